Context: an optimization exercise on an open-source flow, tuned for small area. The choices shown serve that exercise and are no tape-out recipe.
Only simulation tests tie the RTL to the original design; equivalence was not proved.
Order is by start time. A run may have started before the one above it ended, and the first run may already hold edits.
The series may have gaps, and a smaller design here may also do less where the tests do not look.

==> flow/run.sh <==
#!/bin/bash
# synth_recipe.tcl (not shown) runs the flow's synth.tcl, then flattens the netlist and writes it again
# the make line also repeats each setting of config.mk as NAME=value (left out here)
make -C /OpenROAD-flow-scripts/flow DESIGN_CONFIG=/design/flow/config.mk WORK_HOME=/design/flow/orfs CLKGATE_MAP_FILE= SYNTH_SCRIPT=/design/flow/synth_recipe.tcl finish
==> flow/image.hex <==
000
000
000
000
898
818
008
888
088
008
898
818
000
000
000
000
898
898
888
898
088
098
888
098
000
000
000
000
098
09C
09C
898
81C
014
810
814
000
000
000
000
094
89C
89C
8DC
8D4
8D4
894
09C
000
000
000
000
8D4
8DC
8D4
89C
8D4
89C
894
89C
000
000
000
000
8DC
8DC
894
8D4
8D4
89C
8D4
8DC
000
000
000
000
88C
8DE
8DC
88C
89C
8CE
8DC
8CE
000
000
000
000
EAE
CBA
ABA
B8E
9CA
EBA
88A
EEA
000
000
000
000
EBA
FAA
FBA
EBE
7AB
F2E
EAE
EAE
000
000
000
000
32A
62B
2AB
6AE
3AB
32E
7AE
72A
000
000
000
000
323
72B
72A
723
323
72A
32A
72B
000
000
000
000
723
723
722
723
723
723
723
723
000
000
000
000
702
722
702
722
722
723
722
703
000
000
000
000
702
702
722
702
722
722
722
700
000
000
000
000
722
722
722
622
622
622
622
722
000
000
000
000
620
622
702
622
622
622
320
602
000
000
000
000
898
818
008
888
088
008
898
818
000
000
000
000
898
898
888
898
088
098
888
098
000
000
000
000
098
09C
09C
898
81C
014
810
814
000
000
000
000
094
89C
89C
8DC
8D4
8D4
894
09C
000
000
000
000
8D4
8DC
8D4
89C
8D4
89C
894
89C
000
000
000
000
8DC
8DC
894
8D4
8D4
89C
8D4
8DC
000
000
000
000
88C
8DE
8DC
88C
89C
8CE
8DC
8CE
000
000
000
000
EAE
CBA
ABA
B8E
9CA
EBA
88A
EEA
000
000
000
000
EBA
FAA
FBA
EBE
7AB
F2E
EAE
EAE
000
000
000
000
32A
62B
2AB
6AE
3AB
32E
7AE
72A
000
000
000
000
323
72B
72A
723
323
72A
32A
72B
000
000
000
000
723
723
722
723
723
723
723
723
000
000
000
000
702
722
702
722
722
723
722
703
000
000
000
000
702
702
722
702
722
722
722
700
000
000
000
000
722
722
722
622
622
622
622
722
000
000
000
000
620
622
702
622
622
622
320
602
000
000
000
000
898
818
008
888
088
008
898
818
000
000
000
000
898
898
888
898
088
098
888
098
000
000
000
000
098
09C
09C
898
81C
014
810
814
000
000
000
000
094
89C
89C
8DC
8D4
8D4
894
09C
000
000
000
000
8D4
8DC
8D4
89C
8D4
89C
894
89C
000
000
000
000
8DC
8DC
894
8D4
8D4
89C
8D4
8DC
000
000
000
000
88C
8DE
8DC
88C
89C
8CE
8DC
8CE
000
000
000
000
EAE
CBA
ABA
B8E
9CA
EBA
88A
EEA
000
000
000
000
EBA
FAA
FBA
EBE
7AB
F2E
EAE
EAE
000
000
000
000
32A
62B
2AB
6AE
3AB
32E
7AE
72A
000
000
000
000
323
72B
72A
723
323
72A
32A
72B
000
000
000
000
723
723
722
723
723
723
723
723
000
000
000
000
702
722
702
722
722
723
722
703
000
000
000
000
702
702
722
702
722
722
722
700
000
000
000
000
722
722
722
622
622
622
622
722
000
000
000
000
620
622
702
622
622
622
320
602
000
000
000
000
818
810
818
018
810
810
898
890
000
000
000
000
098
098
898
018
898
098
018
898
000
000
000
000
09C
098
098
098
09C
098
098
09C
000
000
000
000
09C
09C
09C
09C
09C
09C
09C
08C
000
000
000
000
09C
89C
8CC
88C
89C
88C
8D4
08C
000
000
000
000
8CC
8CC
8CE
8DC
8DC
8DC
8C4
8DE
000
000
000
000
CDE
8CE
CDE
CCE
CCC
CDE
CCC
CDE
000
000
000
000
EFE
CFE
CBE
EBE
EBE
CBF
C9B
EBF
000
000
000
000
EBF
FBF
EBE
FB6
EBB
6BF
6B2
EBE
000
000
000
000
7B7
7AF
7AF
FB7
7B3
73F
72F
F2B
000
000
000
000
723
323
323
7A7
327
327
38F
397
000
000
000
000
302
322
703
322
302
302
703
703
000
000
000
000
702
702
302
702
302
302
302
302
000
000
000
000
702
702
702
702
702
702
702
702
000
000
000
000
602
702
622
720
602
722
502
702
000
000
000
000
420
620
620
422
600
620
400
620
000
000
000
000
818
810
818
018
810
810
898
890
000
000
000
000
098
098
898
018
898
098
018
898
000
000
000
000
09C
098
098
098
09C
098
098
09C
000
000
000
000
09C
09C
09C
09C
09C
09C
09C
08C
000
000
000
000
09C
89C
8CC
88C
89C
88C
8D4
08C
000
000
000
000
8CC
8CC
8CE
8DC
8DC
8DC
8C4
8DE
000
000
000
000
CDE
8CE
CDE
CCE
CCC
CDE
CCC
CDE
000
000
000
000
EFE
CFE
CBE
EBE
EBE
CBF
C9B
EBF
000
000
000
000
EBF
FBF
EBE
FB6
EBB
6BF
6B2
EBE
000
000
000
000
7B7
7AF
7AF
FB7
7B3
73F
72F
F2B
000
000
000
000
723
323
323
7A7
327
327
38F
397
000
000
000
000
302
322
703
322
302
302
703
703
000
000
000
000
702
702
302
702
302
302
302
302
000
000
000
000
702
702
702
702
702
702
702
702
000
000
000
000
602
702
622
720
602
722
502
702
000
000
000
000
420
620
620
422
600
620
400
620
000
000
000
000
818
810
818
018
810
810
898
890
000
000
000
000
098
098
898
018
898
098
018
898
000
000
000
000
09C
098
098
098
09C
098
098
09C
000
000
000
000
09C
09C
09C
09C
09C
09C
09C
08C
000
000
000
000
09C
89C
8CC
88C
89C
88C
8D4
08C
000
000
000
000
8CC
8CC
8CE
8DC
8DC
8DC
8C4
8DE
000
000
000
000
CDE
8CE
CDE
CCE
CCC
CDE
CCC
CDE
000
000
000
000
EFE
CFE
CBE
EBE
EBE
CBF
C9B
EBF
000
000
000
000
EBF
FBF
EBE
FB6
EBB
6BF
6B2
EBE
000
000
000
000
7B7
7AF
7AF
FB7
7B3
73F
72F
F2B
000
000
000
000
723
323
323
7A7
327
327
38F
397
000
000
000
000
302
322
703
322
302
302
703
703
000
000
000
000
702
702
302
702
302
302
302
302
000
000
000
000
702
702
702
702
702
702
702
702
000
000
000
000
602
702
622
720
602
722
502
702
000
000
000
000
420
620
620
422
600
620
400
620
000
000
000
000
010
000
800
000
810
000
000
008
000
000
000
000
008
01C
01C
018
094
090
008
008
000
000
000
000
08C
01C
08C
09C
01C
09C
00C
00C
000
000
000
000
08C
08C
09C
40C
48C
41C
09C
48C
000
000
000
000
08C
09C
48C
49E
48E
01C
09E
01E
000
000
000
000
49E
8DE
09E
88E
CCC
08C
CCC
09C
000
000
000
000
CDE
CDE
CDE
CDE
CDE
CDE
49E
CDE
000
000
000
000
CFE
EFF
CDF
EFE
FDE
EFE
EDF
FDF
000
000
000
000
FBF
FFF
FFF
FFF
7BF
FFF
FFF
7FF
000
000
000
000
7BF
7BF
7BF
79F
7B7
7BF
79E
79E
000
000
000
000
786
792
7BB
737
7AA
73E
78A
7AA
000
000
000
000
702
302
312
392
700
712
782
302
000
000
000
000
302
302
312
300
302
300
302
302
000
000
000
000
302
300
702
302
700
302
302
300
000
000
000
000
000
600
300
600
702
502
602
302
000
000
000
000
000
420
400
400
420
420
000
420
000
000
000
000
010
000
800
000
810
000
000
008
000
000
000
000
008
01C
01C
018
094
090
008
008
000
000
000
000
08C
01C
08C
09C
01C
09C
00C
00C
000
000
000
000
08C
08C
09C
40C
48C
41C
09C
48C
000
000
000
000
08C
09C
48C
49E
48E
01C
09E
01E
000
000
000
000
49E
8DE
09E
88E
CCC
08C
CCC
09C
000
000
000
000
CDE
CDE
CDE
CDE
CDE
CDE
49E
CDE
000
000
000
000
CFE
EFF
CDF
EFE
FDE
EFE
EDF
FDF
000
000
000
000
FBF
FFF
FFF
FFF
7BF
FFF
FFF
7FF
000
000
000
000
7BF
7BF
7BF
79F
7B7
7BF
79E
79E
000
000
000
000
786
792
7BB
737
7AA
73E
78A
7AA
000
000
000
000
702
302
312
392
700
712
782
302
000
000
000
000
302
302
312
300
302
300
302
302
000
000
000
000
302
300
702
302
700
302
302
300
000
000
000
000
000
600
300
600
702
502
602
302
000
000
000
000
000
420
400
400
420
420
000
420
000
000
000
000
010
000
800
000
810
000
000
008
000
000
000
000
008
01C
01C
018
094
090
008
008
000
000
000
000
08C
01C
08C
09C
01C
09C
00C
00C
000
000
000
000
08C
08C
09C
40C
48C
41C
09C
48C
000
000
000
000
08C
09C
48C
49E
48E
01C
09E
01E
000
000
000
000
49E
8DE
09E
88E
CCC
08C
CCC
09C
000
000
000
000
CDE
CDE
CDE
CDE
CDE
CDE
49E
CDE
000
000
000
000
CFE
EFF
CDF
EFE
FDE
EFE
EDF
FDF
000
000
000
000
FBF
FFF
FFF
FFF
7BF
FFF
FFF
7FF
000
000
000
000
7BF
7BF
7BF
79F
7B7
7BF
79E
79E
000
000
000
000
786
792
7BB
737
7AA
73E
78A
7AA
000
000
000
000
702
302
312
392
700
712
782
302
000
000
000
000
302
302
312
300
302
300
302
302
000
000
000
000
302
300
702
302
700
302
302
300
000
000
000
000
000
600
300
600
702
502
602
302
000
000
000
000
000
420
400
400
420
420
000
420
000
000
000
000
002
000
042
000
002
000
040
002
000
000
000
000
006
00C
00C
00E
400
406
002
40E
000
000
000
000
40C
40E
00C
00E
00E
40E
08E
00E
000
000
000
000
40C
40C
40C
48C
40C
40E
40C
48E
000
000
000
000
40C
40E
40C
48C
41E
48C
41E
48E
000
000
000
000
41E
CDE
49E
4DE
CDE
44E
44C
4DE
000
000
000
000
CDE
CDE
CDE
CDE
CDE
CDE
4DE
C9E
000
000
000
000
CDF
DFF
DFE
CDF
CDE
EDE
EFF
CDE
000
000
000
000
7FF
FFF
FFF
FFF
FBF
FBF
7FF
FFF
000
000
000
000
7BF
7BF
7BF
7BF
7BF
7BF
7BE
79F
000
000
000
000
798
792
7B5
39B
7B3
397
393
7B5
000
000
000
000
390
310
390
392
790
710
790
792
000
000
000
000
310
310
310
312
310
310
310
312
000
000
000
000
310
310
300
300
380
300
302
380
000
000
000
000
100
080
280
000
200
210
100
010
000
000
000
000
080
001
000
081
001
081
081
081
000
000
000
000
002
000
042
000
002
000
040
002
000
000
000
000
006
00C
00C
00E
400
406
002
40E
000
000
000
000
40C
40E
00C
00E
00E
40E
08E
00E
000
000
000
000
40C
40C
40C
48C
40C
40E
40C
48E
000
000
000
000
40C
40E
40C
48C
41E
48C
41E
48E
000
000
000
000
41E
CDE
49E
4DE
CDE
44E
44C
4DE
000
000
000
000
CDE
CDE
CDE
CDE
CDE
CDE
4DE
C9E
000
000
000
000
CDF
DFF
DFE
CDF
CDE
EDE
EFF
CDE
000
000
000
000
7FF
FFF
FFF
FFF
FBF
FBF
7FF
FFF
000
000
000
000
7BF
7BF
7BF
7BF
7BF
7BF
7BE
79F
000
000
000
000
798
792
7B5
39B
7B3
397
393
7B5
000
000
000
000
390
310
390
392
790
710
790
792
000
000
000
000
310
310
310
312
310
310
310
312
000
000
000
000
310
310
300
300
380
300
302
380
000
000
000
000
100
080
280
000
200
210
100
010
000
000
000
000
080
001
000
081
001
081
081
081
000
000
000
000
002
000
042
000
002
000
040
002
000
000
000
000
006
00C
00C
00E
400
406
002
40E
000
000
000
000
40C
40E
00C
00E
00E
40E
08E
00E
000
000
000
000
40C
40C
40C
48C
40C
40E
40C
48E
000
000
000
000
40C
40E
40C
48C
41E
48C
41E
48E
000
000
000
000
41E
CDE
49E
4DE
CDE
44E
44C
4DE
000
000
000
000
CDE
CDE
CDE
CDE
CDE
CDE
4DE
C9E
000
000
000
000
CDF
DFF
DFE
CDF
CDE
EDE
EFF
CDE
000
000
000
000
7FF
FFF
FFF
FFF
FBF
FBF
7FF
FFF
000
000
000
000
7BF
7BF
7BF
7BF
7BF
7BF
7BE
79F
000
000
000
000
798
792
7B5
39B
7B3
397
393
7B5
000
000
000
000
390
310
390
392
790
710
790
792
000
000
000
000
310
310
310
312
310
310
310
312
000
000
000
000
310
310
300
300
380
300
302
380
000
000
000
000
100
080
280
000
200
210
100
010
000
000
000
000
080
001
000
081
001
081
081
081
000
000
000
000
046
042
046
002
446
442
006
402
000
000
000
000
406
406
446
006
046
046
046
046
000
000
000
000
406
40E
40E
40E
40E
40E
40E
406
000
000
000
000
40E
40E
40E
40E
40E
40E
40E
40E
000
000
000
000
40E
44C
C4E
40C
C0E
C4C
C0C
C0C
000
000
000
000
C4C
C4C
C5E
C4E
44C
C5E
C58
C5E
000
000
000
000
CDE
C5C
CDC
C5E
CCE
CDC
CDC
C5E
000
000
000
000
DDF
4DF
CDF
DDF
DDF
CFE
5F7
4C6
000
000
000
000
5FF
7DF
5FF
5F7
7F3
5BF
7BF
7DB
000
000
000
000
7BF
7B9
7B9
3F7
7B1
7B3
3BF
771
000
000
000
000
3B1
331
339
7B1
731
711
719
31D
000
000
000
000
310
311
3B0
391
330
3B1
390
391
000
000
000
000
390
310
390
390
310
310
390
310
000
000
000
000
390
390
390
390
390
390
390
390
000
000
000
000
190
390
191
381
181
281
391
091
000
000
000
000
081
181
181
191
081
180
190
080
000
000
000
000
046
042
046
002
446
442
006
402
000
000
000
000
406
406
446
006
046
046
046
046
000
000
000
000
406
40E
40E
40E
40E
40E
40E
406
000
000
000
000
40E
40E
40E
40E
40E
40E
40E
40E
000
000
000
000
40E
44C
C4E
40C
C0E
C4C
C0C
C0C
000
000
000
000
C4C
C4C
C5E
C4E
44C
C5E
C58
C5E
000
000
000
000
CDE
C5C
CDC
C5E
CCE
CDC
CDC
C5E
000
000
000
000
DDF
4DF
CDF
DDF
DDF
CFE
5F7
4C6
000
000
000
000
5FF
7DF
5FF
5F7
7F3
5BF
7BF
7DB
000
000
000
000
7BF
7B9
7B9
3F7
7B1
7B3
3BF
771
000
000
000
000
3B1
331
339
7B1
731
711
719
31D
000
000
000
000
310
311
3B0
391
330
3B1
390
391
000
000
000
000
390
310
390
390
310
310
390
310
000
000
000
000
390
390
390
390
390
390
390
390
000
000
000
000
190
390
191
381
181
281
391
091
000
000
000
000
081
181
181
191
081
180
190
080
000
000
000
000
046
042
046
002
446
442
006
402
000
000
000
000
406
406
446
006
046
046
046
046
000
000
000
000
406
40E
40E
40E
40E
40E
40E
406
000
000
000
000
40E
40E
40E
40E
40E
40E
40E
40E
000
000
000
000
40E
44C
C4E
40C
C0E
C4C
C0C
C0C
000
000
000
000
C4C
C4C
C5E
C4E
44C
C5E
C58
C5E
000
000
000
000
CDE
C5C
CDC
C5E
CCE
CDC
CDC
C5E
000
000
000
000
DDF
4DF
CDF
DDF
DDF
CFE
5F7
4C6
000
000
000
000
5FF
7DF
5FF
5F7
7F3
5BF
7BF
7DB
000
000
000
000
7BF
7B9
7B9
3F7
7B1
7B3
3BF
771
000
000
000
000
3B1
331
339
7B1
731
711
719
31D
000
000
000
000
310
311
3B0
391
330
3B1
390
391
000
000
000
000
390
310
390
390
310
310
390
310
000
000
000
000
390
390
390
390
390
390
390
390
000
000
000
000
190
390
191
381
181
281
391
091
000
000
000
000
081
181
181
191
081
180
190
080
000
000
000
000
446
046
004
446
406
406
446
444
000
000
000
000
446
446
446
406
446
444
444
404
000
000
000
000
406
40E
40E
40E
446
04E
04E
446
000
000
000
000
44E
40A
40A
C0A
40E
C0A
44E
00A
000
000
000
000
C4A
C4A
C4A
C4E
44E
44A
C4E
C4E
000
000
000
000
C4E
C4A
C4A
C4E
44E
C48
44A
44E
000
000
000
000
C4E
45C
44C
44C
C4C
C5E
4DC
C5C
000
000
000
000
5DD
457
5D4
7DD
4D6
7DD
45F
754
000
000
000
000
5D7
7D5
5D7
7D7
795
7D7
3D5
3D5
000
000
000
000
315
1B5
535
735
735
135
1B5
535
000
000
000
000
3B1
335
335
335
391
395
391
311
000
000
000
000
3B1
3B1
391
3B1
3B1
3B1
311
3B1
000
000
000
000
390
391
391
391
390
391
391
381
000
000
000
000
390
390
391
390
391
381
390
381
000
000
000
000
391
391
391
191
191
391
190
391
000
000
000
000
181
191
191
190
390
380
390
390
000
000
000
000
446
046
004
446
406
406
446
444
000
000
000
000
446
446
446
406
446
444
444
404
000
000
000
000
406
40E
40E
40E
446
04E
04E
446
000
000
000
000
44E
40A
40A
C0A
40E
C0A
44E
00A
000
000
000
000
C4A
C4A
C4A
C4E
44E
44A
C4E
C4E
000
000
000
000
C4E
C4A
C4A
C4E
44E
C48
44A
44E
000
000
000
000
C4E
45C
44C
44C
C4C
C5E
4DC
C5C
000
000
000
000
5DD
457
5D4
7DD
4D6
7DD
45F
754
000
000
000
000
5D7
7D5
5D7
7D7
795
7D7
3D5
3D5
000
000
000
000
315
1B5
535
735
735
135
1B5
535
000
000
000
000
3B1
335
335
335
391
395
391
311
000
000
000
000
3B1
3B1
391
3B1
3B1
3B1
311
3B1
000
000
000
000
390
391
391
391
390
391
391
381
000
000
000
000
390
390
391
390
391
381
390
381
000
000
000
000
391
391
391
191
191
391
190
391
000
000
000
000
181
191
191
190
390
380
390
390
000
000
000
000
446
046
004
446
406
406
446
444
000
000
000
000
446
446
446
406
446
444
444
404
000
000
000
000
406
40E
40E
40E
446
04E
04E
446
000
000
000
000
44E
40A
40A
C0A
40E
C0A
44E
00A
000
000
000
000
C4A
C4A
C4A
C4E
44E
44A
C4E
C4E
000
000
000
000
C4E
C4A
C4A
C4E
44E
C48
44A
44E
000
000
000
000
C4E
45C
44C
44C
C4C
C5E
4DC
C5C
000
000
000
000
5DD
457
5D4
7DD
4D6
7DD
45F
754
000
000
000
000
5D7
7D5
5D7
7D7
795
7D7
3D5
3D5
000
000
000
000
315
1B5
535
735
735
135
1B5
535
000
000
000
000
3B1
335
335
335
391
395
391
311
000
000
000
000
3B1
3B1
391
3B1
3B1
3B1
311
3B1
000
000
000
000
390
391
391
391
390
391
391
381
000
000
000
000
390
390
391
390
391
381
390
381
000
000
000
000
391
391
391
191
191
391
190
391
000
000
000
000
181
191
191
190
390
380
390
390
000
000
000
000
000
000
000
000
000
000
000
000
000
000
000
000
000
000
000
000
000
000
000
000
000
000
000
000
000
000
000
000
000
000
000
000
000
000
000
000
000
000
000
000
000
000
000
000
000
000
000
000
000
000
000
000
000
000
000
000
000
000
000
000
000
000
000
000
000
000
000
000
000
000
000
000
000
000
000
000
000
000
000
000
000
000
000
000
000
000
000
000
000
000
000
000
000
000
000
000
000
000
000
000
000
000
000
000
000
000
000
000
000
000
000
000
000
000
000
000
000
000
000
000
000
000
000
000
000
000
000
000
000
000
000
000
000
000
000
000
000
000
000
000
000
000
000
000
000
000
000
000
000
000
000
000
000
000
000
000
000
000
000
000
000
000
000
000
000
000
000
000
000
000
000
000
000
000
000
000
000
000
000
000
000
000
000
000
000
000
000
000
000
000
000
000
000
000
000
000
000
000
000
000
000
000
000
000
000
000
000
000
000
000
000
000
000
000
000
000
000
000
000
000
000
000
000
000
000
000
000
000
000
000
000
000
000
000
000
000
000
000
000
000
000
000
000
000
000
000
000
000
000
000
000
000
000
000
000
000
000
000
000
000
000
000
000
000
000
000
000
000
000
000
000
000
000
000
000
000
000
000
000
000
000
000
000
000
000
000
000
000
000
000
000
000
000
000
000
000
000
000
000
000
000
000
000
000
000
000
000
000
000
000
000
000
000
000
000
000
000
000
000
000
000
000
000
000
000
000
000
000
000
000
000
000
000
000
000
000
000
000
000
000
000
000
000
000
000
000
000
000
000
000
000
000
000
000
000
000
000
000
000
000
000
000
000
000
000
000
000
000
000
000
000
000
000
000
000
000
000
000
000
000
000
000
000
000
000
000
000
000
000
000
000
000
000
000
000
000
000
000
000
000
000
000
000
000
000
000
000
000
000
000
000
000
000
000
000
000
000
000
000
000
000
000
000
000
000
000
000
000
000
000
000
000
000
000
000
000
000
000
000
000
000
000
000
000
000
000
000
000
000
000
000
000
000
000
000
000
000
000
000
000
000
000
000
000
000
000
000
000
000
000
000
000
000
000
000
000
000
000
000
000
000
000
000
000
000
000
000
000
000
000
000
000
000
000
000
000
000
000
000
000
000
000
000
000
000
000
000
000
000
000
000
000
000
000
000
000
000
000
000
000
000
000
000
000
000
000
000
000
000
000
000
000
000
000
000
000
000
000
000
000
000
000
000
000
000
000
000
000
000
000
000
000
000
000
000
000
000
000
000
000
000
000
000
000
000
000
000
000
000
000
000
000
000
000
000
000
000
000
000
000
000
000
000
000
000
000
000
000
000
000
000
000
000
000
000
000
000
000
000
000
000
000
000
000
000
000
000
000
000
000
000
000
000
000
000
000
000
000
000
000
000
000
000
000
000
000
000
000
000
000
000
000
000
000
000
000
000
000
000
000
000
000
000
000
000
000
000
000
000
000
000
000
000
000
000
000
000
000
000
000
000
000
000
000
000
000
000
000
000
000
000
000
000
000
000
000
000
000
000
000
000
000
000
000
000
000
000
000
000
000
000
000
000
000
000
000
000
000
000
000
000
000
000
000
000
000
000
000
000
000
000
000
000
000
000
000
000
000
000
000
000
000
000
000
000
000
000
000
000
000
000
000
000
000
000
000
000
000
000
000
000
000
000
000
000
000
000
000
000
000
000
000
000
000
000
000
000
000
000
000
000
000
000
000
000
000
000
000
000
000
000
000
000
000
000
000
000
000
000
000
000
000
000
000
000
000
000
000
000
000
000
000
000
000
000
000
000
000
000
000
000
000
000
000
000
000
000
000
000
000
000
000
000
000
000
000
000
000
000
000
000
000
000
000
000
000
000
000
000
000
000
000
000
000
000
000
000
000
000
000
000
000
000
000
000
000
000
000
000
000
000
000
000
000
000
000
000
000
000
000
000
000
000
000
000
000
000
000
000
000
000
000
000
000
000
000
000
000
000
000
000
000
000
000
000
000
000
000
000
000
000
000
000
000
000
000
000
000
000
000
000
000
000
000
000
000
000
000
000
000
000
000
000
000
000
000
000
000
000
000
000
000
000
000
000
000
000
000
000
000
000
000
000
000
000
000
000
000
000
000
000
000
000
000
000
000
000
000
000
000
000
000
000
000
000
000
000
000
000
000
000
000
000
000
000
000
000
000
000
000
000
000
000
000
000
000
000
000
000
000
000
000
000
000
000
000
000
000
000
000
000
000
000
000
000
000
000
000
000
000
000
000
000
000
000
000
000
000
000
000
000
000
000
000
000
000
000
000
000
000
000
000
000
000
000
000
000
000
000
000
000
000
000
000
000
000
000
000
000
000
000
000
000
000
000
000
000
000
000
000
000
000
000
000
000
000
000
000
000
000
000
000
000
000
000
000
000
000
000
000
000
000
000
000
000
000
000
000
000
000
000
000
000
000
000
000
000
000
000
000
000
000
000
000
000
000
000
000
000
000
000
000
000
000
000
000
000
000
000
000
000
000
000
000
000
000
000
000
000
000
000
000
000
000
000
000
000
000
000
000
000
000
000
000
000
000
000
000
000
000
000
000
000
000
000
000
000
000
==> flow/config.mk <==
export PLATFORM = sky130hd
export DESIGN_NAME = toplevel
export DESIGN_NICKNAME = toplevel
export VERILOG_FILES = /design/flow/design.v
export SDC_FILE = /design/flow/constraint.sdc
export NUM_CORES = 4
export LEC_CHECK = 0
export CAP_MARGIN = 20
export CORE_MARGIN = 2
export CORE_UTILIZATION = 40
export SLEW_MARGIN = 20
export SYNTH_MEMORY_MAX_BITS = 65536
==> flow/constraint.sdc <==
create_clock -name core_clock -period 10.0 [get_ports {clock}]
set_input_delay 2.0000 -clock core_clock [delete_from_list [all_inputs] [get_ports {clock}]]
set_output_delay 2.0000 -clock core_clock [all_outputs]
set_load 0.01 [all_outputs]
==> flow/design.v <==
`timescale 1ns / 1ps
module romimage (
    input  clock,
    input  reset,
    output led_sclk,
    output [6:1] led_l_sin,
    output [6:1] led_r_sin,
    output led_mode,
    output led_blank,
    output led_xlat,
    output led_gsclk
  );
  parameter INDEX_MAX   = 576;
  parameter GSCLK_WIDTH = 15;
  reg [11:0] sins;
  reg [2:0]  sclk;
  reg        sclk_pulse;
  reg        sclk_stopped;
  reg        gsclk_pulse;
  reg [GSCLK_WIDTH - 1:0] gsclk;
  reg        gsclk_stopped;
  reg [2:0]  blank;
  reg [11:0] rom[INDEX_MAX*8-1:0];
  reg [12:0] index;
  reg [12:0] offset;
  assign {led_r_sin,led_l_sin} = sins;
  assign led_sclk     = sclk[2];
  assign led_gsclk    = gsclk[2];
  assign led_blank    = |blank;
  assign led_xlat     = blank > 1 && blank < 7 && index == 0;
  assign led_mode     = 0;
  initial begin
    $readmemh("image.hex", rom, 0, INDEX_MAX*8-1);
  end
  always @(posedge clock) begin
    if (reset) begin
      sins          <= 0;
      sclk          <= 0;
      sclk_pulse    <= 0;
      sclk_stopped  <= 0;
      gsclk_pulse   <= 0;
      gsclk         <= 0;
      gsclk_stopped <= 0;
      blank         <= 0;
      index         <= 0;
      offset        <= 0;
    end else begin
      sins <= rom[index + offset];
      if (!sclk_stopped) begin
        {sclk_pulse, sclk} <= sclk + 1;
      end
      if (sclk_pulse) begin
        if (index == INDEX_MAX-1) begin
          index <= 0;
          offset <= offset == INDEX_MAX*7 ? 0 : offset + INDEX_MAX;
          sclk_stopped <= 1;
        end else begin
          index <= index + 1;
        end
      end
      if (blank == 0) begin
        {gsclk_pulse, gsclk} <= gsclk + 1;
        if (gsclk_stopped) begin
          sclk_stopped <= 0;
        end
        gsclk_stopped <= 0;
      end else begin
        blank <= blank + 1;
      end
      if (gsclk_pulse) begin
        gsclk_stopped <= 1;
        gsclk <= 0;
        blank <= 1;
      end
    end
  end
endmodule
`timescale 1ns / 1ps
module toplevel(
    input clock,
    input reset,
    output led_sclk,
    output [6:1] led_l_sin,
    output [6:1] led_r_sin,
    input led_xerr,
    output led_mode,
    output led_blank,
    output led_xlat,
    output led_gsclk,
    output cpld_p8,
    output status_yellow,
    output status_orange,
    output status_red,
    output cpld_p2
  );
  parameter INDEX_MAX   = 576;
  parameter GSCLK_WIDTH = 15;
  romimage #(
    .INDEX_MAX(INDEX_MAX),
    .GSCLK_WIDTH(GSCLK_WIDTH)
  ) driver (
    .clock(clock),
    .reset(reset),
    .led_sclk(led_sclk),
    .led_l_sin(led_l_sin),
    .led_r_sin(led_r_sin),
    .led_mode(led_mode),
    .led_blank(led_blank),
    .led_xlat(led_xlat),
    .led_gsclk(led_gsclk)
  );
  reg blank_previous;
  reg [9:0] blank_count;
  assign status_yellow = blank_count[9];
  assign status_orange = 0;
  assign status_red    = !led_xerr;  
  assign cpld_p8       = led_blank;  
  assign cpld_p2       = 1;          
  always @(posedge clock) begin
    if (reset) begin
      blank_previous <= 0;
      blank_count    <= 0;
    end else begin
      blank_previous <= led_blank;
      if (!blank_previous && led_blank) begin
          blank_count <= blank_count + 1;
      end
    end
  end
endmodule
==> flow_metrics.tcl, run 1 <==
set metrics [dict create \
    status "complete, no violations" \
    drt_iter0_markers 3294 \
    dieWidth_um 172 \
    clockBufferDepth 2 \
    path_delay_family "buffers and inverters" \
    finalClockSkew_ps 19.1 \
    crit_chain "clkdlybuf4s50_1 -> inv_1 -> clkdlybuf4s50_1" \
    cts_sinks 68 \
    root_buffer "clkbuf_16" \
    antenna_found_initial 2 \
    critical_path_class "input port to output port" \
    ctsHoldBuffers 0 \
    grt_max_degree 81 \
    wire_per_inst_um 34.8 \
    cts_buffers 9 \
    setup-tns-final_ps 0 \
    finalCritPeriodShare 0.496 \
    syn_to_final_growth_pct 5.60 \
    grt_pass1_wl_mm 101 \
    synth_edf_count 0 \
    crit_top_cell "clkdlybuf4s50_1" \
    initial_core_util 0.406 \
    ys_types 97 \
    drv_slew 0 \
    relSlewSlack 0.172 \
    cts_setup_buffers 0 \
    max_freq_mhz 202 \
    post-route-min-period_ps 4960 \
    ant_nets 0 \
    end_kind "output port" \
    synthFlopType "dfxtp_1" \
    ios 25 \
    cts_htree_levels 3 \
    grt_pass1_vias 13762 \
    post-synth-top-count-cell "a21oi_1" \
    gp_congestion 1.08 \
    dieArea_mm2 0.0297 \
    startpoint_type "input port" \
    cap_violations 0 \
    die_y_um 172 \
    syn_area_per_cell_um2 6.48 \
    max_stage_delay_ps 520 \
    tightest_slew_ps 1230 \
    insertion_delay_ps 360 \
    syn_area_mm2 0.0113 \
    min_path_type "flip-flop to flip-flop" \
    drive_gt1_frac 0.0762 \
    synthTopCellsByArea "dfxtp_1 (12%), a21oi_1 (8.7%), nor2_1 (5.7%), o21ai_0 (5.7%), nand2_1 (5.2%)" \
    avgViaCountPerCell 7.52 \
    setup_violations 0 \
    synth_top_area_share 0.120 \
    core_area_mm2 0.0279 \
    synth_seq_cells 68 \
    drcViolationCount 0 \
    crit_fanout 1 \
    synth_commonest_cells "a21oi_1 (196), nor2_1 (173), nand2_1 (158)" \
    synth_top_area_cell "dfxtp_1" \
    cp_num_buf_inv 3 \
    vias 15285 \
    syn-instance-count 1748 \
    yosysWarnings 2 \
    post_cts_resized 0 \
    placementRows 61 \
    hold_viol 0 \
    ys_seq_area_frac 0.120 \
    synthArstFlopShare 0 \
    gr-total-overflow 0 \
    rsz0062_at_grt "no" \
    required_ps 8000 \
    cts_tree "yes" \
    drtPass1Iterations 8 \
    layout.nets 1677 \
    dp_hpwl_mm 48.7 \
    portBuffers 21 \
    cp.arrival_ps 2960 \
    clkTransAtPathRegs_ps 60 \
    grtUsageTotal 0.476 \
    wl_mm 70.7 \
    critical_path.slowest_cell "clkdlybuf4s50_1" \
]
[metrics by stage]
| stage | cell area, um^2 | hold slack [ps] | utilization | worst slack [ps] | instances |
|---|---|---|---|---|---|
| finish | 12000 | 451 | 0.429 | 5040 | 2033 |
| floorplan | 11300 | 414 | - | 5930 | 1749 |
| global placement | 11600 | 434 | 0.417 | 5020 | 2014 |
| global route | 11900 | 468 | 0.429 | 4960 | 2031 |
| detailed placement | 11600 | 442 | 0.417 | 5040 | 2014 |
| CTS | 11900 | 452 | 0.428 | 5040 | 2030 |
[cells in the final DEF, fill, tap and decap left out, types with 28 or more instances in the layout]
cell / netlist / layout
a211oi_1: 33 / 33
nand2_1: 158 / 158
nand3_1: 53 / 53
a31oi_1: 34 / 34
nor2b_1: 33 / 32
o21ai_0: 128 / 128
dfxtp_1: 68 / 64
buf_4: 11 / 53
a21oi_1: 196 / 196
o21ai_1: 32 / 32
o22ai_1: 37 / 37
o211ai_1: 43 / 43
nor3_1: 36 / 36
nor2_1: 173 / 173
nand2b_1: 37 / 37
xor2_1: 30 / 28
[per-layer routing]
| metal | vias up | global-route usage | part of all wire |
|---|---|---|---|
| li1 | 6411 | - | - |
| met1 | 7087 | 0.574 | 0.35 |
| met2 | 1375 | 0.670 | 0.39 |
| met3 | 412 | 0.177 | 0.15 |
| met4 | 0 | 0.391 | 0.11 |
| met5 | - | 0 | 0 |
[cell type report]
type                    instances  area (um^2)
diodes                          2         5.00
clock buffers                  11          243
clock inverters                 5         60.1
fillers                      3009        15900
inverters                      23         86.3
multi-input cells            1471         9090
flip-flops and latches         68         1380
well taps                     378          473
repair buffers                 75          616
[sequential cells by signal, indices dropped and copies added (netlist names)]
register	flops
blank_count	10
blank_previous	1
driver.blank	3
driver.gsclk	15
driver.gsclk_pulse	1
driver.gsclk_stopped	1
driver.index	13
driver.offset	7
driver.sclk	3
driver.sclk_pulse	1
driver.sclk_stopped	1
driver.sins	12
[worst paths after layout]
| path | end | slack [ps] | cells past startpoint | start |
|---|---|---|---|---|
| setup reg to reg | driver.sins[3] | 5350 | 10 | driver.index[2] |
| hold reg to reg | driver.sclk_stopped | 450 | 1 | driver.gsclk_stopped |
| setup / recovery | status_red | 5040 | 3 | led_xerr |
| hold / removal | driver.sclk_stopped | 450 | 1 | driver.gsclk_stopped |
[logic make-up (layout without fill, tap and decap cells)]
| logic type | after synthesis | after routing | share of synthesized area |
|---|---|---|---|
| DFF | 68 | 68 | 0.120 |
| other | 2 | 5 | 0.000664 |
| muxes | 15 | 15 | 0.0150 |
| and+or+nand+nor | 619 | 619 | 0.269 |
| adders and majority gates | 28 | 28 | 0.0305 |
| xor gates and xnor gates | 57 | 57 | 0.0448 |
| buffers and inverters | 210 | 114 | 0.0838 |
| AOI/OAI and AO/OA | 749 | 749 | 0.436 |
Power of run 1 is not shown: the default activity estimate is doubtful for this run.
==> run 2, diff against run 1 <==
==> flow/design.v (replaced) <==
`timescale 1ns / 1ps
module romimage (
    input  [2:0]  row,
    input  [3:0]  ch,
    input  [2:0]  pos,    
    output reg [11:0] word
  );
  always @* begin
    case ({row, ch, pos})
      10'd0: word = 12'h898;
      10'd1: word = 12'h818;
      10'd2: word = 12'h008;
      10'd3: word = 12'h888;
      10'd4: word = 12'h088;
      10'd5: word = 12'h008;
      10'd6: word = 12'h898;
      10'd7: word = 12'h818;
      10'd8: word = 12'h898;
      10'd9: word = 12'h898;
      10'd10: word = 12'h888;
      10'd11: word = 12'h898;
      10'd12: word = 12'h088;
      10'd13: word = 12'h098;
      10'd14: word = 12'h888;
      10'd15: word = 12'h098;
      10'd16: word = 12'h098;
      10'd17: word = 12'h09c;
      10'd18: word = 12'h09c;
      10'd19: word = 12'h898;
      10'd20: word = 12'h81c;
      10'd21: word = 12'h014;
      10'd22: word = 12'h810;
      10'd23: word = 12'h814;
      10'd24: word = 12'h094;
      10'd25: word = 12'h89c;
      10'd26: word = 12'h89c;
      10'd27: word = 12'h8dc;
      10'd28: word = 12'h8d4;
      10'd29: word = 12'h8d4;
      10'd30: word = 12'h894;
      10'd31: word = 12'h09c;
      10'd32: word = 12'h8d4;
      10'd33: word = 12'h8dc;
      10'd34: word = 12'h8d4;
      10'd35: word = 12'h89c;
      10'd36: word = 12'h8d4;
      10'd37: word = 12'h89c;
      10'd38: word = 12'h894;
      10'd39: word = 12'h89c;
      10'd40: word = 12'h8dc;
      10'd41: word = 12'h8dc;
      10'd42: word = 12'h894;
      10'd43: word = 12'h8d4;
      10'd44: word = 12'h8d4;
      10'd45: word = 12'h89c;
      10'd46: word = 12'h8d4;
      10'd47: word = 12'h8dc;
      10'd48: word = 12'h88c;
      10'd49: word = 12'h8de;
      10'd50: word = 12'h8dc;
      10'd51: word = 12'h88c;
      10'd52: word = 12'h89c;
      10'd53: word = 12'h8ce;
      10'd54: word = 12'h8dc;
      10'd55: word = 12'h8ce;
      10'd56: word = 12'heae;
      10'd57: word = 12'hcba;
      10'd58: word = 12'haba;
      10'd59: word = 12'hb8e;
      10'd60: word = 12'h9ca;
      10'd61: word = 12'heba;
      10'd62: word = 12'h88a;
      10'd63: word = 12'heea;
      10'd64: word = 12'heba;
      10'd65: word = 12'hfaa;
      10'd66: word = 12'hfba;
      10'd67: word = 12'hebe;
      10'd68: word = 12'h7ab;
      10'd69: word = 12'hf2e;
      10'd70: word = 12'heae;
      10'd71: word = 12'heae;
      10'd72: word = 12'h32a;
      10'd73: word = 12'h62b;
      10'd74: word = 12'h2ab;
      10'd75: word = 12'h6ae;
      10'd76: word = 12'h3ab;
      10'd77: word = 12'h32e;
      10'd78: word = 12'h7ae;
      10'd79: word = 12'h72a;
      10'd80: word = 12'h323;
      10'd81: word = 12'h72b;
      10'd82: word = 12'h72a;
      10'd83: word = 12'h723;
      10'd84: word = 12'h323;
      10'd85: word = 12'h72a;
      10'd86: word = 12'h32a;
      10'd87: word = 12'h72b;
      10'd88: word = 12'h723;
      10'd89: word = 12'h723;
      10'd90: word = 12'h722;
      10'd91: word = 12'h723;
      10'd92: word = 12'h723;
      10'd93: word = 12'h723;
      10'd94: word = 12'h723;
      10'd95: word = 12'h723;
      10'd96: word = 12'h702;
      10'd97: word = 12'h722;
      10'd98: word = 12'h702;
      10'd99: word = 12'h722;
      10'd100: word = 12'h722;
      10'd101: word = 12'h723;
      10'd102: word = 12'h722;
      10'd103: word = 12'h703;
      10'd104: word = 12'h702;
      10'd105: word = 12'h702;
      10'd106: word = 12'h722;
      10'd107: word = 12'h702;
      10'd108: word = 12'h722;
      10'd109: word = 12'h722;
      10'd110: word = 12'h722;
      10'd111: word = 12'h700;
      10'd112: word = 12'h722;
      10'd113: word = 12'h722;
      10'd114: word = 12'h722;
      10'd115: word = 12'h622;
      10'd116: word = 12'h622;
      10'd117: word = 12'h622;
      10'd118: word = 12'h622;
      10'd119: word = 12'h722;
      10'd120: word = 12'h620;
      10'd121: word = 12'h622;
      10'd122: word = 12'h702;
      10'd123: word = 12'h622;
      10'd124: word = 12'h622;
      10'd125: word = 12'h622;
      10'd126: word = 12'h320;
      10'd127: word = 12'h602;
      10'd128: word = 12'h818;
      10'd129: word = 12'h810;
      10'd130: word = 12'h818;
      10'd131: word = 12'h018;
      10'd132: word = 12'h810;
      10'd133: word = 12'h810;
      10'd134: word = 12'h898;
      10'd135: word = 12'h890;
      10'd136: word = 12'h098;
      10'd137: word = 12'h098;
      10'd138: word = 12'h898;
      10'd139: word = 12'h018;
      10'd140: word = 12'h898;
      10'd141: word = 12'h098;
      10'd142: word = 12'h018;
      10'd143: word = 12'h898;
      10'd144: word = 12'h09c;
      10'd145: word = 12'h098;
      10'd146: word = 12'h098;
      10'd147: word = 12'h098;
      10'd148: word = 12'h09c;
      10'd149: word = 12'h098;
      10'd150: word = 12'h098;
      10'd151: word = 12'h09c;
      10'd152: word = 12'h09c;
      10'd153: word = 12'h09c;
      10'd154: word = 12'h09c;
      10'd155: word = 12'h09c;
      10'd156: word = 12'h09c;
      10'd157: word = 12'h09c;
      10'd158: word = 12'h09c;
      10'd159: word = 12'h08c;
      10'd160: word = 12'h09c;
      10'd161: word = 12'h89c;
      10'd162: word = 12'h8cc;
      10'd163: word = 12'h88c;
      10'd164: word = 12'h89c;
      10'd165: word = 12'h88c;
      10'd166: word = 12'h8d4;
      10'd167: word = 12'h08c;
      10'd168: word = 12'h8cc;
      10'd169: word = 12'h8cc;
      10'd170: word = 12'h8ce;
      10'd171: word = 12'h8dc;
      10'd172: word = 12'h8dc;
      10'd173: word = 12'h8dc;
      10'd174: word = 12'h8c4;
      10'd175: word = 12'h8de;
      10'd176: word = 12'hcde;
      10'd177: word = 12'h8ce;
      10'd178: word = 12'hcde;
      10'd179: word = 12'hcce;
      10'd180: word = 12'hccc;
      10'd181: word = 12'hcde;
      10'd182: word = 12'hccc;
      10'd183: word = 12'hcde;
      10'd184: word = 12'hefe;
      10'd185: word = 12'hcfe;
      10'd186: word = 12'hcbe;
      10'd187: word = 12'hebe;
      10'd188: word = 12'hebe;
      10'd189: word = 12'hcbf;
      10'd190: word = 12'hc9b;
      10'd191: word = 12'hebf;
      10'd192: word = 12'hebf;
      10'd193: word = 12'hfbf;
      10'd194: word = 12'hebe;
      10'd195: word = 12'hfb6;
      10'd196: word = 12'hebb;
      10'd197: word = 12'h6bf;
      10'd198: word = 12'h6b2;
      10'd199: word = 12'hebe;
      10'd200: word = 12'h7b7;
      10'd201: word = 12'h7af;
      10'd202: word = 12'h7af;
      10'd203: word = 12'hfb7;
      10'd204: word = 12'h7b3;
      10'd205: word = 12'h73f;
      10'd206: word = 12'h72f;
      10'd207: word = 12'hf2b;
      10'd208: word = 12'h723;
      10'd209: word = 12'h323;
      10'd210: word = 12'h323;
      10'd211: word = 12'h7a7;
      10'd212: word = 12'h327;
      10'd213: word = 12'h327;
      10'd214: word = 12'h38f;
      10'd215: word = 12'h397;
      10'd216: word = 12'h302;
      10'd217: word = 12'h322;
      10'd218: word = 12'h703;
      10'd219: word = 12'h322;
      10'd220: word = 12'h302;
      10'd221: word = 12'h302;
      10'd222: word = 12'h703;
      10'd223: word = 12'h703;
      10'd224: word = 12'h702;
      10'd225: word = 12'h702;
      10'd226: word = 12'h302;
      10'd227: word = 12'h702;
      10'd228: word = 12'h302;
      10'd229: word = 12'h302;
      10'd230: word = 12'h302;
      10'd231: word = 12'h302;
      10'd232: word = 12'h702;
      10'd233: word = 12'h702;
      10'd234: word = 12'h702;
      10'd235: word = 12'h702;
      10'd236: word = 12'h702;
      10'd237: word = 12'h702;
      10'd238: word = 12'h702;
      10'd239: word = 12'h702;
      10'd240: word = 12'h602;
      10'd241: word = 12'h702;
      10'd242: word = 12'h622;
      10'd243: word = 12'h720;
      10'd244: word = 12'h602;
      10'd245: word = 12'h722;
      10'd246: word = 12'h502;
      10'd247: word = 12'h702;
      10'd248: word = 12'h420;
      10'd249: word = 12'h620;
      10'd250: word = 12'h620;
      10'd251: word = 12'h422;
      10'd252: word = 12'h600;
      10'd253: word = 12'h620;
      10'd254: word = 12'h400;
      10'd255: word = 12'h620;
      10'd256: word = 12'h010;
      10'd258: word = 12'h800;
      10'd260: word = 12'h810;
      10'd263: word = 12'h008;
      10'd264: word = 12'h008;
      10'd265: word = 12'h01c;
      10'd266: word = 12'h01c;
      10'd267: word = 12'h018;
      10'd268: word = 12'h094;
      10'd269: word = 12'h090;
      10'd270: word = 12'h008;
      10'd271: word = 12'h008;
      10'd272: word = 12'h08c;
      10'd273: word = 12'h01c;
      10'd274: word = 12'h08c;
      10'd275: word = 12'h09c;
      10'd276: word = 12'h01c;
      10'd277: word = 12'h09c;
      10'd278: word = 12'h00c;
      10'd279: word = 12'h00c;
      10'd280: word = 12'h08c;
      10'd281: word = 12'h08c;
      10'd282: word = 12'h09c;
      10'd283: word = 12'h40c;
      10'd284: word = 12'h48c;
      10'd285: word = 12'h41c;
      10'd286: word = 12'h09c;
      10'd287: word = 12'h48c;
      10'd288: word = 12'h08c;
      10'd289: word = 12'h09c;
      10'd290: word = 12'h48c;
      10'd291: word = 12'h49e;
      10'd292: word = 12'h48e;
      10'd293: word = 12'h01c;
      10'd294: word = 12'h09e;
      10'd295: word = 12'h01e;
      10'd296: word = 12'h49e;
      10'd297: word = 12'h8de;
      10'd298: word = 12'h09e;
      10'd299: word = 12'h88e;
      10'd300: word = 12'hccc;
      10'd301: word = 12'h08c;
      10'd302: word = 12'hccc;
      10'd303: word = 12'h09c;
      10'd304: word = 12'hcde;
      10'd305: word = 12'hcde;
      10'd306: word = 12'hcde;
      10'd307: word = 12'hcde;
      10'd308: word = 12'hcde;
      10'd309: word = 12'hcde;
      10'd310: word = 12'h49e;
      10'd311: word = 12'hcde;
      10'd312: word = 12'hcfe;
      10'd313: word = 12'heff;
      10'd314: word = 12'hcdf;
      10'd315: word = 12'hefe;
      10'd316: word = 12'hfde;
      10'd317: word = 12'hefe;
      10'd318: word = 12'hedf;
      10'd319: word = 12'hfdf;
      10'd320: word = 12'hfbf;
      10'd321: word = 12'hfff;
      10'd322: word = 12'hfff;
      10'd323: word = 12'hfff;
      10'd324: word = 12'h7bf;
      10'd325: word = 12'hfff;
      10'd326: word = 12'hfff;
      10'd327: word = 12'h7ff;
      10'd328: word = 12'h7bf;
      10'd329: word = 12'h7bf;
      10'd330: word = 12'h7bf;
      10'd331: word = 12'h79f;
      10'd332: word = 12'h7b7;
      10'd333: word = 12'h7bf;
      10'd334: word = 12'h79e;
      10'd335: word = 12'h79e;
      10'd336: word = 12'h786;
      10'd337: word = 12'h792;
      10'd338: word = 12'h7bb;
      10'd339: word = 12'h737;
      10'd340: word = 12'h7aa;
      10'd341: word = 12'h73e;
      10'd342: word = 12'h78a;
      10'd343: word = 12'h7aa;
      10'd344: word = 12'h702;
      10'd345: word = 12'h302;
      10'd346: word = 12'h312;
      10'd347: word = 12'h392;
      10'd348: word = 12'h700;
      10'd349: word = 12'h712;
      10'd350: word = 12'h782;
      10'd351: word = 12'h302;
      10'd352: word = 12'h302;
      10'd353: word = 12'h302;
      10'd354: word = 12'h312;
      10'd355: word = 12'h300;
      10'd356: word = 12'h302;
      10'd357: word = 12'h300;
      10'd358: word = 12'h302;
      10'd359: word = 12'h302;
      10'd360: word = 12'h302;
      10'd361: word = 12'h300;
      10'd362: word = 12'h702;
      10'd363: word = 12'h302;
      10'd364: word = 12'h700;
      10'd365: word = 12'h302;
      10'd366: word = 12'h302;
      10'd367: word = 12'h300;
      10'd369: word = 12'h600;
      10'd370: word = 12'h300;
      10'd371: word = 12'h600;
      10'd372: word = 12'h702;
      10'd373: word = 12'h502;
      10'd374: word = 12'h602;
      10'd375: word = 12'h302;
      10'd377: word = 12'h420;
      10'd378: word = 12'h400;
      10'd379: word = 12'h400;
      10'd380: word = 12'h420;
      10'd381: word = 12'h420;
      10'd383: word = 12'h420;
      10'd384: word = 12'h002;
      10'd386: word = 12'h042;
      10'd388: word = 12'h002;
      10'd390: word = 12'h040;
      10'd391: word = 12'h002;
      10'd392: word = 12'h006;
      10'd393: word = 12'h00c;
      10'd394: word = 12'h00c;
      10'd395: word = 12'h00e;
      10'd396: word = 12'h400;
      10'd397: word = 12'h406;
      10'd398: word = 12'h002;
      10'd399: word = 12'h40e;
      10'd400: word = 12'h40c;
      10'd401: word = 12'h40e;
      10'd402: word = 12'h00c;
      10'd403: word = 12'h00e;
      10'd404: word = 12'h00e;
      10'd405: word = 12'h40e;
      10'd406: word = 12'h08e;
      10'd407: word = 12'h00e;
      10'd408: word = 12'h40c;
      10'd409: word = 12'h40c;
      10'd410: word = 12'h40c;
      10'd411: word = 12'h48c;
      10'd412: word = 12'h40c;
      10'd413: word = 12'h40e;
      10'd414: word = 12'h40c;
      10'd415: word = 12'h48e;
      10'd416: word = 12'h40c;
      10'd417: word = 12'h40e;
      10'd418: word = 12'h40c;
      10'd419: word = 12'h48c;
      10'd420: word = 12'h41e;
      10'd421: word = 12'h48c;
      10'd422: word = 12'h41e;
      10'd423: word = 12'h48e;
      10'd424: word = 12'h41e;
      10'd425: word = 12'hcde;
      10'd426: word = 12'h49e;
      10'd427: word = 12'h4de;
      10'd428: word = 12'hcde;
      10'd429: word = 12'h44e;
      10'd430: word = 12'h44c;
      10'd431: word = 12'h4de;
      10'd432: word = 12'hcde;
      10'd433: word = 12'hcde;
      10'd434: word = 12'hcde;
      10'd435: word = 12'hcde;
      10'd436: word = 12'hcde;
      10'd437: word = 12'hcde;
      10'd438: word = 12'h4de;
      10'd439: word = 12'hc9e;
      10'd440: word = 12'hcdf;
      10'd441: word = 12'hdff;
      10'd442: word = 12'hdfe;
      10'd443: word = 12'hcdf;
      10'd444: word = 12'hcde;
      10'd445: word = 12'hede;
      10'd446: word = 12'heff;
      10'd447: word = 12'hcde;
      10'd448: word = 12'h7ff;
      10'd449: word = 12'hfff;
      10'd450: word = 12'hfff;
      10'd451: word = 12'hfff;
      10'd452: word = 12'hfbf;
      10'd453: word = 12'hfbf;
      10'd454: word = 12'h7ff;
      10'd455: word = 12'hfff;
      10'd456: word = 12'h7bf;
      10'd457: word = 12'h7bf;
      10'd458: word = 12'h7bf;
      10'd459: word = 12'h7bf;
      10'd460: word = 12'h7bf;
      10'd461: word = 12'h7bf;
      10'd462: word = 12'h7be;
      10'd463: word = 12'h79f;
      10'd464: word = 12'h798;
      10'd465: word = 12'h792;
      10'd466: word = 12'h7b5;
      10'd467: word = 12'h39b;
      10'd468: word = 12'h7b3;
      10'd469: word = 12'h397;
      10'd470: word = 12'h393;
      10'd471: word = 12'h7b5;
      10'd472: word = 12'h390;
      10'd473: word = 12'h310;
      10'd474: word = 12'h390;
      10'd475: word = 12'h392;
      10'd476: word = 12'h790;
      10'd477: word = 12'h710;
      10'd478: word = 12'h790;
      10'd479: word = 12'h792;
      10'd480: word = 12'h310;
      10'd481: word = 12'h310;
      10'd482: word = 12'h310;
      10'd483: word = 12'h312;
      10'd484: word = 12'h310;
      10'd485: word = 12'h310;
      10'd486: word = 12'h310;
      10'd487: word = 12'h312;
      10'd488: word = 12'h310;
      10'd489: word = 12'h310;
      10'd490: word = 12'h300;
      10'd491: word = 12'h300;
      10'd492: word = 12'h380;
      10'd493: word = 12'h300;
      10'd494: word = 12'h302;
      10'd495: word = 12'h380;
      10'd496: word = 12'h100;
      10'd497: word = 12'h080;
      10'd498: word = 12'h280;
      10'd500: word = 12'h200;
      10'd501: word = 12'h210;
      10'd502: word = 12'h100;
      10'd503: word = 12'h010;
      10'd504: word = 12'h080;
      10'd505: word = 12'h001;
      10'd507: word = 12'h081;
      10'd508: word = 12'h001;
      10'd509: word = 12'h081;
      10'd510: word = 12'h081;
      10'd511: word = 12'h081;
      10'd512: word = 12'h046;
      10'd513: word = 12'h042;
      10'd514: word = 12'h046;
      10'd515: word = 12'h002;
      10'd516: word = 12'h446;
      10'd517: word = 12'h442;
      10'd518: word = 12'h006;
      10'd519: word = 12'h402;
      10'd520: word = 12'h406;
      10'd521: word = 12'h406;
      10'd522: word = 12'h446;
      10'd523: word = 12'h006;
      10'd524: word = 12'h046;
      10'd525: word = 12'h046;
      10'd526: word = 12'h046;
      10'd527: word = 12'h046;
      10'd528: word = 12'h406;
      10'd529: word = 12'h40e;
      10'd530: word = 12'h40e;
      10'd531: word = 12'h40e;
      10'd532: word = 12'h40e;
      10'd533: word = 12'h40e;
      10'd534: word = 12'h40e;
      10'd535: word = 12'h406;
      10'd536: word = 12'h40e;
      10'd537: word = 12'h40e;
      10'd538: word = 12'h40e;
      10'd539: word = 12'h40e;
      10'd540: word = 12'h40e;
      10'd541: word = 12'h40e;
      10'd542: word = 12'h40e;
      10'd543: word = 12'h40e;
      10'd544: word = 12'h40e;
      10'd545: word = 12'h44c;
      10'd546: word = 12'hc4e;
      10'd547: word = 12'h40c;
      10'd548: word = 12'hc0e;
      10'd549: word = 12'hc4c;
      10'd550: word = 12'hc0c;
      10'd551: word = 12'hc0c;
      10'd552: word = 12'hc4c;
      10'd553: word = 12'hc4c;
      10'd554: word = 12'hc5e;
      10'd555: word = 12'hc4e;
      10'd556: word = 12'h44c;
      10'd557: word = 12'hc5e;
      10'd558: word = 12'hc58;
      10'd559: word = 12'hc5e;
      10'd560: word = 12'hcde;
      10'd561: word = 12'hc5c;
      10'd562: word = 12'hcdc;
      10'd563: word = 12'hc5e;
      10'd564: word = 12'hcce;
      10'd565: word = 12'hcdc;
      10'd566: word = 12'hcdc;
      10'd567: word = 12'hc5e;
      10'd568: word = 12'hddf;
      10'd569: word = 12'h4df;
      10'd570: word = 12'hcdf;
      10'd571: word = 12'hddf;
      10'd572: word = 12'hddf;
      10'd573: word = 12'hcfe;
      10'd574: word = 12'h5f7;
      10'd575: word = 12'h4c6;
      10'd576: word = 12'h5ff;
      10'd577: word = 12'h7df;
      10'd578: word = 12'h5ff;
      10'd579: word = 12'h5f7;
      10'd580: word = 12'h7f3;
      10'd581: word = 12'h5bf;
      10'd582: word = 12'h7bf;
      10'd583: word = 12'h7db;
      10'd584: word = 12'h7bf;
      10'd585: word = 12'h7b9;
      10'd586: word = 12'h7b9;
      10'd587: word = 12'h3f7;
      10'd588: word = 12'h7b1;
      10'd589: word = 12'h7b3;
      10'd590: word = 12'h3bf;
      10'd591: word = 12'h771;
      10'd592: word = 12'h3b1;
      10'd593: word = 12'h331;
      10'd594: word = 12'h339;
      10'd595: word = 12'h7b1;
      10'd596: word = 12'h731;
      10'd597: word = 12'h711;
      10'd598: word = 12'h719;
      10'd599: word = 12'h31d;
      10'd600: word = 12'h310;
      10'd601: word = 12'h311;
      10'd602: word = 12'h3b0;
      10'd603: word = 12'h391;
      10'd604: word = 12'h330;
      10'd605: word = 12'h3b1;
      10'd606: word = 12'h390;
      10'd607: word = 12'h391;
      10'd608: word = 12'h390;
      10'd609: word = 12'h310;
      10'd610: word = 12'h390;
      10'd611: word = 12'h390;
      10'd612: word = 12'h310;
      10'd613: word = 12'h310;
      10'd614: word = 12'h390;
      10'd615: word = 12'h310;
      10'd616: word = 12'h390;
      10'd617: word = 12'h390;
      10'd618: word = 12'h390;
      10'd619: word = 12'h390;
      10'd620: word = 12'h390;
      10'd621: word = 12'h390;
      10'd622: word = 12'h390;
      10'd623: word = 12'h390;
      10'd624: word = 12'h190;
      10'd625: word = 12'h390;
      10'd626: word = 12'h191;
      10'd627: word = 12'h381;
      10'd628: word = 12'h181;
      10'd629: word = 12'h281;
      10'd630: word = 12'h391;
      10'd631: word = 12'h091;
      10'd632: word = 12'h081;
      10'd633: word = 12'h181;
      10'd634: word = 12'h181;
      10'd635: word = 12'h191;
      10'd636: word = 12'h081;
      10'd637: word = 12'h180;
      10'd638: word = 12'h190;
      10'd639: word = 12'h080;
      10'd640: word = 12'h446;
      10'd641: word = 12'h046;
      10'd642: word = 12'h004;
      10'd643: word = 12'h446;
      10'd644: word = 12'h406;
      10'd645: word = 12'h406;
      10'd646: word = 12'h446;
      10'd647: word = 12'h444;
      10'd648: word = 12'h446;
      10'd649: word = 12'h446;
      10'd650: word = 12'h446;
      10'd651: word = 12'h406;
      10'd652: word = 12'h446;
      10'd653: word = 12'h444;
      10'd654: word = 12'h444;
      10'd655: word = 12'h404;
      10'd656: word = 12'h406;
      10'd657: word = 12'h40e;
      10'd658: word = 12'h40e;
      10'd659: word = 12'h40e;
      10'd660: word = 12'h446;
      10'd661: word = 12'h04e;
      10'd662: word = 12'h04e;
      10'd663: word = 12'h446;
      10'd664: word = 12'h44e;
      10'd665: word = 12'h40a;
      10'd666: word = 12'h40a;
      10'd667: word = 12'hc0a;
      10'd668: word = 12'h40e;
      10'd669: word = 12'hc0a;
      10'd670: word = 12'h44e;
      10'd671: word = 12'h00a;
      10'd672: word = 12'hc4a;
      10'd673: word = 12'hc4a;
      10'd674: word = 12'hc4a;
      10'd675: word = 12'hc4e;
      10'd676: word = 12'h44e;
      10'd677: word = 12'h44a;
      10'd678: word = 12'hc4e;
      10'd679: word = 12'hc4e;
      10'd680: word = 12'hc4e;
      10'd681: word = 12'hc4a;
      10'd682: word = 12'hc4a;
      10'd683: word = 12'hc4e;
      10'd684: word = 12'h44e;
      10'd685: word = 12'hc48;
      10'd686: word = 12'h44a;
      10'd687: word = 12'h44e;
      10'd688: word = 12'hc4e;
      10'd689: word = 12'h45c;
      10'd690: word = 12'h44c;
      10'd691: word = 12'h44c;
      10'd692: word = 12'hc4c;
      10'd693: word = 12'hc5e;
      10'd694: word = 12'h4dc;
      10'd695: word = 12'hc5c;
      10'd696: word = 12'h5dd;
      10'd697: word = 12'h457;
      10'd698: word = 12'h5d4;
      10'd699: word = 12'h7dd;
      10'd700: word = 12'h4d6;
      10'd701: word = 12'h7dd;
      10'd702: word = 12'h45f;
      10'd703: word = 12'h754;
      10'd704: word = 12'h5d7;
      10'd705: word = 12'h7d5;
      10'd706: word = 12'h5d7;
      10'd707: word = 12'h7d7;
      10'd708: word = 12'h795;
      10'd709: word = 12'h7d7;
      10'd710: word = 12'h3d5;
      10'd711: word = 12'h3d5;
      10'd712: word = 12'h315;
      10'd713: word = 12'h1b5;
      10'd714: word = 12'h535;
      10'd715: word = 12'h735;
      10'd716: word = 12'h735;
      10'd717: word = 12'h135;
      10'd718: word = 12'h1b5;
      10'd719: word = 12'h535;
      10'd720: word = 12'h3b1;
      10'd721: word = 12'h335;
      10'd722: word = 12'h335;
      10'd723: word = 12'h335;
      10'd724: word = 12'h391;
      10'd725: word = 12'h395;
      10'd726: word = 12'h391;
      10'd727: word = 12'h311;
      10'd728: word = 12'h3b1;
      10'd729: word = 12'h3b1;
      10'd730: word = 12'h391;
      10'd731: word = 12'h3b1;
      10'd732: word = 12'h3b1;
      10'd733: word = 12'h3b1;
      10'd734: word = 12'h311;
      10'd735: word = 12'h3b1;
      10'd736: word = 12'h390;
      10'd737: word = 12'h391;
      10'd738: word = 12'h391;
      10'd739: word = 12'h391;
      10'd740: word = 12'h390;
      10'd741: word = 12'h391;
      10'd742: word = 12'h391;
      10'd743: word = 12'h381;
      10'd744: word = 12'h390;
      10'd745: word = 12'h390;
      10'd746: word = 12'h391;
      10'd747: word = 12'h390;
      10'd748: word = 12'h391;
      10'd749: word = 12'h381;
      10'd750: word = 12'h390;
      10'd751: word = 12'h381;
      10'd752: word = 12'h391;
      10'd753: word = 12'h391;
      10'd754: word = 12'h391;
      10'd755: word = 12'h191;
      10'd756: word = 12'h191;
      10'd757: word = 12'h391;
      10'd758: word = 12'h190;
      10'd759: word = 12'h391;
      10'd760: word = 12'h181;
      10'd761: word = 12'h191;
      10'd762: word = 12'h191;
      10'd763: word = 12'h190;
      10'd764: word = 12'h390;
      10'd765: word = 12'h380;
      10'd766: word = 12'h390;
      10'd767: word = 12'h390;
      default: word = 12'h000;
    endcase
  end
endmodule
`timescale 1ns / 1ps
module toplevel(
    input clock,
    input reset,
    output led_sclk,
    output [6:1] led_l_sin,
    output [6:1] led_r_sin,
    input led_xerr,
    output led_mode,
    output led_blank,
    output led_xlat,
    output led_gsclk,
    output cpld_p8,
    output status_yellow,
    output status_orange,
    output status_red,
    output cpld_p2
  );
  reg [2:0] ph;
  reg [3:0] b;
  reg [3:0] ch;
  reg [4:0] hi;
  reg [9:0] blank_count;
  wire ph_end   = ph == 3'd7;
  wire b_end    = b == 4'd15;
  wire last     = hi == 5'd21 && ch == 4'd5 && b == 4'd8;    
  wire pre_last = hi == 5'd21 && ch == 4'd5 && b == 4'd7;    
  wire shifting = hi < 5'd3;
  wire phase    = ph[2] ^ ph[1];                              
  always @(posedge clock) begin
    if (reset) begin
      ph <= 3'd6;
      b  <= 4'd8;
      ch <= 4'd5;
      hi <= 5'd21;
      blank_count <= 0;
    end else begin
      ph <= ph + 3'd1;
      if (ph_end) begin
        if (last) begin
          b  <= 4'd4;
          ch <= 4'd0;
          hi <= 5'd0;
        end else begin
          b <= b_end ? 4'd4 : b + 4'd1;
          if (b_end) begin
            ch <= ch + 4'd1;
            if (ch == 4'd15)
              hi <= hi + 5'd1;
          end
        end
        if (pre_last)
          blank_count <= blank_count + 10'd1;
      end
    end
  end
  wire [11:0] word;
  romimage rom (
    .row(blank_count[2:0]),
    .ch(ch),
    .pos(b[2:0]),
    .word(word)
  );
  assign {led_r_sin, led_l_sin} = (shifting && b[3]) ? word : 12'h000;
  assign led_sclk      = phase && shifting;
  assign led_gsclk     = phase && !last;
  assign led_blank     = (pre_last && ph_end) || (last && ph <= 3'd5);
  assign led_xlat      = last && ph <= 3'd4;
  assign led_mode      = 0;
  assign status_yellow = blank_count[9];
  assign status_orange = 0;
  assign status_red    = !led_xerr;  
  assign cpld_p8       = led_blank;  
  assign cpld_p2       = 1;          
endmodule
removed: flow/image.hex
==> run 2 against run 1 <==
Net effect: still clean; register-to-register slack improved by 1300 ps; fmax fell by 24%; clock skew fell by 11 ps; sequential share of layout area fell by 2.5 points; flip-flop and latch count fell by 42; worst setup slack got worse by 1600 ps; synthesized cell count fell by 50%; design area fell by 51%; critical path depth rose by 6; utilization fell by 0.82 points; first-iteration DRC count fell by 45%; non-clock buffer count fell by 38.
==> flow_metrics.tcl, run 2 <==
set metrics [dict create \
    num-fill-cells 1476 \
    setup-tns-final_ps 0 \
    drt_iter0_markers 1800 \
    dieArea_mm2 0.0153 \
    hold_viol 0 \
    root_buffer "clkbuf_16" \
    wl_met3_mm 4.66 \
    synth_top_family_by_area "compound AO/OA/AOI/OAI gates" \
    wl_met2_mm 11.8 \
    final_common_cell "o21ai_0" \
    synth_top_area_share 0.0911 \
    clockBufferDepth 2 \
    syn_area_mm2 0.00571 \
    post-route-min-period_ps 6540 \
    critical_path_class "flip-flop to output port" \
    max_freq_mhz 153 \
    drtPass1Iterations 9 \
    syn_to_final_growth_pct 2.67 \
    required_ps 8000 \
    wl_mm 30.6 \
    reg_top3 "blank_count x10, hi x5" \
    end_kind "output port" \
    cp.arrival_ps 4540 \
    syn-instance-count 868 \
    synth_top_area_cell "dfxtp_1" \
    die_y_um 123 \
    final_cell_mix "o21ai_0 (79), nor2_1 (72), a21oi_1 (69)" \
    synth_compound_area_frac 0.397 \
    cts_buffers 3 \
    antenna_cells 0 \
    drive_gt1_frac 0.0555 \
    insertion_delay_ps 270 \
    status "complete, no violations" \
    startpoint_type "flip-flop" \
    synth_seq_cells 26 \
    cts_tree "yes" \
    synthTopCellsByArea "dfxtp_1 (9.1%), ha_1 (8.8%), o21ai_0 (6.9%), a21oi_1 (6.0%), nor2_1 (4.7%)" \
    antenna_found_initial 1 \
    gp_congestion 1.16 \
    layout.nets 855 \
    rsz0062_at_grt "no" \
    cts_htree_levels 1 \
    ant_nets 0 \
    syn_area_per_cell_um2 6.58 \
    regMostFlops "blank_count" \
    avgViaCountPerCell 7.65 \
    ctsHoldBuffers 0 \
    synth_commonest_cells "o21ai_0 (79), nor2_1 (72), a21oi_1 (69)" \
    tightest_slew_ps 951 \
    min_path_type "flip-flop to flip-flop" \
    post-place-cells 986 \
    grt_max_degree 79 \
    placementRows 43 \
    drv_slew 0 \
    grtUsageTotal 0.401 \
    relSlewSlack 0.364 \
    met1_length_mm 11.5 \
    core_area_mm2 0.0139 \
    grt_pass1_vias 6825 \
    yosysWarnings 2 \
    dp_hpwl_mm 20.8 \
    drcViolationCount 0 \
    yosys.area_share.xor_xnor 0.0230 \
    clkTransAtPathRegs_ps 70 \
    ys_seq_area_frac 0.0911 \
    post-synth-top-count-cell "o21ai_0" \
    wire_per_inst_um 30.9 \
    synth_edf_count 0 \
    synthMuxAreaShare 0.0110 \
    synthArstFlopShare 0 \
    finalCritPeriodShare 0.654 \
    stdcell_count 991 \
    yosys.area_share.simple 0.287 \
    ios 25 \
    vias 7579 \
    crit_fanout 20 \
    cts_setup_buffers 0 \
    finalClockSkew_ps 7.95 \
    ys_types 76 \
    synthFlopType "dfxtp_1" \
    cts_sinks 26 \
    grt_pass1_wl_mm 45.0 \
    cap_violations 0 \
    whs_ps 488 \
    top_layer "met4" \
    portBuffers 21 \
    initial_core_util 0.410 \
    setup_violations 0 \
    largest_reg_flops 10 \
    yosys.area_share.adder 0.0876 \
    post_cts_resized 0 \
    dieWidth_um 123 \
    gr-total-overflow 0 \
]
==> run 2: path summary, 6_finish.rpt <==
| path | startpoint | endpoint | slack [ps] | cells after the start |
|---|---|---|---|---|
| setup / recovery | b[0] | led_l_sin[2] | 3460 | 9 |
| hold / removal | ph[0] | ph[0] | 490 | 1 |
| setup reg to reg | b[0] | ch[3] | 6690 | 7 |
| hold reg to reg | ph[0] | ph[0] | 490 | 1 |
==> run 2: per-stage QoR <==
step | utilization | setup slack [ps] | area (um^2)
final | 0.421 | 3460 | 5860
after global routing | 0.421 | 3330 | 5860
after CTS | 0.420 | 3800 | 5860
after detailed placement | 0.414 | 4110 | 5770
after global placement | 0.414 | 4100 | 5770
after floorplan | - | 5440 | 5720
==> run 2: critical path, cell delays in order, from the launching register on <==
cell	delay, ps
dfxtp_1	810
inv_1	330
ha_1	910
and2b_1	360
o21ai_0	530
a21oi_1	160
a21oi_1	300
o211ai_1	140
o31ai_1	110
clkdlybuf4s50_1	590
==> run 2: layout make-up <==
| class | count | area (um^2) | share of cell area |
|---|---|---|---|
| inverters | 21 | 78.8 | 0.0134 |
| clock buffers | 4 | 88.8 | 0.0151 |
| flip-flops and latches | 26 | 531 | 0.0905 |
| well taps | 180 | 225 | 0.0384 |
| repair buffers | 37 | 328 | 0.0559 |
| multi-input cells | 723 | 4610 | 0.787 |
==> run 2: per-layer routing <==
metal,GRT usage,vias up
li1,-,3153
met1,0.536,3416
met2,0.548,791
met3,0.141,219
met4,0.238,0
met5,0,-
==> run 2: logic make-up after synthesis <==
family,Yosys count
AO/OA/AOI/OAI,340
flip-flops,26
adder cells (fa/ha/maj),40
XOR/XNOR,15
buffers and inverters,120
other,2
multiplexers,5
AND/OR/NAND/NOR,320
Power of run 2 is not shown: the default activity estimate is doubtful for this run.
==> run 3, diff against run 2 <==
==> flow/design.v (replaced) <==
`timescale 1ns / 1ps
module romimage (
    input  [2:0]  row,
    input  [3:0]  ch,
    input  [2:0]  pos,
    output [11:0] word
  );
  wire a9 = row[2], a8 = row[1], a7 = row[0];
  wire a6 = ch[3], a5 = ch[2], a4 = ch[1], a3 = ch[0];
  wire a2 = pos[2], a1 = pos[1], a0 = pos[0];
  wire w11, w10, w9, w8, w7, w6, w5, w4, w3, w2, w1, w0;
  assign word = {w11, w10, w9, w8, w7, w6, w5, w4, w3, w2, w1, w0};
  wire new_n23, new_n24, new_n25, new_n26, new_n27, new_n28, new_n29,
    new_n30, new_n31, new_n32, new_n33, new_n34, new_n35, new_n36, new_n37,
    new_n38, new_n39, new_n40, new_n41, new_n42, new_n43, new_n44, new_n45,
    new_n46, new_n47, new_n48, new_n49, new_n50, new_n51, new_n52, new_n53,
    new_n54, new_n55, new_n56, new_n57, new_n58, new_n59, new_n60, new_n61,
    new_n62, new_n63, new_n64, new_n65, new_n66, new_n67, new_n68, new_n69,
    new_n70, new_n71, new_n72, new_n73, new_n74, new_n75, new_n76, new_n77,
    new_n78, new_n79, new_n80, new_n81, new_n82, new_n83, new_n84, new_n85,
    new_n86, new_n87, new_n88, new_n89, new_n90, new_n91, new_n92, new_n93,
    new_n94, new_n95, new_n96, new_n97, new_n98, new_n99, new_n100,
    new_n101, new_n102, new_n103, new_n104, new_n105, new_n106, new_n107,
    new_n108, new_n109, new_n110, new_n111, new_n112, new_n113, new_n114,
    new_n115, new_n116, new_n117, new_n118, new_n119, new_n120, new_n121,
    new_n122, new_n123, new_n124, new_n125, new_n126, new_n127, new_n128,
    new_n129, new_n130, new_n131, new_n132, new_n133, new_n134, new_n135,
    new_n136, new_n137, new_n138, new_n139, new_n140, new_n141, new_n142,
    new_n143, new_n144, new_n145, new_n146, new_n147, new_n148, new_n149,
    new_n150, new_n151, new_n152, new_n153, new_n155, new_n156, new_n157,
    new_n158, new_n159, new_n160, new_n161, new_n162, new_n163, new_n164,
    new_n165, new_n166, new_n167, new_n168, new_n169, new_n170, new_n171,
    new_n172, new_n173, new_n174, new_n175, new_n176, new_n177, new_n178,
    new_n179, new_n180, new_n181, new_n182, new_n183, new_n184, new_n185,
    new_n186, new_n187, new_n188, new_n189, new_n190, new_n191, new_n192,
    new_n193, new_n194, new_n195, new_n196, new_n197, new_n198, new_n199,
    new_n200, new_n201, new_n202, new_n203, new_n204, new_n205, new_n206,
    new_n207, new_n208, new_n209, new_n210, new_n211, new_n212, new_n213,
    new_n214, new_n215, new_n216, new_n217, new_n218, new_n219, new_n220,
    new_n221, new_n222, new_n223, new_n224, new_n225, new_n226, new_n227,
    new_n228, new_n229, new_n230, new_n231, new_n232, new_n233, new_n234,
    new_n235, new_n236, new_n237, new_n238, new_n239, new_n240, new_n241,
    new_n242, new_n243, new_n244, new_n245, new_n246, new_n247, new_n248,
    new_n249, new_n250, new_n251, new_n252, new_n253, new_n254, new_n255,
    new_n256, new_n257, new_n258, new_n259, new_n260, new_n261, new_n262,
    new_n263, new_n264, new_n265, new_n266, new_n267, new_n268, new_n269,
    new_n270, new_n271, new_n273, new_n274, new_n275, new_n276, new_n277,
    new_n278, new_n279, new_n280, new_n281, new_n282, new_n283, new_n284,
    new_n285, new_n286, new_n287, new_n288, new_n289, new_n290, new_n291,
    new_n292, new_n293, new_n294, new_n295, new_n296, new_n297, new_n298,
    new_n299, new_n300, new_n301, new_n302, new_n303, new_n304, new_n305,
    new_n306, new_n307, new_n308, new_n309, new_n310, new_n311, new_n312,
    new_n313, new_n314, new_n315, new_n316, new_n317, new_n318, new_n319,
    new_n320, new_n321, new_n322, new_n323, new_n324, new_n325, new_n327,
    new_n328, new_n329, new_n330, new_n331, new_n332, new_n333, new_n334,
    new_n335, new_n336, new_n337, new_n338, new_n339, new_n340, new_n341,
    new_n342, new_n343, new_n344, new_n345, new_n346, new_n347, new_n348,
    new_n349, new_n350, new_n351, new_n352, new_n353, new_n354, new_n355,
    new_n356, new_n357, new_n358, new_n359, new_n360, new_n361, new_n362,
    new_n363, new_n364, new_n365, new_n366, new_n367, new_n368, new_n369,
    new_n371, new_n372, new_n373, new_n374, new_n375, new_n376, new_n377,
    new_n378, new_n379, new_n380, new_n381, new_n382, new_n383, new_n384,
    new_n385, new_n386, new_n387, new_n388, new_n389, new_n390, new_n391,
    new_n392, new_n393, new_n394, new_n395, new_n396, new_n397, new_n398,
    new_n399, new_n400, new_n401, new_n402, new_n403, new_n404, new_n405,
    new_n406, new_n407, new_n408, new_n409, new_n410, new_n411, new_n412,
    new_n413, new_n414, new_n415, new_n416, new_n417, new_n418, new_n419,
    new_n420, new_n421, new_n422, new_n423, new_n424, new_n425, new_n426,
    new_n427, new_n428, new_n429, new_n430, new_n431, new_n432, new_n433,
    new_n434, new_n435, new_n436, new_n437, new_n438, new_n439, new_n440,
    new_n441, new_n442, new_n443, new_n444, new_n445, new_n446, new_n447,
    new_n448, new_n449, new_n450, new_n451, new_n452, new_n453, new_n454,
    new_n455, new_n456, new_n457, new_n458, new_n459, new_n460, new_n461,
    new_n462, new_n463, new_n464, new_n465, new_n466, new_n467, new_n468,
    new_n469, new_n470, new_n471, new_n472, new_n473, new_n474, new_n475,
    new_n476, new_n477, new_n478, new_n479, new_n480, new_n482, new_n483,
    new_n484, new_n485, new_n486, new_n487, new_n488, new_n489, new_n490,
    new_n491, new_n492, new_n493, new_n494, new_n495, new_n496, new_n497,
    new_n498, new_n499, new_n500, new_n501, new_n502, new_n503, new_n504,
    new_n505, new_n506, new_n507, new_n508, new_n509, new_n510, new_n511,
    new_n512, new_n513, new_n514, new_n515, new_n516, new_n517, new_n518,
    new_n519, new_n520, new_n521, new_n522, new_n523, new_n524, new_n525,
    new_n526, new_n527, new_n528, new_n529, new_n530, new_n531, new_n532,
    new_n533, new_n534, new_n535, new_n536, new_n537, new_n538, new_n539,
    new_n540, new_n542, new_n543, new_n544, new_n545, new_n546, new_n547,
    new_n548, new_n549, new_n550, new_n551, new_n552, new_n553, new_n554,
    new_n555, new_n556, new_n557, new_n558, new_n559, new_n560, new_n561,
    new_n562, new_n563, new_n564, new_n565, new_n566, new_n567, new_n568,
    new_n569, new_n570, new_n571, new_n572, new_n573, new_n574, new_n575,
    new_n576, new_n577, new_n578, new_n579, new_n580, new_n581, new_n582,
    new_n583, new_n584, new_n585, new_n586, new_n587, new_n588, new_n589,
    new_n590, new_n591, new_n592, new_n593, new_n594, new_n595, new_n596,
    new_n597, new_n598, new_n599, new_n601, new_n602, new_n603, new_n604,
    new_n605, new_n606, new_n607, new_n608, new_n609, new_n610, new_n611,
    new_n612, new_n613, new_n614, new_n615, new_n616, new_n617, new_n618,
    new_n619, new_n620, new_n621, new_n622, new_n623, new_n624, new_n625,
    new_n626, new_n627, new_n628, new_n629, new_n630, new_n631, new_n632,
    new_n633, new_n634, new_n635, new_n636, new_n637, new_n638, new_n639,
    new_n640, new_n641, new_n642, new_n643, new_n644, new_n645, new_n646,
    new_n647, new_n648, new_n649, new_n650, new_n651, new_n652, new_n653,
    new_n654, new_n655, new_n656, new_n657, new_n658, new_n659, new_n660,
    new_n661, new_n662, new_n663, new_n664, new_n665, new_n666, new_n667,
    new_n668, new_n669, new_n670, new_n671, new_n672, new_n673, new_n674,
    new_n675, new_n676, new_n677, new_n678, new_n679, new_n680, new_n681,
    new_n682, new_n683, new_n684, new_n685, new_n687, new_n688, new_n689,
    new_n690, new_n691, new_n692, new_n693, new_n694, new_n695, new_n696,
    new_n697, new_n698, new_n699, new_n700, new_n701, new_n702, new_n703,
    new_n704, new_n705, new_n706, new_n707, new_n708, new_n709, new_n710,
    new_n711, new_n712, new_n713, new_n714, new_n715, new_n716, new_n717,
    new_n718, new_n719, new_n720, new_n721, new_n722, new_n723, new_n724,
    new_n725, new_n726, new_n727, new_n728, new_n729, new_n730, new_n731,
    new_n732, new_n733, new_n734, new_n735, new_n736, new_n737, new_n739,
    new_n740, new_n741, new_n742, new_n743, new_n744, new_n745, new_n746,
    new_n747, new_n748, new_n749, new_n750, new_n751, new_n752, new_n753,
    new_n754, new_n755, new_n756, new_n757, new_n758, new_n759, new_n760,
    new_n761, new_n762, new_n763, new_n764, new_n765, new_n766, new_n767,
    new_n768, new_n769, new_n770, new_n771, new_n772, new_n773, new_n774,
    new_n775, new_n776, new_n777, new_n778, new_n779, new_n780, new_n781,
    new_n782, new_n783, new_n784, new_n785, new_n786, new_n787, new_n788,
    new_n789, new_n790, new_n791, new_n792, new_n793, new_n794, new_n796,
    new_n797, new_n798, new_n799, new_n800, new_n801, new_n802, new_n803,
    new_n804, new_n805, new_n806, new_n807, new_n808, new_n809, new_n810,
    new_n811, new_n812, new_n813, new_n814, new_n815, new_n816, new_n817,
    new_n818, new_n819, new_n820, new_n821, new_n822, new_n823, new_n824,
    new_n825, new_n826, new_n827, new_n828, new_n829, new_n830, new_n831,
    new_n832, new_n833, new_n834, new_n835, new_n836, new_n837, new_n838,
    new_n839, new_n840, new_n841, new_n842, new_n843, new_n844, new_n845,
    new_n846, new_n847, new_n848, new_n849, new_n850, new_n851, new_n852,
    new_n853, new_n854, new_n855, new_n856, new_n857, new_n858, new_n859,
    new_n860, new_n861, new_n862, new_n863, new_n864, new_n865, new_n866,
    new_n867, new_n868, new_n869, new_n870, new_n871, new_n872, new_n873,
    new_n874, new_n875, new_n876, new_n877, new_n878, new_n879, new_n880,
    new_n881, new_n882, new_n883, new_n885, new_n886, new_n887, new_n888,
    new_n889, new_n890, new_n891, new_n892, new_n893, new_n894, new_n895,
    new_n896, new_n897, new_n898, new_n899, new_n900, new_n901, new_n902,
    new_n903, new_n904, new_n905, new_n906, new_n907, new_n908, new_n909,
    new_n910, new_n911, new_n912, new_n913, new_n914, new_n915, new_n916,
    new_n917, new_n918, new_n919, new_n920, new_n921, new_n922, new_n923,
    new_n924, new_n925, new_n926, new_n927, new_n928, new_n929, new_n930,
    new_n931, new_n932, new_n933, new_n934;
  assign new_n23 = a7 & ~a2;
  assign new_n24 = a3 & ~a1;
  assign new_n25 = new_n23 & new_n24;
  assign new_n26 = a3 & a0;
  assign new_n27 = a2 & new_n26;
  assign new_n28 = ~a7 & new_n27;
  assign new_n29 = a1 & new_n28;
  assign new_n30 = ~new_n25 & ~new_n29;
  assign new_n31 = ~a1 & ~a0;
  assign new_n32 = a3 & ~new_n31;
  assign new_n33 = ~a1 & a0;
  assign new_n34 = ~a2 & ~a0;
  assign new_n35 = ~new_n33 & ~new_n34;
  assign new_n36 = ~new_n32 & ~new_n35;
  assign new_n37 = ~a9 & ~a7;
  assign new_n38 = a7 & a3;
  assign new_n39 = a9 & new_n38;
  assign new_n40 = ~new_n37 & ~new_n39;
  assign new_n41 = ~new_n36 & ~new_n40;
  assign new_n42 = a9 & ~a8;
  assign new_n43 = ~a4 & ~new_n42;
  assign new_n44 = ~a2 & a1;
  assign new_n45 = a0 & new_n44;
  assign new_n46 = a2 & ~a1;
  assign new_n47 = ~new_n44 & ~new_n46;
  assign new_n48 = ~a8 & ~a7;
  assign new_n49 = ~new_n47 & new_n48;
  assign new_n50 = ~new_n45 & ~new_n49;
  assign new_n51 = ~a6 & ~new_n50;
  assign new_n52 = new_n43 & ~new_n51;
  assign new_n53 = ~new_n41 & ~new_n52;
  assign new_n54 = new_n30 & ~new_n53;
  assign new_n55 = ~a5 & ~new_n54;
  assign new_n56 = a8 & ~a2;
  assign new_n57 = ~new_n31 & new_n56;
  assign new_n58 = a8 & a0;
  assign new_n59 = ~a7 & a1;
  assign new_n60 = new_n58 & new_n59;
  assign new_n61 = ~new_n57 & ~new_n60;
  assign new_n62 = a7 & a0;
  assign new_n63 = ~a8 & ~new_n62;
  assign new_n64 = new_n23 & ~new_n63;
  assign new_n65 = new_n61 & new_n64;
  assign new_n66 = ~a7 & a2;
  assign new_n67 = a1 & ~a0;
  assign new_n68 = a8 & ~new_n67;
  assign new_n69 = new_n66 & new_n68;
  assign new_n70 = ~new_n42 & ~new_n44;
  assign new_n71 = ~a7 & ~a0;
  assign new_n72 = ~new_n70 & new_n71;
  assign new_n73 = ~new_n69 & ~new_n72;
  assign new_n74 = ~new_n65 & new_n73;
  assign new_n75 = a5 & ~a3;
  assign new_n76 = a7 & new_n75;
  assign new_n77 = new_n74 & ~new_n76;
  assign new_n78 = ~a4 & ~new_n46;
  assign new_n79 = ~new_n33 & ~new_n67;
  assign new_n80 = new_n78 & new_n79;
  assign new_n81 = new_n70 & new_n80;
  assign new_n82 = ~new_n77 & new_n81;
  assign new_n83 = ~a2 & ~a1;
  assign new_n84 = a8 & ~new_n83;
  assign new_n85 = ~a7 & ~a6;
  assign new_n86 = ~a0 & new_n85;
  assign new_n87 = new_n84 & new_n86;
  assign new_n88 = ~a5 & ~a4;
  assign new_n89 = a8 & ~a6;
  assign new_n90 = new_n46 & new_n71;
  assign new_n91 = ~new_n89 & ~new_n90;
  assign new_n92 = new_n88 & ~new_n91;
  assign new_n93 = ~new_n87 & new_n92;
  assign new_n94 = ~new_n82 & ~new_n93;
  assign new_n95 = a2 & ~a0;
  assign new_n96 = a1 & new_n95;
  assign new_n97 = a8 & ~new_n96;
  assign new_n98 = ~a8 & ~a6;
  assign new_n99 = a7 & a2;
  assign new_n100 = a6 & ~new_n99;
  assign new_n101 = ~new_n98 & ~new_n100;
  assign new_n102 = ~new_n97 & new_n101;
  assign new_n103 = ~a3 & ~new_n79;
  assign new_n104 = new_n102 & new_n103;
  assign new_n105 = ~new_n23 & ~new_n66;
  assign new_n106 = a9 & new_n105;
  assign new_n107 = a8 & a7;
  assign new_n108 = ~new_n106 & ~new_n107;
  assign new_n109 = ~a4 & a3;
  assign new_n110 = a7 & a1;
  assign new_n111 = new_n109 & new_n110;
  assign new_n112 = ~a4 & ~new_n67;
  assign new_n113 = ~a6 & ~a3;
  assign new_n114 = ~new_n110 & new_n113;
  assign new_n115 = new_n112 & new_n114;
  assign new_n116 = ~new_n111 & ~new_n115;
  assign new_n117 = ~new_n108 & ~new_n116;
  assign new_n118 = ~a5 & new_n109;
  assign new_n119 = a2 & a0;
  assign new_n120 = ~a1 & new_n119;
  assign new_n121 = new_n95 & new_n110;
  assign new_n122 = ~a9 & ~new_n121;
  assign new_n123 = ~new_n120 & new_n122;
  assign new_n124 = new_n118 & ~new_n123;
  assign new_n125 = ~new_n117 & ~new_n124;
  assign new_n126 = ~new_n104 & new_n125;
  assign new_n127 = new_n42 & ~new_n78;
  assign new_n128 = a5 & a4;
  assign new_n129 = a7 & new_n128;
  assign new_n130 = ~a0 & ~new_n128;
  assign new_n131 = ~new_n129 & ~new_n130;
  assign new_n132 = a3 & ~new_n131;
  assign new_n133 = new_n32 & new_n47;
  assign new_n134 = a7 & ~a3;
  assign new_n135 = ~a2 & a0;
  assign new_n136 = new_n134 & new_n135;
  assign new_n137 = a7 & new_n67;
  assign new_n138 = ~new_n136 & ~new_n137;
  assign new_n139 = ~new_n133 & new_n138;
  assign new_n140 = ~new_n132 & new_n139;
  assign new_n141 = new_n127 & ~new_n140;
  assign new_n142 = a3 & ~new_n62;
  assign new_n143 = new_n88 & ~new_n142;
  assign new_n144 = a5 & a3;
  assign new_n145 = ~new_n34 & ~new_n119;
  assign new_n146 = new_n144 & new_n145;
  assign new_n147 = a8 & ~new_n128;
  assign new_n148 = ~new_n146 & new_n147;
  assign new_n149 = ~a6 & ~new_n148;
  assign new_n150 = ~new_n143 & ~new_n149;
  assign new_n151 = ~new_n141 & ~new_n150;
  assign new_n152 = new_n126 & new_n151;
  assign new_n153 = new_n94 & new_n152;
  assign w11 = ~new_n55 & new_n153;
  assign new_n155 = ~a9 & ~a8;
  assign new_n156 = ~a6 & new_n155;
  assign new_n157 = a4 & a3;
  assign new_n158 = a1 & a0;
  assign new_n159 = new_n157 & new_n158;
  assign new_n160 = new_n42 & new_n159;
  assign new_n161 = a4 & ~a3;
  assign new_n162 = ~new_n79 & new_n161;
  assign new_n163 = ~new_n160 & ~new_n162;
  assign new_n164 = new_n99 & ~new_n163;
  assign new_n165 = ~new_n34 & ~new_n46;
  assign new_n166 = new_n109 & ~new_n165;
  assign new_n167 = ~a3 & ~a0;
  assign new_n168 = a4 & ~new_n44;
  assign new_n169 = new_n167 & new_n168;
  assign new_n170 = ~new_n166 & ~new_n169;
  assign new_n171 = ~a7 & new_n155;
  assign new_n172 = ~new_n170 & new_n171;
  assign new_n173 = ~new_n46 & ~new_n158;
  assign new_n174 = a3 & ~new_n23;
  assign new_n175 = ~new_n173 & new_n174;
  assign new_n176 = new_n89 & ~new_n175;
  assign new_n177 = ~new_n172 & ~new_n176;
  assign new_n178 = ~new_n164 & new_n177;
  assign new_n179 = ~a3 & ~new_n33;
  assign new_n180 = ~new_n83 & new_n179;
  assign new_n181 = a7 & a4;
  assign new_n182 = new_n89 & new_n181;
  assign new_n183 = ~new_n180 & new_n182;
  assign new_n184 = ~a5 & ~new_n183;
  assign new_n185 = ~new_n178 & new_n184;
  assign new_n186 = ~new_n156 & ~new_n185;
  assign new_n187 = a3 & new_n128;
  assign new_n188 = ~a1 & new_n135;
  assign new_n189 = new_n129 & ~new_n188;
  assign new_n190 = ~new_n187 & ~new_n189;
  assign new_n191 = ~a7 & new_n44;
  assign new_n192 = ~a7 & new_n95;
  assign new_n193 = ~new_n191 & ~new_n192;
  assign new_n194 = ~new_n190 & new_n193;
  assign new_n195 = ~new_n186 & ~new_n194;
  assign new_n196 = a1 & new_n145;
  assign new_n197 = ~new_n23 & new_n196;
  assign new_n198 = new_n38 & ~new_n67;
  assign new_n199 = ~new_n35 & new_n198;
  assign new_n200 = ~a3 & a2;
  assign new_n201 = a1 & new_n200;
  assign new_n202 = new_n88 & ~new_n201;
  assign new_n203 = ~new_n199 & new_n202;
  assign new_n204 = ~new_n197 & new_n203;
  assign new_n205 = ~new_n34 & ~new_n83;
  assign new_n206 = ~a7 & ~a5;
  assign new_n207 = ~a3 & new_n206;
  assign new_n208 = new_n205 & new_n207;
  assign new_n209 = new_n42 & ~new_n208;
  assign new_n210 = ~new_n204 & new_n209;
  assign new_n211 = ~a7 & new_n67;
  assign new_n212 = a2 & new_n187;
  assign new_n213 = new_n211 & new_n212;
  assign new_n214 = a1 & new_n119;
  assign new_n215 = a8 & new_n75;
  assign new_n216 = ~new_n127 & ~new_n215;
  assign new_n217 = new_n214 & ~new_n216;
  assign new_n218 = ~new_n213 & ~new_n217;
  assign new_n219 = ~new_n210 & new_n218;
  assign new_n220 = a6 & ~new_n219;
  assign new_n221 = new_n85 & new_n109;
  assign new_n222 = ~a5 & new_n157;
  assign new_n223 = a6 & new_n222;
  assign new_n224 = ~new_n221 & ~new_n223;
  assign new_n225 = ~a2 & new_n79;
  assign new_n226 = a7 & new_n225;
  assign new_n227 = new_n88 & new_n205;
  assign new_n228 = new_n61 & ~new_n227;
  assign new_n229 = ~new_n226 & new_n228;
  assign new_n230 = ~new_n224 & ~new_n229;
  assign new_n231 = a2 & ~new_n67;
  assign new_n232 = ~a7 & ~new_n231;
  assign new_n233 = ~a2 & ~new_n79;
  assign new_n234 = ~new_n232 & ~new_n233;
  assign new_n235 = new_n88 & new_n113;
  assign new_n236 = ~new_n234 & new_n235;
  assign new_n237 = a6 & a5;
  assign new_n238 = ~a4 & ~a2;
  assign new_n239 = ~new_n34 & ~new_n238;
  assign new_n240 = new_n237 & ~new_n239;
  assign new_n241 = a5 & ~a4;
  assign new_n242 = ~a7 & new_n241;
  assign new_n243 = a6 & a4;
  assign new_n244 = new_n44 & new_n243;
  assign new_n245 = ~new_n242 & ~new_n244;
  assign new_n246 = ~new_n191 & ~new_n245;
  assign new_n247 = ~new_n240 & ~new_n246;
  assign new_n248 = ~a6 & a3;
  assign new_n249 = new_n47 & ~new_n248;
  assign new_n250 = ~a3 & new_n237;
  assign new_n251 = ~a0 & ~new_n250;
  assign new_n252 = ~new_n249 & new_n251;
  assign new_n253 = a8 & ~new_n252;
  assign new_n254 = ~new_n247 & new_n253;
  assign new_n255 = ~new_n236 & ~new_n254;
  assign new_n256 = ~new_n230 & new_n255;
  assign new_n257 = ~new_n220 & new_n256;
  assign new_n258 = ~new_n195 & new_n257;
  assign new_n259 = a7 & a6;
  assign new_n260 = a5 & ~new_n155;
  assign new_n261 = ~a4 & ~a3;
  assign new_n262 = a5 & new_n261;
  assign new_n263 = ~new_n135 & new_n262;
  assign new_n264 = ~a5 & a4;
  assign new_n265 = new_n155 & new_n264;
  assign new_n266 = ~new_n263 & ~new_n265;
  assign new_n267 = a3 & a1;
  assign new_n268 = ~new_n225 & ~new_n267;
  assign new_n269 = ~new_n266 & new_n268;
  assign new_n270 = ~new_n260 & ~new_n269;
  assign new_n271 = new_n259 & ~new_n270;
  assign w10 = new_n258 & ~new_n271;
  assign new_n273 = a8 & new_n24;
  assign new_n274 = new_n34 & new_n273;
  assign new_n275 = ~new_n42 & ~new_n107;
  assign new_n276 = ~new_n274 & new_n275;
  assign new_n277 = a3 & ~new_n276;
  assign new_n278 = new_n42 & new_n95;
  assign new_n279 = ~a1 & new_n278;
  assign new_n280 = ~new_n121 & ~new_n279;
  assign new_n281 = ~new_n277 & ~new_n280;
  assign new_n282 = ~a7 & a0;
  assign new_n283 = ~new_n46 & ~new_n282;
  assign new_n284 = new_n68 & new_n283;
  assign new_n285 = ~new_n281 & ~new_n284;
  assign new_n286 = ~a8 & ~new_n226;
  assign new_n287 = new_n46 & new_n282;
  assign new_n288 = ~a3 & ~new_n287;
  assign new_n289 = a6 & ~new_n288;
  assign new_n290 = ~new_n286 & new_n289;
  assign new_n291 = ~new_n26 & ~new_n167;
  assign new_n292 = a1 & new_n291;
  assign new_n293 = ~new_n24 & ~new_n292;
  assign new_n294 = ~new_n105 & ~new_n276;
  assign new_n295 = ~new_n293 & new_n294;
  assign new_n296 = ~new_n290 & ~new_n295;
  assign new_n297 = new_n285 & new_n296;
  assign new_n298 = new_n128 & ~new_n297;
  assign new_n299 = ~a3 & new_n88;
  assign new_n300 = ~new_n47 & new_n282;
  assign new_n301 = ~new_n34 & ~new_n300;
  assign new_n302 = new_n299 & ~new_n301;
  assign new_n303 = a7 & new_n88;
  assign new_n304 = new_n32 & ~new_n45;
  assign new_n305 = new_n303 & new_n304;
  assign new_n306 = ~a7 & ~new_n95;
  assign new_n307 = ~a3 & a0;
  assign new_n308 = new_n128 & ~new_n307;
  assign new_n309 = new_n306 & new_n308;
  assign new_n310 = ~new_n305 & ~new_n309;
  assign new_n311 = ~new_n302 & new_n310;
  assign new_n312 = new_n42 & ~new_n311;
  assign new_n313 = ~a1 & new_n107;
  assign new_n314 = ~new_n66 & new_n155;
  assign new_n315 = a8 & a2;
  assign new_n316 = ~new_n314 & ~new_n315;
  assign new_n317 = ~new_n313 & ~new_n316;
  assign new_n318 = ~a0 & ~new_n317;
  assign new_n319 = new_n23 & new_n67;
  assign new_n320 = new_n187 & ~new_n319;
  assign new_n321 = new_n33 & new_n314;
  assign new_n322 = new_n320 & ~new_n321;
  assign new_n323 = ~new_n318 & new_n322;
  assign new_n324 = ~a6 & ~new_n323;
  assign new_n325 = ~new_n312 & ~new_n324;
  assign w9 = ~new_n298 & new_n325;
  assign new_n327 = a7 & ~a0;
  assign new_n328 = ~new_n282 & ~new_n327;
  assign new_n329 = a2 & ~new_n328;
  assign new_n330 = ~a8 & ~new_n233;
  assign new_n331 = ~new_n329 & new_n330;
  assign new_n332 = ~new_n319 & ~new_n331;
  assign new_n333 = a9 & ~new_n332;
  assign new_n334 = ~a1 & new_n66;
  assign new_n335 = ~new_n300 & ~new_n334;
  assign new_n336 = ~new_n60 & ~new_n287;
  assign new_n337 = ~new_n335 & new_n336;
  assign new_n338 = new_n23 & ~new_n158;
  assign new_n339 = ~new_n329 & ~new_n338;
  assign new_n340 = ~new_n61 & ~new_n339;
  assign new_n341 = ~new_n337 & ~new_n340;
  assign new_n342 = ~new_n333 & new_n341;
  assign new_n343 = new_n128 & new_n248;
  assign new_n344 = ~new_n342 & new_n343;
  assign new_n345 = ~a7 & ~new_n158;
  assign new_n346 = ~new_n26 & new_n345;
  assign new_n347 = ~a9 & ~new_n346;
  assign new_n348 = ~new_n79 & new_n157;
  assign new_n349 = ~a7 & ~new_n135;
  assign new_n350 = ~new_n348 & new_n349;
  assign new_n351 = ~a8 & a6;
  assign new_n352 = ~new_n350 & new_n351;
  assign new_n353 = ~new_n347 & new_n352;
  assign new_n354 = new_n155 & ~new_n334;
  assign new_n355 = new_n88 & new_n354;
  assign new_n356 = ~new_n67 & ~new_n327;
  assign new_n357 = ~new_n300 & new_n356;
  assign new_n358 = new_n354 & new_n357;
  assign new_n359 = ~new_n121 & new_n128;
  assign new_n360 = ~new_n358 & new_n359;
  assign new_n361 = ~new_n355 & ~new_n360;
  assign new_n362 = a3 & ~new_n135;
  assign new_n363 = ~new_n74 & ~new_n362;
  assign new_n364 = new_n74 & new_n362;
  assign new_n365 = ~new_n363 & ~new_n364;
  assign new_n366 = ~new_n361 & new_n365;
  assign new_n367 = a6 & ~new_n187;
  assign new_n368 = ~new_n366 & new_n367;
  assign new_n369 = ~new_n353 & ~new_n368;
  assign w8 = new_n344 | ~new_n369;
  assign new_n371 = a2 & ~new_n158;
  assign new_n372 = ~a5 & a1;
  assign new_n373 = ~a0 & ~new_n372;
  assign new_n374 = new_n161 & ~new_n373;
  assign new_n375 = a2 & new_n109;
  assign new_n376 = ~new_n374 & ~new_n375;
  assign new_n377 = ~new_n371 & ~new_n376;
  assign new_n378 = ~new_n99 & ~new_n181;
  assign new_n379 = ~a5 & ~new_n157;
  assign new_n380 = ~new_n128 & ~new_n379;
  assign new_n381 = ~a0 & new_n24;
  assign new_n382 = ~a4 & new_n158;
  assign new_n383 = ~new_n381 & ~new_n382;
  assign new_n384 = new_n380 & new_n383;
  assign new_n385 = ~new_n378 & new_n384;
  assign new_n386 = new_n95 & new_n385;
  assign new_n387 = ~new_n377 & ~new_n386;
  assign new_n388 = ~new_n208 & ~new_n237;
  assign new_n389 = ~new_n387 & new_n388;
  assign new_n390 = new_n41 & new_n47;
  assign new_n391 = new_n128 & ~new_n390;
  assign new_n392 = ~a6 & ~new_n391;
  assign new_n393 = new_n42 & ~new_n392;
  assign new_n394 = ~new_n389 & new_n393;
  assign new_n395 = new_n264 & new_n300;
  assign new_n396 = new_n258 & new_n395;
  assign new_n397 = a6 & ~new_n379;
  assign new_n398 = ~a5 & new_n145;
  assign new_n399 = new_n378 & ~new_n398;
  assign new_n400 = new_n187 & ~new_n225;
  assign new_n401 = a2 & ~new_n31;
  assign new_n402 = new_n400 & ~new_n401;
  assign new_n403 = ~new_n399 & ~new_n402;
  assign new_n404 = new_n397 & ~new_n403;
  assign new_n405 = ~new_n24 & ~new_n109;
  assign new_n406 = new_n385 & ~new_n405;
  assign new_n407 = a4 & new_n191;
  assign new_n408 = new_n201 & new_n327;
  assign new_n409 = new_n157 & ~new_n327;
  assign new_n410 = ~a6 & ~a5;
  assign new_n411 = ~new_n409 & new_n410;
  assign new_n412 = ~new_n408 & new_n411;
  assign new_n413 = ~new_n407 & new_n412;
  assign new_n414 = ~new_n406 & ~new_n413;
  assign new_n415 = a4 & ~a0;
  assign new_n416 = new_n306 & new_n415;
  assign new_n417 = ~new_n287 & ~new_n416;
  assign new_n418 = ~new_n414 & new_n417;
  assign new_n419 = a8 & ~new_n418;
  assign new_n420 = ~a7 & ~a1;
  assign new_n421 = ~new_n119 & ~new_n420;
  assign new_n422 = a6 & a3;
  assign new_n423 = ~new_n95 & new_n422;
  assign new_n424 = ~new_n421 & new_n423;
  assign new_n425 = new_n155 & ~new_n397;
  assign new_n426 = ~new_n424 & new_n425;
  assign new_n427 = new_n66 & new_n273;
  assign new_n428 = ~new_n426 & ~new_n427;
  assign new_n429 = ~new_n419 & new_n428;
  assign new_n430 = ~new_n404 & ~new_n429;
  assign new_n431 = ~new_n396 & new_n430;
  assign new_n432 = ~new_n394 & ~new_n431;
  assign new_n433 = a2 & a1;
  assign new_n434 = ~new_n88 & ~new_n113;
  assign new_n435 = new_n82 & new_n434;
  assign new_n436 = ~new_n113 & ~new_n118;
  assign new_n437 = new_n42 & ~new_n188;
  assign new_n438 = ~new_n436 & new_n437;
  assign new_n439 = ~new_n435 & ~new_n438;
  assign new_n440 = a7 & ~new_n439;
  assign new_n441 = ~a7 & new_n79;
  assign new_n442 = new_n235 & ~new_n441;
  assign new_n443 = ~a9 & new_n351;
  assign new_n444 = ~new_n88 & ~new_n158;
  assign new_n445 = new_n443 & new_n444;
  assign new_n446 = ~new_n442 & ~new_n445;
  assign new_n447 = ~new_n440 & new_n446;
  assign new_n448 = ~new_n433 & ~new_n447;
  assign new_n449 = new_n88 & ~new_n155;
  assign new_n450 = ~new_n422 & ~new_n449;
  assign new_n451 = a6 & ~new_n155;
  assign new_n452 = new_n433 & ~new_n451;
  assign new_n453 = ~new_n450 & new_n452;
  assign new_n454 = a1 & new_n443;
  assign new_n455 = ~a5 & new_n155;
  assign new_n456 = ~new_n260 & ~new_n455;
  assign new_n457 = ~a8 & a7;
  assign new_n458 = new_n261 & ~new_n457;
  assign new_n459 = ~new_n456 & new_n458;
  assign new_n460 = ~new_n454 & new_n459;
  assign new_n461 = ~new_n453 & ~new_n460;
  assign new_n462 = ~new_n339 & ~new_n461;
  assign new_n463 = new_n215 & ~new_n233;
  assign new_n464 = ~new_n222 & ~new_n262;
  assign new_n465 = ~new_n119 & new_n420;
  assign new_n466 = ~a3 & ~a2;
  assign new_n467 = new_n31 & new_n466;
  assign new_n468 = new_n465 & ~new_n467;
  assign new_n469 = ~new_n464 & new_n468;
  assign new_n470 = ~new_n463 & ~new_n469;
  assign new_n471 = a6 & ~new_n470;
  assign new_n472 = ~a3 & new_n264;
  assign new_n473 = ~a8 & new_n66;
  assign new_n474 = new_n472 & new_n473;
  assign new_n475 = new_n248 & new_n303;
  assign new_n476 = new_n196 & new_n475;
  assign new_n477 = ~new_n474 & ~new_n476;
  assign new_n478 = ~new_n471 & new_n477;
  assign new_n479 = ~new_n462 & new_n478;
  assign new_n480 = ~new_n448 & new_n479;
  assign w7 = ~new_n432 & new_n480;
  assign new_n482 = new_n48 & ~new_n79;
  assign new_n483 = ~a4 & ~new_n482;
  assign new_n484 = ~a8 & a4;
  assign new_n485 = new_n66 & ~new_n484;
  assign new_n486 = new_n103 & ~new_n485;
  assign new_n487 = ~new_n155 & ~new_n201;
  assign new_n488 = new_n66 & ~new_n167;
  assign new_n489 = new_n79 & new_n488;
  assign new_n490 = ~new_n487 & ~new_n489;
  assign new_n491 = ~new_n486 & new_n490;
  assign new_n492 = ~new_n483 & ~new_n491;
  assign new_n493 = new_n30 & ~new_n109;
  assign new_n494 = ~new_n56 & ~new_n191;
  assign new_n495 = ~a0 & ~new_n494;
  assign new_n496 = new_n336 & ~new_n495;
  assign new_n497 = ~new_n493 & new_n496;
  assign new_n498 = ~new_n492 & ~new_n497;
  assign new_n499 = a5 & ~new_n498;
  assign new_n500 = ~new_n25 & ~new_n375;
  assign new_n501 = ~new_n165 & ~new_n500;
  assign new_n502 = ~a5 & ~new_n96;
  assign new_n503 = a7 & ~new_n502;
  assign new_n504 = ~new_n501 & ~new_n503;
  assign new_n505 = ~new_n35 & new_n112;
  assign new_n506 = ~new_n339 & new_n505;
  assign new_n507 = new_n181 & new_n200;
  assign new_n508 = ~new_n66 & ~new_n67;
  assign new_n509 = new_n109 & ~new_n508;
  assign new_n510 = ~new_n507 & ~new_n509;
  assign new_n511 = ~new_n506 & new_n510;
  assign new_n512 = new_n504 & new_n511;
  assign new_n513 = new_n42 & ~new_n512;
  assign new_n514 = new_n222 & ~new_n335;
  assign new_n515 = new_n128 & new_n134;
  assign new_n516 = ~new_n110 & ~new_n420;
  assign new_n517 = ~a0 & new_n241;
  assign new_n518 = ~new_n516 & new_n517;
  assign new_n519 = ~new_n515 & ~new_n518;
  assign new_n520 = ~new_n514 & new_n519;
  assign new_n521 = new_n155 & ~new_n520;
  assign new_n522 = ~new_n513 & ~new_n521;
  assign new_n523 = ~new_n499 & new_n522;
  assign new_n524 = ~a6 & ~new_n523;
  assign new_n525 = new_n48 & new_n158;
  assign new_n526 = ~new_n31 & new_n48;
  assign new_n527 = ~new_n313 & ~new_n526;
  assign new_n528 = a2 & ~new_n527;
  assign new_n529 = ~a3 & ~new_n528;
  assign new_n530 = ~new_n525 & ~new_n529;
  assign new_n531 = ~new_n23 & new_n31;
  assign new_n532 = a6 & ~new_n531;
  assign new_n533 = a8 & ~new_n137;
  assign new_n534 = a7 & new_n158;
  assign new_n535 = ~a8 & ~new_n345;
  assign new_n536 = ~new_n534 & new_n535;
  assign new_n537 = ~new_n533 & ~new_n536;
  assign new_n538 = ~new_n532 & ~new_n537;
  assign new_n539 = new_n449 & ~new_n538;
  assign new_n540 = ~new_n530 & new_n539;
  assign w6 = new_n524 | new_n540;
  assign new_n542 = new_n42 & ~new_n71;
  assign new_n543 = ~new_n62 & ~new_n433;
  assign new_n544 = new_n58 & new_n433;
  assign new_n545 = ~new_n543 & ~new_n544;
  assign new_n546 = ~new_n542 & ~new_n545;
  assign new_n547 = ~new_n24 & ~new_n546;
  assign new_n548 = a3 & ~new_n42;
  assign new_n549 = ~new_n83 & ~new_n548;
  assign new_n550 = ~new_n547 & new_n549;
  assign new_n551 = new_n39 & ~new_n67;
  assign new_n552 = ~new_n466 & ~new_n551;
  assign new_n553 = new_n484 & ~new_n552;
  assign new_n554 = ~new_n32 & new_n542;
  assign new_n555 = new_n335 & new_n554;
  assign new_n556 = new_n66 & new_n267;
  assign new_n557 = ~new_n214 & ~new_n556;
  assign new_n558 = a8 & ~new_n557;
  assign new_n559 = ~a4 & ~new_n60;
  assign new_n560 = ~new_n558 & new_n559;
  assign new_n561 = ~new_n555 & new_n560;
  assign new_n562 = ~new_n553 & ~new_n561;
  assign new_n563 = ~new_n550 & new_n562;
  assign new_n564 = ~a5 & ~new_n563;
  assign new_n565 = new_n67 & new_n109;
  assign new_n566 = a5 & ~new_n371;
  assign new_n567 = ~new_n565 & new_n566;
  assign new_n568 = ~a7 & ~new_n567;
  assign new_n569 = a7 & ~new_n44;
  assign new_n570 = ~new_n120 & new_n569;
  assign new_n571 = new_n161 & ~new_n570;
  assign new_n572 = ~new_n134 & new_n135;
  assign new_n573 = ~new_n109 & new_n572;
  assign new_n574 = ~new_n571 & ~new_n573;
  assign new_n575 = ~new_n568 & new_n574;
  assign new_n576 = new_n155 & ~new_n575;
  assign new_n577 = ~new_n564 & ~new_n576;
  assign new_n578 = a2 & new_n63;
  assign new_n579 = ~new_n23 & ~new_n119;
  assign new_n580 = a1 & new_n579;
  assign new_n581 = ~new_n578 & ~new_n580;
  assign new_n582 = new_n187 & new_n581;
  assign new_n583 = ~a6 & ~new_n582;
  assign new_n584 = ~new_n577 & ~new_n583;
  assign new_n585 = a7 & ~new_n96;
  assign new_n586 = new_n145 & ~new_n585;
  assign new_n587 = new_n155 & ~new_n586;
  assign new_n588 = ~new_n68 & ~new_n278;
  assign new_n589 = new_n232 & ~new_n588;
  assign new_n590 = ~new_n137 & ~new_n188;
  assign new_n591 = a8 & ~new_n590;
  assign new_n592 = ~new_n287 & ~new_n591;
  assign new_n593 = ~new_n589 & new_n592;
  assign new_n594 = ~new_n587 & new_n593;
  assign new_n595 = ~a6 & ~new_n594;
  assign new_n596 = a6 & new_n276;
  assign new_n597 = new_n581 & new_n596;
  assign new_n598 = ~new_n595 & ~new_n597;
  assign new_n599 = new_n187 & ~new_n598;
  assign w5 = new_n584 | new_n599;
  assign new_n601 = a3 & new_n67;
  assign new_n602 = new_n88 & new_n601;
  assign new_n603 = a2 & ~new_n291;
  assign new_n604 = new_n128 & ~new_n233;
  assign new_n605 = ~new_n603 & new_n604;
  assign new_n606 = ~new_n602 & ~new_n605;
  assign new_n607 = new_n94 & new_n606;
  assign new_n608 = new_n171 & ~new_n607;
  assign new_n609 = ~a3 & new_n145;
  assign new_n610 = new_n129 & new_n609;
  assign new_n611 = new_n233 & new_n422;
  assign new_n612 = ~new_n237 & ~new_n611;
  assign new_n613 = ~new_n610 & new_n612;
  assign new_n614 = ~new_n608 & new_n613;
  assign new_n615 = ~a7 & a5;
  assign new_n616 = new_n145 & ~new_n615;
  assign new_n617 = new_n24 & ~new_n616;
  assign new_n618 = new_n191 & new_n307;
  assign new_n619 = ~new_n334 & ~new_n618;
  assign new_n620 = ~new_n617 & new_n619;
  assign new_n621 = a4 & ~new_n620;
  assign new_n622 = ~new_n84 & ~new_n416;
  assign new_n623 = new_n144 & ~new_n622;
  assign new_n624 = ~new_n155 & ~new_n623;
  assign new_n625 = ~new_n621 & new_n624;
  assign new_n626 = ~new_n614 & ~new_n625;
  assign new_n627 = a4 & ~new_n214;
  assign new_n628 = a7 & ~new_n627;
  assign new_n629 = new_n179 & new_n238;
  assign new_n630 = new_n443 & ~new_n629;
  assign new_n631 = a8 & ~new_n264;
  assign new_n632 = ~new_n421 & ~new_n631;
  assign new_n633 = ~new_n609 & new_n632;
  assign new_n634 = new_n46 & new_n241;
  assign new_n635 = ~a4 & new_n44;
  assign new_n636 = new_n237 & ~new_n635;
  assign new_n637 = ~new_n634 & ~new_n636;
  assign new_n638 = ~new_n633 & new_n637;
  assign new_n639 = new_n27 & new_n128;
  assign new_n640 = ~a8 & ~new_n639;
  assign new_n641 = ~new_n120 & ~new_n640;
  assign new_n642 = ~new_n638 & new_n641;
  assign new_n643 = ~new_n630 & ~new_n642;
  assign new_n644 = ~new_n628 & ~new_n643;
  assign new_n645 = a3 & ~new_n63;
  assign new_n646 = ~new_n158 & ~new_n645;
  assign new_n647 = new_n102 & ~new_n646;
  assign new_n648 = ~new_n95 & new_n113;
  assign new_n649 = ~new_n83 & new_n648;
  assign new_n650 = ~a8 & new_n248;
  assign new_n651 = new_n173 & new_n650;
  assign new_n652 = ~new_n649 & ~new_n651;
  assign new_n653 = a7 & ~new_n652;
  assign new_n654 = ~new_n110 & ~new_n134;
  assign new_n655 = new_n58 & ~new_n113;
  assign new_n656 = new_n654 & new_n655;
  assign new_n657 = ~new_n47 & new_n656;
  assign new_n658 = ~new_n653 & ~new_n657;
  assign new_n659 = ~new_n647 & new_n658;
  assign new_n660 = new_n241 & ~new_n659;
  assign new_n661 = ~new_n49 & ~new_n58;
  assign new_n662 = new_n299 & ~new_n661;
  assign new_n663 = ~new_n99 & new_n155;
  assign new_n664 = new_n159 & ~new_n663;
  assign new_n665 = new_n276 & ~new_n664;
  assign new_n666 = ~new_n662 & new_n665;
  assign new_n667 = ~new_n23 & ~new_n46;
  assign new_n668 = new_n179 & ~new_n667;
  assign new_n669 = a4 & ~new_n668;
  assign new_n670 = new_n98 & ~new_n601;
  assign new_n671 = ~new_n28 & new_n670;
  assign new_n672 = ~new_n669 & new_n671;
  assign new_n673 = ~new_n410 & ~new_n672;
  assign new_n674 = ~new_n666 & ~new_n673;
  assign new_n675 = new_n192 & new_n243;
  assign new_n676 = ~new_n200 & new_n241;
  assign new_n677 = ~new_n372 & ~new_n676;
  assign new_n678 = new_n113 & ~new_n282;
  assign new_n679 = ~new_n677 & new_n678;
  assign new_n680 = ~new_n675 & ~new_n679;
  assign new_n681 = a8 & ~new_n680;
  assign new_n682 = ~new_n453 & ~new_n681;
  assign new_n683 = ~new_n674 & new_n682;
  assign new_n684 = ~new_n660 & new_n683;
  assign new_n685 = ~new_n644 & new_n684;
  assign w4 = ~new_n626 & new_n685;
  assign new_n687 = ~new_n187 & ~new_n472;
  assign new_n688 = a3 & ~a2;
  assign new_n689 = ~new_n79 & ~new_n688;
  assign new_n690 = a7 & ~new_n225;
  assign new_n691 = ~new_n689 & new_n690;
  assign new_n692 = ~new_n467 & ~new_n556;
  assign new_n693 = ~new_n691 & new_n692;
  assign new_n694 = ~new_n687 & ~new_n693;
  assign new_n695 = ~new_n259 & ~new_n694;
  assign new_n696 = new_n42 & ~new_n695;
  assign new_n697 = a3 & new_n504;
  assign new_n698 = new_n89 & ~new_n214;
  assign new_n699 = ~new_n697 & new_n698;
  assign new_n700 = ~new_n71 & ~new_n688;
  assign new_n701 = ~new_n96 & new_n700;
  assign new_n702 = ~new_n59 & new_n688;
  assign new_n703 = ~a5 & ~new_n273;
  assign new_n704 = ~new_n702 & ~new_n703;
  assign new_n705 = ~new_n701 & new_n704;
  assign new_n706 = a6 & ~new_n27;
  assign new_n707 = ~new_n43 & ~new_n706;
  assign new_n708 = ~new_n705 & ~new_n707;
  assign new_n709 = ~new_n699 & new_n708;
  assign new_n710 = ~new_n88 & ~new_n155;
  assign new_n711 = ~new_n217 & new_n710;
  assign new_n712 = ~new_n381 & ~new_n401;
  assign new_n713 = new_n206 & ~new_n712;
  assign new_n714 = a4 & ~new_n713;
  assign new_n715 = ~new_n159 & ~new_n714;
  assign new_n716 = ~new_n711 & new_n715;
  assign new_n717 = ~new_n709 & new_n716;
  assign new_n718 = ~a4 & ~new_n38;
  assign new_n719 = a0 & ~new_n42;
  assign new_n720 = ~new_n718 & ~new_n719;
  assign new_n721 = ~new_n278 & ~new_n720;
  assign new_n722 = a1 & ~new_n721;
  assign new_n723 = ~new_n37 & new_n196;
  assign new_n724 = new_n721 & ~new_n723;
  assign new_n725 = new_n351 & ~new_n724;
  assign new_n726 = ~new_n722 & new_n725;
  assign new_n727 = ~new_n66 & ~new_n211;
  assign new_n728 = ~new_n226 & new_n727;
  assign new_n729 = ~new_n96 & ~new_n420;
  assign new_n730 = ~a8 & ~new_n729;
  assign new_n731 = ~new_n44 & new_n235;
  assign new_n732 = ~new_n243 & ~new_n731;
  assign new_n733 = ~new_n730 & ~new_n732;
  assign new_n734 = new_n728 & new_n733;
  assign new_n735 = ~new_n397 & ~new_n734;
  assign new_n736 = ~new_n726 & new_n735;
  assign new_n737 = ~new_n717 & new_n736;
  assign w3 = ~new_n696 & new_n737;
  assign new_n739 = new_n113 & new_n196;
  assign new_n740 = new_n158 & new_n375;
  assign new_n741 = ~new_n739 & ~new_n740;
  assign new_n742 = ~a5 & ~new_n741;
  assign new_n743 = new_n33 & new_n134;
  assign new_n744 = ~new_n88 & ~new_n743;
  assign new_n745 = ~new_n196 & new_n579;
  assign new_n746 = new_n95 & new_n134;
  assign new_n747 = ~new_n410 & ~new_n746;
  assign new_n748 = ~new_n745 & new_n747;
  assign new_n749 = ~new_n744 & ~new_n748;
  assign new_n750 = new_n319 & new_n472;
  assign new_n751 = new_n400 & ~new_n585;
  assign new_n752 = ~new_n750 & ~new_n751;
  assign new_n753 = ~new_n749 & new_n752;
  assign new_n754 = ~new_n742 & new_n753;
  assign new_n755 = new_n155 & ~new_n754;
  assign new_n756 = ~new_n59 & new_n119;
  assign new_n757 = ~a7 & new_n225;
  assign new_n758 = ~new_n756 & ~new_n757;
  assign new_n759 = a8 & ~new_n758;
  assign new_n760 = new_n34 & new_n267;
  assign new_n761 = ~new_n90 & ~new_n760;
  assign new_n762 = ~a8 & ~new_n761;
  assign new_n763 = ~a4 & ~new_n762;
  assign new_n764 = new_n100 & ~new_n110;
  assign new_n765 = ~new_n451 & ~new_n764;
  assign new_n766 = new_n42 & ~new_n543;
  assign new_n767 = ~new_n319 & ~new_n766;
  assign new_n768 = ~new_n765 & new_n767;
  assign new_n769 = ~new_n763 & new_n768;
  assign new_n770 = ~new_n759 & new_n769;
  assign new_n771 = new_n205 & ~new_n328;
  assign new_n772 = ~new_n113 & ~new_n771;
  assign new_n773 = new_n85 & new_n307;
  assign new_n774 = ~new_n89 & ~new_n773;
  assign new_n775 = new_n88 & ~new_n774;
  assign new_n776 = ~new_n772 & new_n775;
  assign new_n777 = ~new_n397 & ~new_n776;
  assign new_n778 = ~new_n770 & new_n777;
  assign new_n779 = ~new_n755 & new_n778;
  assign new_n780 = new_n47 & new_n71;
  assign new_n781 = ~new_n710 & new_n780;
  assign new_n782 = new_n185 & new_n781;
  assign new_n783 = ~new_n375 & new_n579;
  assign new_n784 = new_n384 & ~new_n783;
  assign new_n785 = new_n243 & new_n433;
  assign new_n786 = ~new_n784 & ~new_n785;
  assign new_n787 = ~new_n24 & ~new_n433;
  assign new_n788 = a6 & ~new_n787;
  assign new_n789 = new_n282 & new_n788;
  assign new_n790 = new_n786 & ~new_n789;
  assign new_n791 = new_n282 & ~new_n786;
  assign new_n792 = new_n42 & ~new_n791;
  assign new_n793 = ~new_n790 & new_n792;
  assign new_n794 = ~new_n782 & ~new_n793;
  assign w2 = new_n779 & new_n794;
  assign new_n796 = a3 & new_n465;
  assign new_n797 = new_n66 & new_n67;
  assign new_n798 = ~new_n796 & ~new_n797;
  assign new_n799 = new_n241 & ~new_n798;
  assign new_n800 = ~a6 & ~new_n799;
  assign new_n801 = ~new_n34 & new_n569;
  assign new_n802 = ~a3 & ~new_n801;
  assign new_n803 = ~new_n120 & ~new_n797;
  assign new_n804 = ~new_n757 & new_n803;
  assign new_n805 = ~new_n802 & new_n804;
  assign new_n806 = new_n88 & ~new_n805;
  assign new_n807 = ~new_n800 & ~new_n806;
  assign new_n808 = a1 & new_n235;
  assign new_n809 = ~new_n187 & ~new_n808;
  assign new_n810 = ~new_n145 & ~new_n809;
  assign new_n811 = new_n128 & new_n158;
  assign new_n812 = ~new_n33 & ~new_n372;
  assign new_n813 = new_n375 & ~new_n812;
  assign new_n814 = ~new_n811 & ~new_n813;
  assign new_n815 = ~new_n810 & new_n814;
  assign new_n816 = a7 & ~new_n815;
  assign new_n817 = ~new_n415 & ~new_n420;
  assign new_n818 = ~new_n31 & new_n75;
  assign new_n819 = ~new_n817 & new_n818;
  assign new_n820 = new_n242 & new_n307;
  assign new_n821 = new_n42 & ~new_n820;
  assign new_n822 = ~new_n819 & new_n821;
  assign new_n823 = ~new_n610 & new_n822;
  assign new_n824 = ~new_n816 & new_n823;
  assign new_n825 = ~new_n807 & new_n824;
  assign new_n826 = ~new_n46 & ~new_n181;
  assign new_n827 = ~a0 & ~new_n826;
  assign new_n828 = ~new_n128 & ~new_n827;
  assign new_n829 = ~new_n200 & ~new_n828;
  assign new_n830 = ~new_n243 & new_n688;
  assign new_n831 = ~new_n382 & new_n830;
  assign new_n832 = ~a3 & ~new_n264;
  assign new_n833 = ~new_n420 & new_n832;
  assign new_n834 = ~new_n534 & new_n833;
  assign new_n835 = ~new_n831 & ~new_n834;
  assign new_n836 = ~a6 & ~a0;
  assign new_n837 = ~new_n267 & new_n836;
  assign new_n838 = ~new_n71 & ~new_n837;
  assign new_n839 = ~new_n835 & new_n838;
  assign new_n840 = ~new_n829 & ~new_n839;
  assign new_n841 = ~new_n217 & ~new_n840;
  assign new_n842 = new_n161 & new_n433;
  assign new_n843 = new_n405 & ~new_n842;
  assign new_n844 = a6 & new_n62;
  assign new_n845 = ~new_n843 & new_n844;
  assign new_n846 = new_n200 & new_n505;
  assign new_n847 = ~new_n85 & ~new_n846;
  assign new_n848 = ~new_n845 & new_n847;
  assign new_n849 = ~new_n841 & new_n848;
  assign new_n850 = ~new_n237 & ~new_n243;
  assign new_n851 = ~new_n410 & new_n850;
  assign new_n852 = a8 & ~new_n851;
  assign new_n853 = ~new_n849 & new_n852;
  assign new_n854 = ~a0 & new_n249;
  assign new_n855 = ~new_n809 & new_n854;
  assign new_n856 = ~new_n113 & ~new_n433;
  assign new_n857 = new_n676 & new_n836;
  assign new_n858 = ~new_n856 & new_n857;
  assign new_n859 = new_n85 & new_n375;
  assign new_n860 = ~new_n42 & ~new_n859;
  assign new_n861 = ~new_n858 & new_n860;
  assign new_n862 = ~new_n855 & new_n861;
  assign new_n863 = ~new_n853 & new_n862;
  assign new_n864 = ~new_n825 & ~new_n863;
  assign new_n865 = new_n179 & new_n579;
  assign new_n866 = a4 & ~new_n865;
  assign new_n867 = new_n110 & new_n362;
  assign new_n868 = ~new_n866 & ~new_n867;
  assign new_n869 = a5 & ~new_n868;
  assign new_n870 = new_n156 & ~new_n869;
  assign new_n871 = ~a4 & new_n107;
  assign new_n872 = ~new_n47 & new_n871;
  assign new_n873 = ~new_n246 & ~new_n872;
  assign new_n874 = new_n128 & new_n291;
  assign new_n875 = ~new_n422 & new_n433;
  assign new_n876 = a0 & ~new_n856;
  assign new_n877 = ~new_n875 & new_n876;
  assign new_n878 = ~new_n874 & ~new_n877;
  assign new_n879 = ~new_n873 & ~new_n878;
  assign new_n880 = new_n144 & new_n181;
  assign new_n881 = new_n788 & new_n880;
  assign new_n882 = ~new_n879 & ~new_n881;
  assign new_n883 = ~new_n870 & new_n882;
  assign w1 = ~new_n864 & new_n883;
  assign new_n885 = a8 & ~new_n204;
  assign new_n886 = ~new_n83 & ~new_n99;
  assign new_n887 = new_n161 & new_n886;
  assign new_n888 = new_n196 & new_n464;
  assign new_n889 = new_n31 & new_n261;
  assign new_n890 = a7 & ~new_n889;
  assign new_n891 = ~new_n212 & new_n890;
  assign new_n892 = ~new_n888 & new_n891;
  assign new_n893 = ~new_n887 & ~new_n892;
  assign new_n894 = new_n83 & new_n109;
  assign new_n895 = a9 & ~new_n894;
  assign new_n896 = ~new_n893 & new_n895;
  assign new_n897 = ~a7 & ~new_n233;
  assign new_n898 = new_n118 & ~new_n897;
  assign new_n899 = ~a9 & a2;
  assign new_n900 = new_n820 & new_n899;
  assign new_n901 = ~new_n898 & ~new_n900;
  assign new_n902 = ~new_n896 & new_n901;
  assign new_n903 = ~new_n885 & ~new_n902;
  assign new_n904 = ~a1 & ~new_n306;
  assign new_n905 = new_n155 & ~new_n904;
  assign new_n906 = ~new_n99 & new_n168;
  assign new_n907 = new_n267 & new_n315;
  assign new_n908 = new_n379 & ~new_n907;
  assign new_n909 = ~new_n906 & new_n908;
  assign new_n910 = ~new_n905 & new_n909;
  assign new_n911 = ~new_n903 & ~new_n910;
  assign new_n912 = a6 & ~new_n911;
  assign new_n913 = a9 & a3;
  assign new_n914 = ~new_n59 & ~new_n913;
  assign new_n915 = ~a0 & ~new_n914;
  assign new_n916 = new_n46 & new_n307;
  assign new_n917 = ~new_n198 & new_n351;
  assign new_n918 = ~new_n916 & new_n917;
  assign new_n919 = ~new_n915 & new_n918;
  assign new_n920 = ~new_n453 & ~new_n919;
  assign new_n921 = new_n264 & ~new_n920;
  assign new_n922 = ~new_n457 & ~new_n758;
  assign new_n923 = new_n23 & new_n58;
  assign new_n924 = a6 & ~new_n923;
  assign new_n925 = ~new_n531 & ~new_n924;
  assign new_n926 = ~new_n922 & new_n925;
  assign new_n927 = new_n48 & ~new_n401;
  assign new_n928 = new_n259 & new_n315;
  assign new_n929 = ~new_n927 & ~new_n928;
  assign new_n930 = ~new_n926 & new_n929;
  assign new_n931 = new_n320 & ~new_n663;
  assign new_n932 = ~new_n217 & new_n931;
  assign new_n933 = ~new_n930 & new_n932;
  assign new_n934 = ~new_n921 & ~new_n933;
  assign w0 = new_n912 | ~new_n934;
endmodule
`timescale 1ns / 1ps
module toplevel(
    input clock,
    input reset,
    output led_sclk,
    output [6:1] led_l_sin,
    output [6:1] led_r_sin,
    input led_xerr,
    output led_mode,
    output led_blank,
    output led_xlat,
    output led_gsclk,
    output cpld_p8,
    output status_yellow,
    output status_orange,
    output status_red,
    output cpld_p2
  );
  reg [2:0] ph;
  reg [3:0] b;
  reg [3:0] ch;
  reg [4:0] hi;
  reg [9:0] blank_count;
  wire ph_end   = ph == 3'd7;
  wire b_end    = b == 4'd15;
  wire last     = hi == 5'd21 && ch == 4'd5 && b == 4'd8;    
  wire pre_last = hi == 5'd21 && ch == 4'd5 && b == 4'd7;    
  wire shifting = hi < 5'd3;
  wire phase    = ph[2] ^ ph[1];                              
  always @(posedge clock) begin
    if (reset) begin
      ph <= 3'd6;
      b  <= 4'd8;
      ch <= 4'd5;
      hi <= 5'd21;
      blank_count <= 0;
    end else begin
      ph <= ph + 3'd1;
      if (ph_end) begin
        if (last) begin
          b  <= 4'd4;
          ch <= 4'd0;
          hi <= 5'd0;
        end else begin
          b <= b_end ? 4'd4 : b + 4'd1;
          if (b_end) begin
            ch <= ch + 4'd1;
            if (ch == 4'd15)
              hi <= hi + 5'd1;
          end
        end
        if (pre_last)
          blank_count <= blank_count + 10'd1;
      end
    end
  end
  wire [11:0] word;
  romimage rom (
    .row(blank_count[2:0]),
    .ch(ch),
    .pos(b[2:0]),
    .word(word)
  );
  assign {led_r_sin, led_l_sin} = (shifting && b[3] && !(blank_count[2] && blank_count[1])) ? word : 12'h000;
  assign led_sclk      = phase && shifting;
  assign led_gsclk     = phase && !last;
  assign led_blank     = (pre_last && ph_end) || (last && ph <= 3'd5);
  assign led_xlat      = last && ph <= 3'd4;
  assign led_mode      = 0;
  assign status_yellow = blank_count[9];
  assign status_orange = 0;
  assign status_red    = !led_xerr;  
  assign cpld_p8       = led_blank;  
  assign cpld_p2       = 1;          
endmodule
==> run 3 against run 2 <==
Net effect: worst setup slack lost 150 ps; count of clock-buffer cells in the layout unchanged; fmax down 2.2%; sequential share of layout area rose by 0.81 points; final cell count down 7.7%; area after synthesis down 13%; first-iteration DRC count fell by 14%; critical path type unchanged; utilization grew 1.7 points; register-to-register slack got worse by 840 ps; largest cell class unchanged.
==> flow_metrics.tcl, run 3 <==
set metrics [dict create \
    root_buffer "clkbuf_16" \
    setup_violations 0 \
    synth_commonest_cells "nor2_1 (85), a21oi_1 (83), nand2_1 (76)" \
    crit_fanout 33 \
    post-route-min-period_ps 6690 \
    hold_viol 0 \
    synth_top_area_share 0.120 \
    min_path_type "flip-flop to flip-flop" \
    required_ps 8000 \
    ctsHoldBuffers 0 \
    core_area_mm2 0.0121 \
    syn_area_mm2 0.00499 \
    yosysWarnings 1 \
    post_cts_resized 0 \
    placementRows 40 \
    drive_gt1_frac 0.0402 \
    portBuffers 21 \
    layout.nets 799 \
    startpoint_type "flip-flop" \
    met1_length_mm 9.47 \
    ios 25 \
    clockBufferDepth 2 \
    reg_top3 "blank_count x10, hi x5" \
    critical_path_class "flip-flop to output port" \
    ys_types 64 \
    syn-instance-count 781 \
    cp.arrival_ps 4690 \
    clkTransAtPathRegs_ps 60 \
    cap_violations 0 \
    ant_nets 0 \
    dieWidth_um 116 \
    wire_per_inst_um 30.3 \
    grt_pass1_wl_mm 41.5 \
    vias 6956 \
    cts_sinks 26 \
    cts_setup_buffers 0 \
    antenna_cells 0 \
    dp_hpwl_mm 18.4 \
    reg2reg_slack_ps 5850 \
    syn_area_per_cell_um2 6.39 \
    wl_mm 27.7 \
    insertion_delay_ps 270 \
    cts_tree "yes" \
    cts_htree_levels 1 \
    status "complete, no violations" \
    wl_met2_mm 11.2 \
    gp_congestion 1.08 \
    grtUsageTotal 0.413 \
    syn_to_final_growth_pct 6.32 \
    die_y_um 116 \
    wl_met3_mm 4.57 \
    relSlewSlack 0.321 \
    top_layer "met4" \
    end_kind "output port" \
    cts_buffers 3 \
    antenna_found_initial 0 \
    avgViaCountPerCell 7.60 \
    finalCritPeriodShare 0.669 \
    max_freq_mhz 150 \
    drtPass1Iterations 10 \
    final_cell_mix "nor2_1 (85), a21oi_1 (83), nand2_1 (76)" \
    grt_max_degree 60 \
    drv_slew 0 \
    post-synth-top-count-cell "nor2_1" \
    gr-total-overflow 0 \
    synth_edf_count 0 \
    setup-tns-final_ps 0 \
    largest_reg_flops 10 \
    dieArea_mm2 0.0134 \
    synthTopCellsByArea "ha_1 (12%), dfxtp_1 (10%), a21oi_1 (8.3%), nor2_1 (6.4%), o21ai_0 (6.1%)" \
    finalClockSkew_ps 4.79 \
    drcViolationCount 0 \
    initial_core_util 0.412 \
    drt_iter0_markers 1557 \
    synth_top_area_cell "ha_1" \
    synthArstFlopShare 0 \
    synthFlopType "dfxtp_1" \
    grt_pass1_vias 6557 \
    tightest_slew_ps 1020 \
    final_common_cell "nor2_1" \
    rsz0062_at_grt "no" \
    ys_seq_area_frac 0.104 \
    regMostFlops "blank_count" \
    synth_seq_cells 26 \
]
[run 3: changes by cell type in the layout (fill, tap and decap cells not counted), sizes merged, moves of 8 or more]
cell,change
nand2b,-8
ha,+8
o211ai,-8
a21oi,+13
o21ai,-18
inv,+9
nor2,+11
and2,-9
a31oi,-11
o31ai,-12
a221oi,+8
nand2,+9
[run 3: cell type report]
cell class                 instances  area, um^2
multi-input combinational        649        4030
clock buffer                       4        88.8
tap                              168         210
fill                            1326        6810
timing repair buffer              38         338
sequential                        26         523
inverter                          30         113
[run 3: cells by family (layout without fill, tap and decap cells)]
group | after synthesis | count (layout) | share of synthesized area
AO/OA/AOI/OAI | 288 | 288 | 0.373
XOR/XNOR | 11 | 11 | 0.0193
adder cells (fa/ha/maj) | 48 | 48 | 0.120
buffers and inverters | 107 | 72 | 0.0883
flip-flops | 26 | 26 | 0.104
multiplexers | 7 | 7 | 0.0143
other | 2 | 3 | 0.00151
AND/OR/NAND/NOR | 292 | 292 | 0.279
[run 3: final timing paths]
check              from            to  cells after the start
setup / recovery   b[0]  led_r_sin[5]                     11
setup reg to reg  ch[1]         hi[3]                     11
hold / removal    ph[0]         ph[0]                      1
hold reg to reg   ph[0]         ph[0]                      1
[run 3: layer usage]
layer,vias to the layer above,global-route usage
li1,2813,-
met1,3134,0.510
met2,794,0.611
met3,215,0.144
met4,0,0.265
met5,-,0
[run 3: critical path, cell delays in order (launching register included)]
cell             delay (ps)
dfxtp_1                 300
buf_4                   260
inv_1                   770
ha_1                    840
a2bb2oi_1               210
nor2_1                  100
a221oi_1                240
o21ai_0                 220
a211o_1                 340
or3_1                   400
nor3_1                  160
clkdlybuf4s50_1         580
[run 3: per-stage QoR]
| stage | utilization | hold WS [ps] | cell area, um^2 | setup slack [ps] | cells |
|---|---|---|---|---|---|
| floorplan | - | 444 | 4990 | 5190 | 782 |
| global placement | 0.431 | 465 | 5220 | 3790 | 911 |
| detailed placement | 0.431 | 484 | 5220 | 3820 | 911 |
| CTS | 0.438 | 498 | 5310 | 3500 | 915 |
| global route | 0.438 | 528 | 5310 | 3260 | 915 |
| finish | 0.438 | 496 | 5310 | 3310 | 915 |
Power of run 3 is not shown: the default activity estimate is doubtful for this run.
==> run 4, diff against run 3 <==
==> flow/design.v (replaced) <==
`timescale 1ns / 1ps
module romimage (
    input  [2:0]  row,
    input  [3:0]  ch,
    input  [2:0]  pos,
    output [11:0] word
  );
  wire a9 = row[2], a8 = row[1], a7 = row[0];
  wire a6 = ch[3], a5 = ch[3] ^ ch[2], a4 = ch[2] ^ ch[1], a3 = ch[1] ^ ch[0];
  wire a2 = pos[2], a1 = pos[2] ^ pos[1], a0 = pos[1] ^ pos[0];
  wire w11, w10, w9, w8, w7, w6, w5, w4, w3, w2, w1, w0;
  assign word = {w11, w10, w9, w8, w7, w6, w5, w4, w3, w2, w1, w0};
  wire new_n23, new_n24, new_n25, new_n26, new_n27, new_n28, new_n29,
    new_n30, new_n31, new_n32, new_n33, new_n34, new_n35, new_n36, new_n37,
    new_n38, new_n39, new_n40, new_n41, new_n42, new_n43, new_n44, new_n45,
    new_n46, new_n47, new_n48, new_n49, new_n50, new_n51, new_n52, new_n53,
    new_n54, new_n55, new_n56, new_n57, new_n58, new_n59, new_n60, new_n61,
    new_n62, new_n63, new_n64, new_n65, new_n66, new_n67, new_n68, new_n69,
    new_n70, new_n71, new_n72, new_n73, new_n74, new_n75, new_n76, new_n77,
    new_n78, new_n79, new_n80, new_n81, new_n82, new_n83, new_n84, new_n85,
    new_n86, new_n87, new_n88, new_n89, new_n90, new_n91, new_n92, new_n93,
    new_n94, new_n95, new_n96, new_n97, new_n98, new_n99, new_n100,
    new_n101, new_n102, new_n103, new_n104, new_n105, new_n106, new_n107,
    new_n108, new_n109, new_n110, new_n111, new_n112, new_n113, new_n114,
    new_n115, new_n116, new_n117, new_n118, new_n119, new_n120, new_n121,
    new_n122, new_n123, new_n124, new_n125, new_n126, new_n127, new_n128,
    new_n129, new_n130, new_n131, new_n132, new_n133, new_n134, new_n135,
    new_n136, new_n137, new_n138, new_n139, new_n140, new_n141, new_n142,
    new_n143, new_n144, new_n145, new_n146, new_n147, new_n148, new_n149,
    new_n150, new_n151, new_n152, new_n154, new_n155, new_n156, new_n157,
    new_n158, new_n159, new_n160, new_n161, new_n162, new_n163, new_n164,
    new_n165, new_n166, new_n167, new_n168, new_n169, new_n170, new_n171,
    new_n172, new_n173, new_n174, new_n175, new_n176, new_n177, new_n178,
    new_n179, new_n180, new_n181, new_n182, new_n183, new_n184, new_n185,
    new_n186, new_n187, new_n188, new_n189, new_n190, new_n191, new_n192,
    new_n193, new_n194, new_n195, new_n196, new_n197, new_n198, new_n199,
    new_n200, new_n201, new_n202, new_n203, new_n204, new_n205, new_n206,
    new_n207, new_n208, new_n209, new_n210, new_n211, new_n212, new_n213,
    new_n214, new_n215, new_n216, new_n217, new_n218, new_n219, new_n220,
    new_n221, new_n222, new_n223, new_n224, new_n225, new_n226, new_n227,
    new_n228, new_n229, new_n230, new_n231, new_n232, new_n233, new_n234,
    new_n235, new_n236, new_n237, new_n238, new_n239, new_n240, new_n241,
    new_n242, new_n243, new_n244, new_n245, new_n246, new_n247, new_n248,
    new_n249, new_n250, new_n251, new_n252, new_n253, new_n254, new_n255,
    new_n256, new_n257, new_n258, new_n259, new_n260, new_n261, new_n262,
    new_n263, new_n264, new_n265, new_n266, new_n267, new_n268, new_n269,
    new_n270, new_n271, new_n272, new_n273, new_n274, new_n275, new_n276,
    new_n277, new_n278, new_n279, new_n280, new_n281, new_n282, new_n283,
    new_n284, new_n285, new_n286, new_n287, new_n288, new_n289, new_n290,
    new_n291, new_n292, new_n293, new_n294, new_n295, new_n296, new_n298,
    new_n299, new_n300, new_n301, new_n302, new_n303, new_n304, new_n305,
    new_n306, new_n307, new_n308, new_n309, new_n310, new_n311, new_n312,
    new_n313, new_n314, new_n315, new_n316, new_n317, new_n318, new_n319,
    new_n320, new_n321, new_n322, new_n323, new_n324, new_n325, new_n326,
    new_n327, new_n328, new_n329, new_n330, new_n331, new_n332, new_n333,
    new_n334, new_n335, new_n337, new_n338, new_n339, new_n340, new_n341,
    new_n342, new_n343, new_n344, new_n345, new_n346, new_n347, new_n348,
    new_n349, new_n350, new_n351, new_n352, new_n353, new_n354, new_n355,
    new_n356, new_n357, new_n358, new_n359, new_n360, new_n362, new_n363,
    new_n364, new_n365, new_n366, new_n367, new_n368, new_n369, new_n370,
    new_n371, new_n372, new_n373, new_n374, new_n375, new_n376, new_n377,
    new_n378, new_n379, new_n380, new_n381, new_n382, new_n383, new_n384,
    new_n385, new_n386, new_n387, new_n388, new_n389, new_n390, new_n391,
    new_n392, new_n393, new_n394, new_n395, new_n396, new_n397, new_n398,
    new_n399, new_n400, new_n401, new_n402, new_n403, new_n404, new_n405,
    new_n406, new_n407, new_n408, new_n409, new_n410, new_n411, new_n412,
    new_n413, new_n414, new_n415, new_n416, new_n417, new_n418, new_n419,
    new_n420, new_n421, new_n422, new_n423, new_n424, new_n425, new_n426,
    new_n427, new_n428, new_n429, new_n430, new_n431, new_n432, new_n433,
    new_n434, new_n435, new_n436, new_n437, new_n438, new_n439, new_n440,
    new_n441, new_n442, new_n443, new_n444, new_n445, new_n446, new_n447,
    new_n448, new_n449, new_n450, new_n451, new_n452, new_n453, new_n454,
    new_n456, new_n457, new_n458, new_n459, new_n460, new_n461, new_n462,
    new_n463, new_n464, new_n465, new_n466, new_n467, new_n468, new_n469,
    new_n470, new_n471, new_n472, new_n473, new_n474, new_n475, new_n476,
    new_n477, new_n478, new_n479, new_n480, new_n481, new_n482, new_n483,
    new_n484, new_n485, new_n486, new_n487, new_n488, new_n489, new_n490,
    new_n491, new_n492, new_n493, new_n494, new_n495, new_n496, new_n497,
    new_n498, new_n499, new_n500, new_n501, new_n502, new_n503, new_n504,
    new_n505, new_n506, new_n507, new_n508, new_n509, new_n510, new_n511,
    new_n512, new_n513, new_n514, new_n515, new_n517, new_n518, new_n519,
    new_n520, new_n521, new_n522, new_n523, new_n524, new_n525, new_n526,
    new_n527, new_n528, new_n529, new_n530, new_n531, new_n532, new_n533,
    new_n534, new_n535, new_n536, new_n537, new_n538, new_n539, new_n540,
    new_n541, new_n542, new_n543, new_n544, new_n545, new_n546, new_n547,
    new_n548, new_n549, new_n550, new_n551, new_n552, new_n553, new_n554,
    new_n555, new_n556, new_n557, new_n558, new_n559, new_n560, new_n561,
    new_n562, new_n563, new_n564, new_n565, new_n566, new_n567, new_n569,
    new_n570, new_n571, new_n572, new_n573, new_n574, new_n575, new_n576,
    new_n577, new_n578, new_n579, new_n580, new_n581, new_n582, new_n583,
    new_n584, new_n585, new_n586, new_n587, new_n588, new_n589, new_n590,
    new_n591, new_n592, new_n593, new_n594, new_n595, new_n596, new_n597,
    new_n598, new_n599, new_n600, new_n601, new_n602, new_n603, new_n604,
    new_n605, new_n606, new_n607, new_n608, new_n609, new_n610, new_n611,
    new_n612, new_n613, new_n614, new_n615, new_n616, new_n617, new_n618,
    new_n619, new_n620, new_n621, new_n622, new_n623, new_n624, new_n625,
    new_n626, new_n627, new_n628, new_n629, new_n630, new_n631, new_n632,
    new_n633, new_n634, new_n635, new_n636, new_n637, new_n638, new_n639,
    new_n640, new_n641, new_n642, new_n643, new_n644, new_n645, new_n646,
    new_n647, new_n648, new_n649, new_n650, new_n651, new_n653, new_n654,
    new_n655, new_n656, new_n657, new_n658, new_n659, new_n660, new_n661,
    new_n662, new_n663, new_n664, new_n665, new_n666, new_n667, new_n668,
    new_n669, new_n670, new_n671, new_n672, new_n673, new_n674, new_n675,
    new_n676, new_n677, new_n678, new_n679, new_n680, new_n681, new_n682,
    new_n683, new_n684, new_n685, new_n686, new_n687, new_n688, new_n689,
    new_n690, new_n691, new_n692, new_n693, new_n694, new_n695, new_n696,
    new_n697, new_n698, new_n699, new_n700, new_n701, new_n703, new_n704,
    new_n705, new_n706, new_n707, new_n708, new_n709, new_n710, new_n711,
    new_n712, new_n713, new_n714, new_n715, new_n716, new_n717, new_n718,
    new_n719, new_n720, new_n721, new_n722, new_n723, new_n724, new_n725,
    new_n726, new_n727, new_n728, new_n729, new_n730, new_n731, new_n732,
    new_n733, new_n734, new_n735, new_n736, new_n737, new_n738, new_n739,
    new_n740, new_n741, new_n742, new_n743, new_n744, new_n745, new_n746,
    new_n747, new_n748, new_n749, new_n750, new_n751, new_n752, new_n753,
    new_n755, new_n756, new_n757, new_n758, new_n759, new_n760, new_n761,
    new_n762, new_n763, new_n764, new_n765, new_n766, new_n767, new_n768,
    new_n769, new_n770, new_n771, new_n772, new_n773, new_n774, new_n775,
    new_n776, new_n777, new_n778, new_n779, new_n780, new_n781, new_n782,
    new_n783, new_n784, new_n785, new_n786, new_n787, new_n788, new_n789,
    new_n790, new_n791, new_n792, new_n793, new_n794, new_n795, new_n796,
    new_n797, new_n798, new_n799, new_n800, new_n801, new_n802, new_n803,
    new_n804, new_n805, new_n806, new_n807, new_n808, new_n809, new_n810,
    new_n811, new_n812, new_n813, new_n814, new_n815, new_n816, new_n817,
    new_n818, new_n819, new_n820, new_n821, new_n822, new_n823, new_n824,
    new_n825, new_n826, new_n827, new_n828, new_n829, new_n831, new_n832,
    new_n833, new_n834, new_n835, new_n836, new_n837, new_n838, new_n839,
    new_n840, new_n841, new_n842, new_n843, new_n844, new_n845, new_n846,
    new_n847, new_n848, new_n849, new_n850, new_n851, new_n852, new_n853,
    new_n854, new_n855, new_n856, new_n857, new_n858, new_n859, new_n860,
    new_n861, new_n862, new_n863, new_n864, new_n865, new_n866, new_n867,
    new_n868, new_n869, new_n870, new_n871, new_n872, new_n873, new_n874,
    new_n875, new_n876, new_n877;
  assign new_n23 = ~a7 & a1;
  assign new_n24 = a3 & a0;
  assign new_n25 = ~a9 & ~a8;
  assign new_n26 = a4 & new_n25;
  assign new_n27 = ~new_n24 & new_n26;
  assign new_n28 = a2 & ~a0;
  assign new_n29 = ~a2 & a0;
  assign new_n30 = ~new_n28 & ~new_n29;
  assign new_n31 = ~a4 & ~a3;
  assign new_n32 = a8 & new_n31;
  assign new_n33 = ~new_n30 & new_n32;
  assign new_n34 = ~new_n27 & ~new_n33;
  assign new_n35 = new_n23 & ~new_n34;
  assign new_n36 = a7 & ~a0;
  assign new_n37 = a5 & ~new_n36;
  assign new_n38 = ~a3 & ~new_n37;
  assign new_n39 = a1 & a0;
  assign new_n40 = ~a7 & new_n39;
  assign new_n41 = a3 & a2;
  assign new_n42 = new_n40 & new_n41;
  assign new_n43 = ~a2 & ~a0;
  assign new_n44 = ~new_n23 & new_n43;
  assign new_n45 = ~a3 & ~a2;
  assign new_n46 = new_n39 & new_n45;
  assign new_n47 = ~new_n44 & ~new_n46;
  assign new_n48 = ~new_n42 & new_n47;
  assign new_n49 = ~new_n38 & new_n48;
  assign new_n50 = a8 & ~new_n49;
  assign new_n51 = a1 & new_n30;
  assign new_n52 = a7 & a4;
  assign new_n53 = ~a3 & new_n52;
  assign new_n54 = ~new_n25 & new_n53;
  assign new_n55 = new_n51 & new_n54;
  assign new_n56 = ~a5 & ~new_n55;
  assign new_n57 = ~a2 & a1;
  assign new_n58 = ~a1 & a0;
  assign new_n59 = a7 & new_n58;
  assign new_n60 = ~new_n57 & ~new_n59;
  assign new_n61 = ~a4 & ~new_n60;
  assign new_n62 = a1 & new_n28;
  assign new_n63 = ~a8 & a4;
  assign new_n64 = new_n62 & new_n63;
  assign new_n65 = ~a1 & ~a0;
  assign new_n66 = ~new_n39 & ~new_n65;
  assign new_n67 = a8 & ~new_n66;
  assign new_n68 = a2 & ~a1;
  assign new_n69 = new_n52 & new_n68;
  assign new_n70 = a8 & ~a4;
  assign new_n71 = a5 & ~a3;
  assign new_n72 = ~new_n70 & ~new_n71;
  assign new_n73 = ~new_n69 & new_n72;
  assign new_n74 = ~new_n67 & new_n73;
  assign new_n75 = ~new_n64 & new_n74;
  assign new_n76 = ~new_n61 & new_n75;
  assign new_n77 = ~new_n56 & new_n76;
  assign new_n78 = ~new_n50 & new_n77;
  assign new_n79 = ~new_n35 & ~new_n78;
  assign new_n80 = ~a7 & a2;
  assign new_n81 = ~new_n40 & ~new_n80;
  assign new_n82 = a2 & a1;
  assign new_n83 = a7 & ~new_n82;
  assign new_n84 = new_n81 & ~new_n83;
  assign new_n85 = new_n71 & ~new_n84;
  assign new_n86 = ~a9 & ~a7;
  assign new_n87 = ~new_n85 & ~new_n86;
  assign new_n88 = ~a3 & ~a1;
  assign new_n89 = a5 & new_n25;
  assign new_n90 = ~new_n88 & new_n89;
  assign new_n91 = new_n24 & new_n68;
  assign new_n92 = ~a4 & ~new_n91;
  assign new_n93 = ~new_n90 & ~new_n92;
  assign new_n94 = ~a9 & new_n36;
  assign new_n95 = ~a8 & ~new_n94;
  assign new_n96 = a3 & ~new_n68;
  assign new_n97 = ~a5 & ~a3;
  assign new_n98 = ~a0 & new_n97;
  assign new_n99 = ~new_n96 & ~new_n98;
  assign new_n100 = new_n95 & new_n99;
  assign new_n101 = new_n93 & new_n100;
  assign new_n102 = ~new_n87 & new_n101;
  assign new_n103 = a3 & a1;
  assign new_n104 = ~a2 & new_n103;
  assign new_n105 = ~new_n36 & ~new_n104;
  assign new_n106 = ~new_n43 & ~new_n105;
  assign new_n107 = ~a3 & ~new_n23;
  assign new_n108 = ~a7 & ~a2;
  assign new_n109 = ~new_n107 & ~new_n108;
  assign new_n110 = ~a3 & a1;
  assign new_n111 = new_n36 & new_n110;
  assign new_n112 = ~new_n40 & ~new_n111;
  assign new_n113 = ~new_n109 & new_n112;
  assign new_n114 = ~new_n106 & ~new_n113;
  assign new_n115 = new_n25 & ~new_n114;
  assign new_n116 = ~a5 & ~new_n115;
  assign new_n117 = a9 & ~a8;
  assign new_n118 = ~a7 & ~new_n68;
  assign new_n119 = ~new_n58 & new_n118;
  assign new_n120 = new_n117 & ~new_n119;
  assign new_n121 = ~new_n93 & ~new_n120;
  assign new_n122 = ~new_n116 & new_n121;
  assign new_n123 = ~new_n102 & ~new_n122;
  assign new_n124 = new_n79 & new_n123;
  assign new_n125 = ~a6 & ~new_n124;
  assign new_n126 = a4 & ~a3;
  assign new_n127 = ~a7 & ~a0;
  assign new_n128 = ~new_n126 & ~new_n127;
  assign new_n129 = ~new_n36 & ~new_n82;
  assign new_n130 = ~new_n128 & ~new_n129;
  assign new_n131 = a2 & a0;
  assign new_n132 = ~a8 & a7;
  assign new_n133 = new_n131 & new_n132;
  assign new_n134 = a8 & ~a7;
  assign new_n135 = new_n28 & new_n134;
  assign new_n136 = ~new_n133 & ~new_n135;
  assign new_n137 = a5 & ~new_n117;
  assign new_n138 = ~a4 & ~new_n24;
  assign new_n139 = new_n137 & new_n138;
  assign new_n140 = new_n136 & new_n139;
  assign new_n141 = ~new_n130 & new_n140;
  assign new_n142 = ~new_n57 & ~new_n68;
  assign new_n143 = new_n132 & ~new_n142;
  assign new_n144 = a3 & ~new_n143;
  assign new_n145 = ~a1 & new_n43;
  assign new_n146 = a8 & a7;
  assign new_n147 = new_n145 & new_n146;
  assign new_n148 = a7 & a0;
  assign new_n149 = new_n68 & new_n148;
  assign new_n150 = ~new_n147 & ~new_n149;
  assign new_n151 = ~new_n144 & new_n150;
  assign new_n152 = new_n141 & new_n151;
  assign w11 = new_n125 | new_n152;
  assign new_n154 = a8 & ~a5;
  assign new_n155 = ~a4 & new_n154;
  assign new_n156 = a1 & ~a0;
  assign new_n157 = ~a2 & ~new_n156;
  assign new_n158 = a3 & new_n157;
  assign new_n159 = ~a3 & a2;
  assign new_n160 = ~new_n36 & ~new_n159;
  assign new_n161 = ~a5 & ~a4;
  assign new_n162 = new_n160 & new_n161;
  assign new_n163 = ~new_n158 & new_n162;
  assign new_n164 = ~new_n155 & ~new_n163;
  assign new_n165 = a7 & new_n41;
  assign new_n166 = ~new_n164 & ~new_n165;
  assign new_n167 = ~new_n25 & ~new_n166;
  assign new_n168 = ~a2 & ~new_n97;
  assign new_n169 = new_n66 & new_n168;
  assign new_n170 = a3 & new_n82;
  assign new_n171 = a9 & ~new_n170;
  assign new_n172 = ~new_n169 & ~new_n171;
  assign new_n173 = new_n127 & new_n172;
  assign new_n174 = a5 & a3;
  assign new_n175 = a7 & a2;
  assign new_n176 = ~new_n108 & ~new_n175;
  assign new_n177 = ~new_n174 & ~new_n176;
  assign new_n178 = ~new_n173 & ~new_n177;
  assign new_n179 = ~a3 & ~new_n57;
  assign new_n180 = ~a9 & new_n156;
  assign new_n181 = ~a8 & ~new_n180;
  assign new_n182 = ~new_n179 & new_n181;
  assign new_n183 = ~new_n178 & new_n182;
  assign new_n184 = a5 & ~a4;
  assign new_n185 = ~a1 & new_n29;
  assign new_n186 = a3 & new_n185;
  assign new_n187 = new_n184 & ~new_n186;
  assign new_n188 = ~new_n68 & ~new_n127;
  assign new_n189 = ~a7 & ~new_n65;
  assign new_n190 = ~new_n188 & new_n189;
  assign new_n191 = new_n187 & ~new_n190;
  assign new_n192 = ~new_n183 & new_n191;
  assign new_n193 = ~a6 & ~new_n192;
  assign new_n194 = a2 & new_n66;
  assign new_n195 = a7 & ~a2;
  assign new_n196 = ~new_n131 & ~new_n195;
  assign new_n197 = ~a4 & ~new_n196;
  assign new_n198 = ~new_n36 & ~new_n197;
  assign new_n199 = new_n194 & new_n198;
  assign new_n200 = ~a2 & new_n36;
  assign new_n201 = ~new_n52 & ~new_n145;
  assign new_n202 = ~new_n200 & ~new_n201;
  assign new_n203 = ~a7 & ~a4;
  assign new_n204 = new_n39 & new_n203;
  assign new_n205 = ~new_n202 & ~new_n204;
  assign new_n206 = ~new_n199 & new_n205;
  assign new_n207 = new_n114 & ~new_n174;
  assign new_n208 = new_n25 & ~new_n174;
  assign new_n209 = ~new_n207 & ~new_n208;
  assign new_n210 = ~new_n206 & new_n209;
  assign new_n211 = ~new_n193 & ~new_n210;
  assign new_n212 = ~new_n167 & ~new_n211;
  assign new_n213 = ~a5 & new_n146;
  assign new_n214 = ~new_n117 & ~new_n213;
  assign new_n215 = ~new_n39 & new_n45;
  assign new_n216 = new_n52 & new_n97;
  assign new_n217 = ~new_n215 & new_n216;
  assign new_n218 = a7 & a5;
  assign new_n219 = new_n215 & new_n218;
  assign new_n220 = ~new_n217 & ~new_n219;
  assign new_n221 = new_n214 & new_n220;
  assign new_n222 = ~new_n29 & ~new_n36;
  assign new_n223 = new_n174 & new_n222;
  assign new_n224 = ~new_n65 & new_n223;
  assign new_n225 = ~new_n184 & ~new_n224;
  assign new_n226 = new_n41 & new_n148;
  assign new_n227 = a7 & ~a1;
  assign new_n228 = ~new_n41 & ~new_n45;
  assign new_n229 = new_n227 & new_n228;
  assign new_n230 = ~new_n226 & ~new_n229;
  assign new_n231 = ~new_n225 & new_n230;
  assign new_n232 = a1 & new_n43;
  assign new_n233 = ~new_n91 & ~new_n232;
  assign new_n234 = a3 & new_n203;
  assign new_n235 = ~new_n233 & new_n234;
  assign new_n236 = new_n231 & ~new_n235;
  assign new_n237 = ~new_n221 & ~new_n236;
  assign new_n238 = a6 & new_n237;
  assign new_n239 = ~a2 & ~a1;
  assign new_n240 = a5 & ~new_n239;
  assign new_n241 = new_n157 & ~new_n240;
  assign new_n242 = ~new_n45 & ~new_n97;
  assign new_n243 = ~new_n241 & ~new_n242;
  assign new_n244 = a6 & a3;
  assign new_n245 = ~new_n30 & new_n244;
  assign new_n246 = a5 & new_n62;
  assign new_n247 = ~a7 & ~new_n246;
  assign new_n248 = ~new_n245 & new_n247;
  assign new_n249 = ~new_n243 & new_n248;
  assign new_n250 = ~new_n30 & ~new_n243;
  assign new_n251 = a6 & ~new_n250;
  assign new_n252 = ~new_n249 & ~new_n251;
  assign new_n253 = ~a7 & a3;
  assign new_n254 = new_n156 & ~new_n253;
  assign new_n255 = a6 & a5;
  assign new_n256 = a3 & ~a1;
  assign new_n257 = ~new_n255 & ~new_n256;
  assign new_n258 = new_n30 & ~new_n257;
  assign new_n259 = ~new_n254 & new_n258;
  assign new_n260 = a8 & a4;
  assign new_n261 = ~new_n259 & new_n260;
  assign new_n262 = ~new_n252 & new_n261;
  assign new_n263 = a4 & new_n41;
  assign new_n264 = ~a8 & ~a6;
  assign new_n265 = ~a5 & new_n264;
  assign new_n266 = ~new_n255 & ~new_n265;
  assign new_n267 = new_n263 & ~new_n266;
  assign new_n268 = ~a6 & new_n233;
  assign new_n269 = new_n154 & ~new_n268;
  assign new_n270 = ~new_n267 & ~new_n269;
  assign new_n271 = new_n148 & ~new_n270;
  assign new_n272 = a0 & new_n80;
  assign new_n273 = ~new_n63 & ~new_n272;
  assign new_n274 = new_n159 & ~new_n273;
  assign new_n275 = ~a4 & a0;
  assign new_n276 = new_n253 & ~new_n275;
  assign new_n277 = ~new_n263 & ~new_n276;
  assign new_n278 = a8 & ~new_n277;
  assign new_n279 = ~new_n274 & ~new_n278;
  assign new_n280 = ~new_n36 & new_n63;
  assign new_n281 = ~a5 & ~a1;
  assign new_n282 = ~new_n280 & new_n281;
  assign new_n283 = ~new_n279 & new_n282;
  assign new_n284 = new_n26 & new_n159;
  assign new_n285 = ~a6 & new_n28;
  assign new_n286 = new_n175 & ~new_n285;
  assign new_n287 = a3 & new_n260;
  assign new_n288 = ~a5 & new_n287;
  assign new_n289 = ~new_n286 & new_n288;
  assign new_n290 = ~new_n284 & ~new_n289;
  assign new_n291 = a7 & a1;
  assign new_n292 = ~new_n290 & new_n291;
  assign new_n293 = ~new_n283 & ~new_n292;
  assign new_n294 = ~new_n271 & new_n293;
  assign new_n295 = ~new_n262 & new_n294;
  assign new_n296 = ~new_n238 & new_n295;
  assign w10 = ~new_n212 & new_n296;
  assign new_n298 = a6 & ~new_n161;
  assign new_n299 = a8 & ~a1;
  assign new_n300 = ~a1 & new_n127;
  assign new_n301 = ~new_n299 & ~new_n300;
  assign new_n302 = ~new_n221 & ~new_n301;
  assign new_n303 = ~new_n149 & ~new_n218;
  assign new_n304 = ~a3 & ~new_n25;
  assign new_n305 = a0 & ~new_n304;
  assign new_n306 = ~new_n303 & new_n305;
  assign new_n307 = ~new_n50 & ~new_n306;
  assign new_n308 = ~new_n302 & new_n307;
  assign new_n309 = ~new_n298 & ~new_n308;
  assign new_n310 = new_n31 & new_n200;
  assign new_n311 = a6 & ~new_n310;
  assign new_n312 = ~a3 & new_n184;
  assign new_n313 = ~new_n43 & new_n66;
  assign new_n314 = new_n95 & new_n313;
  assign new_n315 = new_n312 & ~new_n314;
  assign new_n316 = ~new_n311 & ~new_n315;
  assign new_n317 = new_n23 & new_n29;
  assign new_n318 = ~new_n62 & ~new_n317;
  assign new_n319 = ~a5 & ~new_n318;
  assign new_n320 = ~new_n39 & ~new_n43;
  assign new_n321 = new_n71 & new_n320;
  assign new_n322 = ~a3 & ~new_n321;
  assign new_n323 = new_n36 & new_n57;
  assign new_n324 = a7 & new_n174;
  assign new_n325 = ~new_n43 & new_n324;
  assign new_n326 = ~new_n323 & ~new_n325;
  assign new_n327 = ~new_n322 & new_n326;
  assign new_n328 = ~new_n319 & new_n327;
  assign new_n329 = a5 & new_n156;
  assign new_n330 = ~new_n159 & ~new_n329;
  assign new_n331 = a7 & ~new_n330;
  assign new_n332 = ~a4 & new_n117;
  assign new_n333 = ~new_n331 & new_n332;
  assign new_n334 = ~new_n328 & new_n333;
  assign new_n335 = ~new_n316 & ~new_n334;
  assign w9 = ~new_n309 & new_n335;
  assign new_n337 = a7 & ~new_n66;
  assign new_n338 = ~new_n43 & ~new_n337;
  assign new_n339 = ~new_n190 & new_n338;
  assign new_n340 = new_n312 & ~new_n339;
  assign new_n341 = new_n23 & new_n264;
  assign new_n342 = ~new_n117 & ~new_n341;
  assign new_n343 = new_n340 & ~new_n342;
  assign new_n344 = new_n33 & new_n176;
  assign new_n345 = ~a6 & ~new_n344;
  assign new_n346 = ~new_n127 & ~new_n174;
  assign new_n347 = ~new_n172 & new_n346;
  assign new_n348 = ~new_n283 & ~new_n347;
  assign new_n349 = ~a8 & ~new_n348;
  assign new_n350 = a8 & new_n40;
  assign new_n351 = ~new_n135 & ~new_n350;
  assign new_n352 = new_n150 & new_n351;
  assign new_n353 = a3 & ~new_n352;
  assign new_n354 = ~a4 & new_n25;
  assign new_n355 = ~new_n109 & new_n354;
  assign new_n356 = ~new_n161 & ~new_n355;
  assign new_n357 = ~new_n353 & ~new_n356;
  assign new_n358 = ~new_n183 & new_n357;
  assign new_n359 = ~new_n349 & new_n358;
  assign new_n360 = ~new_n345 & ~new_n359;
  assign w8 = new_n343 | new_n360;
  assign new_n362 = ~a7 & ~a3;
  assign new_n363 = ~new_n80 & ~new_n103;
  assign new_n364 = ~new_n362 & new_n363;
  assign new_n365 = ~a4 & ~new_n364;
  assign new_n366 = ~a1 & new_n159;
  assign new_n367 = new_n365 & new_n366;
  assign new_n368 = ~new_n146 & ~new_n367;
  assign new_n369 = ~new_n283 & ~new_n368;
  assign new_n370 = a2 & ~new_n283;
  assign new_n371 = new_n70 & ~new_n370;
  assign new_n372 = ~new_n369 & ~new_n371;
  assign new_n373 = ~a1 & ~new_n30;
  assign new_n374 = ~new_n57 & ~new_n373;
  assign new_n375 = a4 & new_n374;
  assign new_n376 = ~a3 & new_n156;
  assign new_n377 = ~new_n24 & ~new_n376;
  assign new_n378 = new_n82 & new_n377;
  assign new_n379 = new_n375 & ~new_n378;
  assign new_n380 = ~a5 & ~new_n126;
  assign new_n381 = ~new_n46 & ~new_n380;
  assign new_n382 = ~new_n379 & new_n381;
  assign new_n383 = ~new_n372 & ~new_n382;
  assign new_n384 = ~new_n117 & ~new_n383;
  assign new_n385 = a4 & new_n29;
  assign new_n386 = ~new_n58 & ~new_n118;
  assign new_n387 = ~new_n375 & new_n386;
  assign new_n388 = ~new_n385 & ~new_n387;
  assign new_n389 = new_n174 & ~new_n388;
  assign new_n390 = ~new_n232 & ~new_n321;
  assign new_n391 = new_n187 & new_n390;
  assign new_n392 = ~new_n227 & new_n312;
  assign new_n393 = ~a6 & ~new_n392;
  assign new_n394 = ~new_n391 & new_n393;
  assign new_n395 = ~new_n389 & ~new_n394;
  assign new_n396 = ~new_n384 & ~new_n395;
  assign new_n397 = a5 & ~new_n231;
  assign new_n398 = a3 & new_n28;
  assign new_n399 = new_n260 & ~new_n398;
  assign new_n400 = ~new_n397 & new_n399;
  assign new_n401 = ~new_n25 & ~new_n400;
  assign new_n402 = ~new_n138 & new_n174;
  assign new_n403 = ~new_n68 & ~new_n323;
  assign new_n404 = new_n402 & ~new_n403;
  assign new_n405 = a6 & ~new_n404;
  assign new_n406 = a7 & ~a4;
  assign new_n407 = ~new_n233 & new_n406;
  assign new_n408 = new_n31 & new_n188;
  assign new_n409 = ~new_n407 & ~new_n408;
  assign new_n410 = ~new_n405 & new_n409;
  assign new_n411 = ~new_n24 & ~new_n256;
  assign new_n412 = new_n84 & ~new_n411;
  assign new_n413 = ~a7 & a0;
  assign new_n414 = a1 & ~new_n413;
  assign new_n415 = a6 & a2;
  assign new_n416 = ~new_n88 & new_n415;
  assign new_n417 = ~new_n414 & new_n416;
  assign new_n418 = new_n184 & ~new_n417;
  assign new_n419 = ~new_n412 & new_n418;
  assign new_n420 = ~new_n410 & ~new_n419;
  assign new_n421 = ~new_n401 & new_n420;
  assign new_n422 = new_n70 & new_n97;
  assign new_n423 = new_n270 & ~new_n422;
  assign new_n424 = a7 & ~new_n62;
  assign new_n425 = ~a3 & new_n29;
  assign new_n426 = a3 & ~new_n29;
  assign new_n427 = ~new_n425 & ~new_n426;
  assign new_n428 = new_n424 & new_n427;
  assign new_n429 = ~new_n132 & ~new_n287;
  assign new_n430 = ~new_n428 & new_n429;
  assign new_n431 = ~new_n423 & new_n430;
  assign new_n432 = new_n289 & new_n320;
  assign new_n433 = ~a6 & new_n175;
  assign new_n434 = ~a8 & new_n80;
  assign new_n435 = a5 & ~new_n434;
  assign new_n436 = ~new_n433 & new_n435;
  assign new_n437 = ~a5 & ~new_n43;
  assign new_n438 = ~new_n156 & ~new_n437;
  assign new_n439 = ~new_n436 & new_n438;
  assign new_n440 = a8 & ~new_n196;
  assign new_n441 = ~a7 & a6;
  assign new_n442 = a5 & new_n68;
  assign new_n443 = ~new_n441 & ~new_n442;
  assign new_n444 = ~new_n440 & new_n443;
  assign new_n445 = ~new_n28 & ~new_n132;
  assign new_n446 = ~new_n142 & new_n445;
  assign new_n447 = ~new_n350 & new_n446;
  assign new_n448 = ~new_n36 & new_n126;
  assign new_n449 = ~new_n447 & new_n448;
  assign new_n450 = ~new_n444 & new_n449;
  assign new_n451 = ~new_n439 & new_n450;
  assign new_n452 = ~new_n432 & ~new_n451;
  assign new_n453 = ~new_n431 & new_n452;
  assign new_n454 = ~new_n421 & new_n453;
  assign w7 = ~new_n396 & new_n454;
  assign new_n456 = new_n43 & new_n134;
  assign new_n457 = new_n82 & new_n146;
  assign new_n458 = new_n312 & ~new_n457;
  assign new_n459 = ~new_n456 & new_n458;
  assign new_n460 = ~new_n142 & new_n184;
  assign new_n461 = ~new_n459 & ~new_n460;
  assign new_n462 = ~a0 & new_n117;
  assign new_n463 = ~new_n285 & ~new_n462;
  assign new_n464 = ~a7 & ~new_n463;
  assign new_n465 = ~new_n62 & new_n304;
  assign new_n466 = ~new_n434 & new_n465;
  assign new_n467 = ~new_n464 & ~new_n466;
  assign new_n468 = ~new_n461 & ~new_n467;
  assign new_n469 = ~a8 & ~a3;
  assign new_n470 = ~new_n127 & ~new_n469;
  assign new_n471 = ~a4 & ~new_n470;
  assign new_n472 = a5 & a0;
  assign new_n473 = new_n132 & new_n472;
  assign new_n474 = ~new_n31 & ~new_n473;
  assign new_n475 = ~new_n142 & ~new_n474;
  assign new_n476 = ~new_n39 & ~new_n67;
  assign new_n477 = a4 & ~new_n175;
  assign new_n478 = ~new_n476 & new_n477;
  assign new_n479 = new_n174 & ~new_n478;
  assign new_n480 = ~new_n475 & ~new_n479;
  assign new_n481 = new_n70 & ~new_n148;
  assign new_n482 = ~new_n456 & ~new_n481;
  assign new_n483 = ~new_n480 & new_n482;
  assign new_n484 = new_n30 & new_n240;
  assign new_n485 = a1 & ~new_n29;
  assign new_n486 = ~a5 & ~new_n485;
  assign new_n487 = new_n25 & ~new_n68;
  assign new_n488 = new_n362 & new_n487;
  assign new_n489 = ~new_n486 & new_n488;
  assign new_n490 = ~new_n484 & new_n489;
  assign new_n491 = ~new_n483 & ~new_n490;
  assign new_n492 = ~new_n471 & ~new_n491;
  assign new_n493 = ~new_n232 & ~new_n366;
  assign new_n494 = new_n36 & new_n88;
  assign new_n495 = ~new_n472 & ~new_n494;
  assign new_n496 = ~new_n365 & new_n495;
  assign new_n497 = new_n493 & ~new_n496;
  assign new_n498 = a4 & new_n165;
  assign new_n499 = new_n303 & ~new_n498;
  assign new_n500 = ~new_n497 & new_n499;
  assign new_n501 = new_n117 & ~new_n500;
  assign new_n502 = ~a3 & new_n43;
  assign new_n503 = a1 & ~new_n502;
  assign new_n504 = ~a7 & ~a5;
  assign new_n505 = ~new_n41 & ~new_n504;
  assign new_n506 = new_n332 & new_n505;
  assign new_n507 = ~new_n503 & new_n506;
  assign new_n508 = ~a8 & ~new_n227;
  assign new_n509 = ~a4 & ~new_n68;
  assign new_n510 = a5 & new_n509;
  assign new_n511 = ~new_n508 & new_n510;
  assign new_n512 = ~new_n507 & ~new_n511;
  assign new_n513 = ~new_n501 & new_n512;
  assign new_n514 = ~new_n492 & new_n513;
  assign new_n515 = ~a6 & ~new_n514;
  assign w6 = new_n468 | new_n515;
  assign new_n517 = ~a3 & ~new_n30;
  assign new_n518 = ~a1 & ~new_n517;
  assign new_n519 = ~new_n483 & new_n518;
  assign new_n520 = new_n25 & ~new_n338;
  assign new_n521 = ~new_n174 & ~new_n362;
  assign new_n522 = ~new_n469 & ~new_n521;
  assign new_n523 = ~new_n520 & ~new_n522;
  assign new_n524 = ~a8 & a1;
  assign new_n525 = ~a2 & ~new_n299;
  assign new_n526 = ~new_n524 & new_n525;
  assign new_n527 = ~a4 & ~new_n526;
  assign new_n528 = ~new_n523 & new_n527;
  assign new_n529 = ~new_n519 & new_n528;
  assign new_n530 = ~new_n163 & ~new_n189;
  assign new_n531 = ~new_n25 & ~new_n312;
  assign new_n532 = ~new_n530 & ~new_n531;
  assign new_n533 = ~new_n89 & ~new_n532;
  assign new_n534 = new_n43 & ~new_n110;
  assign new_n535 = ~new_n43 & new_n363;
  assign new_n536 = ~new_n534 & ~new_n535;
  assign new_n537 = ~new_n533 & new_n536;
  assign new_n538 = ~new_n23 & ~new_n28;
  assign new_n539 = a8 & ~new_n538;
  assign new_n540 = a8 & ~new_n39;
  assign new_n541 = ~a2 & ~new_n540;
  assign new_n542 = ~new_n539 & ~new_n541;
  assign new_n543 = new_n402 & ~new_n542;
  assign new_n544 = new_n117 & ~new_n130;
  assign new_n545 = ~new_n31 & ~new_n117;
  assign new_n546 = a5 & ~new_n545;
  assign new_n547 = ~new_n544 & new_n546;
  assign new_n548 = ~new_n543 & ~new_n547;
  assign new_n549 = ~new_n537 & new_n548;
  assign new_n550 = ~new_n529 & new_n549;
  assign new_n551 = a0 & new_n68;
  assign new_n552 = ~new_n413 & ~new_n551;
  assign new_n553 = new_n25 & ~new_n552;
  assign new_n554 = ~new_n524 & ~new_n553;
  assign new_n555 = ~new_n188 & ~new_n554;
  assign new_n556 = a8 & ~new_n148;
  assign new_n557 = ~new_n118 & new_n556;
  assign new_n558 = new_n458 & ~new_n557;
  assign new_n559 = ~new_n555 & new_n558;
  assign new_n560 = new_n79 & new_n559;
  assign new_n561 = ~a6 & ~new_n560;
  assign new_n562 = ~new_n550 & ~new_n561;
  assign new_n563 = a5 & new_n40;
  assign new_n564 = ~new_n239 & ~new_n323;
  assign new_n565 = ~new_n563 & new_n564;
  assign new_n566 = a6 & ~new_n565;
  assign new_n567 = ~new_n123 & new_n566;
  assign w5 = new_n562 | new_n567;
  assign new_n569 = ~a7 & ~a1;
  assign new_n570 = new_n168 & new_n346;
  assign new_n571 = ~new_n223 & ~new_n570;
  assign new_n572 = new_n260 & ~new_n571;
  assign new_n573 = a7 & ~a3;
  assign new_n574 = ~new_n194 & new_n573;
  assign new_n575 = new_n240 & new_n574;
  assign new_n576 = ~new_n572 & ~new_n575;
  assign new_n577 = ~new_n569 & ~new_n576;
  assign new_n578 = ~new_n52 & ~new_n195;
  assign new_n579 = new_n240 & new_n578;
  assign new_n580 = ~new_n411 & new_n579;
  assign new_n581 = ~new_n214 & ~new_n580;
  assign new_n582 = ~new_n577 & ~new_n581;
  assign new_n583 = ~new_n41 & new_n184;
  assign new_n584 = ~new_n389 & new_n583;
  assign new_n585 = ~new_n582 & ~new_n584;
  assign new_n586 = a5 & new_n103;
  assign new_n587 = ~new_n281 & ~new_n586;
  assign new_n588 = new_n173 & ~new_n587;
  assign new_n589 = new_n493 & new_n587;
  assign new_n590 = ~new_n173 & new_n589;
  assign new_n591 = new_n28 & new_n332;
  assign new_n592 = ~new_n354 & ~new_n591;
  assign new_n593 = ~a0 & ~new_n521;
  assign new_n594 = new_n80 & ~new_n97;
  assign new_n595 = ~new_n593 & ~new_n594;
  assign new_n596 = ~new_n592 & ~new_n595;
  assign new_n597 = ~new_n590 & new_n596;
  assign new_n598 = ~new_n588 & new_n597;
  assign new_n599 = ~new_n585 & ~new_n598;
  assign new_n600 = ~a6 & ~new_n599;
  assign new_n601 = new_n227 & new_n402;
  assign new_n602 = a6 & ~new_n406;
  assign new_n603 = ~new_n601 & ~new_n602;
  assign new_n604 = ~new_n30 & ~new_n142;
  assign new_n605 = new_n324 & new_n604;
  assign new_n606 = ~new_n603 & ~new_n605;
  assign new_n607 = ~a6 & ~a4;
  assign new_n608 = ~new_n601 & ~new_n607;
  assign new_n609 = new_n605 & new_n608;
  assign new_n610 = ~new_n606 & ~new_n609;
  assign new_n611 = ~new_n43 & new_n179;
  assign new_n612 = new_n31 & ~new_n611;
  assign new_n613 = new_n25 & ~new_n612;
  assign new_n614 = ~new_n610 & new_n613;
  assign new_n615 = ~a4 & ~new_n411;
  assign new_n616 = ~new_n126 & ~new_n551;
  assign new_n617 = new_n45 & new_n156;
  assign new_n618 = ~new_n175 & new_n256;
  assign new_n619 = ~new_n617 & ~new_n618;
  assign new_n620 = new_n616 & new_n619;
  assign new_n621 = ~new_n615 & new_n620;
  assign new_n622 = ~new_n82 & ~new_n540;
  assign new_n623 = ~a7 & ~new_n622;
  assign new_n624 = ~new_n25 & ~new_n623;
  assign new_n625 = ~new_n621 & new_n624;
  assign new_n626 = a8 & ~a3;
  assign new_n627 = ~new_n374 & new_n626;
  assign new_n628 = ~new_n41 & new_n204;
  assign new_n629 = ~a6 & ~new_n628;
  assign new_n630 = ~new_n627 & new_n629;
  assign new_n631 = new_n117 & ~new_n203;
  assign new_n632 = ~new_n133 & new_n631;
  assign new_n633 = ~new_n518 & new_n632;
  assign new_n634 = ~a5 & ~new_n633;
  assign new_n635 = ~new_n630 & new_n634;
  assign new_n636 = ~new_n625 & new_n635;
  assign new_n637 = new_n283 & ~new_n413;
  assign new_n638 = a6 & ~a2;
  assign new_n639 = ~new_n551 & ~new_n638;
  assign new_n640 = new_n155 & ~new_n639;
  assign new_n641 = ~a6 & ~new_n502;
  assign new_n642 = new_n377 & new_n641;
  assign new_n643 = ~new_n24 & new_n569;
  assign new_n644 = ~new_n80 & ~new_n643;
  assign new_n645 = a4 & new_n540;
  assign new_n646 = ~new_n644 & new_n645;
  assign new_n647 = ~new_n642 & new_n646;
  assign new_n648 = ~new_n640 & ~new_n647;
  assign new_n649 = ~new_n637 & new_n648;
  assign new_n650 = ~new_n636 & new_n649;
  assign new_n651 = ~new_n614 & new_n650;
  assign w4 = ~new_n600 & new_n651;
  assign new_n653 = ~new_n30 & new_n573;
  assign new_n654 = a5 & ~new_n653;
  assign new_n655 = new_n368 & new_n654;
  assign new_n656 = new_n332 & ~new_n655;
  assign new_n657 = ~new_n270 & new_n300;
  assign new_n658 = a5 & ~new_n317;
  assign new_n659 = ~new_n551 & new_n658;
  assign new_n660 = ~a5 & ~new_n272;
  assign new_n661 = new_n26 & ~new_n660;
  assign new_n662 = ~new_n659 & new_n661;
  assign new_n663 = ~new_n657 & ~new_n662;
  assign new_n664 = ~new_n656 & new_n663;
  assign new_n665 = a9 & new_n28;
  assign new_n666 = new_n60 & ~new_n96;
  assign new_n667 = ~new_n160 & ~new_n666;
  assign new_n668 = ~new_n665 & ~new_n667;
  assign new_n669 = ~a8 & ~new_n668;
  assign new_n670 = new_n664 & new_n669;
  assign new_n671 = ~a7 & ~new_n156;
  assign new_n672 = ~new_n170 & new_n671;
  assign new_n673 = new_n117 & ~new_n672;
  assign new_n674 = a5 & ~new_n126;
  assign new_n675 = ~new_n673 & new_n674;
  assign new_n676 = ~new_n670 & new_n675;
  assign new_n677 = a6 & ~new_n676;
  assign new_n678 = ~a6 & ~new_n664;
  assign new_n679 = ~new_n104 & new_n155;
  assign new_n680 = new_n25 & ~new_n380;
  assign new_n681 = ~new_n245 & ~new_n680;
  assign new_n682 = a4 & ~new_n25;
  assign new_n683 = new_n127 & ~new_n354;
  assign new_n684 = ~new_n682 & new_n683;
  assign new_n685 = ~new_n681 & new_n684;
  assign new_n686 = ~new_n679 & ~new_n685;
  assign new_n687 = new_n51 & new_n126;
  assign new_n688 = new_n30 & ~new_n253;
  assign new_n689 = ~a1 & ~new_n688;
  assign new_n690 = ~new_n687 & ~new_n689;
  assign new_n691 = ~new_n686 & new_n690;
  assign new_n692 = new_n81 & ~new_n553;
  assign new_n693 = a6 & a4;
  assign new_n694 = ~new_n200 & new_n693;
  assign new_n695 = ~new_n57 & new_n462;
  assign new_n696 = ~new_n611 & ~new_n695;
  assign new_n697 = new_n380 & ~new_n696;
  assign new_n698 = ~new_n694 & ~new_n697;
  assign new_n699 = new_n692 & ~new_n698;
  assign new_n700 = ~new_n691 & ~new_n699;
  assign new_n701 = ~new_n678 & new_n700;
  assign w3 = ~new_n677 & new_n701;
  assign new_n703 = ~new_n176 & ~new_n194;
  assign new_n704 = new_n540 & ~new_n703;
  assign new_n705 = new_n174 & ~new_n704;
  assign new_n706 = ~new_n184 & ~new_n705;
  assign new_n707 = a4 & new_n36;
  assign new_n708 = a9 & ~new_n707;
  assign new_n709 = new_n493 & ~new_n708;
  assign new_n710 = new_n118 & ~new_n138;
  assign new_n711 = ~new_n709 & ~new_n710;
  assign new_n712 = a2 & new_n52;
  assign new_n713 = ~new_n197 & ~new_n712;
  assign new_n714 = ~a9 & ~new_n713;
  assign new_n715 = ~a8 & ~new_n714;
  assign new_n716 = ~new_n711 & new_n715;
  assign new_n717 = ~new_n706 & ~new_n716;
  assign new_n718 = ~new_n574 & ~new_n717;
  assign new_n719 = ~a5 & new_n239;
  assign new_n720 = ~new_n240 & ~new_n719;
  assign new_n721 = ~a0 & ~new_n720;
  assign new_n722 = a9 & new_n63;
  assign new_n723 = a6 & ~new_n68;
  assign new_n724 = new_n722 & ~new_n723;
  assign new_n725 = ~new_n721 & new_n724;
  assign new_n726 = ~new_n718 & new_n725;
  assign new_n727 = ~new_n62 & new_n222;
  assign new_n728 = ~new_n175 & ~new_n727;
  assign new_n729 = ~new_n337 & ~new_n728;
  assign new_n730 = a3 & ~new_n729;
  assign new_n731 = new_n70 & ~new_n730;
  assign new_n732 = ~a6 & ~new_n731;
  assign new_n733 = ~new_n385 & ~new_n591;
  assign new_n734 = ~a7 & ~new_n733;
  assign new_n735 = new_n717 & ~new_n734;
  assign new_n736 = ~new_n732 & ~new_n735;
  assign new_n737 = ~new_n441 & ~new_n692;
  assign new_n738 = a5 & ~new_n737;
  assign new_n739 = ~a7 & a5;
  assign new_n740 = ~a2 & ~new_n66;
  assign new_n741 = ~new_n739 & ~new_n740;
  assign new_n742 = ~new_n194 & new_n362;
  assign new_n743 = new_n741 & new_n742;
  assign new_n744 = ~new_n208 & ~new_n743;
  assign new_n745 = ~new_n148 & ~new_n232;
  assign new_n746 = a3 & ~new_n745;
  assign new_n747 = new_n43 & new_n253;
  assign new_n748 = ~new_n91 & ~new_n747;
  assign new_n749 = a4 & new_n748;
  assign new_n750 = ~new_n746 & new_n749;
  assign new_n751 = ~new_n744 & ~new_n750;
  assign new_n752 = ~new_n738 & new_n751;
  assign new_n753 = ~new_n736 & ~new_n752;
  assign w2 = ~new_n726 & new_n753;
  assign new_n755 = a5 & new_n412;
  assign new_n756 = ~a6 & ~new_n755;
  assign new_n757 = ~new_n340 & ~new_n756;
  assign new_n758 = new_n117 & new_n757;
  assign new_n759 = ~new_n24 & ~new_n65;
  assign new_n760 = new_n175 & new_n332;
  assign new_n761 = ~new_n759 & new_n760;
  assign new_n762 = ~new_n758 & ~new_n761;
  assign new_n763 = new_n757 & new_n761;
  assign new_n764 = ~new_n248 & ~new_n763;
  assign new_n765 = new_n184 & ~new_n764;
  assign new_n766 = ~new_n762 & ~new_n765;
  assign new_n767 = ~new_n142 & new_n540;
  assign new_n768 = ~new_n62 & ~new_n174;
  assign new_n769 = ~new_n263 & ~new_n768;
  assign new_n770 = ~new_n741 & ~new_n769;
  assign new_n771 = ~new_n25 & ~new_n770;
  assign new_n772 = ~new_n767 & ~new_n771;
  assign new_n773 = new_n287 & new_n442;
  assign new_n774 = ~new_n772 & ~new_n773;
  assign new_n775 = ~new_n30 & new_n103;
  assign new_n776 = ~a4 & new_n748;
  assign new_n777 = ~new_n775 & new_n776;
  assign new_n778 = new_n117 & ~new_n159;
  assign new_n779 = ~new_n66 & new_n778;
  assign new_n780 = ~new_n605 & ~new_n779;
  assign new_n781 = ~new_n777 & new_n780;
  assign new_n782 = ~new_n774 & new_n781;
  assign new_n783 = new_n66 & ~new_n380;
  assign new_n784 = new_n237 & ~new_n783;
  assign new_n785 = ~new_n321 & ~new_n722;
  assign new_n786 = ~new_n53 & new_n137;
  assign new_n787 = ~a7 & ~new_n24;
  assign new_n788 = new_n117 & new_n787;
  assign new_n789 = ~new_n786 & ~new_n788;
  assign new_n790 = new_n785 & new_n789;
  assign new_n791 = ~new_n784 & new_n790;
  assign new_n792 = ~new_n782 & ~new_n791;
  assign new_n793 = ~a6 & ~new_n792;
  assign new_n794 = a8 & ~new_n617;
  assign new_n795 = ~new_n185 & new_n794;
  assign new_n796 = ~a8 & ~new_n46;
  assign new_n797 = ~new_n795 & ~new_n796;
  assign new_n798 = a6 & ~new_n41;
  assign new_n799 = ~new_n617 & new_n798;
  assign new_n800 = ~new_n158 & new_n799;
  assign new_n801 = ~new_n797 & ~new_n800;
  assign new_n802 = ~new_n569 & ~new_n794;
  assign new_n803 = ~a0 & new_n366;
  assign new_n804 = ~new_n366 & new_n413;
  assign new_n805 = ~new_n803 & ~new_n804;
  assign new_n806 = ~new_n802 & new_n805;
  assign new_n807 = new_n248 & ~new_n806;
  assign new_n808 = new_n161 & ~new_n807;
  assign new_n809 = ~new_n801 & new_n808;
  assign new_n810 = a2 & ~new_n362;
  assign new_n811 = ~new_n406 & new_n810;
  assign new_n812 = new_n154 & ~new_n811;
  assign new_n813 = ~new_n761 & ~new_n812;
  assign new_n814 = ~a3 & ~new_n671;
  assign new_n815 = new_n727 & new_n814;
  assign new_n816 = a0 & new_n256;
  assign new_n817 = new_n693 & ~new_n816;
  assign new_n818 = a6 & ~new_n817;
  assign new_n819 = ~new_n378 & ~new_n818;
  assign new_n820 = ~new_n815 & new_n819;
  assign new_n821 = ~new_n813 & ~new_n820;
  assign new_n822 = a7 & ~new_n485;
  assign new_n823 = new_n174 & ~new_n822;
  assign new_n824 = new_n817 & ~new_n823;
  assign new_n825 = ~new_n248 & new_n824;
  assign new_n826 = new_n806 & new_n825;
  assign new_n827 = ~new_n821 & ~new_n826;
  assign new_n828 = ~new_n809 & new_n827;
  assign new_n829 = ~new_n793 & new_n828;
  assign w1 = ~new_n766 & new_n829;
  assign new_n831 = ~a8 & new_n114;
  assign new_n832 = a7 & ~new_n39;
  assign new_n833 = new_n25 & ~new_n131;
  assign new_n834 = ~new_n40 & new_n833;
  assign new_n835 = ~new_n832 & new_n834;
  assign new_n836 = new_n509 & ~new_n835;
  assign new_n837 = ~new_n831 & new_n836;
  assign new_n838 = a8 & new_n57;
  assign new_n839 = ~new_n132 & ~new_n175;
  assign new_n840 = ~new_n838 & new_n839;
  assign new_n841 = a3 & ~new_n840;
  assign new_n842 = ~new_n117 & ~new_n841;
  assign new_n843 = ~new_n70 & ~new_n362;
  assign new_n844 = ~new_n51 & ~new_n843;
  assign new_n845 = ~new_n373 & new_n844;
  assign new_n846 = ~new_n842 & ~new_n845;
  assign new_n847 = ~new_n82 & new_n138;
  assign new_n848 = new_n835 & ~new_n847;
  assign new_n849 = ~new_n846 & ~new_n848;
  assign new_n850 = ~new_n837 & new_n849;
  assign new_n851 = ~new_n56 & ~new_n850;
  assign new_n852 = new_n32 & ~new_n541;
  assign new_n853 = ~new_n31 & new_n117;
  assign new_n854 = ~new_n376 & new_n853;
  assign new_n855 = ~new_n852 & ~new_n854;
  assign new_n856 = a7 & ~new_n534;
  assign new_n857 = ~new_n816 & new_n856;
  assign new_n858 = ~new_n855 & new_n857;
  assign new_n859 = ~new_n851 & ~new_n858;
  assign new_n860 = new_n285 & ~new_n859;
  assign new_n861 = ~new_n175 & new_n332;
  assign new_n862 = new_n108 & new_n256;
  assign new_n863 = ~new_n156 & new_n159;
  assign new_n864 = ~new_n862 & ~new_n863;
  assign new_n865 = new_n861 & new_n864;
  assign new_n866 = ~new_n127 & new_n281;
  assign new_n867 = ~new_n414 & ~new_n866;
  assign new_n868 = new_n284 & new_n867;
  assign new_n869 = ~new_n865 & ~new_n868;
  assign new_n870 = ~new_n111 & ~new_n869;
  assign new_n871 = new_n859 & ~new_n870;
  assign new_n872 = a6 & ~new_n871;
  assign new_n873 = new_n39 & ~new_n108;
  assign new_n874 = ~new_n25 & ~new_n873;
  assign new_n875 = ~new_n433 & ~new_n874;
  assign new_n876 = new_n459 & ~new_n875;
  assign new_n877 = ~new_n872 & ~new_n876;
  assign w0 = ~new_n860 & ~new_n877;
endmodule
`timescale 1ns / 1ps
module toplevel(
    input clock,
    input reset,
    output led_sclk,
    output [6:1] led_l_sin,
    output [6:1] led_r_sin,
    input led_xerr,
    output led_mode,
    output led_blank,
    output led_xlat,
    output led_gsclk,
    output cpld_p8,
    output status_yellow,
    output status_orange,
    output status_red,
    output cpld_p2
  );
  reg [2:0] ph;
  reg [3:0] b;
  reg [3:0] ch;
  reg [4:0] hi;
  reg [9:0] blank_count;
  wire step     = &ph;                                         
  wire b_end    = &b;
  wire ch_end   = &ch;
  wire hi21ch5  = hi == 5'd21 && ch == 4'd5;
  wire last     = hi21ch5 && b == 4'd8;                        
  wire pre_last = hi21ch5 && b == 4'd7;                        
  wire shifting = !(hi[4] | hi[3] | hi[2] | (hi[1] & hi[0]));  
  wire phase    = ph[2] ^ ph[1];                               
  wire [2:0] ph_n = ph + 3'd1;
  wire       wrap = step && last;
  wire       b_t  = step && !last;
  wire [3:0] b_n  = wrap ? 4'd4 : !b_t ? b : b_end ? 4'd4 : b + 4'd1;
  wire       ch_t = b_t && b_end;
  wire [3:0] ch_n = wrap ? 4'd0 : ch_t ? ch + 4'd1 : ch;
  wire       hi_t = ch_t && ch_end;
  wire [4:0] hi_n = wrap ? 5'd0 : hi_t ? hi + 5'd1 : hi;
  wire       bc_t = step && pre_last;
  wire [9:0] bc_n = bc_t ? blank_count + 10'd1 : blank_count;
  always @(posedge clock) begin
    ph <= reset ? 3'd6  : ph_n;
    b  <= reset ? 4'd8  : b_n;
    ch <= reset ? 4'd5  : ch_n;
    hi <= reset ? 5'd21 : hi_n;
    blank_count <= reset ? 10'd0 : bc_n;
  end
  wire [11:0] word;
  romimage rom (
    .row(blank_count[2:0]),
    .ch(ch),
    .pos(b[2:0]),
    .word(word)
  );
  assign {led_r_sin, led_l_sin} = (shifting && b[3] && !(blank_count[2] && blank_count[1])) ? word : 12'h000;
  assign led_sclk      = phase && shifting;
  assign led_gsclk     = phase && !last;
  assign led_blank     = (pre_last && step) || (last && !(ph[2] & ph[1]));
  assign led_xlat      = last && (!ph[2] || (!ph[1] && !ph[0]));
  assign led_mode      = 0;
  assign status_yellow = blank_count[9];
  assign status_orange = 0;
  assign status_red    = !led_xerr;  
  assign cpld_p8       = led_blank;  
  assign cpld_p2       = 1;          
endmodule
==> flow/flow/run.sh (new file) <==
#!/bin/bash
# Own layout flow: the standard flow, except that synthesis maps the logic
# with an area-only ABC script and without ORFS's adder extraction.
# Each tool's output goes to a log file of its own in the work folder.
set -euo pipefail
W=$(pwd)
R=$W/orfs/results/$FLOW_PLATFORM/toplevel/base

bash standard.sh synth > log_1_standard_synth.txt 2>&1
cp "$R/1_2_yosys.v" std_1_2_yosys.v

# 2. Own synthesis: same scripts and registers, own ABC mapping.
rm -f "$R/1_2_yosys.v" "$R/1_2_yosys.sdc" "$R/1_synth.odb" "$R/1_synth.sdc"
bash standard.sh SYNTH_SCRIPT="$W/flow/own_synth.tcl" ADDER_MAP_FILE= synth > log_2_own_synth.txt 2>&1

regs() { grep -E '^\s*sky130_fd_sc_hd__(df|dl|sdf|edf)[a-z0-9_]*\s' "$1" | awk '{print $1, $2}' | sort; }
if ! diff <(regs std_1_2_yosys.v) <(regs "$R/1_2_yosys.v") > log_3_regs_diff.txt 2>&1; then
  echo "register mismatch: using the standard synthesis" >> log_3_regs_diff.txt
  rm -f "$R/1_2_yosys.v" "$R/1_2_yosys.sdc" "$R/1_synth.odb" "$R/1_synth.sdc"
  bash standard.sh synth > log_2b_standard_synth_again.txt 2>&1
fi

# 3. The rest of the standard flow, from floorplan to the final layout.
bash standard.sh > log_4_standard_finish.txt 2>&1
==> flow/flow/own.abc (new file) <==
strash
&get -n
&dch
&nf -R 1000 -p -F 8 -A 4
&put
topo
==> flow/flow/own_synth.tcl (new file) <==
# The standard synthesis (synth_recipe.tcl on ORFS's synth.tcl) with one change:
# the final technology mapping runs ABC with an area-only script (own.abc)
# instead of ORFS's. run.sh also turns off ORFS's adder extraction
# (ADDER_MAP_FILE=). Registers are made exactly as in the standard synthesis.
set own_abc_script [file join [file dirname [file normalize [info script]]] own.abc]
proc synth {args} { yosys synth -nofsm -noshare {*}$args }
proc abc {args} {
  set i [lsearch -exact $args -script]
  if { $i >= 0 } {
    set args [lreplace $args [expr { $i + 1 }] [expr { $i + 1 }] $::own_abc_script]
  }
  puts "own abc: $args"
  yosys abc {*}$args
}
source $::env(SCRIPTS_DIR)/synth.tcl
# left out here: clear keep_hierarchy, flatten, clean up, hide names made inside functions, write 1_2_yosys.v
==> flow/standard.sh (new file) <==
#!/bin/bash
# synth_recipe.tcl (not shown) runs the flow's synth.tcl, then flattens the netlist and writes it again
# the make line also repeats each setting of config.mk as NAME=value (left out here)
make -C /OpenROAD-flow-scripts/flow DESIGN_CONFIG=/design/flow/config.mk WORK_HOME=/design/flow/orfs CLKGATE_MAP_FILE= SYNTH_SCRIPT=/design/flow/synth_recipe.tcl "${@:-finish}"
--- a/flow/config.mk
+++ b/flow/config.mk
@@ -7,6 +7,6 @@
 export LEC_CHECK = 0
 export CAP_MARGIN = 20
 export CORE_MARGIN = 2
-export CORE_UTILIZATION = 40
+export CORE_UTILIZATION = 25
 export SLEW_MARGIN = 20
 export SYNTH_MEMORY_MAX_BITS = 65536
removed: flow/run.sh
==> run 4 against run 3 <==
Net effect: still clean; global-route usage fell by 12 points; fmax shrank 3.8%; register-to-register slack better by 210 ps; design area down 15%; die area increased by 20%; area after synthesis is 25% lower; synthesized cell count down 21%; critical path depth did not move; wire length decreased by 12%; utilization shrank 13 points; first-iteration DRC count is 3.9% higher.
==> flow_metrics.tcl, run 4 <==
set metrics [dict create \
    status "complete, no violations" \
    syn-instance-count 619 \
    gr-total-overflow 0 \
    placementRows 44 \
    end_kind "output port" \
    synth_top_area_cell "dfxtp_1" \
    die_y_um 127 \
    drcViolationCount 0 \
    root_buffer "clkbuf_16" \
    drv_slew 0 \
    initial_core_util 0.257 \
    ios 25 \
    syn_to_final_growth_pct 19.8 \
    wl_mm 24.5 \
    startpoint_type "flip-flop" \
    post-synth-top-count-cell "nor2_1" \
    grt_pass1_wl_mm 36.2 \
    critical_path_class "flip-flop to output port" \
    finalCritPeriodShare 0.695 \
    gp_congestion 1.16 \
    ys_types 51 \
    cap_violations 0 \
    clkTransAtPathRegs_ps 70 \
    insertion_delay_ps 260 \
    required_ps 8000 \
    ys_seq_area_frac 0.139 \
    synthArstFlopShare 0 \
    reg_top3 "blank_count x10, hi x5" \
    drtPass1Iterations 7 \
    synthTopCellsByArea "dfxtp_1 (14%), a21oi_1 (11%), o21ai_0 (10%), nor2_1 (9.4%), nand2_1 (7.8%)" \
    ctsHoldBuffers 0 \
    cts_htree_levels 1 \
    cts_buffers 3 \
    ant_nets 0 \
    setup_violations 0 \
    drive_gt1_frac 0.0497 \
    grt_pass1_vias 5765 \
    synth_commonest_cells "nor2_1 (94), a21oi_1 (84), nand2_1 (78)" \
    relSlewSlack 0.328 \
    rsz0062_at_grt "no" \
    regMostFlops "blank_count" \
    synth_top_area_share 0.139 \
    final_cell_mix "nor2_1 (94), a21oi_1 (84), nand2_1 (78)" \
    largest_reg_flops 10 \
    min_path_type "flip-flop to flip-flop" \
    grtUsageTotal 0.292 \
    cts_setup_buffers 0 \
    cts_sinks 26 \
    layout.nets 668 \
    core_area_mm2 0.0146 \
    hold_viol 0 \
    dp_hpwl_mm 16.8 \
    dieWidth_um 127 \
    crit_fanout 24 \
    synth_seq_cells 26 \
    clockBufferDepth 2 \
    cp.arrival_ps 4950 \
    yosysWarnings 1 \
    avgViaCountPerCell 7.28 \
    post-route-min-period_ps 6950 \
    synth_edf_count 0 \
    post_cts_resized 0 \
    cts_tree "yes" \
    finalClockSkew_ps 1.31 \
    portBuffers 21 \
    max_freq_mhz 144 \
    final_common_cell "nor2_1" \
    syn_area_per_cell_um2 6.07 \
    syn_area_mm2 0.00376 \
    wire_per_inst_um 28.9 \
    tightest_slew_ps 1000 \
    vias 6183 \
    antenna_found_initial 1 \
    drt_iter0_markers 1617 \
    setup-tns-final_ps 0 \
    synthFlopType "dfxtp_1" \
    dieArea_mm2 0.0160 \
    grt_max_degree 58 \
]
-- run 4: final timing paths --
kind / slack, ps / start / to / cells after the start
max: 3050 / b[0] / led_r_sin[2] / 11
min: 490 / blank_count[6] / blank_count[6] / 2
max reg2reg: 6060 / ch[2] / blank_count[9] / 12
min reg2reg: 490 / blank_count[6] / blank_count[6] / 2
-- run 4: layer usage --
metal	routed length, um	global-route usage	vias to the layer above	share of wire
met5	0	0	-	0
met4	2190	0.171	0	0.089
met3	4150	0.114	220	0.17
met2	9400	0.407	647	0.38
met1	8770	0.379	2768	0.36
li1	-	-	2548	-
-- run 4: worst max-delay path, stage by stage (launching register included) --
cell and delay, ps:
dfxtp_1 910, and2_0 380, or2_0 530, buf_4 290, nand2_1 380, a221oi_1 760, clkinv_1 210, a21oi_1 210
o32ai_1 90, a22oi_1 290, nor4_1 110, clkdlybuf4s50_1 520
-- run 4: stage by stage --
stage,instances,area [um^2],hold slack [ps],worst slack (ps),util
2_1_floorplan,620,3760,441,4310,-
3_3_place_gp,844,4390,462,3420,0.301
3_5_place_dp,844,4390,473,3600,0.301
4_1_cts,848,4500,490,3320,0.308
5_1_grt,848,4500,501,2910,0.308
6_report,849,4500,489,3050,0.308
-- run 4: cell type report --
type                    count  area (um^2)
diodes                      1         2.50
clock buffers               3         75.1
clock inverters             1         30.0
fillers                  1607        10100
inverters                   6         22.5
multi-input cells         584         3240
flip-flops and latches     26          522
well taps                 184          230
repair buffers             44          383
-- run 4: logic make-up (layout without fill, tap and decap cells) --
family,Yosys count,count (layout),share of synthesized area
other,2,4,0.00200
buffers and inverters,10,54,0.0140
AO/OA/AOI/OAI,298,298,0.496
XOR/XNOR,7,7,0.0163
flip-flops,26,26,0.139
AND/OR/NAND/NOR,276,276,0.333
Power of run 4 is not shown: the default activity estimate is doubtful for this run.
==> run 5, diff against run 4 <==
--- a/flow/flow/run.sh
+++ b/flow/flow/run.sh
@@ -21,4 +21,5 @@
 fi
 
 # 3. The rest of the standard flow, from floorplan to the final layout.
-bash standard.sh > log_4_standard_finish.txt 2>&1
+# Ports are buffered as in the standard flow, with the smallest buffer.
+bash standard.sh BUFFER_PORTS_ARGS="-buffer_cell sky130_fd_sc_hd__buf_1" finish > log_4_standard_finish.txt 2>&1
--- a/flow/config.mk
+++ b/flow/config.mk
@@ -8,5 +8,6 @@
 export CAP_MARGIN = 20
 export CORE_MARGIN = 2
 export CORE_UTILIZATION = 25
+export GPL_TIMING_DRIVEN = 0
 export SLEW_MARGIN = 20
 export SYNTH_MEMORY_MAX_BITS = 65536
==> run 5 against run 4 <==
Net effect: worst setup slack got worse by 63 ps; utilization is 0.36 points lower; highest routed layer unchanged; design area decreased by 1.2%; fmax shrank 0.90%; via count down 2.3%; critical path depth is 2 lower; count of clock-buffer cells in the layout increased by 1; flip-flop and latch count did not move; non-clock buffer count fell by 7; sequential share of layout area rose by 0.22 points.
==> flow_metrics.tcl, run 5 <==
set metrics [dict create \
    dieArea_mm2 0.0160 \
    synth_commonest_cells "nor2_1 (94), a21oi_1 (84), nand2_1 (78)" \
    synth_top_area_share 0.139 \
    post-synth-top-count-cell "nor2_1" \
    regMostFlops "blank_count" \
    initial_core_util 0.257 \
    final_common_cell "nor2_1" \
    final_cell_mix "nor2_1 (90), a21oi_1 (84), nand2_1 (78)" \
    cp_num_buf_inv 1 \
    tightest_slew_ps 1170 \
    portBuffers 21 \
    drcViolationCount 0 \
    avgViaCountPerCell 7.18 \
    dp_hpwl_mm 15.6 \
    cp.arrival_ps 5020 \
    cts_buffers 3 \
    whs_ps 486 \
    finalCritPeriodShare 0.702 \
    hold_viol 0 \
    relSlewSlack 0.201 \
    synthTopCellsByArea "dfxtp_1 (14%), a21oi_1 (11%), o21ai_0 (10%), nor2_1 (9.4%), nand2_1 (7.8%)" \
    cts_tree "yes" \
    grt_max_degree 41 \
    critical_path_class "flip-flop to output port" \
    multi_input_area_mm2 0.00328 \
    wire_per_inst_um 26.8 \
    ctsHoldBuffers 0 \
    reg_top3 "blank_count x10, hi x5" \
    drv_slew 0 \
    antenna_found_initial 0 \
    gp_congestion 1.09 \
    cp-startpoint "b[0]" \
    syn_area_per_cell_um2 6.07 \
    r2r.worst_path.cells 12 \
    vias 6042 \
    cts_setup_buffers 0 \
    ys_seq_area_frac 0.139 \
    drive_gt1_frac 0.0518 \
    synthFlopType "dfxtp_1" \
    grtUsageTotal 0.269 \
    die_y_um 127 \
    cts_sinks 26 \
    syn_to_final_growth_pct 18.4 \
    post_cts_resized 0 \
    r2r_end "blank_count[9]" \
    placementRows 44 \
    min_path_type "flip-flop to flip-flop" \
    post-route-min-period_ps 7020 \
    crit_chain "and2_0 -> or2_1 -> nand2_1 -> a221oi_1 -> a21oi_1 -> o32ai_1 -> a22oi_1 -> nor4_1 -> buf_1" \
    crit_fanout 24 \
    seqCellArea_um2 526 \
    synth_seq_cells 26 \
    antenna_cells 0 \
    status "complete, no violations" \
    gr-total-overflow 0 \
    min_delay_path_depth 1 \
    wl_mm 22.6 \
    layout.nets 661 \
    ys_types 51 \
    core_area_mm2 0.0146 \
    hold_start "ph[0]" \
    min_to "ph[0]" \
    max_stage_delay_ps 1000 \
    grt_pass1_wl_mm 33.5 \
    regToRegStartpoint "ch[3]" \
    synth_edf_count 0 \
    syn_area_mm2 0.00376 \
    required_ps 8000 \
    setup_violations 0 \
    max_freq_mhz 143 \
    synthArstFlopShare 0 \
    reg2reg_slack_ps 6020 \
    clockBufferDepth 2 \
    yosysWarnings 1 \
    insertion_delay_ps 250 \
    root_buffer "clkbuf_16" \
    startpoint_type "flip-flop" \
    ant_nets 0 \
    setup-tns-final_ps 0 \
    critical_path.slowest_cell "dfxtp_1" \
    cts_htree_levels 1 \
    path_delay_family "simple AND/OR/NAND/NOR gates" \
    finalClockSkew_ps 2.64 \
    drtPass1Iterations 9 \
    drt_iter0_markers 1641 \
    finish.utilization 0.305 \
    grt_pass1_vias 5496 \
    num-fill-cells 1612 \
    rsz0062_at_grt "no" \
    dieWidth_um 127 \
    syn-instance-count 619 \
    synth_top_area_cell "dfxtp_1" \
    clkTransAtPathRegs_ps 60 \
    ios 25 \
    end_kind "output port" \
    cap_violations 0 \
    largest_reg_flops 10 \
]
## run 5: through the flow
stage / cells / instance area [um^2] / setup slack [ps]
detailed placement: 837 / 4360 / 3590
CTS: 841 / 4450 / 3350
global route: 841 / 4450 / 2910
finish: 841 / 4450 / 2980
global placement: 825 / 4070 / 1920
floorplan: 620 / 3760 / 4310
## run 5: per-layer routing
| layer | global-route usage | share of wire |
|---|---|---|
| met1 | 0.342 | 0.35 |
| met2 | 0.389 | 0.40 |
| met3 | 0.0957 | 0.16 |
| met4 | 0.155 | 0.090 |
| met5 | 0 | 0 |
## run 5: logic make-up after synthesis
logic type | Yosys count | share of synthesized area
and+or+nand+nor | 276 | 0.333
DFF | 26 | 0.139
other | 2 | 0.00200
AOI/OAI and AO/OA | 298 | 0.496
buffers and inverters | 10 | 0.0140
xor gates and xnor gates | 7 | 0.0163
## run 5: worst max path at each step
stage                         endpoint  slack [ps]  cells after the start
after detailed placement  led_l_sin[6]        3590                     11
after global routing      led_l_sin[6]        2910                     11
after global placement    led_r_sin[2]        1920                     10
after floorplan           led_r_sin[2]        4310                      9
after CTS                 led_l_sin[6]        3350                     11
final                     led_r_sin[2]        2980                      9
## run 5: final cells by class
type,count,share of cell area
buffer,4,0.00675
clock buffer,4,0.0200
inverter,6,0.00506
multi-input combinational,584,0.736
sequential,26,0.118
tap,184,0.0518
timing repair buffer,33,0.0619
Power of run 5 is not shown: the default activity estimate is doubtful for this run.
==> run 6, diff against run 5 <==
--- a/flow/flow/run.sh
+++ b/flow/flow/run.sh
@@ -21,5 +21,7 @@
 fi
 
 # 3. The rest of the standard flow, from floorplan to the final layout.
-# Ports are buffered as in the standard flow, with the smallest buffer.
-bash standard.sh BUFFER_PORTS_ARGS="-buffer_cell sky130_fd_sc_hd__buf_1" finish > log_4_standard_finish.txt 2>&1
+# Ports are buffered as in the standard flow, with the smallest buffer, and
+# repair may not use the largest buffers (buf_8, buf_12, buf_16) on top of
+# the platform's own dont-use list.
+bash standard.sh BUFFER_PORTS_ARGS="-buffer_cell sky130_fd_sc_hd__buf_1" DONT_USE_CELLS="sky130_fd_sc_hd__probe_p_8 sky130_fd_sc_hd__probec_p_8 sky130_fd_sc_hd__lpflow_bleeder_1 sky130_fd_sc_hd__lpflow_clkbufkapwr_1 sky130_fd_sc_hd__lpflow_clkbufkapwr_16 sky130_fd_sc_hd__lpflow_clkbufkapwr_2 sky130_fd_sc_hd__lpflow_clkbufkapwr_4 sky130_fd_sc_hd__lpflow_clkbufkapwr_8 sky130_fd_sc_hd__lpflow_clkinvkapwr_1 sky130_fd_sc_hd__lpflow_clkinvkapwr_16 sky130_fd_sc_hd__lpflow_clkinvkapwr_2 sky130_fd_sc_hd__lpflow_clkinvkapwr_4 sky130_fd_sc_hd__lpflow_clkinvkapwr_8 sky130_fd_sc_hd__lpflow_decapkapwr_12 sky130_fd_sc_hd__lpflow_decapkapwr_3 sky130_fd_sc_hd__lpflow_decapkapwr_4 sky130_fd_sc_hd__lpflow_decapkapwr_6 sky130_fd_sc_hd__lpflow_decapkapwr_8 sky130_fd_sc_hd__lpflow_inputiso0n_1 sky130_fd_sc_hd__lpflow_inputiso0p_1 sky130_fd_sc_hd__lpflow_inputiso1n_1 sky130_fd_sc_hd__lpflow_inputiso1p_1 sky130_fd_sc_hd__lpflow_inputisolatch_1 sky130_fd_sc_hd__lpflow_isobufsrc_1 sky130_fd_sc_hd__lpflow_isobufsrc_16 sky130_fd_sc_hd__lpflow_isobufsrc_2 sky130_fd_sc_hd__lpflow_isobufsrc_4 sky130_fd_sc_hd__lpflow_isobufsrc_8 sky130_fd_sc_hd__lpflow_isobufsrckapwr_16 sky130_fd_sc_hd__lpflow_lsbuf_lh_hl_isowell_tap_1 sky130_fd_sc_hd__lpflow_lsbuf_lh_hl_isowell_tap_2 sky130_fd_sc_hd__lpflow_lsbuf_lh_hl_isowell_tap_4 sky130_fd_sc_hd__lpflow_lsbuf_lh_isowell_4 sky130_fd_sc_hd__lpflow_lsbuf_lh_isowell_tap_1 sky130_fd_sc_hd__lpflow_lsbuf_lh_isowell_tap_2 sky130_fd_sc_hd__lpflow_lsbuf_lh_isowell_tap_4 sky130_fd_sc_hd__buf_8 sky130_fd_sc_hd__buf_12 sky130_fd_sc_hd__buf_16" finish > log_4_standard_finish.txt 2>&1
--- a/flow/config.mk
+++ b/flow/config.mk
@@ -8,6 +8,7 @@
 export CAP_MARGIN = 20
 export CORE_MARGIN = 2
 export CORE_UTILIZATION = 25
+export CTS_BUF_LIST = sky130_fd_sc_hd__clkbuf_8
 export GPL_TIMING_DRIVEN = 0
 export SLEW_MARGIN = 20
 export SYNTH_MEMORY_MAX_BITS = 65536
==> run 6 against run 5 <==
Net effect: utilization fell by 0.58 points; count of clock-buffer cells in the layout is 1 lower; flip-flop and latch count unchanged; critical path type unchanged; largest cell class unchanged.
==> flow_metrics.tcl, run 6 <==
set metrics [dict create \
    post_cts_resized 0 \
    drcViolationCount 0 \
    layout.nets 661 \
    core_area_mm2 0.0146 \
    synthTopCellsByArea "dfxtp_1 (14%), a21oi_1 (11%), o21ai_0 (10%), nor2_1 (9.4%), nand2_1 (7.8%)" \
    placementRows 44 \
    drt_iter0_markers 1460 \
    avgViaCountPerCell 7.22 \
    final_common_cell "nor2_1" \
    drive_gt1_frac 0.0518 \
    finish.utilization 0.299 \
    wl_mm 22.8 \
    antenna_cells 0 \
    cts_buffers 3 \
    tightest_slew_ps 1170 \
    ant_nets 0 \
    clockBufferDepth 2 \
    end_kind "output port" \
    synth_top_area_cell "dfxtp_1" \
    synth_top_area_share 0.139 \
    antenna_found_initial 0 \
    cts_tree "yes" \
    rsz0062_at_grt "no" \
    post-route-min-period_ps 7230 \
    cp.arrival_ps 5230 \
    dieArea_mm2 0.0160 \
    clkTransAtPathRegs_ps 90 \
    yosysWarnings 1 \
    syn_to_final_growth_pct 16.2 \
    drv_slew 0 \
    finalWorstSetupSlack_ps 2770 \
    reg_top3 "blank_count x10, hi x5" \
    startpoint_type "flip-flop" \
    ctsHoldBuffers 0 \
    setup_violations 0 \
    pre_cts_slack_ps 3600 \
    post-synth-top-count-cell "nor2_1" \
    dp_hpwl_mm 15.7 \
    status "complete, no violations" \
    ys_seq_area_frac 0.139 \
    wl_met3_mm 3.77 \
    top_layer "met4" \
    wire_per_inst_um 27.1 \
    grtUsageTotal 0.274 \
    initial_core_util 0.257 \
    cap_violations 0 \
    crit_fanout 24 \
    crit_chain "and2_0 -> or2_1 -> nand2_1 -> a221oi_1 -> a21oi_1 -> o32ai_1 -> a22oi_1 -> nor4_1 -> buf_1" \
    syn-instance-count 619 \
    synthFlopType "dfxtp_1" \
    placed_area_mm2 0.00429 \
    cts_sinks 26 \
    grt_pass1_vias 5579 \
    met1_length_mm 8.21 \
    gp_congestion 1.09 \
    wl_met2_mm 8.85 \
    critical_path.slowest_cell "a221oi_1" \
    regMostFlops "blank_count" \
    synthArstFlopShare 0 \
    cts_setup_buffers 0 \
    largest_reg_flops 10 \
    cts_htree_levels 1 \
    vias 6074 \
    ios 25 \
    required_ps 8000 \
    max_stage_delay_ps 1050 \
    die_y_um 127 \
    cp_num_buf_inv 1 \
    hold_viol 0 \
    gr-total-overflow 0 \
    synth_seq_cells 26 \
    path_delay_family "simple AND/OR/NAND/NOR gates" \
    finalClockSkew_ps 2.17 \
    drtPass1Iterations 9 \
    max_freq_mhz 138 \
    min_path_type "flip-flop to flip-flop" \
    grt_max_degree 41 \
    relSlewSlack 0.221 \
    finalCritPeriodShare 0.723 \
    critical_path_class "flip-flop to output port" \
    synth_edf_count 0 \
    dieWidth_um 127 \
    syn_area_mm2 0.00376 \
    ys_types 51 \
    syn_area_per_cell_um2 6.07 \
    insertion_delay_ps 260 \
    setup-tns-final_ps 0 \
    portBuffers 21 \
    stdcell_area_mm2 0.00436 \
    synth_commonest_cells "nor2_1 (94), a21oi_1 (84), nand2_1 (78)" \
    root_buffer "clkbuf_8" \
    final_cell_mix "nor2_1 (90), a21oi_1 (84), nand2_1 (78)" \
    grt_pass1_wl_mm 34.3 \
]
[run 6: cell count changes in the layout (fill, tap and decap cells not counted)]
cell       previous run  this run
buf_12                1         0
a2111oi_1             0         1
clkbuf_16             3         0
a2111oi_0             7         6
buf_8                 1         0
buf_4                 4         6
buf_6                 7        10
buf_16                3         0
clkbuf_8              1         3
bufinv_16             0         1
[run 6: kinds of logic (layout without fill, tap and decap cells)]
family | count (synthesis) | count (layout) | synth area share
flops | 26 | 26 | 0.139
buf+inv | 10 | 47 | 0.0140
xor+xnor | 7 | 7 | 0.0163
other cells | 2 | 3 | 0.00200
compound gates | 298 | 298 | 0.496
simple gates | 276 | 276 | 0.333
[run 6: final timing paths]
kind	startpoint	end	slack [ps]	cells after the start
max	b[0]	led_r_sin[2]	2770	9
min	ph[0]	ph[0]	500	1
max reg2reg	ch[3]	blank_count[9]	6030	12
min reg2reg	ph[0]	ph[0]	500	1
[run 6: cell type report]
type	instances	area (um^2)
well taps	184	230
inverters	6	22.5
clock buffers	3	41.3
repair buffers	33	206
fillers	1623	10200
plain buffers	4	30.0
flip-flops and latches	26	526
multi-input cells	584	3280
clock inverters	1	30.0
[run 6: stage by stage]
stage	instances	hold WS, ps
6_report	841	496
5_1_grt	841	514
4_1_cts	841	494
3_5_place_dp	837	470
3_3_place_gp	825	461
2_1_floorplan	620	441
[run 6: per-layer routing]
layer	GRT usage	vias up
met3	0.0860	187
met1	0.358	2678
met4	0.164	0
met2	0.393	678
met5	0	-
li1	-	2531
Power of run 6 is not shown: the default activity estimate is doubtful for this run.
==> run 7, diff against run 6 <==
--- a/flow/config.mk
+++ b/flow/config.mk
@@ -9,6 +9,6 @@
 export CORE_MARGIN = 2
 export CORE_UTILIZATION = 25
 export CTS_BUF_LIST = sky130_fd_sc_hd__clkbuf_8
-export GPL_TIMING_DRIVEN = 0
+export GPL_TIMING_DRIVEN = 1
 export SLEW_MARGIN = 20
 export SYNTH_MEMORY_MAX_BITS = 65536
==> run 7 against run 6 <==
Net effect: design area shrank 1.9%; highest routed layer is now met5; worst setup slack gained 320 ps; final cell count rose by 1.2%; still clean on timing, DRC and antenna; non-clock buffer count up 10.
==> flow_metrics.tcl, run 7 <==
set metrics [dict create \
    status "complete, no violations" \
    syn_to_final_growth_pct 13.9 \
    drtPass1Iterations 8 \
    synthFlopType "dfxtp_1" \
    syn_area_per_cell_um2 6.07 \
    placementRows 44 \
    critical_path_class "flip-flop to output port" \
    portBuffers 21 \
    grt_max_degree 35 \
    min_delay_path_depth 1 \
    end_kind "output port" \
    cts_buffers 3 \
    yosysWarnings 1 \
    synth_top_area_cell "dfxtp_1" \
    rsz0062_at_grt "no" \
    r2r_end "blank_count[9]" \
    dieWidth_um 127 \
    post_cts_resized 0 \
    wire_per_inst_um 29.5 \
    die_y_um 127 \
    startpoint_type "flip-flop" \
    avgViaCountPerCell 7.31 \
    num-fill-cells 1672 \
    r2r.worst_path.cells 13 \
    core_area_mm2 0.0146 \
    drive_gt1_frac 0.0540 \
    grtUsageTotal 0.297 \
    grt_pass1_wl_mm 36.6 \
    setup-tns-final_ps 0 \
    min_to "ph[0]" \
    cts_setup_buffers 0 \
    ys_seq_area_frac 0.139 \
    synthArstFlopShare 0 \
    finalClockSkew_ps 9.80 \
    regToRegStartpoint "ch[2]" \
    cts_sinks 26 \
    ios 25 \
    gr-total-overflow 0 \
    post-synth-top-count-cell "nor2_1" \
    cap_violations 0 \
    relSlewSlack 0.207 \
    cts_tree "yes" \
    drcViolationCount 0 \
    final_cell_mix "nor2_1 (94), a21oi_1 (84), nand2_1 (78)" \
    insertion_delay_ps 270 \
    finalCritPeriodShare 0.690 \
    synth_seq_cells 26 \
    dieArea_mm2 0.0160 \
    syn_area_mm2 0.00376 \
    crit_fanout 24 \
    ys_types 51 \
    antenna_cells 0 \
    ctsHoldBuffers 0 \
    reg_top3 "blank_count x10, hi x5" \
    wl_mm 25.1 \
    synth_edf_count 0 \
    drv_slew 0 \
    largest_reg_flops 10 \
    hold_start "ph[0]" \
    setup_violations 0 \
    reg2reg_slack_ps 6280 \
    grt_pass1_vias 5657 \
    clkTransAtPathRegs_ps 90 \
    synth_top_area_share 0.139 \
    root_buffer "clkbuf_8" \
    vias 6222 \
    ant_nets 0 \
    min_path_type "flip-flop to flip-flop" \
    layout.nets 671 \
    dp_hpwl_mm 17.1 \
    final_common_cell "nor2_1" \
    clockBufferDepth 2 \
    cts_htree_levels 1 \
    gp_congestion 1.16 \
    drt_iter0_markers 1651 \
    cp.arrival_ps 4900 \
    antenna_found_initial 1 \
    post-route-min-period_ps 6900 \
    syn-instance-count 619 \
    tightest_slew_ps 1190 \
    synth_commonest_cells "nor2_1 (94), a21oi_1 (84), nand2_1 (78)" \
    synthTopCellsByArea "dfxtp_1 (14%), a21oi_1 (11%), o21ai_0 (10%), nor2_1 (9.4%), nand2_1 (7.8%)" \
    hold_viol 0 \
    max_freq_mhz 145 \
    initial_core_util 0.257 \
    required_ps 8000 \
    regMostFlops "blank_count" \
]
==> run 7: cell count changes in the layout (fill, tap and decap cells not counted), moves of 2 or more <==
cell and change:
buf_2 +26, buf_4 -6, buf_6 -10, dfxtp_1 +3
dfxtp_2 -3, nor2_1 +4, nor2_2 -4, or2_0 +2
or2_1 -2, xor2_2 +2, xor2_4 -3
==> run 7: area by class of cell <==
type | count | area (um^2) | share of cell area
multi-input cells | 584 | 3220 | 0.754
flip-flops and latches | 26 | 522 | 0.122
well taps | 184 | 230 | 0.0538
repair buffers | 47 | 209 | 0.0488
clock buffers | 3 | 41.3 | 0.00965
clock inverters | 1 | 30.0 | 0.00702
inverters | 6 | 22.5 | 0.00526
==> run 7: per-layer routing <==
metal / vias up / GRT usage / routed length (um)
met5: - / 0 / 8
met4: 2 / 0.155 / 1960
met3: 193 / 0.108 / 3910
met2: 669 / 0.424 / 9890
met1: 2811 / 0.389 / 9360
li1: 2547 / - / -
==> run 7: worst max-delay path, cell delays in order (launching register included) <==
cell and delay (ps):
dfxtp_1 980, nor2_1 180, nor2_1 140, buf_2 400, nand2_1 410, nor2_1 550, a211oi_1 140, o32a_1 370
a2111oi_0 640, a32oi_1 180, o32a_1 370, nor2_1 90, buf_1 170
==> run 7: worst max path at each step <==
stage          cells after the start  startpoint            to  slack, ps
6_report                          12        b[0]  led_l_sin[6]       3100
5_1_grt                           12        b[0]  led_l_sin[6]       3010
4_1_cts                           12        b[0]  led_l_sin[6]       3370
3_5_place_dp                      12        b[0]  led_l_sin[6]       3680
3_3_place_gp                      12        b[0]  led_l_sin[6]       3450
2_1_floorplan                      9       ch[1]  led_r_sin[2]       4310
==> run 7: metrics by stage <==
step | worst slack (ps) | utilization | cells | area, um^2 | hold WS [ps]
floorplan | 4310 | - | 620 | 3760 | 441
detailed placement | 3680 | 0.288 | 847 | 4210 | 475
global placement | 3450 | 0.288 | 847 | 4210 | 467
global route | 3010 | 0.293 | 851 | 4280 | 528
CTS | 3370 | 0.293 | 851 | 4280 | 495
finish | 3100 | 0.293 | 851 | 4280 | 491
==> run 7: logic make-up after synthesis <==
family | Yosys count | synth area share
simple gates | 276 | 0.333
buf+inv | 10 | 0.0140
other cells | 2 | 0.00200
flops | 26 | 0.139
xor+xnor | 7 | 0.0163
compound gates | 298 | 0.496
Power of run 7 is not shown: the default activity estimate is doubtful for this run.

[afterwards: timing with drivers on the ports]
The flow's constraints put no driver on any port. The routed layouts listed below were extracted and timed again, unchanged, in two steps.
Step 1 assumes that a clkbuf_16 drives the clock port and a buf_2 every other input.
Step 2 adds t to the input delays and takes it off the output delays; t is the mean of the earliest and latest rising clock arrival at the registers after step 1. Input paths then give back, and output paths get back, about the clock's delay inside the block.
Slacks: ideal / step 1 / step 2; pairs: ideal / step 1.
| run | shift t [ns] | slack for setup (ns) | latest minus earliest clock arrival (ns) |
|---|---|---|---|
| run 1 | 0.402 | 5.043 / 5.019 / 5.019 | 0.019 / 0.019 |
| run 2 | 0.294 | 3.462 / 3.431 / 3.725 | 0.008 / 0.008 |
| run 3 | 0.291 | 3.314 / 3.286 / 3.577 | 0.004 / 0.004 |
| run 4 | 0.282 | 3.048 / 3.022 / 3.305 | 0.001 / 0.001 |
| run 5 | 0.280 | 2.985 / 2.956 / 3.237 | 0.003 / 0.003 |
| run 6 | 0.285 | 2.774 / 2.750 / 3.035 | 0.002 / 0.002 |
| run 7 | 0.289 | 3.097 / 3.076 / 3.365 | 0.010 / 0.010 |
After both steps every run listed still meets setup and hold. For run 1, which loses most, drivers alone change the setup slack by -0.024 ns; drivers and shift together by -0.024 ns.
